Context: an optimization exercise on an open-source flow, tuned for small area. The choices shown serve that exercise and are no tape-out recipe.
RTL that was checked went through simulation tests only; none was proved equivalent to the original.
Runs are listed by start time; runs that overlapped did not see each other's results, and the first one shown may already differ from the original design.
Not every run is shown, and edits may drop behaviour that the tests do not exercise.
No functional check of the RTL was part of runs 3 to 7 and 11 to 13.
No activity file was given, so power comes from the tool's default toggle rates. The clock port is modelled as an ideal driver; clocking choices that lean on that would not hold on a real chip.

$ cat run.sh
#!/bin/bash
# synth_recipe.tcl (not shown) runs the flow's synth.tcl, then flattens the netlist and writes it again
# the make line also repeats each setting of config.mk as NAME=value (left out here)
make -C /OpenROAD-flow-scripts/flow DESIGN_CONFIG=/design/flow/config.mk WORK_HOME=/design/flow/orfs CLKGATE_MAP_FILE= SYNTH_SCRIPT=/design/flow/synth_recipe.tcl finish
$ cat config.mk
export PLATFORM = sky130hd
export DESIGN_NAME = router
export DESIGN_NICKNAME = router
export VERILOG_FILES = /design/flow/design.v
export SDC_FILE = /design/flow/constraint.sdc
export NUM_CORES = 8
export LEC_CHECK = 0
export CAP_MARGIN = 20
export CORE_MARGIN = 2
export CORE_UTILIZATION = 35
export SLEW_MARGIN = 30
$ cat constraint.sdc
create_clock -name core_clock -period 12.0 [get_ports {clock}]
set_input_delay 2.4000 -clock core_clock [delete_from_list [all_inputs] [get_ports {clock}]]
set_output_delay 2.4000 -clock core_clock [all_outputs]
set_load 0.01 [all_outputs]
$ cat design.v
`timescale 1ns/1ps
module ingress (
    input reset_n, clock, 
    input frame_n,valid_n,di, 
    output reg [2:0] address, 
    output reg [31:0] data,
    output reg dataValid
);
    integer count; 
    always @ (posedge clock) begin
        if(!reset_n) begin 
            count = 0;
            dataValid <= 0; 
        end
        else begin
            if(!frame_n && valid_n) begin 
                if(count <= 2) begin 
                    address[count] <= di; 
                    count = count + 1; 
                end
            end
            if(!valid_n) begin 
                data[count - 3] <= di; 
                count = count + 1; 
            end
            if(count > 32 && valid_n) begin 
                dataValid <= 1'b1; 
                count = count + 1; 
            end
            if(count == 37) begin 
                dataValid <= 1'b0;
                count = 0;  
            end
        end
    end
endmodule
`timescale 1ns/1ps
module selector(
    input reset_n, clk, dataValid,
    input [2:0] address, 
    input [31:0] datain, 
    input [7:0] grant,             
    output reg [255:0] dataout,    
    output reg [7:0] push          
);
    integer i; 
    reg [2:0] addr_q;
    reg [31:0] data_q;
    reg pending;
    always@(posedge clk) begin
        if(!reset_n) begin
            pending <= 1'b0;
        end
        else if(dataValid) begin
            pending <= 1'b1;
            addr_q <= address;
            data_q <= datain;
        end
        else if(grant[addr_q]) begin
            pending <= 1'b0;
        end
    end
    always@(*) begin 
        for(i = 0; i <= 7; i = i+1) begin 
            if(pending && (addr_q == i)) begin 
                dataout[32*i +: 32] = data_q; 
                push[i] = 1'b1;
            end
            else begin 
                dataout[32*i +: 32] = 32'b0; 
                push[i] = 1'b0; 
            end
        end
    end
endmodule
`timescale 1ns/1ps
module rf32 (ra, wa, wen, din, clk, dout);
input [3:0] ra, wa;
input wen;
input [31:0] din;
input clk;
output reg [31:0] dout;
reg [31:0] r [15:0];
wire [15:0] y;
integer i;
assign y[0] = (wa == 4'b0000) && wen;
assign y[1] = (wa == 4'b0001) && wen;
assign y[2] = (wa == 4'b0010) && wen;
assign y[3] = (wa == 4'b0011) && wen;
assign y[4] = (wa == 4'b0100) && wen;
assign y[5] = (wa == 4'b0101) && wen;
assign y[6] = (wa == 4'b0110) && wen;
assign y[7] = (wa == 4'b0111) && wen;
assign y[8] = (wa == 4'b1000) && wen;
assign y[9] = (wa == 4'b1001) && wen;
assign y[10] = (wa == 4'b1010) && wen;
assign y[11] = (wa == 4'b1011) && wen;
assign y[12] = (wa == 4'b1100) && wen;
assign y[13] = (wa == 4'b1101) && wen;
assign y[14] = (wa == 4'b1110) && wen;
assign y[15] = (wa == 4'b1111) && wen;
always @(posedge clk) begin
  for (i=0; i<16; i=i+1) 
    if (y[i]) r[i]<=din;
end
always @(*)
  begin
  dout <= r[ra];
  end
endmodule
`timescale 1ns/1ps
module fifo3(clk, resetn, din, push, pop, dout, empty, full, grant);
input clk;
input resetn;
input [255:0] din;     
input [7:0] push; 
input pop;
output [31:0] dout;
output reg empty;
output full;
output reg [7:0] grant;
reg [3:0] head, tail;
wire we;
reg pushreg; 
integer i; 
reg [31:0] datareg; 
rf32 m_rf32(tail, head, we, datareg, clk, dout);
always @(*) begin
  pushreg = 1'b0;
  grant = 8'b0;
  datareg = 32'b0;
  for (i = 0; i < 8; i = i + 1) begin
    if (push[i] && !pushreg) begin
      pushreg = 1'b1;
      grant[i] = 1'b1;
      datareg = din[32*i +: 32];
    end
  end
end
always @(posedge clk) begin
  if (resetn == 0) begin
    head <= 0;
    tail <= 0;
    empty <= 1;
  end
  else begin
    if(we) begin
      head <= head + 1;
    end 
    if (!empty & pop) begin
      tail <= tail + 1;
    end
    if (we && !(!empty & pop)) empty <= 0;
    else if (!we && (!empty & pop) && (tail + 4'd1 == head)) empty <= 1;
  end
end
assign full = ((head == tail) & !empty);
assign we = (!full & pushreg);
endmodule
`timescale 1ns/1ps
module egress (
    input [31:0] datain, 
    input empty, full, clk, reset_n, push,
    output reg dataout, 
    output reg pop,
    output reg frameo_n, valido_n
);
    integer i; 
    always@(posedge clk) begin 
        if(!reset_n) begin 
            dataout <= 1'b0; 
            i = 0; 
            frameo_n <= 1'b1; 
            valido_n <= 1'b1;
            pop <= 1'b0;  
        end
        else begin
            pop <= 1'b0;
            if(!empty && !pop) begin 
                if(i < 32) begin 
                    dataout <= datain[i]; 
                    frameo_n <= 1'b0; 
                    valido_n <= 1'b0; 
                    i = i + 1;
                end
                else begin 
                    frameo_n <= 1'b1; 
                    valido_n <= 1'b1; 
                    pop <= 1'b1; 
                    i = 0;
                end
            end
            else begin 
                frameo_n <= 1'b1; 
                valido_n <= 1'b1; 
            end
        end
    end  
endmodule
`timescale 1ns/1ps
module router( 
    input clock, reset_n, 
    input [7:0] frame_n,valid_n,di, 
    output [7:0] dout,valido_n,frameo_n
);
    wire [23:0] address;           
    wire [7:0] dataValid; 
    wire [7:0] full, empty; 
    wire [255:0] ingressOut;       
    wire [255:0] datafifo;         
    wire [2047:0] dataSel;         
    wire [63:0] pushSel;           
    wire [63:0] grantSel;          
    wire [7:0] pop;
    genvar i, j;
    generate 
        for (i = 0; i < 8; i = i + 1) begin : g_in
            ingress in (.reset_n(reset_n), .clock(clock), .frame_n(frame_n[i]), .valid_n(valid_n[i]), .di(di[i]), .address(address[3*i +: 3]), .data(ingressOut[32*i +: 32]), .dataValid(dataValid[i])); 
            selector s (.reset_n(reset_n), .clk(clock), .dataValid(dataValid[i]), .address(address[3*i +: 3]), .datain(ingressOut[32*i +: 32]), .grant(grantSel[8*i +: 8]), .dataout(dataSel[256*i +: 256]), .push(pushSel[8*i +: 8])); 
        end
        for (i = 0; i < 8; i = i + 1) begin : g_out
            wire [255:0] fifoIn;       
            wire [7:0] pushfifo;
            wire [7:0] grantfifo;
            for (j = 0; j < 8; j = j + 1) begin : g_cross
                assign fifoIn[32*j +: 32] = dataSel[256*j + 32*i +: 32];
                assign pushfifo[j] = pushSel[8*j + i];
                assign grantSel[8*j + i] = grantfifo[j];
            end
            fifo3 f (.clk(clock), .resetn(reset_n), .din(fifoIn), .push(pushfifo), .pop(pop[i]), .dout(datafifo[32*i +: 32]), .empty(empty[i]), .full(full[i]), .grant(grantfifo));
            egress e (.datain(datafifo[32*i +: 32]), .empty(empty[i]), .full(full[i]), .clk(clock), .reset_n(reset_n), .push(|pushfifo), .dataout(dout[i]), .pop(pop[i]), .frameo_n(frameo_n[i]), .valido_n(valido_n[i]));
        end
    endgenerate
endmodule
==> results.py, run 1 <==
metrics = {
    "run_status": {
        "outcome": "complete, no violations",
    },
    "critical_path": {
        "cp_max_fo": 15,
        "criticalPathCategory": "in -> reg",
        "crit_chain": "clkdlybuf4s50_1, nor4b_1, nand4_1, nor4_1, a311oi_2, buf_4, inv_1, ha_1, nor2b_1, nand2_1, a21oi_1, o21ai_0, or3_1, a2111oi_0, o211ai_1, nor4_1, buf_4, nor4b_1, nand3_1, xor2_1, nand2_1, o41ai_1, nor2_1",
        "slowest_stage": "a2111oi_0",
        "worstPathArrival_ns": 10.39,
        "crit_family": "simple AND/OR/NAND/NOR gates",
        "max_stage_delay_ns": 0.89,
        "critPathCaptureType": "flop",
        "crit_required_ns": 12.93,
        "path_buf_inv": 4,
        "cp-start-kind": "primary input",
        "reg2reg_setup_slack_ns": 2.87,
    },
    "final_layout": {
        "drive_gt1_share_pct": 11.3,
        "regArea_sq_um": 152000,
        "multiInputGateArea_sq_um": 105000,
        "final_nets": 22732,
        "fillCellCount": 70797,
        "area_delta_synth_final_pct": 12.5,
    },
    "floorplan": {
        "start_util_pct": 35.1,
        "dieArea_sq_um": 757000,
        "fp-row-count": 318,
        "fp.dieH_um": 870,
        "core_area_sq_um": 749000,
        "fp.dieW_um": 870,
        "ios": 50,
    },
    "logic_synthesis": {
        "yosys_warnings": 6,
        "syn-num-nets": 23193,
        "synthesis.area_sq_um": 263000,
        "synth.distinct_cells": 115,
        "synth_ff_type": "edfxtp_1",
        "synth_edf_count": 4656,
        "synthArstFlopShare_pct": 0,
        "synth_seq_cells": 5280,
        "yosysSeqAreaShare_pct": 58.0,
        "synth_area_per_cell_sq_um": 11.4,
        "syn_inst": 23047,
    },
    "timing": {
        "rsz0062_at_grt": "no",
        "fmax_ghz": 0.106,
        "drv_slew": 0,
        "finalClockSkew_ns": 0.0849,
        "worst_pin_slew_ns": 1.18,
        "slew_headroom_pct": 21.4,
        "setup-tns-final_ns": 0,
        "setup_ws_ns": 2.54,
        "period_needed_ns": 9.46,
        "hold_viol": 0,
        "finalCritPeriodShare_pct": 78.8,
        "setup_viol": 0,
    },
    "pwr": {
        "peakVddDrop_uv": 156,
        "power_switching_w": 0.0122,
        "p_int_w": 0.0320,
        "p_sw_share_pct": 27.6,
        "leakage_nw": 93.0,
        "total_power_w": 0.0442,
        "clkPwrFrac_pct": 39.7,
        "power_density_nw_per_um2": 150,
        "power_frac_comb_pct": 14.3,
        "pwr-share-seq_pct": 45.9,
    },
    "clocking": {
        "htreeDepth": 6,
        "cts_tree": "done",
        "cts-resized-gates": 0,
        "cts_max_path_buffers": 4,
        "clkSlewWorstSetupHoldPaths_ns": 0.06,
        "postCtsHoldBufs": 0,
        "cts_setup_buffers": 0,
        "cts-root-buf": "clkbuf_16",
        "clk_latency_ns": 1.12,
        "clock-sinks": 5280,
        "cts_inserted_buffers": 562,
    },
    "detailed_routing": {
        "first_pass_iters": 8,
        "routed-via-count": 207557,
        "antenna_left": 0,
        "wl_per_cell_um": 30.2,
        "routed_via_density": 6.29,
        "drc": 0,
        "drt_iter0_drc": 28304,
        "drt_wl_total_mm": 997,
    },
    "job": {
        "drv_cap": 0,
    },
    "worst_hold_path": {
        "hold_path_class": "reg -> reg",
    },
    "placement": {
        "io_buffers": 49,
        "place_ws_ns": 1.72,
        "hpwl_mm": 636,
        "gp_congestion": 1.01,
    },
    "global_route": {
        "gr-total-overflow": 0,
        "grt_pass1_wl_mm": 1420,
        "grt_max_degree": 95,
        "antenna_found_initial": 35,
        "grt_util_all_layers_pct": 25.0,
        "grt_pass1_vias": 193840,
    },
}
-- worst paths after layout --
check,startpoint,to,cells after the start
setup / recovery,valid_n[5],g_in[5].in.count[2]$_SDFF_PP0_,23
hold / removal,g_in[3].in.address[2]$_DFFE_PP_,g_in[3].s.addr_q[2]$_DFFE_PP_,0
setup reg to reg,g_in[7].in.count[20]$_SDFF_PP0_,g_in[7].in.count[0]$_SDFF_PP0_,26
hold reg to reg,g_in[3].in.address[2]$_DFFE_PP_,g_in[3].s.addr_q[2]$_DFFE_PP_,0
-- cell families after synthesis --
group | count (synthesis) | synth area share, %
adder cells (fa/ha/maj) | 120 | 0.572
AO/OA/AOI/OAI | 5712 | 16.0
multiplexers | 435 | 1.90
XOR/XNOR | 1454 | 4.86
flip-flops | 5280 | 58.0
AND/OR/NAND/NOR | 7979 | 15.6
buffers and inverters | 2067 | 3.07
-- state kept, by name (all words and copies together), names as in the netlist --
signal / flops
g_out.f.m_rf32.r: 4096
g_in.in.count: 256
g_in.in.data: 256
g_in.s.data_q: 256
g_out.e.i: 256
g_out.f.head: 32
g_out.f.tail: 32
g_in.in.address: 24
g_in.s.addr_q: 24
g_in.in.dataValid: 8
g_in.s.pending: 8
g_out.e.dataout: 8
g_out.e.pop: 8
g_out.f.empty: 8
g_out.e.valido_n: 7
g_out.e.frameo_n: 1
-- per-stage QoR --
stage               std cells  hold slack (ns)  utilization [%]  area (sq um)
floorplan               23047            0.420                -        263000
global placement        31915            0.428             36.8        276000
detailed placement      31925            0.429             36.9        276000
CTS                     32949            0.426             39.4        295000
global route            32972            0.432             39.4        295000
finish                  32987            0.422             39.5        295000
-- cells in the final DEF, fill, tap and decap left out, types with 618 or more instances in the layout --
cell,n
a21oi_1,696
o21ai_0,618
nor2_1,1816
buf_4,758
a22oi_1,1351
nand3_1,959
nand2_1,1329
xnor2_1,918
nand4_1,826
nor3_1,694
a221oi_1,629
dfxtp_1,622
edfxtp_1,4656
-- layout make-up --
class | count | share of cell area, %
clock buffers | 689 | 5.03
well taps | 9920 | 4.20
multi-input cells | 15700 | 35.5
flip-flops and latches | 5280 | 51.6
repair buffers | 835 | 2.20
inverters | 207 | 0.266
diodes | 21 | 0.0178
clock inverters | 335 | 1.25
-- worst register-to-register path, cell delays in order (launching register included) --
cell	delay [ns]
dfxtp_1	0.50
nor3_1	0.59
nand4b_1	0.49
or3_1	0.57
o21ai_1	0.15
buf_4	0.30
nand3_1	0.20
nand2_1	0.31
ha_1	0.20
buf_4	0.18
inv_1	0.15
nor2_1	0.26
nand3_1	0.11
buf_4	0.23
a21oi_1	0.13
o2111ai_1	0.16
a211oi_1	0.70
xnor2_1	0.37
a211o_1	0.31
or4b_1	0.47
or4_1	0.61
o21ai_1	0.17
buf_4	0.21
mux2_2	0.34
or4_1	0.52
nor4_2	0.65
nor3_1	0.11
-- cells in the mapped netlist (48+ instances only) --
cell type  instances  area, sq um
o2111ai_1         70          613
a222oi_1         100         1000
a21oi_1          751         3760
o41ai_1           48          420
o21ai_0          658         3290
o31ai_1          114          856
dfxtp_1          624        12500
edfxtp_1        4656       140000
nand2b_1         125          782
a221o_1          182         1820
o221ai_1          99          867
or2_2            112          701
or4_1            168         1260
nor2_1          1948         7310
o211ai_1         149         1120
or3_1            204         1280
xnor2_1          927         8120
mux2i_1          101         1010
nand3_1          962         4810
o22ai_1          130          813
mux2_1            49          552
o211a_1           48          480
inv_1            204          766
nand2_1         1337         5020
and2_1           297         1860
a41oi_1           54          473
a211oi_1         113          848
xor2_1           526         4610
nand4_1          826         5170
ha_1             120         1500
o21a_1            65          488
clkbuf_1        1478         5550
a31oi_1          256         1600
a22o_1           366         3210
clkbuf_2          84          420
nor4_1           430         2690
and3_1           265         1660
nor3b_1           54          405
buf_1            219          822
nor2b_1          114          713
a221oi_1         633         5540
a22oi_1         1351        10100
nor3_1           743         3720
mux2_2           266         3000
and4_1           142         1240
-- power groups by stage --
| stage | registers, W | clock network [W] | logic, W |
|---|---|---|---|
| 3_3_place_gp | 0.0207 | 0 | 0.00607 |
| 3_5_place_dp | 0.0207 | 0 | 0.00614 |
| 4_1_cts | 0.0203 | 0.0178 | 0.00616 |
| 2_1_floorplan | 0.0205 | 0 | 0.00437 |
| 6_report | 0.0203 | 0.0176 | 0.00634 |
| 5_1_grt | 0.0203 | 0.0185 | 0.00682 |
-- per-layer routing --
| metal | wire length, um | global-route usage [%] |
|---|---|---|
| met4 | 47900 | 9.99 |
| met1 | 399000 | 33.9 |
| met5 | 374 | 0 |
| met3 | 112000 | 6.09 |
| met2 | 437000 | 38.5 |
==> run 2, diff against run 1 <==
==> design.v (replaced) <==
`timescale 1ns/1ps
module ingress #(parameter LL = 72) (
    input clock, reset_n,
    input frame_n, valid_n, di,
    input granted,
    output reg pend,
    output reg [2:0] aq,
    output reg [2:0] w,
    output reg [LL-1:0] line,
    output b0                   
);
    reg [1:0] ca;
    reg [2:0] ain;
    reg d1, d2;
    always @(posedge clock) begin
        line <= {line[LL-2:0], di};
        if (!reset_n) begin
            ca <= 2'd0;
            d1 <= 1'b0;
            d2 <= 1'b0;
            pend <= 1'b0;
        end else begin
            if (frame_n & valid_n) ca <= 2'd0;
            else if (!frame_n & valid_n & (ca != 2'd3)) begin
                ca <= ca + 2'd1;
                ain <= {di, ain[2:1]};
            end
            d1 <= !valid_n & frame_n;
            d2 <= d1;
            if (d2) pend <= 1'b1;
            else if (granted) pend <= 1'b0;
        end
        if (d2) begin
            aq <= ain;
            w <= 3'd0;
        end else if (pend) w <= w + 3'd1;
    end
    assign b0 = line[33 + w];
endmodule
`timescale 1ns/1ps
module selector #(parameter LL = 72) (
    input clock, reset_n, start,
    input [2:0] aq,             
    input [3:0] hd,             
    input [4:0] jc1,            
    input [2:0] w,              
    input [LL-1:0] line,
    output reg act,
    output reg [2:0] tq,
    output reg [3:0] ts,
    output busy,
    output stream
);
    reg [4:0] jc, cnt;
    reg [6:0] k;
    always @(posedge clock) begin
        if (!reset_n) act <= 1'b0;
        else if (start) act <= 1'b1;
        else if (cnt == 5'd0) act <= 1'b0;
        if (start) begin
            tq <= aq;
            ts <= hd;
            jc <= jc1;
            k <= 7'd34 + w - jc1;
            cnt <= (jc1 == 5'd1) ? 5'd30 : 5'd31;
        end else begin
            jc <= jc + 5'd1;
            cnt <= cnt - 5'd1;
            if (jc == 5'd31) k <= k + 7'd32;
        end
    end
    assign busy = act & (cnt != 5'd0);
    assign stream = line[k];
endmodule
`timescale 1ns/1ps
module rf32 (
    input clock, x, clr,
    output r1
);
    reg [31:0] r;
    always @(posedge clock) r <= {r[30:2], r[1] & ~clr, r[0], r[31] | x};
    assign r1 = r[1];
endmodule
`timescale 1ns/1ps
module fifo3 (
    input clock, reset_n, init,
    input [4:0] G,
    input [7:0] req,            
    input xs,                   
    input [9:0] cq,             
    input [159:0] csd,          
    output we,
    output reg [3:0] head,
    output [4:0] jc1,
    output dout, valido_n
);
    reg [3:0] tail;
    reg emp;
    reg [4:0] L;
    wire pop, snd;
    wire full = (head == tail) & ~emp;
    assign we = (|req) & ~full;
    assign jc1 = emp ? 5'd1 : G - L;
    wire jz = (jc1 == 5'd1);
    always @(posedge clock) begin
        if (!reset_n) begin
            head <= 4'd0;
            tail <= 4'd0;
            emp <= 1'b1;
        end else begin
            if (we) head <= head + 4'd1;
            if (pop) tail <= tail + 4'd1;
            if (we && !pop) emp <= 1'b0;
            else if (!we && pop && (tail + 4'd1 == head)) emp <= 1'b1;
        end
        if (we) L <= emp ? G + 5'd1 : L + 5'd2;
    end
    egress e (.clock(clock), .reset_n(reset_n), .empty(emp), .pop(pop), .snd(snd),
        .valido_n(valido_n));
    wire [15:0] r1v;
    genvar s, c;
    generate
        for (s = 0; s < 16; s = s + 1) begin : g_s
            wire [9:0] hd;
            for (c = 0; c < 10; c = c + 1) begin : g_h
                assign hd[c] = cq[c] & csd[16*c + s];
            end
            wire x = (we & jz & (head == s) & xs) | (|hd);
            wire clr = init | (snd & (tail == s));
            rf32 r (.clock(clock), .x(x), .clr(clr), .r1(r1v[s]));
        end
    endgenerate
    assign dout = r1v[tail];
endmodule
`timescale 1ns/1ps
module egress (
    input clock, reset_n, empty,
    output pop, snd, valido_n
);
    reg [5:0] ec;
    always @(posedge clock) begin
        if (!reset_n) ec <= 6'd0;
        else if (ec == 6'd0) ec <= empty ? 6'd0 : 6'd1;
        else if (ec == 6'd33) ec <= 6'd0;
        else ec <= ec + 6'd1;
    end
    assign pop = (ec == 6'd33);
    assign snd = (ec != 6'd0) & (ec != 6'd33);
    assign valido_n = ~snd;
endmodule
`timescale 1ns/1ps
module router(
    input clock, reset_n,
    input [7:0] frame_n, valid_n, di,
    output [7:0] dout, valido_n, frameo_n
);
    reg [4:0] G;
    always @(posedge clock) if (!reset_n) G <= 5'd0; else G <= G + 5'd1;
    reg init;
    always @(posedge clock) if (!reset_n) init <= 1'b1; else if (G == 5'd31) init <= 1'b0;
    wire [7:0] pend, granted, b0;
    wire [23:0] aq, wv;
    wire [63:0] grant;            
    wire [7:0] we_all, jz_all;
    wire [31:0] head_all;
    wire [39:0] jc1_all;
    wire [9:0] cact, cbusy, cstr;
    wire [29:0] ctq;
    wire [39:0] cts;
    wire [79:0] cq;               
    wire [159:0] csd;             
    genvar i, q, s, c;
    generate
        for (c = 0; c < 10; c = c + 1) begin : g_dec
            for (q = 0; q < 8; q = q + 1) begin : g_dq
                assign cq[8*c + q] = cact[c] & (ctq[3*c +: 3] == q);
            end
            for (s = 0; s < 16; s = s + 1) begin : g_ds
                assign csd[16*c + s] = (cts[4*c +: 4] == s) & cstr[c];
            end
        end
        for (i = 0; i < 8; i = i + 1) begin : g_in
            wire [64+i:0] line;
            ingress #(.LL(65 + i)) ip (.clock(clock), .reset_n(reset_n), .frame_n(frame_n[i]),
                .valid_n(valid_n[i]), .di(di[i]), .granted(granted[i]), .pend(pend[i]),
                .aq(aq[3*i +: 3]), .w(wv[3*i +: 3]), .line(line), .b0(b0[i]));
            wire [7:0] blk;
            for (c = 0; c < 8; c = c + 1) begin : g_b
                if (c < i) assign blk[c] = pend[c] & (aq[3*c +: 3] == aq[3*i +: 3]);
                else assign blk[c] = 1'b0;
            end
            assign granted[i] = pend[i] & ~|blk;
            wire [7:0] g;
            wire [3:0] hd;
            wire [4:0] j1;
            wire st;
            for (q = 0; q < 8; q = q + 1) begin : g_g
                assign g[q] = grant[8*q + i];
            end
            assign st = |(g & we_all);
            sel8 #(.W(4)) sh (.s(g), .d(head_all), .y(hd));
            sel8 #(.W(5)) sj (.s(g), .d(jc1_all), .y(j1));
            wire prim_start = (i < 6) ? st : (st & ~cbusy[i]);
            selector #(.LL(65 + i)) ch (.clock(clock), .reset_n(reset_n), .start(prim_start),
                .aq(aq[3*i +: 3]), .hd(hd), .jc1(j1), .w(wv[3*i +: 3]),
                .line(line), .act(cact[i]), .tq(ctq[3*i +: 3]), .ts(cts[4*i +: 4]),
                .busy(cbusy[i]), .stream(cstr[i]));
            if (i >= 6) begin : g_sec
                selector #(.LL(65 + i)) ch2 (.clock(clock), .reset_n(reset_n), .start(st & cbusy[i]),
                    .aq(aq[3*i +: 3]), .hd(hd), .jc1(j1), .w(wv[3*i +: 3]),
                    .line(line), .act(cact[i+2]), .tq(ctq[3*(i+2) +: 3]), .ts(cts[4*(i+2) +: 4]),
                    .busy(cbusy[i+2]), .stream(cstr[i+2]));
            end
        end
        for (q = 0; q < 8; q = q + 1) begin : g_q
            wire [7:0] req;
            for (i = 0; i < 8; i = i + 1) begin : g_r
                assign req[i] = pend[i] & (aq[3*i +: 3] == q);
            end
            assign grant[8*q +: 8] = req & granted;
            wire [9:0] cqq;
            for (c = 0; c < 10; c = c + 1) begin : g_c
                assign cqq[c] = cq[8*c + q];
            end
            fifo3 f (.clock(clock), .reset_n(reset_n), .init(init), .G(G), .req(req),
                .xs(|(req & granted & b0)), .cq(cqq), .csd(csd), .we(we_all[q]),
                .head(head_all[4*q +: 4]), .jc1(jc1_all[5*q +: 5]),
                .dout(dout[q]), .valido_n(valido_n[q]));
            assign frameo_n[q] = valido_n[q];
        end
    endgenerate
endmodule
module sel8 #(parameter W = 4) (
    input [7:0] s,
    input [8*W-1:0] d,
    output [W-1:0] y
);
    genvar b, q;
    generate
        for (b = 0; b < W; b = b + 1) begin : g_b
            wire [7:0] t;
            for (q = 0; q < 8; q = q + 1) begin : g_q
                assign t[q] = s[q] & d[W*q + b];
            end
            assign y[b] = |t;
        end
    endgenerate
endmodule
==> run 2 against run 1 <==
- clock skew up 0.029 ns
- final area decreased by 42%
- non-clock buffer count fell by 435
- core utilization increased by 1.8 points
- sequential power fell by 13%
- setup slack better by 3.6 ns
- first-iteration DRC count decreased by 66%
- critical endpoint is now valido_n[6]
- largest power group unchanged
- highest routed layer unchanged
==> results.py, run 2 <==
metrics = {
    "detailed_routing": {
        "routed-via-count": 87253,
        "routed_via_density": 5.07,
        "drt_iter0_drc": 9621,
        "wl_per_cell_um": 28.5,
        "first_pass_iters": 14,
        "drc": 0,
        "drt_wl_total_mm": 490,
        "antenna_left": 0,
    },
    "timing": {
        "fmax_ghz": 0.171,
        "rsz0062_at_grt": "no",
        "setup_ws_ns": 6.14,
        "slew_headroom_pct": 20.2,
        "finalClockSkew_ns": 0.114,
        "hold_viol": 0,
        "drv_slew": 0,
        "worst_pin_slew_ns": 1.20,
        "setup-tns-final_ns": 0,
        "finalCritPeriodShare_pct": 48.8,
        "setup_viol": 0,
        "period_needed_ns": 5.86,
    },
    "clocking": {
        "postCtsHoldBufs": 0,
        "clk_latency_ns": 1.04,
        "cts-resized-gates": 0,
        "cts_max_path_buffers": 4,
        "cts_inserted_buffers": 464,
        "htreeDepth": 5,
        "cts-root-buf": "clkbuf_16",
        "cts_setup_buffers": 0,
        "clock-sinks": 5172,
        "cts_tree": "done",
        "clkSlewWorstSetupHoldPaths_ns": 0.06,
    },
    "final_layout": {
        "regArea_sq_um": 106000,
        "fin_area_sq_um": 170000,
        "final_common_cell": "dfxtp_1",
        "largest_register_ffs": 4096,
        "final_nets": 11568,
        "area_delta_synth_final_pct": 17.5,
        "multiInputGateArea_sq_um": 36800,
        "utilization_pct": 41.2,
        "regMostFlops": "g_q.f.g_s.r.r",
        "instances_no_fill": 17216,
        "largest_registers": "g_q.f.g_s.r.r (4096), g_in.ip.line (548), g_in.ch.k (56)",
        "fillCellCount": 38077,
        "drive_gt1_share_pct": 13.1,
        "layout_common_cells": "dfxtp_1, nand2_1, nor2_1, clkbuf_16, buf_4",
    },
    "placement": {
        "io_buffers": 49,
        "place_ws_ns": 7.05,
        "hpwl_mm": 360,
        "dpl.cell_count": 16308,
        "dpl_cell_area_sq_um": 153000,
        "gp_congestion": 1.08,
    },
    "logic_synthesis": {
        "synth_top_area_cell": "dfxtp_1",
        "synth_edf_count": 228,
        "syn-num-nets": 11180,
        "synth.distinct_cells": 113,
        "synth_area_per_cell_sq_um": 13.3,
        "synth_seq_cells": 5172,
        "synth_common_cells": "dfxtp_1, nand2_1, nor2_1",
        "synthesis.area_sq_um": 145000,
        "yosysSeqAreaShare_pct": 73.1,
        "yosysTopAreaCellShare_pct": 68.4,
        "netlist_top_cells_area": "dfxtp_1, edfxtp_1, mux4_2, ha_1, mux2i_1",
        "synthArstFlopShare_pct": 0,
        "yosys_warnings": 20,
        "synth_ff_type": "dfxtp_1",
        "synth_most_common_cell": "dfxtp_1",
        "syn_inst": 10914,
    },
    "pwr": {
        "power_switching_w": 0.00700,
        "leakage_nw": 65.1,
        "power_density_nw_per_um2": 199,
        "pwr-share-seq_pct": 52.5,
        "p_int_w": 0.0268,
        "p_sw_share_pct": 20.7,
        "power_frac_comb_pct": 2.4,
        "peakVddDrop_uv": 145,
        "clkPwrFrac_pct": 45.1,
    },
    "critical_path": {
        "criticalPathCategory": "reg -> out",
        "critPathCaptureType": "output port",
        "slowest_stage": "clkdlybuf4s50_1",
        "crit_chain": "inv_1, ha_1, and3_1, nor2b_1, inv_1, clkdlybuf4s50_1",
        "worstPathArrival_ns": 3.46,
        "cp-start-kind": "flop",
        "cp_max_fo": 7,
        "max_stage_delay_ns": 0.59,
        "crit_required_ns": 9.60,
        "worst_path_most_repeated_cell": "inv_1",
    },
    "floorplan": {
        "start_util_pct": 35.1,
        "ios": 50,
        "fp.dieW_um": 647,
        "core_area_sq_um": 413000,
        "dieArea_sq_um": 419000,
        "fp.dieH_um": 647,
        "fp-row-count": 236,
    },
    "global_route": {
        "grt_pass1_wl_mm": 668,
        "grt_max_degree": 69,
        "grt_pass1_vias": 82926,
        "gr-total-overflow": 0,
        "antenna_found_initial": 73,
        "grt_util_all_layers_pct": 22.9,
    },
    "worst_hold_path": {
        "hold_path_class": "reg -> reg",
    },
    "job": {
        "drv_cap": 0,
    },
    "run_status": {
        "outcome": "complete, no violations",
    },
}
run 2: cell types whose count changed after synthesis, sizes merged, moves of 740 or more:
cell    previous run  this run
nor2            1948       517
a22oi           1351       249
edfxtp          4656       228
nand2           1338       598
clkbuf          1562       275
dfxtp            624      4944
run 2: area by class of cell:
cell class	instances	area share (%)
flip-flops and latches	5172	62.2
repair buffers	400	1.86
clock inverters	184	1.51
inverters	227	0.502
multi-input cells	5037	21.6
clock buffers	684	8.18
diodes	38	0.0559
well taps	5474	4.03
run 2: routing by layer:
layer	up-vias	track usage, %	share of wire, %
li1	39021	-	-
met1	43072	30.7	44
met2	3992	32.8	41
met3	1150	7.05	9.4
met4	18	12.3	6.2
met5	-	0	0.024
run 2: power by group through the flow:
| stage | logic [W] | registers (W) | clock network [W] |
|---|---|---|---|
| after floorplan | 0.000602 | 0.0181 | 0 |
| after global placement | 0.000783 | 0.0181 | 0 |
| after detailed placement | 0.000806 | 0.0181 | 0 |
| after CTS | 0.000811 | 0.0177 | 0.0157 |
| after global routing | 0.000911 | 0.0178 | 0.0164 |
| final | 0.000813 | 0.0177 | 0.0152 |
run 2: logic make-up (layout without fill, tap and decap cells):
logic type      Yosys count  after routing  share of synthesized area, %
flops                  5172           5172                          73.1
simple gates           2472           2472                          8.71
compound gates         1562           1562                          7.63
buf+inv                 705           1495                          2.10
mux                     418            418                          4.20
xor+xnor                345            345                          2.10
fa+ha+maj               240            240                          2.16
other cells               0             38                             0
run 2: path summary, 6_finish.rpt:
check        slack (ns)                             end  depth (start not counted)                        start
min reg2reg        0.24     g_in[5].ip.line[66]$_DFF_P_                          0  g_in[5].ip.line[65]$_DFF_P_
max reg2reg        6.79  g_q[5].f.g_s[6].r.r[0]$_DFF_P_                         11    g_in[7].ch.k[1]$_DFFE_PP_
min                0.24     g_in[5].ip.line[66]$_DFF_P_                          0  g_in[5].ip.line[65]$_DFF_P_
max                6.14                     valido_n[6]                          6  g_q[6].f.e.ec[1]$_SDFF_PP0_
run 2: worst max-delay path: cells and delay by family (launching register included):
kind                     cells  cell delay (ns)
buffers and inverters        3             1.11
flip-flops                   1             0.37
AND/OR/NAND/NOR              2             0.77
adder cells (fa/ha/maj)      1             0.18
run 2: per-stage QoR:
step / hold slack, ns / total power (W)
finish: 0.242 / 0.0338
global route: 0.250 / 0.0350
CTS: 0.232 / 0.0342
detailed placement: 0.312 / 0.0189
global placement: 0.309 / 0.0189
floorplan: 0.310 / 0.0187
==> run 3, diff against run 2 <==
==> design.v (replaced) <==
`timescale 1ns/1ps
module ingress (
    input clock, reset_n,
    input frame_n, valid_n, di,
    input granted,
    output reg pend,
    output reg [2:0] aq,
    output reg [2:0] w,
    output reg cur,
    output reg [31:0] ra, rb
);
    reg [1:0] ca;
    reg [2:0] ain;
    reg d1;
    wire last = !valid_n & frame_n;
    always @(posedge clock) begin
        ra <= {ra[30:0], (!valid_n & !cur) ? di : ra[31]};
        rb <= {rb[30:0], (!valid_n & cur) ? di : rb[31]};
        if (last) cur <= ~cur;
        if (!reset_n) begin
            ca <= 2'd0;
            d1 <= 1'b0;
            pend <= 1'b0;
        end else begin
            if (frame_n & valid_n) ca <= 2'd0;
            else if (!frame_n & valid_n & (ca != 2'd3)) begin
                ca <= ca + 2'd1;
                ain <= {di, ain[2:1]};
            end
            d1 <= last;
            if (d1) pend <= 1'b1;
            else if (granted) pend <= 1'b0;
        end
        if (d1) begin
            aq <= ain;
            w <= 3'd0;
        end else if (pend) w <= w + 3'd1;
    end
endmodule
`timescale 1ns/1ps
module selector #(parameter TWO = 1, parameter OWNQ = 1) (
    input clock, reset_n, start,
    input [2:0] aq,             
    input [3:0] hd,             
    input [4:0] m,              
    input [2:0] w,              
    input rsel,                 
    input [31:0] ra, rb,
    output reg act,
    output [2:0] tq,
    output reg [3:0] ts,
    output stream
);
    reg [4:0] kp, cnt;
    reg rs;
    reg [2:0] tqr;
    always @(posedge clock) begin
        if (!reset_n) act <= 1'b0;
        else if (start) act <= 1'b1;
        else if (cnt == 5'd0) act <= 1'b0;
        if (start) begin
            tqr <= aq;
            ts <= hd;
            rs <= rsel;
            kp <= m + w;
            cnt <= 5'd31;
        end else begin
            cnt <= cnt - 5'd1;
        end
    end
    assign tq = OWNQ ? tqr : aq;
    wire [31:0] r = (TWO && rs) ? rb : ra;
    assign stream = r[kp];
endmodule
`timescale 1ns/1ps
module rf32 (
    input clock, x, clr,
    output r1
);
    reg [31:0] r;
    always @(posedge clock) r <= {r[30:2], r[1] & ~clr, r[0], r[31] | x};
    assign r1 = r[1];
endmodule
`timescale 1ns/1ps
module fifo3 (
    input clock, reset_n, init,
    input [4:0] G,
    input [7:0] req,            
    input [9:0] cq,             
    input [159:0] csd,          
    output we,
    output reg [3:0] head,
    output [4:0] m,             
    output dout, valido_n
);
    reg [3:0] tail;
    reg emp, emp_d;
    reg [4:0] L;
    wire pop, snd;
    wire full = (head == tail) & ~emp;
    assign we = (|req) & ~full;
    assign m = emp ? 5'd1 : L + 5'd1 - G;
    always @(posedge clock) begin
        if (!reset_n) begin
            head <= 4'd0;
            tail <= 4'd0;
            emp <= 1'b1;
        end else begin
            if (we) head <= head + 4'd1;
            if (pop) tail <= tail + 4'd1;
            if (we && !pop) emp <= 1'b0;
            else if (!we && pop && (tail + 4'd1 == head)) emp <= 1'b1;
        end
        if (we) L <= emp ? G + 5'd2 : L + 5'd2;
        emp_d <= emp | ~reset_n;
    end
    egress e (.clock(clock), .reset_n(reset_n), .empty(emp_d), .pop(pop), .snd(snd),
        .valido_n(valido_n));
    wire [15:0] r1v;
    genvar s, c;
    generate
        for (s = 0; s < 16; s = s + 1) begin : g_s
            wire [9:0] hd;
            for (c = 0; c < 10; c = c + 1) begin : g_h
                assign hd[c] = cq[c] & csd[16*c + s];
            end
            wire x = |hd;
            wire clr = init | (snd & (tail == s));
            rf32 r (.clock(clock), .x(x), .clr(clr), .r1(r1v[s]));
        end
    endgenerate
    assign dout = r1v[tail];
endmodule
`timescale 1ns/1ps
module egress (
    input clock, reset_n, empty,
    output pop, snd, valido_n
);
    reg [5:0] ec;
    always @(posedge clock) begin
        if (!reset_n) ec <= 6'd0;
        else if (ec == 6'd0) ec <= empty ? 6'd0 : 6'd1;
        else if (ec == 6'd33) ec <= 6'd0;
        else ec <= ec + 6'd1;
    end
    assign pop = (ec == 6'd32);
    assign snd = (ec != 6'd0) & (ec != 6'd33);
    assign valido_n = ~snd;
endmodule
`timescale 1ns/1ps
module router(
    input clock, reset_n,
    input [7:0] frame_n, valid_n, di,
    output [7:0] dout, valido_n, frameo_n
);
    reg [4:0] G;
    always @(posedge clock) if (!reset_n) G <= 5'd0; else G <= G + 5'd1;
    reg init;
    always @(posedge clock) if (!reset_n) init <= 1'b1; else if (G == 5'd31) init <= 1'b0;
    wire [7:0] pend, granted;
    wire [23:0] aq, wv;
    wire [63:0] grant;            
    wire [7:0] we_all;
    wire [31:0] head_all;
    wire [39:0] m_all;
    wire [9:0] cact, cstr;
    wire [29:0] ctq;
    wire [39:0] cts;
    wire [79:0] cq;               
    wire [159:0] csd;             
    genvar i, q, s, c;
    generate
        for (c = 0; c < 10; c = c + 1) begin : g_dec
            for (q = 0; q < 8; q = q + 1) begin : g_dq
                assign cq[8*c + q] = cact[c] & (ctq[3*c +: 3] == q);
            end
            for (s = 0; s < 16; s = s + 1) begin : g_ds
                assign csd[16*c + s] = (cts[4*c +: 4] == s) & cstr[c];
            end
        end
        for (i = 0; i < 8; i = i + 1) begin : g_in
            wire [31:0] ra, rb;
            wire cur;
            ingress ip (.clock(clock), .reset_n(reset_n), .frame_n(frame_n[i]),
                .valid_n(valid_n[i]), .di(di[i]), .granted(granted[i]), .pend(pend[i]),
                .aq(aq[3*i +: 3]), .w(wv[3*i +: 3]), .cur(cur), .ra(ra), .rb(rb));
            wire [7:0] blk;
            for (c = 0; c < 8; c = c + 1) begin : g_b
                if (c < i) assign blk[c] = pend[c] & (aq[3*c +: 3] == aq[3*i +: 3]);
                else assign blk[c] = 1'b0;
            end
            assign granted[i] = pend[i] & ~|blk;
            wire [7:0] g;
            wire [3:0] hd;
            wire [4:0] m;
            wire st;
            for (q = 0; q < 8; q = q + 1) begin : g_g
                assign g[q] = grant[8*q + i];
            end
            assign st = |(g & we_all);
            sel8 #(.W(4)) sh (.s(g), .d(head_all), .y(hd));
            sel8 #(.W(5)) sm (.s(g), .d(m_all), .y(m));
            if (i < 6) begin : g_one
                selector #(.TWO(1), .OWNQ(i >= 5)) ch (.clock(clock), .reset_n(reset_n),
                    .start(st), .aq(aq[3*i +: 3]), .hd(hd), .m(m), .w(wv[3*i +: 3]),
                    .rsel(cur), .ra(rb), .rb(ra), .act(cact[i]), .tq(ctq[3*i +: 3]),
                    .ts(cts[4*i +: 4]), .stream(cstr[i]));
            end else begin : g_two
                selector #(.TWO(0), .OWNQ(1)) cha (.clock(clock), .reset_n(reset_n),
                    .start(st & cur), .aq(aq[3*i +: 3]), .hd(hd), .m(m), .w(wv[3*i +: 3]),
                    .rsel(1'b0), .ra(ra), .rb(ra), .act(cact[i]), .tq(ctq[3*i +: 3]),
                    .ts(cts[4*i +: 4]), .stream(cstr[i]));
                selector #(.TWO(0), .OWNQ(1)) chb (.clock(clock), .reset_n(reset_n),
                    .start(st & ~cur), .aq(aq[3*i +: 3]), .hd(hd), .m(m), .w(wv[3*i +: 3]),
                    .rsel(1'b0), .ra(rb), .rb(rb), .act(cact[i+2]), .tq(ctq[3*(i+2) +: 3]),
                    .ts(cts[4*(i+2) +: 4]), .stream(cstr[i+2]));
            end
        end
        for (q = 0; q < 8; q = q + 1) begin : g_q
            wire [7:0] req;
            for (i = 0; i < 8; i = i + 1) begin : g_r
                assign req[i] = pend[i] & (aq[3*i +: 3] == q);
            end
            assign grant[8*q +: 8] = req & granted;
            wire [9:0] cqq;
            for (c = 0; c < 10; c = c + 1) begin : g_c
                assign cqq[c] = cq[8*c + q];
            end
            fifo3 f (.clock(clock), .reset_n(reset_n), .init(init), .G(G), .req(req),
                .cq(cqq), .csd(csd), .we(we_all[q]),
                .head(head_all[4*q +: 4]), .m(m_all[5*q +: 5]),
                .dout(dout[q]), .valido_n(valido_n[q]));
            assign frameo_n[q] = valido_n[q];
        end
    endgenerate
endmodule
module sel8 #(parameter W = 4) (
    input [7:0] s,
    input [8*W-1:0] d,
    output [W-1:0] y
);
    genvar b, q;
    generate
        for (b = 0; b < W; b = b + 1) begin : g_b
            wire [7:0] t;
            for (q = 0; q < 8; q = q + 1) begin : g_q
                assign t[q] = s[q] & d[W*q + b];
            end
            assign y[b] = |t;
        end
    endgenerate
endmodule
--- a/config.mk
+++ b/config.mk
@@ -9,3 +9,4 @@
 export CORE_MARGIN = 2
 export CORE_UTILIZATION = 35
+export CTS_BUF_LIST = sky130_fd_sc_hd__clkbuf_8
 export SLEW_MARGIN = 30
==> run 3 against run 2 <==
- count of clock-buffer cells in the layout is 228 higher
- sequential power is 2% lower
- sequential share of layout area is 2.1 points higher
- synthesized cell count is 7.4% lower
- clock skew is 0.020 ns higher
- sequential cell count is 107 lower
- combinational power is 31% lower
- die area is 5.2% lower
- first-iteration DRC count is 6.8% lower
- area after synthesis is 5.2% lower
- non-clock buffer count is 83 lower
- critical path type unchanged
- largest cell class unchanged
==> results.py, run 3 <==
metrics = {
    "run_status": {
        "outcome": "complete, no violations",
    },
    "logic_synthesis": {
        "synth_most_common_cell": "dfxtp_1",
        "synth_common_cells": "dfxtp_1, nor2_1, nand2_1",
        "synth_top_area_cell": "dfxtp_1",
        "syn-num-nets": 10339,
        "synth_ff_type": "dfxtp_1",
        "netlist_top_cells_area": "dfxtp_1, edfxtp_1, a22oi_1, mux4_2, ha_1",
        "synth_area_per_cell_sq_um": 13.6,
        "yosysSeqAreaShare_pct": 75.4,
        "synth.distinct_cells": 96,
        "synthArstFlopShare_pct": 0,
        "synth_seq_cells": 5065,
        "synth_edf_count": 207,
        "yosys_warnings": 8,
        "yosysTopAreaCellShare_pct": 70.9,
        "synthesis.area_sq_um": 137000,
        "syn_inst": 10110,
    },
    "timing": {
        "rsz0062_at_grt": "no",
        "finalCritPeriodShare_pct": 51.1,
        "worst_pin_slew_ns": 1.24,
        "hold_viol": 0,
        "slew_headroom_pct": 16.8,
        "finalClockSkew_ns": 0.134,
        "fmax_ghz": 0.163,
        "period_needed_ns": 6.13,
        "setup-tns-final_ns": 0,
        "setup_viol": 0,
        "drv_slew": 0,
    },
    "critical_path": {
        "path_buf_inv": 1,
        "critPathCaptureType": "output port",
        "worstPathArrival_ns": 3.73,
        "cp-start-kind": "flop",
        "criticalPathCategory": "reg -> out",
        "cp_max_fo": 10,
        "worst_path_most_repeated_cell": "mux4_2",
        "slowest_stage": "mux4_2",
        "crit_chain": "mux4_2, mux4_2, clkdlybuf4s50_1",
        "crit_required_ns": 9.60,
        "crit_family": "multiplexers",
        "max_stage_delay_ns": 0.68,
    },
    "final_layout": {
        "utilization_pct": 41.3,
        "final_common_cell": "dfxtp_1",
        "area_delta_synth_final_pct": 17.2,
        "drive_gt1_share_pct": 14.5,
        "largest_register_ffs": 4096,
        "layout_common_cells": "dfxtp_1, clkbuf_8, nand2_1, nor2_1, inv_1",
        "final_nets": 10942,
        "regMostFlops": "g_q.f.g_s.r.r",
        "largest_registers": "g_q.f.g_s.r.r (4096), g_in.ip.ra (256), g_in.ip.rb (256)",
    },
    "global_route": {
        "antenna_found_initial": 48,
        "grt_util_all_layers_pct": 19.7,
        "gr-total-overflow": 0,
        "grt_pass1_vias": 77155,
        "grt_pass1_wl_mm": 562,
        "grt_max_degree": 69,
    },
    "floorplan": {
        "dieArea_sq_um": 397000,
        "start_util_pct": 35.2,
        "fp.dieH_um": 630,
        "fp-row-count": 229,
        "ios": 50,
        "fp.dieW_um": 630,
        "core_area_sq_um": 390000,
    },
    "clocking": {
        "cts_setup_buffers": 0,
        "htreeDepth": 6,
        "clkSlewWorstSetupHoldPaths_ns": 0.06,
        "cts-root-buf": "clkbuf_8",
        "clock-sinks": 5065,
        "cts_inserted_buffers": 738,
        "cts-resized-gates": 0,
        "cts_max_path_buffers": 4,
        "cts_tree": "done",
        "postCtsHoldBufs": 0,
        "clk_latency_ns": 1.25,
    },
    "pwr": {
        "p_sw_share_pct": 21.7,
        "power_switching_w": 0.00694,
        "clkPwrFrac_pct": 44.1,
        "peakVddDrop_uv": 162,
        "power_density_nw_per_um2": 198,
        "pwr-share-seq_pct": 54.2,
        "leakage_nw": 62.7,
        "power_frac_comb_pct": 1.8,
        "p_int_w": 0.0250,
    },
    "placement": {
        "gp_congestion": 1.06,
        "io_buffers": 49,
        "hpwl_mm": 277,
    },
    "detailed_routing": {
        "drt_wl_total_mm": 402,
        "wl_per_cell_um": 24.3,
        "first_pass_iters": 10,
        "drt_iter0_drc": 8964,
        "routed-via-count": 80797,
        "routed_via_density": 4.89,
        "antenna_left": 0,
        "drc": 0,
    },
    "worst_hold_path": {
        "hold_path_class": "reg -> reg",
    },
    "job": {
        "drv_cap": 0,
    },
}
[run 3: cell types whose count changed in the layout (fill, tap and decap cells not counted), moves of 110 or more]
cell	before	now
nand2_1	596	486
o22ai_1	293	71
inv_1	220	422
clkbuf_8	126	912
clkbuf_16	474	0
a22oi_1	249	366
[run 3: final cells by class]
class | instances | area (sq um)
antenna | 26 | 65.1
clock buffer | 912 | 12600
clock inverter | 408 | 3420
fill | 36255 | 229000
inverter | 189 | 711
multi-input combinational | 4402 | 31600
sequential | 5065 | 103000
tap | 5197 | 6500
timing repair buffer | 317 | 2510
[run 3: metal layers]
layer	track usage, %	wire length, um	up-vias	share of wire [%]
met5	0.145	243	-	0.060
met4	10.1	22400	26	5.6
met3	7.19	41600	1181	10
met2	28.3	165000	4203	41
met1	25.8	173000	38967	43
li1	-	-	36420	-
[run 3: final timing paths]
kind / start / to / slack, ns / cells after the start
hold reg to reg: g_q[4].f.g_s[13].r.r[10]$_DFF_P_ / g_q[4].f.g_s[13].r.r[11]$_DFF_P_ / 0.28 / 0
setup / recovery: g_q[0].f.tail[0]$_SDFFE_PN0P_ / dout[0] / 5.87 / 3
setup reg to reg: g_in[6].ip.aq[1]$_DFFE_PP_ / g_in[5].g_one.ch.kp[4]$_DFFE_PP_ / 7.14 / 8
hold / removal: g_q[4].f.g_s[13].r.r[10]$_DFF_P_ / g_q[4].f.g_s[13].r.r[11]$_DFF_P_ / 0.28 / 0
[run 3: cells by family after synthesis]
logic type	after synthesis	synth area share [%]
XOR/XNOR	334	2.13
multiplexers	326	3.42
flip-flops	5065	75.4
AO/OA/AOI/OAI	1281	6.83
AND/OR/NAND/NOR	2258	8.29
adder cells (fa/ha/maj)	203	1.94
buffers and inverters	643	1.96
[run 3: power groups by stage]
stage,registers [W],clock network [W],logic [W]
finish,0.0173,0.0141,0.000560
CTS,0.0173,0.0146,0.000552
floorplan,0.0176,0,0.000371
detailed placement,0.0176,0,0.000547
global route,0.0173,0.0153,0.000611
global placement,0.0176,0,0.000540
[run 3: per-stage QoR]
step	total power (W)	cell area [sq um]	worst slack, ns	hold WS [ns]	instances
final	0.0319	161000	5.87	0.275	16516
after global routing	0.0332	161000	5.66	0.266	16494
after CTS	0.0324	161000	5.67	0.246	16488
after detailed placement	0.0182	145000	7.07	0.312	15168
after global placement	0.0182	145000	7.12	0.309	15168
after floorplan	0.0180	137000	7.78	0.310	10110
==> run 4, diff against run 3 <==
--- a/config.mk
+++ b/config.mk
@@ -9,4 +9,4 @@
 export CORE_MARGIN = 2
 export CORE_UTILIZATION = 35
-export CTS_BUF_LIST = sky130_fd_sc_hd__clkbuf_8
+export CTS_BUF_LIST = sky130_fd_sc_hd__clkbuf_4
 export SLEW_MARGIN = 30
==> run 4 against run 3 <==
- fmax is 6.8% lower
- highest routed layer unchanged
- synthesized cell count stayed put
- routed wire length is 0.56% higher
- die area stayed put
- sequential power hardly changed
- final cell count is 4.6% higher
- critical endpoint unchanged
- largest power group unchanged
- sequential cell count stayed put
- core utilization is 0.17 points lower
==> results.py, run 4 <==
metrics = {
    "run_status": {
        "outcome": "complete, no violations",
    },
    "logic_synthesis": {
        "synthArstFlopShare_pct": 0,
        "synth_common_cells": "dfxtp_1, nor2_1, nand2_1",
        "synth_most_common_cell": "dfxtp_1",
        "synth_top_area_cell": "dfxtp_1",
        "synth_edf_count": 207,
        "synth_seq_cells": 5065,
        "syn-num-nets": 10339,
        "yosys_warnings": 8,
        "synth.distinct_cells": 96,
        "synth_area_per_cell_sq_um": 13.6,
        "netlist_top_cells_area": "dfxtp_1, edfxtp_1, a22oi_1, mux4_2, ha_1",
        "synth_ff_type": "dfxtp_1",
        "syn_inst": 10110,
        "synthesis.area_sq_um": 137000,
        "yosysSeqAreaShare_pct": 75.4,
        "yosysTopAreaCellShare_pct": 70.9,
    },
    "floorplan": {
        "core_area_sq_um": 390000,
        "fp.dieW_um": 630,
        "dieArea_sq_um": 397000,
        "start_util_pct": 35.2,
        "fp-row-count": 229,
        "ios": 50,
        "fp.dieH_um": 630,
    },
    "clocking": {
        "cts-resized-gates": 0,
        "cts_tree": "done",
        "cts-root-buf": "clkbuf_4",
        "clock-sinks": 5065,
        "cts_inserted_buffers": 1267,
        "clk_latency_ns": 1.71,
        "clkSlewWorstSetupHoldPaths_ns": 0.07,
        "cts_setup_buffers": 0,
        "htreeDepth": 7,
        "postCtsHoldBufs": 0,
        "cts_max_path_buffers": 5,
    },
    "final_layout": {
        "drive_gt1_share_pct": 20.5,
        "regMostFlops": "g_q.f.g_s.r.r",
        "final_nets": 11471,
        "largest_registers": "g_q.f.g_s.r.r (4096), g_in.ip.ra (256), g_in.ip.rb (256)",
        "fillCellCount": 36752,
        "final_common_cell": "dfxtp_1",
        "largest_register_ffs": 4096,
        "fin_area_sq_um": 160000,
        "area_delta_synth_final_pct": 16.7,
        "layout_common_cells": "dfxtp_1, clkbuf_4, nand2_1, nor2_1, a22oi_1",
    },
    "timing": {
        "period_needed_ns": 6.58,
        "setup-tns-final_ns": 0,
        "finalClockSkew_ns": 0.216,
        "rsz0062_at_grt": "no",
        "worst_pin_slew_ns": 1.21,
        "hold_viol": 0,
        "finalCritPeriodShare_pct": 54.8,
        "setup_viol": 0,
        "setup_ws_ns": 5.42,
        "slew_headroom_pct": 18.9,
        "drv_slew": 0,
        "fmax_ghz": 0.152,
    },
    "detailed_routing": {
        "routed_via_density": 4.84,
        "drt_iter0_drc": 8921,
        "drt_wl_total_mm": 404,
        "drc": 0,
        "routed-via-count": 83644,
        "first_pass_iters": 9,
        "wl_per_cell_um": 23.4,
        "antenna_left": 0,
    },
    "global_route": {
        "grt_max_degree": 69,
        "grt_util_all_layers_pct": 20.2,
        "grt_pass1_wl_mm": 569,
        "grt_pass1_vias": 81906,
        "antenna_found_initial": 48,
        "gr-total-overflow": 0,
    },
    "pwr": {
        "peakVddDrop_uv": 145,
        "leakage_nw": 62.9,
        "power_density_nw_per_um2": 196,
    },
    "critical_path": {
        "cp_max_fo": 10,
        "crit_required_ns": 9.60,
        "critPathCaptureType": "output port",
        "worst_path_most_repeated_cell": "mux4_2",
        "criticalPathCategory": "reg -> out",
        "crit_family": "multiplexers",
        "max_stage_delay_ns": 0.68,
        "path_buf_inv": 1,
        "crit_chain": "mux4_2, mux4_2, clkdlybuf4s50_1",
        "slowest_stage": "mux4_2",
        "worstPathArrival_ns": 4.18,
        "cp-start-kind": "flop",
    },
    "job": {
        "drv_cap": 0,
    },
    "placement": {
        "place_ws_ns": 7.07,
        "hpwl_mm": 277,
        "io_buffers": 49,
        "gp_congestion": 1.06,
        "dpl_cell_area_sq_um": 145000,
    },
    "worst_hold_path": {
        "hold_path_class": "reg -> reg",
    },
}
==> run 4: cell counts after synthesis <==
No cell type changed its count.
==> run 4: power by group <==
| part | internal (W) | switching, W |
|---|---|---|
| Combinational | 0.000231 | 0.000328 |
| Sequential | 0.0171 | 0.000143 |
| Clock | 0.00739 | 0.00610 |
==> run 4: cells by family (layout without fill, tap and decap cells) <==
family,count (synthesis),after routing,synth area share [%]
adders and majority gates,203,203,1.94
xor gates and xnor gates,334,334,2.13
other,0,36,0
DFF,5065,5065,75.4
buffers and inverters,643,2573,1.96
AOI/OAI and AO/OA,1281,1281,6.83
and+or+nand+nor,2258,2258,8.29
muxes,326,326,3.42
==> run 4: final timing paths <==
kind | from | end | slack (ns) | cells past startpoint
worst max register to register | g_in[6].ip.aq[1]$_DFFE_PP_ | g_in[5].g_one.ch.tqr[2]$_DFFE_PP_ | 7.06 | 8
worst max-delay path | g_q[0].f.tail[0]$_SDFFE_PN0P_ | dout[0] | 5.42 | 3
worst min register to register | g_q[7].f.g_s[0].r.r[10]$_DFF_P_ | g_q[7].f.g_s[0].r.r[11]$_DFF_P_ | 0.19 | 0
worst min-delay path | g_q[7].f.g_s[0].r.r[10]$_DFF_P_ | g_q[7].f.g_s[0].r.r[11]$_DFF_P_ | 0.19 | 0
==> run 4: per-layer routing <==
| metal | up-vias | wire [um] | global-route usage (%) | part of all wire [%] |
|---|---|---|---|---|
| met1 | 40040 | 171000 | 25.4 | 42 |
| met4 | 37 | 24100 | 12.2 | 6.0 |
| met2 | 4242 | 165000 | 28.3 | 41 |
| met5 | - | 579 | 0.145 | 0.14 |
| li1 | 38139 | - | - | - |
| met3 | 1186 | 42700 | 8.80 | 11 |
==> run 4: layout make-up <==
class,count,area (sq um),area share (%)
Clock inverter,243,1570,0.983
Inverter,189,711,0.444
Timing Repair Buffer,317,2510,1.57
Tap cell,5197,6500,4.06
Antenna cell,36,90.1,0.0563
Sequential cell,5065,103000,64.6
Multi-Input combinational cell,4402,31600,19.7
Clock buffer,1824,13700,8.55
==> run 4: per-stage QoR <==
step | power (W) | hold slack (ns) | std cells | util, %
2_1_floorplan | 0.0180 | 0.310 | 10110 | -
3_3_place_gp | 0.0182 | 0.309 | 15168 | 37.1
3_5_place_dp | 0.0182 | 0.312 | 15168 | 37.1
4_1_cts | 0.0319 | 0.185 | 17235 | 41.1
5_1_grt | 0.0329 | 0.204 | 17251 | 41.1
6_report | 0.0313 | 0.192 | 17273 | 41.1
==> run 5, diff against run 4 <==
--- a/config.mk
+++ b/config.mk
@@ -9,4 +9,6 @@
 export CORE_MARGIN = 2
 export CORE_UTILIZATION = 35
-export CTS_BUF_LIST = sky130_fd_sc_hd__clkbuf_4
+export CTS_BUF_LIST = sky130_fd_sc_hd__clkbuf_16
+export CTS_CLUSTER_DIAMETER = 60
+export CTS_CLUSTER_SIZE = 30
 export SLEW_MARGIN = 30
==> run 5 against run 4 <==
- via count shrank 7.0%
- synthesized cell count unchanged
- non-clock buffer count down 1
- final area fell by 2.5%
- routed wire length fell by 2.3%
- critical path depth is the same
- fmax increased by 12%
- sequential power barely moved
- die area is the same
- sequential share of layout area rose by 1.7 points
- final cell count is 8.8% lower
- first-iteration DRC count increased by 5.8%
==> results.py, run 5 <==
metrics = {
    "run_status": {
        "outcome": "complete, no violations",
    },
    "timing": {
        "drv_slew": 0,
        "hold_viol": 0,
        "rsz0062_at_grt": "no",
        "finalCritPeriodShare_pct": 49.0,
        "period_needed_ns": 5.89,
        "fmax_ghz": 0.170,
        "setup_viol": 0,
        "worst_pin_slew_ns": 1.23,
        "finalClockSkew_ns": 0.120,
        "setup-tns-final_ns": 0,
        "slew_headroom_pct": 17.9,
    },
    "critical_path": {
        "worstPathArrival_ns": 3.49,
        "critPathCaptureType": "output port",
        "crit_required_ns": 9.60,
        "criticalPathCategory": "reg -> out",
        "cp_max_fo": 10,
        "cp-start-kind": "flop",
    },
    "logic_synthesis": {
        "synth_compound_area_share_pct": 6.83,
        "synth.distinct_cells": 96,
        "synthArstFlopShare_pct": 0,
        "synth_area_per_cell_sq_um": 13.6,
        "yosysSeqAreaShare_pct": 75.4,
        "synth_simple_gate_area_share_pct": 8.29,
        "syn_inst": 10110,
        "syn-num-nets": 10339,
        "netlist_top_cells_area": "dfxtp_1, edfxtp_1, a22oi_1, mux4_2, ha_1",
        "yosysTopAreaCellShare_pct": 70.9,
        "synthMuxAreaShare_pct": 3.42,
        "synth_seq_cells": 5065,
        "synth_common_cells": "dfxtp_1, nor2_1, nand2_1",
        "yosys_warnings": 8,
        "synthesis.area_sq_um": 137000,
        "synth_top_area_cell": "dfxtp_1",
        "synth_top_family_by_area": "simple AND/OR/NAND/NOR gates",
        "synthAdderAreaFrac_pct": 1.94,
        "synth_edf_count": 207,
        "synth_most_common_cell": "dfxtp_1",
        "synth_ff_type": "dfxtp_1",
        "yosys.area_share.xor_xnor_pct": 2.13,
    },
    "clocking": {
        "cts_setup_buffers": 0,
        "clk_latency_ns": 0.98,
        "cts_inserted_buffers": 305,
        "cts-resized-gates": 0,
        "cts_max_path_buffers": 4,
        "htreeDepth": 5,
        "postCtsHoldBufs": 0,
        "clock-sinks": 5065,
        "cts-root-buf": "clkbuf_16",
        "clkSlewWorstSetupHoldPaths_ns": 0.10,
        "cts_tree": "done",
    },
    "final_layout": {
        "fin_area_sq_um": 156000,
        "final_common_cell": "dfxtp_1",
        "regMostFlops": "g_q.f.g_s.r.r",
        "largest_register_ffs": 4096,
        "drive_gt1_share_pct": 10.4,
        "final_nets": 10508,
        "fillCellCount": 36474,
        "largest_registers": "g_q.f.g_s.r.r (4096), g_in.ip.ra (256), g_in.ip.rb (256)",
        "area_delta_synth_final_pct": 13.8,
        "layout_common_cells": "dfxtp_1, nand2_1, nor2_1, a22oi_1, clkbuf_16",
    },
    "detailed_routing": {
        "first_pass_iters": 8,
        "antenna_left": 0,
        "routed-via-count": 77827,
        "drc": 0,
        "drt_wl_total_mm": 395,
        "wl_per_cell_um": 25.1,
        "drt_iter0_drc": 9440,
        "routed_via_density": 4.94,
    },
    "pwr": {
        "power_density_nw_per_um2": 189,
        "peakVddDrop_uv": 152,
        "leakage_nw": 59.1,
    },
    "placement": {
        "gp_congestion": 1.06,
        "hpwl_mm": 277,
        "io_buffers": 49,
        "dpl_cell_area_sq_um": 145000,
    },
    "global_route": {
        "grt_pass1_vias": 72646,
        "gr-total-overflow": 0,
        "antenna_found_initial": 42,
        "grt_pass1_wl_mm": 548,
        "grt_max_degree": 69,
        "grt_util_all_layers_pct": 19.3,
    },
    "job": {
        "drv_cap": 0,
    },
    "floorplan": {
        "dieArea_sq_um": 397000,
        "core_area_sq_um": 390000,
        "fp.dieH_um": 630,
        "fp-row-count": 229,
        "ios": 50,
        "start_util_pct": 35.2,
        "fp.dieW_um": 630,
    },
    "worst_hold_path": {
        "hold_path_class": "reg -> reg",
    },
}
==> run 5: area by class of cell <==
type / instances / area, sq um / share of cell area, %
flip-flops and latches: 5065 / 103000 / 66.3
multi-input cells: 4402 / 31600 / 20.2
clock buffers: 309 / 7730 / 4.95
well taps: 5197 / 6500 / 4.17
clock inverters: 246 / 3500 / 2.24
repair buffers: 316 / 2500 / 1.60
inverters: 189 / 711 / 0.455
diodes: 27 / 67.6 / 0.0433
==> run 5: per-layer routing <==
| layer | vias to the layer above | global-route usage [%] | share of wire [%] | wire length [um] |
|---|---|---|---|---|
| met5 | - | 0.145 | 0.032 | 127 |
| li1 | 35366 | - | - | - |
| met2 | 3879 | 27.5 | 40 | 159000 |
| met3 | 1061 | 6.48 | 10 | 40700 |
| met4 | 18 | 9.55 | 5.9 | 23400 |
| met1 | 37503 | 26.0 | 44 | 172000 |
==> run 5: final timing paths <==
check / to / start / cells after the start / slack (ns)
min: g_q[5].f.g_s[9].r.r[22]$_DFF_P_ / g_q[5].f.g_s[9].r.r[21]$_DFF_P_ / 0 / 0.30
max: dout[0] / g_q[0].f.tail[0]$_SDFFE_PN0P_ / 3 / 6.11
min reg2reg: g_q[5].f.g_s[9].r.r[22]$_DFF_P_ / g_q[5].f.g_s[9].r.r[21]$_DFF_P_ / 0 / 0.30
max reg2reg: g_in[5].g_one.ch.tqr[1]$_DFFE_PP_ / g_in[6].ip.aq[1]$_DFFE_PP_ / 8 / 7.14
==> run 5: cell families after synthesis <==
kind of cell	Yosys count
mux	326
buf+inv	643
fa+ha+maj	203
xor+xnor	334
flops	5065
compound gates	1281
simple gates	2258
==> run 5: worst max-delay path: stages, from the launching register on <==
cell and delay (ns):
dfxtp_1 0.64, mux4_2 0.58, mux4_2 0.68, clkdlybuf4s50_1 0.57
==> run 5: stage by stage <==
stage / cells / util (%) / hold WS [ns] / setup slack, ns / total power (W)
after floorplan: 10110 / - / 0.310 / 7.78 / 0.0180
after global placement: 15168 / 37.1 / 0.309 / 7.12 / 0.0182
after detailed placement: 15168 / 37.1 / 0.312 / 7.07 / 0.0182
after CTS: 15723 / 40.0 / 0.287 / 5.99 / 0.0299
after global routing: 15725 / 40.0 / 0.277 / 5.97 / 0.0306
final: 15751 / 40.1 / 0.301 / 6.11 / 0.0296
==> run 5: report_power, final <==
part           total, W  switching (W)  leakage [nW]  internal [W]
combinational  0.000559       0.000328          12.6      0.000231
sequential       0.0172       0.000144          41.2        0.0171
clock            0.0118        0.00625          5.41       0.00551
==> run 6, diff against run 5 <==
--- a/config.mk
+++ b/config.mk
@@ -10,5 +10,5 @@
 export CORE_UTILIZATION = 35
 export CTS_BUF_LIST = sky130_fd_sc_hd__clkbuf_16
-export CTS_CLUSTER_DIAMETER = 60
-export CTS_CLUSTER_SIZE = 30
+export CTS_CLUSTER_DIAMETER = 50
+export CTS_CLUSTER_SIZE = 24
 export SLEW_MARGIN = 30
==> run 6 against run 5 <==
- final cell count is 0.53% higher
- clock power rose by 8%
- largest cell class unchanged
- clock skew fell by 0.029 ns
- count of clock-buffer cells in the layout grew 56
- still clean on timing, DRC and antenna
- sequential power about the same
- total power rose by 3.4%
==> results.py, run 6 <==
metrics = {
    "critical_path": {
        "crit_chain": "mux4_2, mux4_2, clkdlybuf4s50_1",
        "r2r_start": "g_in[6].ip.aq[1]$_DFFE_PP_",
        "worstSetupStartpoint": "g_q[0].f.tail[0]$_SDFFE_PN0P_",
        "crit_family": "multiplexers",
        "crit_path_end": "dout[0]",
        "worstSetupPathDepth": 3,
        "criticalPathCategory": "reg -> out",
        "max_stage_delay_ns": 0.68,
        "worstPathArrival_ns": 3.49,
        "worst_path_most_repeated_cell": "mux4_2",
        "cp-start-kind": "flop",
        "cp_max_fo": 10,
        "crit_required_ns": 9.60,
        "reg2reg_setup_slack_ns": 7.15,
        "critPathCaptureType": "output port",
        "reg2reg_to": "g_in[5].g_one.ch.tqr[2]$_DFFE_PP_",
        "slowest_stage": "mux4_2",
        "path_buf_inv": 1,
        "rr_worst_depth": 8,
    },
    "clocking": {
        "clkSlewWorstSetupHoldPaths_ns": 0.08,
        "postCtsHoldBufs": 0,
        "cts_setup_buffers": 0,
        "clock-sinks": 5065,
        "htreeDepth": 5,
        "cts_inserted_buffers": 361,
        "clk_latency_ns": 0.98,
        "cts-root-buf": "clkbuf_16",
        "cts_tree": "done",
        "cts_max_path_buffers": 4,
        "cts-resized-gates": 0,
    },
    "pwr": {
        "p_sw_share_pct": 22.7,
        "leakage_nw": 60.0,
        "clkPwrFrac_pct": 41.8,
        "power_density_nw_per_um2": 194,
        "peakVddDrop_uv": 145,
        "power_frac_comb_pct": 1.8,
        "total_power_w": 0.0306,
        "power_switching_w": 0.00696,
        "p_int_w": 0.0236,
        "pwr-share-seq_pct": 56.4,
    },
    "global_route": {
        "gr-total-overflow": 0,
        "antenna_found_initial": 38,
        "grt_util_all_layers_pct": 19.3,
        "grt_max_degree": 69,
        "grt_pass1_wl_mm": 550,
        "grt_pass1_vias": 73200,
    },
    "timing": {
        "drv_slew": 0,
        "setup-tns-final_ns": 0,
        "fmax_ghz": 0.170,
        "worst_pin_slew_ns": 1.19,
        "setup_viol": 0,
        "hold_viol": 0,
        "period_needed_ns": 5.89,
        "finalClockSkew_ns": 0.0906,
        "rsz0062_at_grt": "no",
        "setup_ws_ns": 6.11,
        "slew_headroom_pct": 20.3,
        "finalCritPeriodShare_pct": 49.1,
    },
    "floorplan": {
        "dieArea_sq_um": 397000,
        "start_util_pct": 35.2,
        "core_area_sq_um": 390000,
        "ios": 50,
        "fp.dieW_um": 630,
        "fp-row-count": 229,
        "fp.dieH_um": 630,
    },
    "logic_synthesis": {
        "synth.distinct_cells": 96,
        "synth_seq_cells": 5065,
        "synthArstFlopShare_pct": 0,
        "yosysTopAreaCellShare_pct": 70.9,
        "synth_top_area_cell": "dfxtp_1",
        "netlist_top_cells_area": "dfxtp_1, edfxtp_1, a22oi_1, mux4_2, ha_1",
        "synth_common_cells": "dfxtp_1, nor2_1, nand2_1",
        "synth_most_common_cell": "dfxtp_1",
        "synth_ff_type": "dfxtp_1",
        "syn-num-nets": 10339,
        "syn_inst": 10110,
        "synth_edf_count": 207,
        "synthesis.area_sq_um": 137000,
        "synth_area_per_cell_sq_um": 13.6,
        "yosysSeqAreaShare_pct": 75.4,
        "yosys_warnings": 8,
    },
    "detailed_routing": {
        "first_pass_iters": 9,
        "antenna_left": 0,
        "wl_per_cell_um": 25.0,
        "routed-via-count": 77977,
        "routed_via_density": 4.92,
        "drt_wl_total_mm": 396,
        "drc": 0,
        "drt_iter0_drc": 8733,
    },
    "final_layout": {
        "largest_registers": "g_q.f.g_s.r.r (4096), g_in.ip.ra (256), g_in.ip.rb (256)",
        "area_delta_synth_final_pct": 15.0,
        "final_common_cell": "dfxtp_1",
        "regMostFlops": "g_q.f.g_s.r.r",
        "layout_common_cells": "dfxtp_1, nand2_1, nor2_1, a22oi_1, clkbuf_16",
        "drive_gt1_share_pct": 11.0,
        "largest_register_ffs": 4096,
        "utilization_pct": 40.5,
        "fin_area_sq_um": 158000,
        "final_nets": 10564,
    },
    "placement": {
        "place_ws_ns": 7.07,
        "dpl_cell_area_sq_um": 145000,
        "gp_congestion": 1.06,
        "io_buffers": 49,
        "hpwl_mm": 277,
    },
    "worst_hold_path": {
        "hold_path_class": "reg -> reg",
    },
    "job": {
        "drv_cap": 0,
    },
    "run_status": {
        "outcome": "complete, no violations",
    },
}
==> run 6: changes by cell type in the layout (fill, tap and decap cells not counted), moves of 2 or more <==
cell,previous run,this run
clkinvlp_4,14,17
inv_6,40,31
inv_8,17,20
inv_1,198,203
clkinv_1,16,18
clkbuf_16,309,365
clkinv_16,19,26
clkinv_2,12,26
clkinv_8,30,51
clkinv_4,15,10
inv_16,31,24
inv_12,29,21
==> run 6: area by class of cell <==
class	instances	area, sq um
Timing Repair Buffer	316	2500
Clock buffer	365	9130
Multi-Input combinational cell	4402	31600
Fill cell	36354	232000
Inverter	189	711
Antenna cell	27	67.6
Clock inverter	273	3790
Tap cell	5197	6500
Sequential cell	5065	103000
==> run 6: kinds of logic after synthesis <==
logic type | after synthesis | share of synthesized area, %
compound gates | 1281 | 6.83
xor+xnor | 334 | 2.13
fa+ha+maj | 203 | 1.94
buf+inv | 643 | 1.96
flops | 5065 | 75.4
mux | 326 | 3.42
simple gates | 2258 | 8.29
==> run 6: worst reg2reg max path: cells and delay by family (launching register included) <==
kind,cells,cell delay (ns)
and+or+nand+nor,4,2.05
buffers and inverters,2,0.79
DFF,1,0.86
AOI/OAI and AO/OA,2,0.83
==> run 6: power groups by stage <==
stage / Clock (W) / Sequential, W / Combinational [W]
after global placement: 0 / 0.0176 / 0.000540
final: 0.0128 / 0.0172 / 0.000560
after CTS: 0.0132 / 0.0172 / 0.000552
after floorplan: 0 / 0.0176 / 0.000371
after detailed placement: 0 / 0.0176 / 0.000547
after global routing: 0.0138 / 0.0173 / 0.000612
==> run 6: how the worst min path moves through the flow <==
stage                     slack [ns]  cells past startpoint                          endpoint                        startpoint
after CTS                       0.26                      0  g_q[0].f.g_s[14].r.r[21]$_DFF_P_  g_q[0].f.g_s[14].r.r[20]$_DFF_P_
after global placement          0.31                      0    g_q[6].f.g_s[5].r.r[1]$_DFF_P_    g_q[6].f.g_s[5].r.r[0]$_DFF_P_
after detailed placement        0.31                      0   g_q[0].f.g_s[13].r.r[6]$_DFF_P_   g_q[0].f.g_s[13].r.r[5]$_DFF_P_
final                           0.26                      0  g_q[0].f.g_s[14].r.r[21]$_DFF_P_  g_q[0].f.g_s[14].r.r[20]$_DFF_P_
after floorplan                 0.31                      0   g_q[0].f.g_s[0].r.r[10]$_DFF_P_    g_q[0].f.g_s[0].r.r[9]$_DFF_P_
after global routing            0.27                      0  g_q[0].f.g_s[14].r.r[21]$_DFF_P_  g_q[0].f.g_s[14].r.r[20]$_DFF_P_
==> run 6: stage by stage <==
step	instances	hold WS, ns
floorplan	10110	0.310
global placement	15168	0.309
detailed placement	15168	0.312
CTS	15806	0.256
global route	15808	0.271
finish	15834	0.261
==> run 6: metal layers <==
layer	part of all wire (%)	track usage, %	up-vias
met3	11	6.95	1095
li1	-	-	35496
met4	5.8	9.57	32
met1	43	25.7	37585
met2	40	27.7	3769
met5	0.070	0.145	-
==> run 7, diff against run 6 <==
--- a/config.mk
+++ b/config.mk
@@ -10,5 +10,5 @@
 export CORE_UTILIZATION = 35
 export CTS_BUF_LIST = sky130_fd_sc_hd__clkbuf_16
-export CTS_CLUSTER_DIAMETER = 50
-export CTS_CLUSTER_SIZE = 24
+export CTS_CLUSTER_DIAMETER = 80
+export CTS_CLUSTER_SIZE = 32
 export SLEW_MARGIN = 30
==> run 7 against run 6 <==
- core utilization decreased by 1.6 points
- combinational power about the same
- fmax about the same
- global-route usage decreased by 0.18 points
- clock skew increased by 0.039 ns
- total power decreased by 14%
- first-iteration DRC count increased by 5.1%
==> results.py, run 7 <==
metrics = {
    "logic_synthesis": {
        "synth_edf_count": 207,
        "yosysSeqAreaShare_pct": 75.4,
        "netlist_top_cells_area": "dfxtp_1, edfxtp_1, a22oi_1, mux4_2, ha_1",
        "synth_top_area_cell": "dfxtp_1",
        "synth.distinct_cells": 96,
        "synth_most_common_cell": "dfxtp_1",
        "yosys_warnings": 8,
        "synth_common_cells": "dfxtp_1, nor2_1, nand2_1",
        "synth_ff_type": "dfxtp_1",
        "syn-num-nets": 10339,
        "synth_seq_cells": 5065,
        "synthArstFlopShare_pct": 0,
        "syn_inst": 10110,
        "yosysTopAreaCellShare_pct": 70.9,
        "synthesis.area_sq_um": 137000,
        "synth_area_per_cell_sq_um": 13.6,
    },
    "floorplan": {
        "core_area_sq_um": 390000,
        "dieArea_sq_um": 397000,
        "fp.dieW_um": 630,
        "fp-row-count": 229,
        "fp.dieH_um": 630,
        "start_util_pct": 35.2,
        "ios": 50,
    },
    "worst_hold_path": {
        "hold_path_class": "reg -> reg",
    },
    "pwr": {
        "p_int_w": 0.0208,
        "leakage_nw": 56.9,
        "power_switching_w": 0.00566,
        "p_sw_share_pct": 21.4,
        "pwr-share-seq_pct": 65.3,
        "power_density_nw_per_um2": 174,
        "clkPwrFrac_pct": 32.5,
        "peakVddDrop_uv": 151,
        "power_frac_comb_pct": 2.1,
    },
    "job": {
        "drv_cap": 0,
    },
    "detailed_routing": {
        "antenna_left": 0,
        "routed_via_density": 4.95,
        "drc": 0,
        "first_pass_iters": 11,
        "routed-via-count": 76657,
        "wl_per_cell_um": 25.4,
        "drt_iter0_drc": 9179,
        "drt_wl_total_mm": 393,
    },
    "critical_path": {
        "path_buf_inv": 1,
        "crit_family": "multiplexers",
        "criticalPathCategory": "reg -> out",
        "cp_max_fo": 10,
        "slowest_stage": "dfxtp_1",
        "crit_required_ns": 9.60,
        "crit_chain": "mux4_2, mux4_2, clkdlybuf4s50_1",
        "cp-start-kind": "flop",
        "critPathCaptureType": "output port",
        "worst_path_most_repeated_cell": "mux4_2",
        "max_stage_delay_ns": 0.67,
        "worstPathArrival_ns": 3.50,
    },
    "final_layout": {
        "area_delta_synth_final_pct": 10.4,
        "final_common_cell": "dfxtp_1",
        "utilization_pct": 38.9,
        "regMostFlops": "g_q.f.g_s.r.r",
        "layout_common_cells": "dfxtp_1, nand2_1, nor2_1, a22oi_1, nand3_1",
        "final_nets": 10409,
        "fin_area_sq_um": 151000,
        "largest_register_ffs": 4096,
        "drive_gt1_share_pct": 8.12,
        "instances_no_fill": 15476,
        "largest_registers": "g_q.f.g_s.r.r (4096), g_in.ip.ra (256), g_in.ip.rb (256)",
    },
    "global_route": {
        "antenna_found_initial": 46,
        "grt_pass1_vias": 71324,
        "grt_max_degree": 69,
        "grt_util_all_layers_pct": 19.2,
        "gr-total-overflow": 0,
        "grt_pass1_wl_mm": 543,
    },
    "clocking": {
        "cts_max_path_buffers": 4,
        "postCtsHoldBufs": 0,
        "cts-root-buf": "clkbuf_16",
        "cts_inserted_buffers": 205,
        "cts_tree": "done",
        "clk_latency_ns": 1.01,
        "clkSlewWorstSetupHoldPaths_ns": 0.12,
        "clock-sinks": 5065,
        "cts-resized-gates": 0,
        "htreeDepth": 4,
        "cts_setup_buffers": 0,
    },
    "timing": {
        "whs_ns": 0.273,
        "finalClockSkew_ns": 0.130,
        "setup-tns-final_ns": 0,
        "hold_viol": 0,
        "fmax_ghz": 0.170,
        "setup_viol": 0,
        "period_needed_ns": 5.90,
        "drv_slew": 0,
        "rsz0062_at_grt": "no",
        "slew_headroom_pct": 20.2,
        "finalCritPeriodShare_pct": 49.1,
        "worst_pin_slew_ns": 1.19,
    },
    "placement": {
        "gp_congestion": 1.06,
        "hpwl_mm": 277,
        "dpl.cell_count": 15168,
        "io_buffers": 49,
        "dpl_cell_area_sq_um": 145000,
    },
    "run_status": {
        "outcome": "complete, no violations",
    },
}
run 7: cell counts after synthesis:
No cell type changed its count.
run 7: routing by layer:
metal / wire, um / global-route usage (%) / part of all wire, % / vias up
met5: 321 / 0.145 / 0.082 / -
met4: 23100 / 9.24 / 5.9 / 36
met3: 39100 / 6.25 / 10 / 1071
met2: 158000 / 27.5 / 40 / 3587
met1: 172000 / 25.9 / 44 / 37084
li1: - / - / - / 34879
run 7: final timing paths:
kind,startpoint,end,slack [ns],depth (start not counted)
max,g_q[0].f.tail[0]$_SDFFE_PN0P_,dout[0],6.10,3
min,g_q[4].f.g_s[13].r.r[13]$_DFF_P_,g_q[4].f.g_s[13].r.r[14]$_DFF_P_,0.27,0
max reg2reg,g_in[6].ip.aq[1]$_DFFE_PP_,g_in[5].g_one.ch.tqr[1]$_DFFE_PP_,6.99,8
min reg2reg,g_q[4].f.g_s[13].r.r[13]$_DFF_P_,g_q[4].f.g_s[13].r.r[14]$_DFF_P_,0.27,0
run 7: final cells by class:
cell class | instances | area (sq um)
fillers | 36934 | 238000
flip-flops and latches | 5065 | 103000
multi-input cells | 4402 | 31600
well taps | 5197 | 6500
clock buffers | 208 | 5200
repair buffers | 317 | 2510
clock inverters | 79 | 1370
inverters | 189 | 711
diodes | 19 | 47.5
run 7: power groups by stage:
stage | clock network, W | registers (W) | logic (W)
global placement | 0 | 0.0176 | 0.000540
global route | 0.00949 | 0.0173 | 0.000612
finish | 0.00859 | 0.0173 | 0.000561
floorplan | 0 | 0.0176 | 0.000371
CTS | 0.00892 | 0.0173 | 0.000553
detailed placement | 0 | 0.0176 | 0.000547
run 7: metrics by stage:
step	setup WS (ns)	total power (W)
6_report	6.10	0.0264
5_1_grt	5.95	0.0274
2_1_floorplan	7.78	0.0180
4_1_cts	5.97	0.0267
3_5_place_dp	7.07	0.0182
3_3_place_gp	7.12	0.0182
run 7: kinds of logic after synthesis:
| logic type | Yosys count | synth area share, % |
|---|---|---|
| simple gates | 2258 | 8.29 |
| flops | 5065 | 75.4 |
| compound gates | 1281 | 6.83 |
| xor+xnor | 334 | 2.13 |
| buf+inv | 643 | 1.96 |
| fa+ha+maj | 203 | 1.94 |
| mux | 326 | 3.42 |
==> run 8, diff against run 7 <==
--- a/design.v
+++ b/design.v
@@ -1,10 +1,11 @@
 `timescale 1ns/1ps
-module ingress (
+module ingress #(parameter SHARED = 0) (
     input clock, reset_n,
     input frame_n, valid_n, di,
     input granted,
+    input start,                
     output reg pend,
     output reg [2:0] aq,
-    output reg [2:0] w,
+    output reg [4:0] w,
     output reg cur,
     output reg [31:0] ra, rb
@@ -32,17 +33,21 @@
             else if (granted) pend <= 1'b0;
         end
-        if (d1) begin
-            aq <= ain;
-            w <= 3'd0;
-        end else if (pend) w <= w + 3'd1;
-    end
-endmodule
-`timescale 1ns/1ps
-module selector #(parameter TWO = 1, parameter OWNQ = 1) (
+        if (d1) aq <= ain;
+        if (SHARED) begin
+            if (d1 | start) w <= 5'd0;
+            else w <= w + 5'd1;
+        end else begin
+            if (d1) w <= 5'd0;
+            else if (pend) w <= {2'b00, w[2:0] + 3'd1};
+        end
+    end
+endmodule
+`timescale 1ns/1ps
+module selector #(parameter TWO = 1, parameter OWNQ = 1, parameter EXTCNT = 0) (
     input clock, reset_n, start,
     input [2:0] aq,             
     input [3:0] hd,             
     input [4:0] m,              
-    input [2:0] w,              
+    input [4:0] w,              
     input rsel,                 
     input [31:0] ra, rb,
@@ -58,10 +63,10 @@
         if (!reset_n) act <= 1'b0;
         else if (start) act <= 1'b1;
-        else if (cnt == 5'd0) act <= 1'b0;
+        else if (EXTCNT ? (w == 5'd31) : (cnt == 5'd0)) act <= 1'b0;
         if (start) begin
             tqr <= aq;
             ts <= hd;
             rs <= rsel;
-            kp <= m + w;
+            kp <= m + w[2:0];
             cnt <= 5'd31;
         end else begin
@@ -85,5 +90,4 @@
 module fifo3 (
     input clock, reset_n, init,
-    input [4:0] G,
     input [7:0] req,            
     input [9:0] cq,             
@@ -96,9 +100,9 @@
     reg [3:0] tail;
     reg emp, emp_d;
-    reg [4:0] L;
+    reg [4:0] M;
     wire pop, snd;
     wire full = (head == tail) & ~emp;
     assign we = (|req) & ~full;
-    assign m = emp ? 5'd1 : L + 5'd1 - G;
+    assign m = emp ? 5'd1 : M;
     always @(posedge clock) begin
         if (!reset_n) begin
@@ -112,5 +116,6 @@
             else if (!we && pop && (tail + 4'd1 == head)) emp <= 1'b1;
         end
-        if (we) L <= emp ? G + 5'd2 : L + 5'd2;
+        if (we) M <= emp ? 5'd2 : M + 5'd1;
+        else M <= M - 5'd1;
         emp_d <= emp | ~reset_n;
     end
@@ -159,5 +164,6 @@
     always @(posedge clock) if (!reset_n) init <= 1'b1; else if (G == 5'd31) init <= 1'b0;
     wire [7:0] pend, granted;
-    wire [23:0] aq, wv;
+    wire [23:0] aq;
+    wire [39:0] wv;
     wire [63:0] grant;            
     wire [7:0] we_all;
@@ -182,17 +188,12 @@
             wire [31:0] ra, rb;
             wire cur;
-            ingress ip (.clock(clock), .reset_n(reset_n), .frame_n(frame_n[i]),
-                .valid_n(valid_n[i]), .di(di[i]), .granted(granted[i]), .pend(pend[i]),
-                .aq(aq[3*i +: 3]), .w(wv[3*i +: 3]), .cur(cur), .ra(ra), .rb(rb));
-            wire [7:0] blk;
-            for (c = 0; c < 8; c = c + 1) begin : g_b
-                if (c < i) assign blk[c] = pend[c] & (aq[3*c +: 3] == aq[3*i +: 3]);
-                else assign blk[c] = 1'b0;
-            end
-            assign granted[i] = pend[i] & ~|blk;
+            wire st;
+            ingress #(.SHARED(i < 5)) ip (.clock(clock), .reset_n(reset_n), .frame_n(frame_n[i]),
+                .valid_n(valid_n[i]), .di(di[i]), .granted(granted[i]), .start(st),
+                .pend(pend[i]), .aq(aq[3*i +: 3]), .w(wv[5*i +: 5]), .cur(cur), .ra(ra), .rb(rb));
             wire [7:0] g;
+            assign granted[i] = |g;
             wire [3:0] hd;
             wire [4:0] m;
-            wire st;
             for (q = 0; q < 8; q = q + 1) begin : g_g
                 assign g[q] = grant[8*q + i];
@@ -202,15 +203,15 @@
             sel8 #(.W(5)) sm (.s(g), .d(m_all), .y(m));
             if (i < 6) begin : g_one
-                selector #(.TWO(1), .OWNQ(i >= 5)) ch (.clock(clock), .reset_n(reset_n),
-                    .start(st), .aq(aq[3*i +: 3]), .hd(hd), .m(m), .w(wv[3*i +: 3]),
+                selector #(.TWO(1), .OWNQ(i >= 5), .EXTCNT(i < 5)) ch (.clock(clock), .reset_n(reset_n),
+                    .start(st), .aq(aq[3*i +: 3]), .hd(hd), .m(m), .w(wv[5*i +: 5]),
                     .rsel(cur), .ra(rb), .rb(ra), .act(cact[i]), .tq(ctq[3*i +: 3]),
                     .ts(cts[4*i +: 4]), .stream(cstr[i]));
             end else begin : g_two
                 selector #(.TWO(0), .OWNQ(1)) cha (.clock(clock), .reset_n(reset_n),
-                    .start(st & cur), .aq(aq[3*i +: 3]), .hd(hd), .m(m), .w(wv[3*i +: 3]),
+                    .start(st & cur), .aq(aq[3*i +: 3]), .hd(hd), .m(m), .w(wv[5*i +: 5]),
                     .rsel(1'b0), .ra(ra), .rb(ra), .act(cact[i]), .tq(ctq[3*i +: 3]),
                     .ts(cts[4*i +: 4]), .stream(cstr[i]));
                 selector #(.TWO(0), .OWNQ(1)) chb (.clock(clock), .reset_n(reset_n),
-                    .start(st & ~cur), .aq(aq[3*i +: 3]), .hd(hd), .m(m), .w(wv[3*i +: 3]),
+                    .start(st & ~cur), .aq(aq[3*i +: 3]), .hd(hd), .m(m), .w(wv[5*i +: 5]),
                     .rsel(1'b0), .ra(rb), .rb(rb), .act(cact[i+2]), .tq(ctq[3*(i+2) +: 3]),
                     .ts(cts[4*(i+2) +: 4]), .stream(cstr[i+2]));
@@ -222,10 +223,13 @@
                 assign req[i] = pend[i] & (aq[3*i +: 3] == q);
             end
-            assign grant[8*q +: 8] = req & granted;
+            for (i = 0; i < 8; i = i + 1) begin : g_w
+                if (i == 0) assign grant[8*q] = req[0];
+                else assign grant[8*q + i] = req[i] & ~|req[i-1:0];
+            end
             wire [9:0] cqq;
             for (c = 0; c < 10; c = c + 1) begin : g_c
                 assign cqq[c] = cq[8*c + q];
             end
-            fifo3 f (.clock(clock), .reset_n(reset_n), .init(init), .G(G), .req(req),
+            fifo3 f (.clock(clock), .reset_n(reset_n), .init(init), .req(req),
                 .cq(cqq), .csd(csd), .we(we_all[q]),
                 .head(head_all[4*q +: 4]), .m(m_all[5*q +: 5]),
==> flow/run.sh (new file) <==
#!/bin/bash
# The standard layout (standard.sh), with two changes:
#  - synthesis maps the logic with an area-oriented ABC script
#    (strash; dch -f; amap -m) instead of ORFS's delay-oriented one; every step
#    before it, flip-flop mapping included, is unchanged, so the registers are
#    the standard synthesis's;
#  - the clock tree is built from sink clusters of up to 32 flip-flops within
#    80 um, driven by clkbuf_16, without dummy loads.
set -eo pipefail
rm -rf scripts_abc
cp -r "$FLOW_HOME/scripts" scripts_abc
printf 'strash\ndch -f\namap -m\n' > scripts_abc/abc_speed.script
export SCRIPTS_DIR="$PWD/scripts_abc"
export CTS_ARGS="-sink_clustering_enable -repair_clock_nets -sink_clustering_size 32 -sink_clustering_max_diameter 80 -buf_list sky130_fd_sc_hd__clkbuf_16 -dont_use_dummy_load"
bash standard.sh > standard.log 2>&1
==> standard.sh (new file) <==
#!/bin/bash
# synth_recipe.tcl (not shown) runs the flow's synth.tcl, then flattens the netlist and writes it again
# the make line also repeats each setting of config.mk as NAME=value (left out here)
make -C /OpenROAD-flow-scripts/flow DESIGN_CONFIG=/design/flow/config.mk WORK_HOME=/design/flow/orfs CLKGATE_MAP_FILE= SYNTH_SCRIPT=/design/flow/synth_recipe.tcl "${@:-finish}"
--- a/config.mk
+++ b/config.mk
@@ -9,6 +9,3 @@
 export CORE_MARGIN = 2
 export CORE_UTILIZATION = 35
-export CTS_BUF_LIST = sky130_fd_sc_hd__clkbuf_16
-export CTS_CLUSTER_DIAMETER = 80
-export CTS_CLUSTER_SIZE = 32
 export SLEW_MARGIN = 30
removed: run.sh
==> run 8 against run 7 <==
- register-to-register slack got worse by 2.0 ns
- sequential cell count decreased by 15
- via count decreased by 3.0%
- clock skew increased by 0.039 ns
- worst hold slack got worse by 0.054 ns
- area after synthesis decreased by 5.6%
- final cell count decreased by 4.9%
- die area decreased by 5.6%
- synthesized cell count decreased by 7.3%
- combinational power increased by 49%
- critical path depth increased by 12
- sequential power about the same
==> results.py, run 8 <==
metrics = {
    "run_status": {
        "outcome": "complete, no violations",
    },
    "timing": {
        "slew_headroom_pct": 22.7,
        "worst_pin_slew_ns": 1.15,
        "period_needed_ns": 6.97,
        "finalCritPeriodShare_pct": 58.1,
        "drv_slew": 0,
        "finalClockSkew_ns": 0.169,
        "setup-tns-final_ns": 0,
        "setup_viol": 0,
        "fmax_ghz": 0.143,
        "rsz0062_at_grt": "no",
        "hold_viol": 0,
    },
    "final_layout": {
        "final_nets": 9916,
        "layout_common_cells": "dfxtp_1, o22ai_1, clkinv_1, nor2_1, or3_1",
        "largest_register_ffs": 4096,
        "drive_gt1_share_pct": 3.85,
        "final_common_cell": "dfxtp_1",
        "regMostFlops": "g_q.f.g_s.r.r",
        "area_delta_synth_final_pct": 10.1,
        "largest_registers": "g_q.f.g_s.r.r (4096), g_in.ip.ra (256), g_in.ip.rb (256)",
    },
    "detailed_routing": {
        "drt_iter0_drc": 6664,
        "routed-via-count": 74384,
        "wl_per_cell_um": 26.6,
        "routed_via_density": 5.06,
        "drc": 0,
        "first_pass_iters": 6,
        "antenna_left": 0,
        "drt_wl_total_mm": 391,
    },
    "job": {
        "drv_cap": 0,
    },
    "pwr": {
        "total_power_w": 0.0262,
        "peakVddDrop_uv": 126,
        "leakage_nw": 51.7,
        "power_density_nw_per_um2": 184,
    },
    "global_route": {
        "antenna_found_initial": 45,
        "gr-total-overflow": 0,
        "grt_pass1_vias": 71076,
        "grt_pass1_wl_mm": 541,
        "grt_util_all_layers_pct": 20.3,
        "grt_max_degree": 78,
    },
    "clocking": {
        "clock-sinks": 5050,
        "clkSlewWorstSetupHoldPaths_ns": 0.10,
        "cts_setup_buffers": 0,
        "cts_inserted_buffers": 215,
        "postCtsHoldBufs": 0,
        "cts_tree": "done",
        "cts-resized-gates": 0,
        "cts_max_path_buffers": 4,
        "cts-root-buf": "clkbuf_16",
        "htreeDepth": 4,
        "clk_latency_ns": 0.98,
    },
    "logic_synthesis": {
        "synthesis.area_sq_um": 129000,
        "synth_area_per_cell_sq_um": 13.8,
        "synthArstFlopShare_pct": 0,
        "synth_common_cells": "dfxtp_1, o22ai_1, clkinv_1",
        "yosys_warnings": 9,
        "synth_top_area_cell": "dfxtp_1",
        "synth_seq_cells": 5050,
        "synth_edf_count": 167,
        "yosysSeqAreaShare_pct": 79.4,
        "synth_most_common_cell": "dfxtp_1",
        "syn_inst": 9370,
        "syn-num-nets": 9540,
        "netlist_top_cells_area": "dfxtp_1, o22ai_1, edfxtp_1, clkinv_1, nor2_1",
        "yosysTopAreaCellShare_pct": 75.5,
        "synth.distinct_cells": 50,
        "synth_ff_type": "dfxtp_1",
    },
    "placement": {
        "io_buffers": 49,
        "gp_congestion": 0.980,
        "hpwl_mm": 282,
    },
    "critical_path": {
        "critPathCaptureType": "flop",
        "crit_required_ns": 12.77,
        "slowest_stage": "clkinv_1",
        "cp-start-kind": "flop",
        "worst_path_most_repeated_cell": "clkinv_1",
        "worstPathArrival_ns": 7.74,
        "criticalPathCategory": "reg -> reg",
        "crit_family": "simple AND/OR/NAND/NOR gates",
        "max_stage_delay_ns": 0.88,
        "crit_chain": "clkinv_1, nor4_1, clkinv_1, nand4_1, o21bai_1, nor2_1, o21ai_0, nor2_1, a21oi_1, clkinv_1, o22ai_1, nor4_1, nor2_1, clkinv_1, o311ai_0",
        "path_buf_inv": 4,
        "cp_max_fo": 19,
    },
    "worst_hold_path": {
        "hold_path_class": "reg -> reg",
    },
    "floorplan": {
        "start_util_pct": 35.1,
        "dieArea_sq_um": 375000,
        "fp.dieH_um": 612,
        "core_area_sq_um": 369000,
        "fp-row-count": 223,
        "fp.dieW_um": 612,
        "ios": 50,
    },
}
[run 8: cell count changes after synthesis, sizes merged, moves of 205 or more]
cell	before	now
nand3	295	90
or3	10	238
xnor2	230	13
nand2	488	175
clkinv	0	521
o22ai	71	808
clkbuf	295	0
[run 8: final timing paths]
check,startpoint,end,slack [ns],cells past startpoint
hold reg to reg,g_q[1].f.g_s[12].r.r[26]$_DFF_P_,g_q[1].f.g_s[12].r.r[27]$_DFF_P_,0.22,0
hold / removal,g_q[1].f.g_s[12].r.r[26]$_DFF_P_,g_q[1].f.g_s[12].r.r[27]$_DFF_P_,0.22,0
setup reg to reg,g_in[0].ip.aq[0]$_DFFE_PP_,g_in[7].g_two.cha.cnt[4]$_SDFF_PP1_,5.03,15
setup / recovery,g_in[0].ip.aq[0]$_DFFE_PP_,g_in[7].g_two.cha.cnt[4]$_SDFF_PP1_,5.03,15
[run 8: final cells by class]
| class | count | area, sq um |
|---|---|---|
| Multi-Input combinational cell | 3775 | 24700 |
| Antenna cell | 16 | 40.0 |
| Inverter | 521 | 1960 |
| Tap cell | 4950 | 6190 |
| Fill cell | 34335 | 226000 |
| Timing Repair Buffer | 183 | 1510 |
| Sequential cell | 5050 | 103000 |
| Clock buffer | 215 | 5380 |
[run 8: layer usage]
layer	GRT usage (%)	wire length, um	up-vias
met3	4.17	26400	732
met1	27.0	172000	36594
met2	31.6	172000	2626
met5	0	37	-
li1	-	-	34426
met4	9.30	20800	6
[run 8: where the power goes]
| part | total (W) | switching, W | internal (W) | leakage [nW] |
|---|---|---|---|---|
| registers | 0.0174 | 0.000269 | 0.0171 | 41.1 |
| logic | 0.000835 | 0.000529 | 0.000306 | 7.94 |
| clock network | 0.00793 | 0.00472 | 0.00320 | 2.65 |
[run 8: kinds of logic after synthesis]
| family | count (synthesis) | share of synthesized area, % |
|---|---|---|
| buffers and inverters | 545 | 1.65 |
| AOI/OAI and AO/OA | 1990 | 10.9 |
| adders and majority gates | 144 | 1.44 |
| DFF | 5050 | 79.4 |
| xor gates and xnor gates | 13 | 0.0880 |
| and+or+nand+nor | 1625 | 6.51 |
| muxes | 3 | 0.0261 |
[run 8: worst reg2reg max path, delay by kind of cell, from the launching register on]
kind | cells | cell delay, ns
flip-flops | 1 | 0.51
AND/OR/NAND/NOR | 6 | 2.41
AO/OA/AOI/OAI | 5 | 1.72
buffers and inverters | 4 | 2.16
[run 8: per-stage QoR]
step                      utilization [%]  hold slack [ns]  setup WS [ns]  instance area (sq um)  std cells
final                                38.7            0.219           5.03                 143000      14710
after global routing                 38.7            0.212           4.64                 143000      14695
after floorplan                         -            0.310           7.17                 129000       9370
after global placement               37.2            0.309           5.47                 137000      14477
after detailed placement             37.2            0.312           5.27                 137000      14477
after CTS                            38.7            0.212           5.16                 142000      14692
==> run 9, diff against run 8 <==
--- a/design.v
+++ b/design.v
@@ -1,4 +1,4 @@
 `timescale 1ns/1ps
-module ingress #(parameter SHARED = 0) (
+module ingress #(parameter SHARED = 0, parameter WRST = 0) (
     input clock, reset_n,
     input frame_n, valid_n, di,
@@ -35,5 +35,5 @@
         if (d1) aq <= ain;
         if (SHARED) begin
-            if (d1 | start) w <= 5'd0;
+            if (d1 | start | (WRST && !reset_n)) w <= 5'd0;
             else w <= w + 5'd1;
         end else begin
@@ -44,5 +44,6 @@
 endmodule
 `timescale 1ns/1ps
-module selector #(parameter TWO = 1, parameter OWNQ = 1, parameter EXTCNT = 0) (
+module selector #(parameter TWO = 1, parameter OWNQ = 1, parameter EXTCNT = 0,
+                  parameter LIVE = 0) (
     input clock, reset_n, start,
     input [2:0] aq,             
@@ -75,5 +76,5 @@
     end
     assign tq = OWNQ ? tqr : aq;
-    wire [31:0] r = (TWO && rs) ? rb : ra;
+    wire [31:0] r = (TWO && (LIVE ? rsel : rs)) ? rb : ra;
     assign stream = r[kp];
 endmodule
@@ -159,11 +160,9 @@
     output [7:0] dout, valido_n, frameo_n
 );
-    reg [4:0] G;
-    always @(posedge clock) if (!reset_n) G <= 5'd0; else G <= G + 5'd1;
     reg init;
-    always @(posedge clock) if (!reset_n) init <= 1'b1; else if (G == 5'd31) init <= 1'b0;
+    wire [39:0] wv;
+    always @(posedge clock) if (!reset_n) init <= 1'b1; else if (wv[4:0] == 5'd31) init <= 1'b0;
     wire [7:0] pend, granted;
     wire [23:0] aq;
-    wire [39:0] wv;
     wire [63:0] grant;            
     wire [7:0] we_all;
@@ -189,5 +188,5 @@
             wire cur;
             wire st;
-            ingress #(.SHARED(i < 5)) ip (.clock(clock), .reset_n(reset_n), .frame_n(frame_n[i]),
+            ingress #(.SHARED(i < 5), .WRST(i == 0)) ip (.clock(clock), .reset_n(reset_n), .frame_n(frame_n[i]),
                 .valid_n(valid_n[i]), .di(di[i]), .granted(granted[i]), .start(st),
                 .pend(pend[i]), .aq(aq[3*i +: 3]), .w(wv[5*i +: 5]), .cur(cur), .ra(ra), .rb(rb));
@@ -203,5 +202,5 @@
             sel8 #(.W(5)) sm (.s(g), .d(m_all), .y(m));
             if (i < 6) begin : g_one
-                selector #(.TWO(1), .OWNQ(i >= 5), .EXTCNT(i < 5)) ch (.clock(clock), .reset_n(reset_n),
+                selector #(.TWO(1), .OWNQ(i >= 5), .EXTCNT(i < 5), .LIVE(i < 3)) ch (.clock(clock), .reset_n(reset_n),
                     .start(st), .aq(aq[3*i +: 3]), .hd(hd), .m(m), .w(wv[5*i +: 5]),
                     .rsel(cur), .ra(rb), .rb(ra), .act(cact[i]), .tq(ctq[3*i +: 3]),
==> run 9 against run 8 <==
- still clean
- clock skew decreased by 0.039 ns
- sequential cell count shrank 8
- sequential share of layout area rose by 0.061 points
- final cell count shrank 1.2%
- non-clock buffer count rose by 2
- setup slack better by 0.64 ns
- sequential power about the same
- die area decreased by 0.23%
- critical endpoint is now dout[2]
==> results.py, run 9 <==
metrics = {
    "logic_synthesis": {
        "netlist_top_cells_area": "dfxtp_1, edfxtp_1, o22ai_1, o221ai_1, clkinv_1",
        "synth_area_per_cell_sq_um": 13.9,
        "yosysSeqAreaShare_pct": 79.4,
        "syn_inst": 9315,
        "synth_common_cells": "dfxtp_1, o22ai_1, clkinv_1",
        "synthArstFlopShare_pct": 0,
        "synth.distinct_cells": 46,
        "synth_most_common_cell": "dfxtp_1",
        "syn-num-nets": 9481,
        "synthesis.area_sq_um": 129000,
        "synth_seq_cells": 5042,
        "synth_top_area_cell": "dfxtp_1",
        "synth_ff_type": "dfxtp_1",
        "yosysTopAreaCellShare_pct": 75.6,
        "synth_edf_count": 164,
        "yosys_warnings": 11,
    },
    "pwr": {
        "p_sw_share_pct": 21.2,
        "power_switching_w": 0.00554,
        "clkPwrFrac_pct": 30.4,
        "pwr-share-seq_pct": 66.4,
        "leakage_nw": 51.5,
        "peakVddDrop_uv": 121,
        "power_density_nw_per_um2": 184,
        "p_int_w": 0.0206,
        "power_frac_comb_pct": 3.2,
    },
    "global_route": {
        "grt_util_all_layers_pct": 20.1,
        "grt_pass1_vias": 71262,
        "antenna_found_initial": 39,
        "grt_max_degree": 97,
        "grt_pass1_wl_mm": 539,
        "gr-total-overflow": 0,
    },
    "worst_hold_path": {
        "hold_path_class": "reg -> reg",
    },
    "clocking": {
        "clk_latency_ns": 0.98,
        "cts_max_path_buffers": 4,
        "clock-sinks": 5042,
        "cts_setup_buffers": 0,
        "clkSlewWorstSetupHoldPaths_ns": 0.10,
        "cts_inserted_buffers": 215,
        "cts-root-buf": "clkbuf_16",
        "cts_tree": "done",
        "htreeDepth": 4,
        "postCtsHoldBufs": 0,
        "cts-resized-gates": 0,
    },
    "final_layout": {
        "largest_registers": "g_q.f.g_s.r.r (4096), g_in.ip.ra (256), g_in.ip.rb (256)",
        "regMostFlops": "g_q.f.g_s.r.r",
        "area_delta_synth_final_pct": 10.1,
        "drive_gt1_share_pct": 3.99,
        "final_common_cell": "dfxtp_1",
        "layout_common_cells": "dfxtp_1, o22ai_1, clkinv_1, nor2_1, o221ai_1",
        "largest_register_ffs": 4096,
        "final_nets": 9859,
    },
    "timing": {
        "period_needed_ns": 6.33,
        "finalCritPeriodShare_pct": 52.7,
        "setup-tns-final_ns": 0,
        "setup_viol": 0,
        "rsz0062_at_grt": "no",
        "whs_ns": 0.248,
        "hold_viol": 0,
        "drv_slew": 0,
        "finalClockSkew_ns": 0.130,
        "worst_pin_slew_ns": 1.12,
        "fmax_ghz": 0.158,
        "slew_headroom_pct": 25.5,
    },
    "floorplan": {
        "core_area_sq_um": 368000,
        "ios": 50,
        "start_util_pct": 35.1,
        "dieArea_sq_um": 374000,
        "fp.dieH_um": 611,
        "fp-row-count": 223,
        "fp.dieW_um": 611,
    },
    "critical_path": {
        "crit_required_ns": 9.60,
        "cp-start-kind": "flop",
        "worstPathArrival_ns": 3.93,
        "cp_max_fo": 13,
        "criticalPathCategory": "reg -> out",
        "critPathCaptureType": "output port",
    },
    "placement": {
        "io_buffers": 49,
        "hpwl_mm": 276,
        "gp_congestion": 0.989,
    },
    "detailed_routing": {
        "drt_wl_total_mm": 388,
        "drt_iter0_drc": 7451,
        "routed_via_density": 5.12,
        "antenna_left": 0,
        "first_pass_iters": 6,
        "wl_per_cell_um": 26.7,
        "drc": 0,
        "routed-via-count": 74398,
    },
    "job": {
        "drv_cap": 0,
    },
    "run_status": {
        "outcome": "complete, no violations",
    },
}
==> run 9: cell count changes in the layout (fill, tap and decap cells not counted), sizes merged, moves of 21 or more <==
| cell | delta |
|---|---|
| nor4 | -26 |
| o221ai | +73 |
| or4 | -30 |
| nor3 | +39 |
| o21ai | -44 |
| o22a | +21 |
| o22ai | -47 |
==> run 9: power groups by stage <==
stage	Combinational, W	Sequential [W]	Clock (W)
after global placement	0.000757	0.0177	0
after CTS	0.000822	0.0174	0.00825
final	0.000835	0.0174	0.00794
after global routing	0.000915	0.0174	0.00883
after detailed placement	0.000818	0.0177	0
after floorplan	0.000527	0.0177	0
==> run 9: layout make-up <==
class                           count  area [sq um]
Antenna cell                       12          30.0
Clock buffer                      215          5380
Fill cell                       34168        226000
Inverter                          515          1940
Multi-Input combinational cell   3734         24700
Sequential cell                  5042        103000
Tap cell                         4837          6050
Timing Repair Buffer              185          1550
==> run 9: worst max-delay path, stage by stage (launching register included) <==
cell,delay (ns)
dfxtp_1,0.79
clkinv_1,0.70
a22oi_1,0.37
o22a_1,0.18
o22a_1,0.12
o221ai_1,0.23
clkdlybuf4s50_1,0.56
==> run 9: layer usage <==
metal / GRT usage, % / share of wire [%]
met5: 0 / 0.023
met4: 8.68 / 5.0
met3: 4.64 / 7.4
met2: 30.9 / 43
met1: 27.1 / 44
==> run 9: cell families after synthesis <==
logic type | count (synthesis) | synth area share (%)
flip-flops | 5042 | 79.4
AO/OA/AOI/OAI | 1988 | 11.1
AND/OR/NAND/NOR | 1593 | 6.36
buffers and inverters | 539 | 1.64
adder cells (fa/ha/maj) | 140 | 1.40
XOR/XNOR | 9 | 0.0610
multiplexers | 4 | 0.0349
==> run 9: metrics by stage <==
stage / total power [W] / util, % / cells / setup WS (ns) / cell area (sq um)
floorplan: 0.0182 / - / 9315 / 7.13 / 129000
global placement: 0.0185 / 37.1 / 14300 / 6.00 / 137000
detailed placement: 0.0186 / 37.1 / 14304 / 5.91 / 137000
CTS: 0.0264 / 38.6 / 14519 / 5.60 / 142000
global route: 0.0271 / 38.6 / 14529 / 5.50 / 142000
finish: 0.0261 / 38.6 / 14540 / 5.67 / 142000
==> run 9: worst paths after layout <==
check	startpoint	end	slack (ns)	depth (start not counted)
max	g_q[2].f.tail[0]$_SDFFE_PN0P_	dout[2]	5.67	6
min	g_q[2].f.g_s[7].r.r[25]$_DFF_P_	g_q[2].f.g_s[7].r.r[26]$_DFF_P_	0.25	0
max reg2reg	g_in[4].g_one.ch.rs$_DFFE_PP_	g_q[7].f.g_s[3].r.r[0]$_DFF_P_	5.99	11
min reg2reg	g_q[2].f.g_s[7].r.r[25]$_DFF_P_	g_q[2].f.g_s[7].r.r[26]$_DFF_P_	0.25	0
==> run 10, diff against run 9 <==
--- a/flow/run.sh
+++ b/flow/run.sh
@@ -12,4 +12,4 @@
 printf 'strash\ndch -f\namap -m\n' > scripts_abc/abc_speed.script
 export SCRIPTS_DIR="$PWD/scripts_abc"
-export CTS_ARGS="-sink_clustering_enable -repair_clock_nets -sink_clustering_size 32 -sink_clustering_max_diameter 80 -buf_list sky130_fd_sc_hd__clkbuf_16 -dont_use_dummy_load"
+export CTS_ARGS="-sink_clustering_enable -repair_clock_nets -sink_clustering_size 36 -sink_clustering_max_diameter 70 -buf_list sky130_fd_sc_hd__clkbuf_16 -dont_use_dummy_load"
 bash standard.sh > standard.log 2>&1
--- a/config.mk
+++ b/config.mk
@@ -8,4 +8,4 @@
 export CAP_MARGIN = 20
 export CORE_MARGIN = 2
-export CORE_UTILIZATION = 35
+export CORE_UTILIZATION = 50
 export SLEW_MARGIN = 30
==> run 10 against run 9 <==
- core utilization is 16 points higher
- sequential cell count unchanged
- combinational power shrank 1%
- final area decreased by 1.7%
- via count increased by 0.43%
- final cell count is 10% lower
- non-clock buffer count decreased by 22
- count of clock-buffer cells in the layout down 18
- sequential power about the same
- register-to-register slack better by 0.61 ns
- global-route usage is 7.2 points higher
- synthesized cell count unchanged
- critical path type unchanged
- critical endpoint is now dout[7]
==> results.py, run 10 <==
metrics = {
    "logic_synthesis": {
        "yosys_warnings": 11,
        "syn_inst": 9315,
        "yosysSeqAreaShare_pct": 79.4,
        "synth_seq_cells": 5042,
        "yosysTopAreaCellShare_pct": 75.6,
        "synthesis.area_sq_um": 129000,
        "synth.distinct_cells": 46,
        "synth_edf_count": 164,
        "synthArstFlopShare_pct": 0,
        "netlist_top_cells_area": "dfxtp_1, edfxtp_1, o22ai_1, o221ai_1, clkinv_1",
        "synth_area_per_cell_sq_um": 13.9,
        "synth_common_cells": "dfxtp_1, o22ai_1, clkinv_1",
        "synth_top_area_cell": "dfxtp_1",
        "synth_ff_type": "dfxtp_1",
        "syn-num-nets": 9481,
        "synth_most_common_cell": "dfxtp_1",
    },
    "placement": {
        "hpwl_mm": 262,
        "io_buffers": 49,
        "gp_congestion": 1.00,
        "dpl.cell_count": 12832,
        "place_ws_ns": 6.27,
    },
    "final_layout": {
        "area_delta_synth_final_pct": 8.17,
        "largest_register_ffs": 4096,
        "instances_no_fill": 13060,
        "final_common_cell": "dfxtp_1",
        "regMostFlops": "g_q.f.g_s.r.r",
        "final_nets": 9819,
        "multiInputGateArea_sq_um": 24600,
        "fillCellCount": 20997,
        "layout_common_cells": "dfxtp_1, o22ai_1, clkinv_1, nor2_1, o221ai_1",
        "drive_gt1_share_pct": 3.48,
        "largest_registers": "g_q.f.g_s.r.r (4096), g_in.ip.ra (256), g_in.ip.rb (256)",
        "regArea_sq_um": 103000,
    },
    "timing": {
        "setup_viol": 0,
        "period_needed_ns": 5.98,
        "drv_slew": 0,
        "slew_headroom_pct": 19.5,
        "worst_pin_slew_ns": 1.20,
        "finalClockSkew_ns": 0.173,
        "hold_viol": 0,
        "rsz0062_at_grt": "no",
        "finalCritPeriodShare_pct": 49.8,
        "setup-tns-final_ns": 0,
        "fmax_ghz": 0.167,
        "setup_ws_ns": 6.02,
    },
    "pwr": {
        "leakage_nw": 51.2,
        "peakVddDrop_uv": 168,
        "power_density_nw_per_um2": 184,
    },
    "clocking": {
        "cts_tree": "done",
        "cts_max_path_buffers": 3,
        "clk_latency_ns": 0.92,
        "postCtsHoldBufs": 0,
        "cts_inserted_buffers": 197,
        "cts-root-buf": "clkbuf_16",
        "htreeDepth": 4,
        "clkSlewWorstSetupHoldPaths_ns": 0.12,
        "clock-sinks": 5042,
        "cts_setup_buffers": 0,
        "cts-resized-gates": 0,
    },
    "detailed_routing": {
        "routed-via-count": 74715,
        "drt_iter0_drc": 8017,
        "drc": 0,
        "drt_wl_total_mm": 369,
        "routed_via_density": 5.72,
        "antenna_left": 0,
        "wl_per_cell_um": 28.3,
        "first_pass_iters": 7,
    },
    "critical_path": {
        "worst_path_most_repeated_cell": "o22a_1",
        "max_stage_delay_ns": 0.70,
        "crit_required_ns": 9.60,
        "slowest_stage": "dfxtp_1",
        "critPathCaptureType": "output port",
        "crit_chain": "clkinv_1, a22oi_1, o22a_1, o22a_1, o221ai_1, clkdlybuf4s50_1",
        "path_buf_inv": 2,
        "cp_max_fo": 14,
        "crit_family": "buffers and inverters",
        "cp-start-kind": "flop",
        "r2r_start": "g_in[3].g_one.ch.rs$_DFFE_PP_",
        "worstPathArrival_ns": 3.58,
        "worstSetupStartpoint": "g_q[7].f.tail[0]$_SDFFE_PN0P_",
        "criticalPathCategory": "reg -> out",
    },
    "floorplan": {
        "fp-row-count": 186,
        "start_util_pct": 50.3,
        "fp.dieH_um": 512,
        "core_area_sq_um": 257000,
        "ios": 50,
        "fp.dieW_um": 512,
        "dieArea_sq_um": 262000,
    },
    "job": {
        "drv_cap": 0,
    },
    "run_status": {
        "outcome": "complete, no violations",
    },
    "global_route": {
        "grt_pass1_vias": 69971,
        "gr-total-overflow": 0,
        "grt_max_degree": 77,
        "grt_util_all_layers_pct": 27.4,
        "antenna_found_initial": 65,
        "grt_pass1_wl_mm": 514,
    },
    "worst_hold_path": {
        "hp-start": "g_q[3].f.g_s[4].r.r[9]$_DFF_P_",
        "hold_path_class": "reg -> reg",
    },
}
==> run 10: cell counts after synthesis <==
No cell type changed its count.
==> run 10: final timing paths <==
check                                    end  slack (ns)  depth (start not counted)
min          g_q[3].f.g_s[4].r.r[10]$_DFF_P_        0.17                          0
max                                  dout[7]        6.02                          6
min reg2reg  g_q[3].f.g_s[4].r.r[10]$_DFF_P_        0.17                          0
max reg2reg  g_q[2].f.g_s[11].r.r[0]$_DFF_P_        6.60                         14
==> run 10: stage by stage <==
step	utilization, %	cell area [sq um]	power (W)	hold slack (ns)
finish	54.4	140000	0.0257	0.173
global route	54.4	140000	0.0266	0.150
floorplan	-	129000	0.0182	0.310
global placement	52.4	135000	0.0185	0.310
CTS	54.3	140000	0.0259	0.142
detailed placement	52.4	135000	0.0185	0.312
==> run 10: area by class of cell <==
cell class,instances,share of cell area (%)
inverters,515,1.39
multi-input cells,3734,17.6
flip-flops and latches,5042,73.4
well taps,3384,3.03
clock buffers,197,3.53
diodes,25,0.0448
repair buffers,163,0.982
==> run 10: power breakdown <==
part	switching, W	internal (W)	total (W)
logic	0.000525	0.000300	0.000825
registers	0.000265	0.0171	0.0174
clock network	0.00458	0.00294	0.00752
==> run 10: worst reg2reg max path, stage by stage (launching register included) <==
cell and delay [ns]:
edfxtp_1 0.65, buf_8 0.24, clkinv_1 0.66, o221ai_1 0.44, o21ai_0 0.11, o21ai_0 0.16
a31oi_1 0.07, a311oi_1 0.27, nor3_1 0.10, a21oi_2 0.67, or3_1 0.34, or3_1 0.37
o22ai_1 0.15, or4_1 0.49, or4_1 0.46
==> run 10: per-layer routing <==
layer	vias to the layer above	track usage, %	routed length (um)
met3	812	7.14	31800
met1	36310	38.3	165000
li1	34266	-	-
met4	28	11.1	17200
met5	-	0.292	411
met2	3299	40.3	155000
==> run 10: kinds of logic (layout without fill, tap and decap cells) <==
kind of cell / Yosys count / in the layout / share of synthesized area [%]
AND/OR/NAND/NOR: 1593 / 1593 / 6.36
buffers and inverters: 539 / 875 / 1.64
AO/OA/AOI/OAI: 1988 / 1988 / 11.1
other: 0 / 25 / 0
multiplexers: 4 / 4 / 0.0349
flip-flops: 5042 / 5042 / 79.4
adder cells (fa/ha/maj): 140 / 140 / 1.40
XOR/XNOR: 9 / 9 / 0.0610
==> run 11, diff against run 10 <==
--- a/design.v
+++ b/design.v
@@ -178,8 +178,8 @@
         for (c = 0; c < 10; c = c + 1) begin : g_dec
             for (q = 0; q < 8; q = q + 1) begin : g_dq
-                assign cq[8*c + q] = cact[c] & (ctq[3*c +: 3] == q);
+                assign cq[8*c + q] = cact[c] & cstr[c] & (ctq[3*c +: 3] == q);
             end
             for (s = 0; s < 16; s = s + 1) begin : g_ds
-                assign csd[16*c + s] = (cts[4*c +: 4] == s) & cstr[c];
+                assign csd[16*c + s] = (cts[4*c +: 4] == s);
             end
         end
==> run 11 against run 10 <==
- sequential share of layout area is 0.29 points lower
- count of clock-buffer cells in the layout is 7 lower
- global-route usage is 0.26 points lower
- synthesized cell count is 0.64% lower
- largest cell class unchanged
- via count is 0.27% higher
- register-to-register slack worse by 0.66 ns
==> results.py, run 11 <==
metrics = {
    "timing": {
        "finalCritPeriodShare_pct": 50.6,
        "setup-tns-final_ns": 0,
        "fmax_ghz": 0.165,
        "worst_pin_slew_ns": 1.19,
        "slew_headroom_pct": 20.5,
        "finalClockSkew_ns": 0.157,
        "hold_viol": 0,
        "setup_viol": 0,
        "setup_ws_ns": 5.92,
        "drv_slew": 0,
        "period_needed_ns": 6.08,
        "rsz0062_at_grt": "no",
    },
    "logic_synthesis": {
        "synth.distinct_cells": 49,
        "yosysSeqAreaShare_pct": 79.5,
        "synth_common_cells": "dfxtp_1, o22ai_1, clkinv_1",
        "syn-num-nets": 9421,
        "synth_area_per_cell_sq_um": 13.9,
        "syn_inst": 9255,
        "synth_ff_type": "dfxtp_1",
        "synth_edf_count": 164,
        "synthesis.area_sq_um": 129000,
        "synth_seq_cells": 5042,
        "netlist_top_cells_area": "dfxtp_1, o22ai_1, edfxtp_1, o221ai_1, clkinv_1",
        "synth_most_common_cell": "dfxtp_1",
        "synth_top_area_cell": "dfxtp_1",
        "yosysTopAreaCellShare_pct": 75.7,
        "yosys_warnings": 11,
        "synthArstFlopShare_pct": 0,
    },
    "final_layout": {
        "final_nets": 9854,
        "layout_common_cells": "dfxtp_1, o22ai_1, clkinv_1, nor2_1, o221ai_1",
        "largest_register_ffs": 4096,
        "regMostFlops": "g_q.f.g_s.r.r",
        "drive_gt1_share_pct": 4.46,
        "final_common_cell": "dfxtp_1",
        "largest_registers": "g_q.f.g_s.r.r (4096), g_in.ip.ra (256), g_in.ip.rb (256)",
        "area_delta_synth_final_pct": 8.66,
    },
    "worst_hold_path": {
        "hold_depth": 0,
        "hp-start": "g_q[7].f.g_s[14].r.r[29]$_DFF_P_",
        "hold_path_class": "reg -> reg",
    },
    "clocking": {
        "clk_latency_ns": 0.91,
        "cts_tree": "done",
        "cts_max_path_buffers": 3,
        "postCtsHoldBufs": 0,
        "cts-resized-gates": 0,
        "clock-sinks": 5042,
        "cts_setup_buffers": 0,
        "cts_inserted_buffers": 190,
        "clkSlewWorstSetupHoldPaths_ns": 0.10,
        "cts-root-buf": "clkbuf_16",
        "htreeDepth": 4,
    },
    "floorplan": {
        "ios": 50,
        "core_area_sq_um": 257000,
        "start_util_pct": 50.3,
        "fp-row-count": 186,
        "fp.dieW_um": 512,
        "fp.dieH_um": 512,
        "dieArea_sq_um": 262000,
    },
    "critical_path": {
        "cp-start-kind": "flop",
        "reg2reg_setup_slack_ns": 5.94,
        "worstPathArrival_ns": 3.68,
        "critPathCaptureType": "output port",
        "worstSetupStartpoint": "g_q[6].f.tail[0]$_SDFFE_PN0P_",
        "cp_max_fo": 13,
        "rr_worst_depth": 13,
        "crit_required_ns": 9.60,
        "r2r_start": "g_in[5].g_one.ch.rs$_DFFE_PP_",
        "criticalPathCategory": "reg -> out",
    },
    "global_route": {
        "antenna_found_initial": 27,
        "gr-total-overflow": 0,
        "grt_pass1_vias": 70813,
        "grt_pass1_wl_mm": 512,
        "grt_util_all_layers_pct": 27.1,
        "grt_max_degree": 79,
    },
    "detailed_routing": {
        "routed_via_density": 5.73,
        "drt_iter0_drc": 7839,
        "first_pass_iters": 7,
        "routed-via-count": 74920,
        "drt_wl_total_mm": 366,
        "wl_per_cell_um": 28.0,
        "antenna_left": 0,
        "drc": 0,
    },
    "pwr": {
        "peakVddDrop_uv": 170,
        "power_switching_w": 0.00529,
        "pwr-share-seq_pct": 68.0,
        "power_density_nw_per_um2": 182,
        "power_frac_comb_pct": 3.2,
        "p_int_w": 0.0203,
        "leakage_nw": 51.4,
        "clkPwrFrac_pct": 28.8,
        "total_power_w": 0.0255,
        "p_sw_share_pct": 20.7,
    },
    "placement": {
        "io_buffers": 49,
        "place_ws_ns": 5.92,
        "hpwl_mm": 251,
        "gp_congestion": 1.05,
    },
    "job": {
        "drv_cap": 0,
    },
    "run_status": {
        "outcome": "complete, no violations",
    },
}
==> run 11: cell count changes after synthesis, moves of 38 or more <==
cell | previous run | this run
o22a_1 | 106 | 68
or2_0 | 30 | 172
nor2_1 | 479 | 372
o22ai_1 | 761 | 885
nand4_1 | 67 | 180
or4_1 | 157 | 63
nor3_1 | 218 | 124
a22oi_1 | 172 | 237
or3_1 | 252 | 70
nor4_1 | 86 | 169
o21ai_0 | 133 | 77
==> run 11: power groups by stage <==
stage,Combinational [W],Sequential [W],Clock (W)
global route,0.000902,0.0174,0.00812
global placement,0.000751,0.0177,0
floorplan,0.000546,0.0177,0
finish,0.000815,0.0174,0.00737
detailed placement,0.000795,0.0177,0
CTS,0.000801,0.0174,0.00759
==> run 11: final cells by class <==
class / count / area, sq um
antenna: 14 / 35.0
tap: 3384 / 4230
fill: 20735 / 116000
multi-input combinational: 3643 / 24400
inverter: 546 / 2050
timing repair buffer: 265 / 2250
sequential: 5042 / 103000
clock buffer: 190 / 4750
==> run 11: cell families after synthesis <==
family,Yosys count,synth area share [%]
AOI/OAI and AO/OA,2044,11.3
xor gates and xnor gates,6,0.0407
adders and majority gates,140,1.40
buffers and inverters,570,1.73
DFF,5042,79.5
and+or+nand+nor,1453,6.01
==> run 11: final timing paths <==
path / to
worst max register to register: g_q[6].f.g_s[6].r.r[0]$_DFF_P_
worst min-delay path: g_q[7].f.g_s[14].r.r[30]$_DFF_P_
worst min register to register: g_q[7].f.g_s[14].r.r[30]$_DFF_P_
worst max-delay path: dout[6]
==> run 11: metal layers <==
| metal | part of all wire (%) | track usage, % | vias up |
|---|---|---|---|
| li1 | - | - | 34281 |
| met1 | 45 | 37.8 | 36501 |
| met2 | 41 | 39.3 | 3259 |
| met3 | 8.4 | 6.81 | 871 |
| met4 | 5.7 | 13.3 | 8 |
| met5 | 0.013 | 0 | - |
==> run 11: critical path, stage by stage (launching register included) <==
cell and delay (ns):
dfxtp_1 0.68, clkinv_1 0.52, a22oi_1 0.31, o22a_1 0.16, o22a_1 0.11, o221ai_1 0.38
clkdlybuf4s50_1 0.63
==> run 11: through the flow <==
step                hold WS, ns  util (%)  instances  cell area, sq um
floorplan                 0.310         -       9255            129000
global placement          0.309      52.6      12844            135000
detailed placement        0.312      52.7      12870            135000
CTS                       0.226      54.6      13060            140000
global route              0.235      54.6      13072            140000
finish                    0.240      54.6      13084            140000
==> run 12, diff against run 11 <==
--- a/config.mk
+++ b/config.mk
@@ -6,6 +6,6 @@
 export NUM_CORES = 8
 export LEC_CHECK = 0
-export CAP_MARGIN = 20
+export CAP_MARGIN = 10
 export CORE_MARGIN = 2
 export CORE_UTILIZATION = 50
-export SLEW_MARGIN = 30
+export SLEW_MARGIN = 10
==> run 12 against run 11 <==
- still clean on timing, DRC and antenna
- setup slack lost 0.24 ns
- clock power rose by 1%
- final area decreased by 0.20%
- critical endpoint is now g_q[0].f.g_s[6].r.r[0]$_DFF_P_
==> results.py, run 12 <==
metrics = {
    "timing": {
        "drv_slew": 0,
        "setup-tns-final_ns": 0,
        "period_needed_ns": 6.32,
        "worst_pin_slew_ns": 1.44,
        "fmax_ghz": 0.158,
        "rsz0062_at_grt": "no",
        "finalClockSkew_ns": 0.174,
        "setup_viol": 0,
        "hold_viol": 0,
        "slew_headroom_pct": 3.74,
        "finalCritPeriodShare_pct": 52.6,
    },
    "logic_synthesis": {
        "syn-num-nets": 9421,
        "synth_area_per_cell_sq_um": 13.9,
        "synthArstFlopShare_pct": 0,
        "synthesis.area_sq_um": 129000,
        "synth.distinct_cells": 49,
        "synth_top_area_cell": "dfxtp_1",
        "netlist_top_cells_area": "dfxtp_1, o22ai_1, edfxtp_1, o221ai_1, clkinv_1",
        "yosysSeqAreaShare_pct": 79.5,
        "synth_most_common_cell": "dfxtp_1",
        "yosysTopAreaCellShare_pct": 75.7,
        "synth_common_cells": "dfxtp_1, o22ai_1, clkinv_1",
        "synth_edf_count": 164,
        "syn_inst": 9255,
        "synth_ff_type": "dfxtp_1",
        "yosys_warnings": 11,
        "synth_seq_cells": 5042,
    },
    "detailed_routing": {
        "drt_wl_total_mm": 366,
        "antenna_left": 0,
        "routed-via-count": 75101,
        "wl_per_cell_um": 28.0,
        "drt_iter0_drc": 7943,
        "first_pass_iters": 10,
        "drc": 0,
        "routed_via_density": 5.75,
    },
    "placement": {
        "hpwl_mm": 249,
        "io_buffers": 49,
        "gp_congestion": 1.05,
        "dpl.cell_count": 12847,
    },
    "clocking": {
        "htreeDepth": 4,
        "cts_tree": "done",
        "clock-sinks": 5042,
        "clkSlewWorstSetupHoldPaths_ns": 0.12,
        "cts_inserted_buffers": 194,
        "cts_max_path_buffers": 3,
        "cts_setup_buffers": 0,
        "clk_latency_ns": 0.92,
        "postCtsHoldBufs": 0,
        "cts-resized-gates": 0,
        "cts-root-buf": "clkbuf_16",
    },
    "global_route": {
        "grt_pass1_wl_mm": 513,
        "antenna_found_initial": 35,
        "gr-total-overflow": 0,
        "grt_max_degree": 79,
        "grt_pass1_vias": 71033,
        "grt_util_all_layers_pct": 27.1,
    },
    "critical_path": {
        "crit_chain": "clkinv_1, a22oi_1, o22a_1, a21oi_1, a32oi_1, a21oi_1, a22oi_1, or2_1, or2_0, buf_4, o22ai_1, nor4_1, or4b_1",
        "crit_required_ns": 12.74,
        "worstPathArrival_ns": 7.05,
        "critPathCaptureType": "flop",
        "slowest_stage": "edfxtp_1",
        "criticalPathCategory": "reg -> reg",
        "cp-start-kind": "flop",
        "cp_max_fo": 30,
        "max_stage_delay_ns": 1.04,
    },
    "final_layout": {
        "area_delta_synth_final_pct": 8.45,
        "instances_no_fill": 13058,
        "fillCellCount": 20759,
        "regMostFlops": "g_q.f.g_s.r.r",
        "largest_registers": "g_q.f.g_s.r.r (4096), g_in.ip.ra (256), g_in.ip.rb (256)",
        "drive_gt1_share_pct": 4.04,
        "largest_register_ffs": 4096,
        "multiInputGateArea_sq_um": 24300,
        "regArea_sq_um": 103000,
        "final_common_cell": "dfxtp_1",
        "layout_common_cells": "dfxtp_1, o22ai_1, clkinv_1, nor2_1, o221ai_1",
        "final_nets": 9826,
    },
    "pwr": {
        "power_density_nw_per_um2": 183,
        "total_power_w": 0.0256,
        "leakage_nw": 51.2,
        "peakVddDrop_uv": 181,
    },
    "floorplan": {
        "dieArea_sq_um": 262000,
        "core_area_sq_um": 257000,
        "fp.dieH_um": 512,
        "start_util_pct": 50.3,
        "fp.dieW_um": 512,
        "fp-row-count": 186,
        "ios": 50,
    },
    "worst_hold_path": {
        "hold_path_class": "reg -> reg",
    },
    "run_status": {
        "outcome": "complete, no violations",
    },
    "job": {
        "drv_cap": 0,
    },
}
-- run 12: final timing paths --
kind / startpoint / end / slack (ns) / cells after the start
worst min-delay path: g_q[7].f.g_s[14].r.r[29]$_DFF_P_ / g_q[7].f.g_s[14].r.r[30]$_DFF_P_ / 0.25 / 0
worst max register to register: g_in[4].g_one.ch.rs$_DFFE_PP_ / g_q[0].f.g_s[6].r.r[0]$_DFF_P_ / 5.68 / 13
worst min register to register: g_q[7].f.g_s[14].r.r[29]$_DFF_P_ / g_q[7].f.g_s[14].r.r[30]$_DFF_P_ / 0.25 / 0
worst max-delay path: g_in[4].g_one.ch.rs$_DFFE_PP_ / g_q[0].f.g_s[6].r.r[0]$_DFF_P_ / 5.68 / 13
-- run 12: report_power, final --
part           switching (W)  internal (W)
clock network        0.00456       0.00290
logic               0.000501      0.000309
registers           0.000262        0.0171
total                0.00532        0.0203
-- run 12: cells by family (layout without fill, tap and decap cells) --
family,count (synthesis),after routing,synth area share (%)
compound gates,2044,2044,11.3
xor+xnor,6,6,0.0407
fa+ha+maj,140,140,1.40
buf+inv,570,973,1.73
flops,5042,5042,79.5
other cells,0,16,0
simple gates,1453,1453,6.01
-- run 12: through the flow --
stage	util, %	setup WS (ns)	area (sq um)	hold slack [ns]
after global placement	52.6	5.95	135000	0.309
final	54.5	5.68	140000	0.253
after detailed placement	52.6	5.87	135000	0.312
after global routing	54.5	5.42	140000	0.233
after floorplan	-	7.10	129000	0.310
after CTS	54.5	5.82	140000	0.227
-- run 12: critical path, delay by kind of cell (launching register included) --
family / cells / cell delay, ns
AOI/OAI and AO/OA: 7 / 1.47
and+or+nand+nor: 4 / 2.35
DFF: 1 / 1.04
buffers and inverters: 2 / 1.28
-- run 12: metal layers --
layer / track usage (%) / up-vias / routed length [um]
li1: - / 34259 / -
met1: 37.4 / 36646 / 163000
met2: 39.5 / 3288 / 152000
met3: 7.20 / 890 / 30300
met4: 13.1 / 18 / 20400
met5: 0.311 / - / 224
-- run 12: area by class of cell --
class	count	area share, %
antenna	16	0.0286
clock buffer	194	3.47
inverter	546	1.47
multi-input combinational	3643	17.4
sequential	5042	73.3
tap	3384	3.02
timing repair buffer	233	1.35
==> run 13, diff against run 12 <==
--- a/flow/run.sh
+++ b/flow/run.sh
@@ -13,3 +13,4 @@
 export SCRIPTS_DIR="$PWD/scripts_abc"
 export CTS_ARGS="-sink_clustering_enable -repair_clock_nets -sink_clustering_size 36 -sink_clustering_max_diameter 70 -buf_list sky130_fd_sc_hd__clkbuf_16 -dont_use_dummy_load"
+export BUFFER_PORTS_ARGS="-buffer_cell sky130_fd_sc_hd__buf_1"
 bash standard.sh > standard.log 2>&1
--- a/config.mk
+++ b/config.mk
@@ -6,6 +6,6 @@
 export NUM_CORES = 8
 export LEC_CHECK = 0
-export CAP_MARGIN = 10
+export CAP_MARGIN = 20
 export CORE_MARGIN = 2
 export CORE_UTILIZATION = 50
-export SLEW_MARGIN = 10
+export SLEW_MARGIN = 30
==> run 13 against run 12 <==
- still clean
- critical path depth is 1 higher
- sequential share of layout area is 0.052 points lower
- via count is 1.2% higher
- setup slack better by 0.48 ns
- synthesized cell count stayed put
- global-route usage hardly changed
- core utilization hardly changed
- final cell count is 0.27% higher
- non-clock buffer count is 39 higher
- largest power group unchanged
- highest routed layer unchanged
==> results.py, run 13 <==
metrics = {
    "run_status": {
        "outcome": "complete, no violations",
    },
    "clocking": {
        "clk_latency_ns": 0.94,
        "htreeDepth": 4,
        "cts_tree": "done",
        "cts-root-buf": "clkbuf_16",
        "cts-resized-gates": 0,
        "cts_inserted_buffers": 189,
        "clock-sinks": 5042,
        "cts_max_path_buffers": 3,
        "postCtsHoldBufs": 0,
        "clkSlewWorstSetupHoldPaths_ns": 0.12,
        "cts_setup_buffers": 0,
    },
    "critical_path": {
        "cp-start-kind": "flop",
        "worstPathArrival_ns": 6.53,
        "cp_max_fo": 29,
        "rr_worst_depth": 14,
        "crit_required_ns": 12.69,
        "crit_chain": "clkinv_1, a22oi_1, o22ai_1, o22ai_1, nor2_1, a31oi_1, o22ai_1, a21oi_1, or2_1, or2_1, o22ai_1, nor4_1, o221ai_1, or2_0",
        "slowest_stage": "edfxtp_1",
        "criticalPathCategory": "reg -> reg",
        "crit_family": "simple AND/OR/NAND/NOR gates",
        "reg2reg_setup_slack_ns": 6.16,
        "worst_path_most_repeated_cell": "o22ai_1",
        "path_buf_inv": 1,
        "critPathCaptureType": "flop",
        "max_stage_delay_ns": 0.95,
        "worstSetupPathDepth": 14,
    },
    "timing": {
        "drv_slew": 0,
        "setup_ws_ns": 6.16,
        "worst_pin_slew_ns": 1.25,
        "setup_viol": 0,
        "rsz0062_at_grt": "no",
        "period_needed_ns": 5.84,
        "slew_headroom_pct": 16.1,
        "finalCritPeriodShare_pct": 48.7,
        "finalClockSkew_ns": 0.165,
        "fmax_ghz": 0.171,
        "hold_viol": 0,
        "setup-tns-final_ns": 0,
    },
    "logic_synthesis": {
        "yosysTopAreaCellShare_pct": 75.7,
        "synth_simple_gate_area_share_pct": 6.01,
        "synth_top_area_cell": "dfxtp_1",
        "netlist_top_cells_area": "dfxtp_1, o22ai_1, edfxtp_1, o221ai_1, clkinv_1",
        "yosys_warnings": 11,
        "synth_seq_cells": 5042,
        "syn-num-nets": 9421,
        "synthesis.area_sq_um": 129000,
        "syn_inst": 9255,
        "synth_most_common_cell": "dfxtp_1",
        "yosys.area_share.xor_xnor_pct": 0.0407,
        "synth_edf_count": 164,
        "synthMuxAreaShare_pct": 0,
        "synth_ff_type": "dfxtp_1",
        "synth_top_family_by_area": "compound AO/OA/AOI/OAI gates",
        "synth_area_per_cell_sq_um": 13.9,
        "yosysSeqAreaShare_pct": 79.5,
        "synthArstFlopShare_pct": 0,
        "synthAdderAreaFrac_pct": 1.40,
        "synth_compound_area_share_pct": 11.3,
        "synth_common_cells": "dfxtp_1, o22ai_1, clkinv_1",
        "synth.distinct_cells": 49,
    },
    "pwr": {
        "pwr-share-seq_pct": 68.0,
        "peakVddDrop_uv": 152,
        "clkPwrFrac_pct": 28.9,
        "power_density_nw_per_um2": 182,
        "p_int_w": 0.0202,
        "leakage_nw": 51.3,
        "power_switching_w": 0.00529,
        "total_power_w": 0.0255,
        "power_frac_comb_pct": 3.1,
        "p_sw_share_pct": 20.7,
    },
    "final_layout": {
        "largest_registers": "g_q.f.g_s.r.r (4096), g_in.ip.ra (256), g_in.ip.rb (256)",
        "drive_gt1_share_pct": 4.48,
        "largest_register_ffs": 4096,
        "area_delta_synth_final_pct": 8.53,
        "utilization_pct": 54.6,
        "layout_common_cells": "dfxtp_1, o22ai_1, clkinv_1, nor2_1, o221ai_1",
        "final_common_cell": "dfxtp_1",
        "regMostFlops": "g_q.f.g_s.r.r",
        "final_nets": 9860,
    },
    "detailed_routing": {
        "wl_per_cell_um": 27.9,
        "first_pass_iters": 10,
        "antenna_left": 0,
        "drt_iter0_drc": 8806,
        "routed_via_density": 5.81,
        "routed-via-count": 76034,
        "drc": 0,
        "drt_wl_total_mm": 365,
    },
    "global_route": {
        "grt_max_degree": 84,
        "grt_pass1_wl_mm": 512,
        "antenna_found_initial": 37,
        "gr-total-overflow": 0,
        "grt_util_all_layers_pct": 27.1,
        "grt_pass1_vias": 70900,
    },
    "placement": {
        "gp_congestion": 1.06,
        "hpwl_mm": 248,
        "io_buffers": 49,
        "place_ws_ns": 6.14,
    },
    "worst_hold_path": {
        "hold_depth": 0,
        "hold_path_class": "reg -> reg",
    },
    "floorplan": {
        "fp.dieW_um": 512,
        "dieArea_sq_um": 262000,
        "fp-row-count": 186,
        "fp.dieH_um": 512,
        "start_util_pct": 50.3,
        "ios": 50,
        "core_area_sq_um": 257000,
    },
    "job": {
        "drv_cap": 0,
    },
}
## run 13: logic make-up (layout without fill, tap and decap cells)
group / after synthesis / count (layout)
compound gates: 2044 / 2044
xor+xnor: 6 / 6
fa+ha+maj: 140 / 140
buf+inv: 570 / 1007
flops: 5042 / 5042
other cells: 0 / 17
simple gates: 1453 / 1453
## run 13: area by class of cell
type / instances / area [sq um]
Multi-Input combinational cell: 3643 / 24400
Antenna cell: 17 / 42.5
Tap cell: 3384 / 4230
Clock buffer: 189 / 4730
Fill cell: 21134 / 117000
Sequential cell: 5042 / 103000
Timing Repair Buffer: 272 / 2070
Inverter: 546 / 2050
## run 13: metal layers
metal / global-route usage (%) / share of wire [%] / wire length (um) / up-vias
met5: 0 / 0.061 / 221 / -
li1: - / - / - / 34314
met3: 8.77 / 9.7 / 35400 / 1076
met2: 37.8 / 40 / 146000 / 3698
met4: 14.9 / 6.5 / 23600 / 26
met1: 37.2 / 44 / 160000 / 36920
## run 13: path summary, 6_finish.rpt
| check | end | from |
|---|---|---|
| max reg2reg | g_q[4].f.g_s[4].r.r[0]$_DFF_P_ | g_in[1].ip.cur$_DFFE_PP_ |
| min | g_q[6].f.g_s[12].r.r[1]$_DFF_P_ | g_q[6].f.g_s[12].r.r[0]$_DFF_P_ |
| max | g_q[4].f.g_s[4].r.r[0]$_DFF_P_ | g_in[1].ip.cur$_DFFE_PP_ |
| min reg2reg | g_q[6].f.g_s[12].r.r[1]$_DFF_P_ | g_q[6].f.g_s[12].r.r[0]$_DFF_P_ |
## run 13: power by group through the flow
| stage | combinational, W | sequential (W) | clock (W) |
|---|---|---|---|
| after global routing | 0.000885 | 0.0174 | 0.00815 |
| final | 0.000793 | 0.0174 | 0.00736 |
| after floorplan | 0.000546 | 0.0177 | 0 |
| after CTS | 0.000779 | 0.0174 | 0.00760 |
| after global placement | 0.000732 | 0.0177 | 0 |
| after detailed placement | 0.000775 | 0.0177 | 0 |
## run 13: per-stage QoR
stage / hold WS (ns) / cells / area, sq um
3_3_place_gp: 0.309 / 12836 / 135000
6_report: 0.259 / 13093 / 140000
2_1_floorplan: 0.310 / 9255 / 129000
5_1_grt: 0.233 / 13077 / 140000
4_1_cts: 0.224 / 13066 / 140000
3_5_place_dp: 0.312 / 12877 / 135000
==> run 14, diff against run 13 <==
--- a/design.v
+++ b/design.v
@@ -202,5 +202,5 @@
             sel8 #(.W(5)) sm (.s(g), .d(m_all), .y(m));
             if (i < 6) begin : g_one
-                selector #(.TWO(1), .OWNQ(i >= 5), .EXTCNT(i < 5), .LIVE(i < 3)) ch (.clock(clock), .reset_n(reset_n),
+                selector #(.TWO(1), .OWNQ(i >= 5), .EXTCNT(i < 5), .LIVE(i < 4)) ch (.clock(clock), .reset_n(reset_n),
                     .start(st), .aq(aq[3*i +: 3]), .hd(hd), .m(m), .w(wv[5*i +: 5]),
                     .rsel(cur), .ra(rb), .rb(ra), .act(cact[i]), .tq(ctq[3*i +: 3]),
--- a/flow/run.sh
+++ b/flow/run.sh
@@ -13,4 +13,3 @@
 export SCRIPTS_DIR="$PWD/scripts_abc"
 export CTS_ARGS="-sink_clustering_enable -repair_clock_nets -sink_clustering_size 36 -sink_clustering_max_diameter 70 -buf_list sky130_fd_sc_hd__clkbuf_16 -dont_use_dummy_load"
-export BUFFER_PORTS_ARGS="-buffer_cell sky130_fd_sc_hd__buf_1"
 bash standard.sh > standard.log 2>&1
==> run 14 against run 13 <==
- register-to-register slack got worse by 0.58 ns
- still clean
- die area barely moved
- worst hold slack improved by 0.0087 ns
- non-clock buffer count fell by 16
- critical path type unchanged
- largest cell class unchanged
- sequential cell count fell by 1
- clock skew rose by 0.0024 ns
- fmax fell by 9.0%
==> results.py, run 14 <==
metrics = {
    "logic_synthesis": {
        "synth_top_area_cell": "dfxtp_1",
        "synthAdderAreaFrac_pct": 1.40,
        "synth_compound_area_share_pct": 11.4,
        "synth_most_common_cell": "dfxtp_1",
        "syn-num-nets": 9410,
        "synth_area_per_cell_sq_um": 14.0,
        "synthArstFlopShare_pct": 0,
        "yosysTopAreaCellShare_pct": 75.7,
        "synth_ff_type": "dfxtp_1",
        "synthesis.area_sq_um": 129000,
        "synth_common_cells": "dfxtp_1, o22ai_1, clkinv_1",
        "yosys_warnings": 11,
        "synth_seq_cells": 5041,
        "synth.distinct_cells": 44,
        "syn_inst": 9244,
        "synth_edf_count": 163,
        "yosys.area_share.xor_xnor_pct": 0.0340,
        "synth_top_family_by_area": "compound AO/OA/AOI/OAI gates",
        "synth_simple_gate_area_share_pct": 5.92,
        "yosysSeqAreaShare_pct": 79.5,
        "synthMuxAreaShare_pct": 0,
        "netlist_top_cells_area": "dfxtp_1, o22ai_1, edfxtp_1, o221ai_1, clkinv_1",
    },
    "final_layout": {
        "drive_gt1_share_pct": 4.51,
        "largest_registers": "g_q.f.g_s.r.r (4096), g_in.ip.ra (256), g_in.ip.rb (256)",
        "fin_area_sq_um": 140000,
        "regMostFlops": "g_q.f.g_s.r.r",
        "area_delta_synth_final_pct": 8.71,
        "largest_register_ffs": 4096,
        "layout_common_cells": "dfxtp_1, o22ai_1, clkinv_1, nor2_1, o221ai_1",
        "instances_no_fill": 13068,
        "final_common_cell": "dfxtp_1",
        "final_nets": 9834,
        "fillCellCount": 20760,
    },
    "clocking": {
        "cts_tree": "done",
        "htreeDepth": 4,
        "cts_max_path_buffers": 3,
        "clk_latency_ns": 0.91,
        "cts_inserted_buffers": 190,
        "postCtsHoldBufs": 0,
        "clkSlewWorstSetupHoldPaths_ns": 0.12,
        "cts_setup_buffers": 0,
        "clock-sinks": 5041,
        "cts-resized-gates": 0,
        "cts-root-buf": "clkbuf_16",
    },
    "global_route": {
        "grt_use_met3_pct": 7.10,
        "grt_pass1_wl_mm": 518,
        "gr-usage-met1_pct": 38.3,
        "use_met2_pct": 39.8,
        "grt_util_all_layers_pct": 27.4,
        "grt_pass1_vias": 71237,
        "gr-total-overflow": 0,
        "antenna_found_initial": 30,
        "top_usage_layer": "met2",
        "grt_max_degree": 85,
    },
    "run_status": {
        "outcome": "complete, no violations",
    },
    "placement": {
        "dpl_cell_area_sq_um": 135000,
        "dpl.cell_count": 12850,
        "io_buffers": 49,
        "gp_congestion": 1.09,
        "hpwl_mm": 255,
    },
    "detailed_routing": {
        "routed_via_density": 5.77,
        "routed-via-count": 75441,
        "wl_per_cell_um": 28.2,
        "drc": 0,
        "drt_iter0_drc": 7480,
        "first_pass_iters": 7,
        "antenna_left": 0,
        "drt_wl_total_mm": 369,
    },
    "floorplan": {
        "ios": 50,
        "fp-row-count": 186,
        "fp.dieW_um": 512,
        "fp.dieH_um": 512,
        "dieArea_sq_um": 262000,
        "start_util_pct": 50.2,
        "core_area_sq_um": 257000,
    },
    "timing": {
        "rsz0062_at_grt": "no",
        "setup-tns-final_ns": 0,
        "worst_pin_slew_ns": 1.24,
        "setup_viol": 0,
        "slew_headroom_pct": 17.3,
        "finalCritPeriodShare_pct": 53.5,
        "drv_slew": 0,
        "finalClockSkew_ns": 0.167,
        "fmax_ghz": 0.156,
        "period_needed_ns": 6.42,
        "hold_viol": 0,
    },
    "critical_path": {
        "max_stage_delay_ns": 0.97,
        "criticalPathCategory": "reg -> reg",
        "cp_max_fo": 30,
        "cp-start-kind": "flop",
        "crit_chain": "clkinv_1, a22oi_1, o22a_1, a21oi_1, a32oi_1, o22ai_1, a22oi_1, or2_0, or4_1, o22ai_1, nor4_1, or4b_1",
        "critPathCaptureType": "flop",
        "worstPathArrival_ns": 7.07,
        "slowest_stage": "edfxtp_1",
        "crit_required_ns": 12.65,
    },
    "pwr": {
        "p_sw_share_pct": 20.8,
        "p_int_w": 0.0203,
        "peakVddDrop_uv": 160,
        "power_frac_comb_pct": 3.2,
        "power_density_nw_per_um2": 182,
        "leakage_nw": 51.3,
        "pwr-share-seq_pct": 67.8,
        "clkPwrFrac_pct": 28.9,
        "power_switching_w": 0.00533,
    },
    "job": {
        "drv_cap": 0,
    },
    "worst_hold_path": {
        "hold_path_class": "reg -> reg",
    },
}
run 14: power groups by stage:
stage | clock (W) | combinational (W) | sequential (W)
floorplan | 0 | 0.000551 | 0.0176
global placement | 0 | 0.000763 | 0.0177
detailed placement | 0 | 0.000806 | 0.0177
CTS | 0.00762 | 0.000810 | 0.0174
global route | 0.00816 | 0.000921 | 0.0174
finish | 0.00740 | 0.000824 | 0.0174
run 14: final cells by class:
type,instances,area [sq um],share of cell area [%]
antenna,18,45.0,0.0321
sequential,5041,103000,73.1
tap,3384,4230,3.02
inverter,550,2070,1.48
multi-input combinational,3629,24300,17.4
timing repair buffer,256,2230,1.59
clock buffer,190,4750,3.39
run 14: worst max-delay path, delay by kind of cell, from the launching register on:
kind | cells | cell delay (ns)
and+or+nand+nor | 4 | 2.77
AOI/OAI and AO/OA | 7 | 1.49
DFF | 1 | 0.97
buffers and inverters | 1 | 0.96
run 14: through the flow:
| stage | hold WS, ns | total power, W | utilization, % | worst slack, ns |
|---|---|---|---|---|
| finish | 0.268 | 0.0256 | 54.6 | 5.58 |
| global route | 0.231 | 0.0265 | 54.6 | 5.40 |
| CTS | 0.239 | 0.0258 | 54.5 | 5.70 |
| detailed placement | 0.312 | 0.0185 | 52.7 | 5.79 |
| global placement | 0.309 | 0.0185 | 52.5 | 5.96 |
| floorplan | 0.310 | 0.0182 | - | 7.10 |
run 14: final timing paths:
kind / to / slack, ns / depth (start not counted) / start
setup / recovery: g_q[0].f.g_s[3].r.r[0]$_DFF_P_ / 5.58 / 12 / g_in[3].ip.cur$_DFFE_PP_
hold / removal: g_q[4].f.g_s[8].r.r[24]$_DFF_P_ / 0.27 / 0 / g_q[4].f.g_s[8].r.r[23]$_DFF_P_
setup reg to reg: g_q[0].f.g_s[3].r.r[0]$_DFF_P_ / 5.58 / 12 / g_in[3].ip.cur$_DFFE_PP_
hold reg to reg: g_q[4].f.g_s[8].r.r[24]$_DFF_P_ / 0.27 / 0 / g_q[4].f.g_s[8].r.r[23]$_DFF_P_
run 14: per-layer routing:
| metal | up-vias | share of wire, % |
|---|---|---|
| li1 | 34301 | - |
| met5 | - | 0.025 |
| met4 | 14 | 5.4 |
| met3 | 872 | 8.3 |
| met2 | 3231 | 41 |
| met1 | 37023 | 45 |
run 14: cells by family (layout without fill, tap and decap cells):
family	count (synthesis)	in the layout
simple gates	1435	1435
compound gates	2049	2049
other cells	0	18
buf+inv	574	996
fa+ha+maj	140	140
xor+xnor	5	5
flops	5041	5041
==> run 15, diff against run 14 <==
--- a/design.v
+++ b/design.v
@@ -79,4 +79,49 @@
     assign stream = r[kp];
 endmodule
+module selector_e #(parameter TH = 5) (
+    input clock, reset_n,
+    input pend, granted, st,    
+    input we_q,                 
+    input full_n,               
+    input [2:0] aq,
+    input [3:0] hd,             
+    input [4:0] m,              
+    input [4:0] w,
+    input rsel,
+    input [31:0] ra, rb,
+    output act_e,
+    output [2:0] tq_e,
+    output [3:0] ts_e,
+    output stream
+);
+    reg act, rs;
+    reg [2:0] tqr;
+    reg [3:0] ts;
+    reg [4:0] kp, cnt;
+    wire es = pend & (w[2:0] == TH) & (granted ? st : ~full_n);
+    wire ns = st & (w[2:0] < TH);
+    wire nx = ~granted & we_q;
+    wire [3:0] ts_c = hd + {3'd0, nx};
+    wire [4:0] kp_c = m + {2'd0, w[2:0]} + {3'd0, nx, 1'b0};
+    always @(posedge clock) begin
+        if (!reset_n) act <= 1'b0;
+        else if (es | ns) act <= 1'b1;
+        else if (cnt == 5'd0) act <= 1'b0;
+        if (es | ns) begin
+            tqr <= aq;
+            ts <= ts_c;
+            rs <= rsel;
+            kp <= kp_c;
+            cnt <= es ? 5'd30 : 5'd31;
+        end else begin
+            cnt <= cnt - 5'd1;
+        end
+    end
+    assign act_e = act | es;
+    assign tq_e = es ? aq : tqr;
+    assign ts_e = es ? ts_c : ts;
+    wire [31:0] r = (es ? rsel : rs) ? rb : ra;
+    assign stream = r[es ? kp_c : kp];
+endmodule
 `timescale 1ns/1ps
 module rf32 (
@@ -92,9 +137,10 @@
     input clock, reset_n, init,
     input [7:0] req,            
-    input [9:0] cq,             
-    input [159:0] csd,          
+    input [7:0] cq,             
+    input [127:0] csd,          
     output we,
     output reg [3:0] head,
     output [4:0] m,             
+    output full_n,              
     output dout, valido_n
 );
@@ -106,4 +152,9 @@
     assign we = (|req) & ~full;
     assign m = emp ? 5'd1 : M;
+    wire [3:0] head_n = head + {3'd0, we};
+    wire [3:0] tail_n = tail + {3'd0, pop};
+    wire emp_n = (we && !pop) ? 1'b0 : (!we && pop && (tail + 4'd1 == head)) ? 1'b1 : emp;
+    wire [4:0] M_n = we ? (emp ? 5'd2 : M + 5'd1) : M - 5'd1;
+    assign full_n = (head_n == tail_n) & ~emp_n;
     always @(posedge clock) begin
         if (!reset_n) begin
@@ -112,11 +163,9 @@
             emp <= 1'b1;
         end else begin
-            if (we) head <= head + 4'd1;
-            if (pop) tail <= tail + 4'd1;
-            if (we && !pop) emp <= 1'b0;
-            else if (!we && pop && (tail + 4'd1 == head)) emp <= 1'b1;
-        end
-        if (we) M <= emp ? 5'd2 : M + 5'd1;
-        else M <= M - 5'd1;
+            head <= head_n;
+            tail <= tail_n;
+            emp <= emp_n;
+        end
+        M <= M_n;
         emp_d <= emp | ~reset_n;
     end
@@ -127,6 +176,6 @@
     generate
         for (s = 0; s < 16; s = s + 1) begin : g_s
-            wire [9:0] hd;
-            for (c = 0; c < 10; c = c + 1) begin : g_h
+            wire [7:0] hd;
+            for (c = 0; c < 8; c = c + 1) begin : g_h
                 assign hd[c] = cq[c] & csd[16*c + s];
             end
@@ -169,12 +218,14 @@
     wire [31:0] head_all;
     wire [39:0] m_all;
-    wire [9:0] cact, cstr;
-    wire [29:0] ctq;
-    wire [39:0] cts;
-    wire [79:0] cq;               
-    wire [159:0] csd;             
+    wire [7:0] cact, cstr;
+    wire [23:0] ctq;
+    wire [31:0] cts;
+    wire [63:0] reqv;             
+    wire [7:0] fulln_all;
+    wire [63:0] cq;               
+    wire [127:0] csd;             
     genvar i, q, s, c;
     generate
-        for (c = 0; c < 10; c = c + 1) begin : g_dec
+        for (c = 0; c < 8; c = c + 1) begin : g_dec
             for (q = 0; q < 8; q = q + 1) begin : g_dq
                 assign cq[8*c + q] = cact[c] & cstr[c] & (ctq[3*c +: 3] == q);
@@ -191,5 +242,5 @@
                 .valid_n(valid_n[i]), .di(di[i]), .granted(granted[i]), .start(st),
                 .pend(pend[i]), .aq(aq[3*i +: 3]), .w(wv[5*i +: 5]), .cur(cur), .ra(ra), .rb(rb));
-            wire [7:0] g;
+            wire [7:0] g, rq;
             assign granted[i] = |g;
             wire [3:0] hd;
@@ -197,8 +248,9 @@
             for (q = 0; q < 8; q = q + 1) begin : g_g
                 assign g[q] = grant[8*q + i];
+                assign rq[q] = reqv[8*q + i];
             end
             assign st = |(g & we_all);
-            sel8 #(.W(4)) sh (.s(g), .d(head_all), .y(hd));
-            sel8 #(.W(5)) sm (.s(g), .d(m_all), .y(m));
+            sel8 #(.W(4)) sh (.s(rq), .d(head_all), .y(hd));
+            sel8 #(.W(5)) sm (.s(rq), .d(m_all), .y(m));
             if (i < 6) begin : g_one
                 selector #(.TWO(1), .OWNQ(i >= 5), .EXTCNT(i < 5), .LIVE(i < 4)) ch (.clock(clock), .reset_n(reset_n),
@@ -206,13 +258,10 @@
                     .rsel(cur), .ra(rb), .rb(ra), .act(cact[i]), .tq(ctq[3*i +: 3]),
                     .ts(cts[4*i +: 4]), .stream(cstr[i]));
-            end else begin : g_two
-                selector #(.TWO(0), .OWNQ(1)) cha (.clock(clock), .reset_n(reset_n),
-                    .start(st & cur), .aq(aq[3*i +: 3]), .hd(hd), .m(m), .w(wv[5*i +: 5]),
-                    .rsel(1'b0), .ra(ra), .rb(ra), .act(cact[i]), .tq(ctq[3*i +: 3]),
-                    .ts(cts[4*i +: 4]), .stream(cstr[i]));
-                selector #(.TWO(0), .OWNQ(1)) chb (.clock(clock), .reset_n(reset_n),
-                    .start(st & ~cur), .aq(aq[3*i +: 3]), .hd(hd), .m(m), .w(wv[5*i +: 5]),
-                    .rsel(1'b0), .ra(rb), .rb(rb), .act(cact[i+2]), .tq(ctq[3*(i+2) +: 3]),
-                    .ts(cts[4*(i+2) +: 4]), .stream(cstr[i+2]));
+            end else begin : g_early
+                selector_e #(.TH(i - 1)) ch (.clock(clock), .reset_n(reset_n),
+                    .pend(pend[i]), .granted(granted[i]), .st(st), .we_q(|(rq & we_all)),
+                    .full_n(|(rq & fulln_all)), .aq(aq[3*i +: 3]), .hd(hd), .m(m),
+                    .w(wv[5*i +: 5]), .rsel(cur), .ra(rb), .rb(ra), .act_e(cact[i]),
+                    .tq_e(ctq[3*i +: 3]), .ts_e(cts[4*i +: 4]), .stream(cstr[i]));
             end
         end
@@ -226,6 +275,7 @@
                 else assign grant[8*q + i] = req[i] & ~|req[i-1:0];
             end
-            wire [9:0] cqq;
-            for (c = 0; c < 10; c = c + 1) begin : g_c
+            assign reqv[8*q +: 8] = req;
+            wire [7:0] cqq;
+            for (c = 0; c < 8; c = c + 1) begin : g_c
                 assign cqq[c] = cq[8*c + q];
             end
@@ -233,4 +283,5 @@
                 .cq(cqq), .csd(csd), .we(we_all[q]),
                 .head(head_all[4*q +: 4]), .m(m_all[5*q +: 5]),
+                .full_n(fulln_all[q]),
                 .dout(dout[q]), .valido_n(valido_n[q]));
             assign frameo_n[q] = valido_n[q];
==> run 15 against run 14 <==
- still clean on timing, DRC and antenna
- sequential share of layout area up 0.37 points
- core utilization decreased by 0.12 points
- critical path depth rose by 15
- register-to-register slack got worse by 3.7 ns
- critical path type unchanged
- critical endpoint is now g_q[6].f.g_s[6].r.r[0]$_DFF_P_
==> results.py, run 15 <==
metrics = {
    "logic_synthesis": {
        "synth_area_per_cell_sq_um": 14.0,
        "synthArstFlopShare_pct": 0,
        "synth_common_cells": "dfxtp_1, o22ai_1, clkinv_1",
        "synth_ff_type": "dfxtp_1",
        "yosysSeqAreaShare_pct": 79.9,
        "netlist_top_cells_area": "dfxtp_1, o22ai_1, edfxtp_1, ha_1, clkinv_1",
        "syn-num-nets": 9311,
        "synth.distinct_cells": 48,
        "synth_seq_cells": 5007,
        "yosys_warnings": 12,
        "synth_most_common_cell": "dfxtp_1",
        "synth_edf_count": 141,
        "synth_top_area_cell": "dfxtp_1",
        "yosysTopAreaCellShare_pct": 76.5,
        "syn_inst": 9111,
        "synthesis.area_sq_um": 127000,
    },
    "timing": {
        "hold_viol": 0,
        "period_needed_ns": 10.15,
        "fmax_ghz": 0.0985,
        "finalClockSkew_ns": 0.134,
        "slew_headroom_pct": 21.0,
        "setup_viol": 0,
        "setup-tns-final_ns": 0,
        "finalCritPeriodShare_pct": 84.6,
        "worst_pin_slew_ns": 1.18,
        "drv_slew": 0,
        "rsz0062_at_grt": "no",
    },
    "detailed_routing": {
        "drc": 0,
        "first_pass_iters": 10,
        "routed_via_density": 5.68,
        "routed-via-count": 73251,
        "antenna_left": 0,
        "wl_per_cell_um": 26.7,
        "drt_wl_total_mm": 344,
        "drt_iter0_drc": 8071,
    },
    "critical_path": {
        "cp-start-kind": "flop",
        "crit_required_ns": 12.66,
        "criticalPathCategory": "reg -> reg",
        "worst_path_most_repeated_cell": "clkinv_1",
        "cp_max_fo": 16,
        "worstPathArrival_ns": 10.81,
        "slowest_stage": "o22ai_1",
        "max_stage_delay_ns": 0.77,
        "path_buf_inv": 6,
        "crit_family": "compound AO/OA/AOI/OAI gates",
        "critPathCaptureType": "flop",
    },
    "final_layout": {
        "final_common_cell": "dfxtp_1",
        "fillCellCount": 20663,
        "largest_registers": "g_q.f.g_s.r.r (4096), g_in.ip.ra (256), g_in.ip.rb (256)",
        "drive_gt1_share_pct": 4.33,
        "layout_common_cells": "dfxtp_1, o22ai_1, clkinv_1, nor2_1, nand2_1",
        "area_delta_synth_final_pct": 8.65,
        "final_nets": 9719,
        "regArea_sq_um": 102000,
        "largest_register_ffs": 4096,
        "regMostFlops": "g_q.f.g_s.r.r",
        "instances_no_fill": 12898,
        "multiInputGateArea_sq_um": 23800,
    },
    "clocking": {
        "htreeDepth": 4,
        "clk_latency_ns": 0.87,
        "cts_inserted_buffers": 190,
        "cts-root-buf": "clkbuf_16",
        "postCtsHoldBufs": 0,
        "cts_max_path_buffers": 3,
        "clock-sinks": 5007,
        "cts_tree": "done",
        "cts-resized-gates": 0,
        "cts_setup_buffers": 0,
        "clkSlewWorstSetupHoldPaths_ns": 0.12,
    },
    "global_route": {
        "grt_util_all_layers_pct": 25.9,
        "grt_pass1_wl_mm": 483,
        "gr-total-overflow": 0,
        "grt_max_degree": 97,
        "antenna_found_initial": 30,
        "grt_pass1_vias": 68038,
    },
    "pwr": {
        "power_density_nw_per_um2": 184,
        "leakage_nw": 51.7,
        "peakVddDrop_uv": 191,
    },
    "floorplan": {
        "fp.dieH_um": 509,
        "core_area_sq_um": 254000,
        "fp.dieW_um": 509,
        "dieArea_sq_um": 259000,
        "fp-row-count": 185,
        "start_util_pct": 50.2,
        "ios": 50,
    },
    "job": {
        "drv_cap": 0,
    },
    "placement": {
        "dpl.cell_count": 12684,
        "gp_congestion": 1.05,
        "io_buffers": 49,
        "hpwl_mm": 243,
    },
    "run_status": {
        "outcome": "complete, no violations",
    },
    "worst_hold_path": {
        "hold_path_class": "reg -> reg",
    },
}
[run 15: changes by cell type after synthesis, sizes merged, moves of 32 or more]
cell and delta:
nor4 -46, nand4 -55, or4b -39, o221ai -110
nand2 +64, clkinv -67, nand2b +91, ha +32
or2 -92
[run 15: cell families after synthesis]
family / Yosys count / share of synthesized area [%]
DFF: 5007 / 79.9
AOI/OAI and AO/OA: 1975 / 11.0
adders and majority gates: 174 / 1.77
and+or+nand+nor: 1444 / 5.80
xor gates and xnor gates: 4 / 0.0275
buffers and inverters: 507 / 1.57
[run 15: worst paths after layout]
path	slack, ns	cells past startpoint	to	start
worst max-delay path	1.85	27	g_q[6].f.g_s[6].r.r[0]$_DFF_P_	g_q[5].f.tail[1]$_SDFF_PN0_
worst min-delay path	0.24	0	g_q[1].f.g_s[4].r.r[1]$_DFF_P_	g_q[1].f.g_s[4].r.r[0]$_DFF_P_
worst max register to register	1.85	27	g_q[6].f.g_s[6].r.r[0]$_DFF_P_	g_q[5].f.tail[1]$_SDFF_PN0_
worst min register to register	0.24	0	g_q[1].f.g_s[4].r.r[1]$_DFF_P_	g_q[1].f.g_s[4].r.r[0]$_DFF_P_
[run 15: layout make-up]
type / count / share of cell area (%)
sequential: 5007 / 73.5
multi-input combinational: 3597 / 17.2
clock buffer: 190 / 3.44
tap: 3366 / 3.05
timing repair buffer: 240 / 1.47
inverter: 483 / 1.31
antenna: 15 / 0.0271
[run 15: power breakdown]
group	switching, W	internal (W)	total [W]
combinational	0.000506	0.000306	0.000812
sequential	0.000245	0.0170	0.0172
clock	0.00452	0.00284	0.00736
[run 15: metal layers]
layer,GRT usage [%],vias up,part of all wire (%)
met5,0.0926,-,0.030
met4,12.8,10,5.8
met3,6.12,923,8.0
met2,37.6,3230,41
met1,36.3,35625,45
li1,-,33463,-
[run 15: through the flow]
step | area (sq um) | total power (W) | hold WS [ns] | worst slack [ns] | utilization [%]
CTS | 138000 | 0.0256 | 0.220 | 2.10 | 54.4
finish | 138000 | 0.0254 | 0.240 | 1.85 | 54.5
floorplan | 127000 | 0.0180 | 0.310 | 1.46 | -
global placement | 133000 | 0.0183 | 0.309 | 2.19 | 52.5
global route | 138000 | 0.0263 | 0.220 | 1.40 | 54.5
detailed placement | 133000 | 0.0184 | 0.312 | 2.14 | 52.6
==> run 16, diff against run 15 <==
--- a/flow/run.sh
+++ b/flow/run.sh
@@ -12,4 +12,4 @@
 printf 'strash\ndch -f\namap -m\n' > scripts_abc/abc_speed.script
 export SCRIPTS_DIR="$PWD/scripts_abc"
-export CTS_ARGS="-sink_clustering_enable -repair_clock_nets -sink_clustering_size 36 -sink_clustering_max_diameter 70 -buf_list sky130_fd_sc_hd__clkbuf_16 -dont_use_dummy_load"
+export CTS_ARGS="-sink_clustering_enable -repair_clock_nets -sink_clustering_size 32 -sink_clustering_max_diameter 80 -buf_list sky130_fd_sc_hd__clkbuf_16 -dont_use_dummy_load"
 bash standard.sh > standard.log 2>&1
--- a/config.mk
+++ b/config.mk
@@ -8,4 +8,4 @@
 export CAP_MARGIN = 20
 export CORE_MARGIN = 2
-export CORE_UTILIZATION = 50
+export CORE_UTILIZATION = 35
 export SLEW_MARGIN = 30
==> run 16 against run 15 <==
- setup slack lost 0.059 ns
- count of clock-buffer cells in the layout grew 9
- worst hold slack lost 0.0011 ns
- sequential power is essentially flat
- critical path depth grew 5
- final cell count grew 11%
==> results.py, run 16 <==
metrics = {
    "placement": {
        "gp_congestion": 1.02,
        "io_buffers": 49,
        "place_ws_ns": 2.13,
        "hpwl_mm": 252,
    },
    "critical_path": {
        "crit_family": "simple AND/OR/NAND/NOR gates",
        "cp_max_fo": 33,
        "max_stage_delay_ns": 0.98,
        "worst_path_most_repeated_cell": "clkinv_1",
        "slowest_stage": "nor4_1",
        "path_buf_inv": 8,
        "crit_required_ns": 12.74,
        "criticalPathCategory": "reg -> reg",
        "critPathCaptureType": "flop",
        "cp-start-kind": "flop",
        "worstPathArrival_ns": 10.95,
        "reg2reg_setup_slack_ns": 1.79,
    },
    "worst_hold_path": {
        "hold_path_class": "reg -> reg",
    },
    "logic_synthesis": {
        "syn-num-nets": 9311,
        "synthesis.area_sq_um": 127000,
        "synth_edf_count": 141,
        "yosys_warnings": 12,
        "yosysSeqAreaShare_pct": 79.9,
        "synth_common_cells": "dfxtp_1, o22ai_1, clkinv_1",
        "syn_inst": 9111,
        "synth_top_area_cell": "dfxtp_1",
        "yosysTopAreaCellShare_pct": 76.5,
        "synth_most_common_cell": "dfxtp_1",
        "synthArstFlopShare_pct": 0,
        "synth_seq_cells": 5007,
        "netlist_top_cells_area": "dfxtp_1, o22ai_1, edfxtp_1, ha_1, clkinv_1",
        "synth_ff_type": "dfxtp_1",
        "synth_area_per_cell_sq_um": 14.0,
        "synth.distinct_cells": 48,
    },
    "clocking": {
        "cts_max_path_buffers": 4,
        "cts_tree": "done",
        "clock-sinks": 5007,
        "clkSlewWorstSetupHoldPaths_ns": 0.11,
        "cts_inserted_buffers": 199,
        "cts-root-buf": "clkbuf_16",
        "htreeDepth": 4,
        "cts-resized-gates": 0,
        "cts_setup_buffers": 0,
        "clk_latency_ns": 0.97,
        "postCtsHoldBufs": 0,
    },
    "timing": {
        "setup_viol": 0,
        "fmax_ghz": 0.0979,
        "period_needed_ns": 10.21,
        "worst_pin_slew_ns": 1.20,
        "rsz0062_at_grt": "no",
        "slew_headroom_pct": 19.7,
        "finalClockSkew_ns": 0.127,
        "drv_slew": 0,
        "finalCritPeriodShare_pct": 85.1,
        "hold_viol": 0,
        "whs_ns": 0.239,
        "setup_ws_ns": 1.79,
        "setup-tns-final_ns": 0,
    },
    "detailed_routing": {
        "drc": 0,
        "drt_iter0_drc": 8273,
        "routed_via_density": 5.10,
        "drt_wl_total_mm": 360,
        "wl_per_cell_um": 25.1,
        "antenna_left": 0,
        "routed-via-count": 73220,
        "first_pass_iters": 6,
    },
    "run_status": {
        "outcome": "complete, no violations",
    },
    "final_layout": {
        "largest_register_ffs": 4096,
        "largest_registers": "g_q.f.g_s.r.r (4096), g_in.ip.ra (256), g_in.ip.rb (256)",
        "layout_common_cells": "dfxtp_1, o22ai_1, clkinv_1, nor2_1, nand2_1",
        "final_common_cell": "dfxtp_1",
        "final_nets": 9744,
        "area_delta_synth_final_pct": 10.4,
        "regMostFlops": "g_q.f.g_s.r.r",
        "drive_gt1_share_pct": 4.63,
    },
    "floorplan": {
        "core_area_sq_um": 362000,
        "ios": 50,
        "start_util_pct": 35.1,
        "fp-row-count": 221,
        "fp.dieH_um": 607,
        "dieArea_sq_um": 368000,
        "fp.dieW_um": 607,
    },
    "pwr": {
        "power_switching_w": 0.00536,
        "power_frac_comb_pct": 3.2,
        "p_sw_share_pct": 20.9,
        "peakVddDrop_uv": 133,
        "power_density_nw_per_um2": 182,
        "pwr-share-seq_pct": 67.2,
        "p_int_w": 0.0202,
        "clkPwrFrac_pct": 29.6,
        "leakage_nw": 51.9,
    },
    "global_route": {
        "grt_pass1_wl_mm": 501,
        "antenna_found_initial": 26,
        "grt_max_degree": 68,
        "grt_util_all_layers_pct": 18.9,
        "grt_pass1_vias": 69821,
        "gr-total-overflow": 0,
    },
    "job": {
        "drv_cap": 0,
    },
}
## run 16: cell counts after synthesis
No cell type changed its count.
## run 16: final cells by class
class,instances,area [sq um]
antenna,13,32.5
clock buffer,199,4980
fill,33751,222000
inverter,483,1820
multi-input combinational,3597,23800
sequential,5007,102000
tap,4794,6000
timing repair buffer,256,2190
## run 16: worst paths after layout
check	start	to	depth (start not counted)
setup / recovery	g_in[2].ip.aq[0]$_DFFE_PP_	g_q[6].f.g_s[12].r.r[0]$_DFF_P_	32
hold / removal	g_q[1].f.g_s[4].r.r[14]$_DFF_P_	g_q[1].f.g_s[4].r.r[15]$_DFF_P_	0
setup reg to reg	g_in[2].ip.aq[0]$_DFFE_PP_	g_q[6].f.g_s[12].r.r[0]$_DFF_P_	32
hold reg to reg	g_q[1].f.g_s[4].r.r[14]$_DFF_P_	g_q[1].f.g_s[4].r.r[15]$_DFF_P_	0
## run 16: layer usage
metal	global-route usage, %	vias to the layer above	part of all wire (%)
met2	28.3	3124	42
met1	26.0	35715	45
met4	10.1	8	6.2
li1	-	33472	-
met3	3.47	901	7.2
met5	0	-	0.017
## run 16: power groups by stage
stage	registers [W]	clock network, W	logic, W
finish	0.0172	0.00757	0.000826
global placement	0.0176	0	0.000755
global route	0.0173	0.00841	0.000902
floorplan	0.0175	0	0.000519
detailed placement	0.0176	0	0.000806
CTS	0.0172	0.00788	0.000810
## run 16: logic make-up after synthesis
logic type	after synthesis	synth area share (%)
AND/OR/NAND/NOR	1444	5.80
flip-flops	5007	79.9
adder cells (fa/ha/maj)	174	1.77
AO/OA/AOI/OAI	1975	11.0
buffers and inverters	507	1.57
XOR/XNOR	4	0.0275
## run 16: metrics by stage
stage | power [W] | util (%) | cell area, sq um | instances
CTS | 0.0259 | 38.8 | 140000 | 14331
finish | 0.0256 | 38.8 | 140000 | 14349
global placement | 0.0183 | 37.3 | 135000 | 14102
floorplan | 0.0180 | - | 127000 | 9111
detailed placement | 0.0184 | 37.4 | 135000 | 14132
global route | 0.0266 | 38.8 | 140000 | 14337
## run 16: worst register-to-register path: cells and delay by family, from the launching register on
kind,cells,cell delay [ns]
AOI/OAI and AO/OA,14,2.46
adders and majority gates,2,0.57
and+or+nand+nor,8,3.93
buffers and inverters,8,2.64
DFF,1,0.49
==> run 17, diff against run 16 <==
--- a/flow/run.sh
+++ b/flow/run.sh
@@ -12,4 +12,4 @@
 printf 'strash\ndch -f\namap -m\n' > scripts_abc/abc_speed.script
 export SCRIPTS_DIR="$PWD/scripts_abc"
-export CTS_ARGS="-sink_clustering_enable -repair_clock_nets -sink_clustering_size 32 -sink_clustering_max_diameter 80 -buf_list sky130_fd_sc_hd__clkbuf_16 -dont_use_dummy_load"
+export CTS_ARGS="-sink_clustering_enable -repair_clock_nets -sink_clustering_size 34 -sink_clustering_max_diameter 75 -buf_list sky130_fd_sc_hd__clkbuf_16 -dont_use_dummy_load"
 bash standard.sh > standard.log 2>&1
--- a/config.mk
+++ b/config.mk
@@ -8,4 +8,4 @@
 export CAP_MARGIN = 20
 export CORE_MARGIN = 2
-export CORE_UTILIZATION = 35
+export CORE_UTILIZATION = 45
 export SLEW_MARGIN = 30
==> run 17 against run 16 <==
- still clean on timing, DRC and antenna
- clock power shrank 0.5%
- non-clock buffer count grew 13
- area after synthesis is the same
- core utilization grew 11 points
- critical endpoint is now g_q[2].f.g_s[15].r.r[0]$_DFF_P_
==> results.py, run 17 <==
metrics = {
    "worst_hold_path": {
        "hold_path_class": "reg -> reg",
        "hp-start": "g_q[3].f.g_s[0].r.r[27]$_DFF_P_",
        "hold_depth": 0,
        "worstHoldEndpoint": "g_q[3].f.g_s[0].r.r[28]$_DFF_P_",
    },
    "floorplan": {
        "start_util_pct": 45.2,
        "ios": 50,
        "fp.dieH_um": 536,
        "dieArea_sq_um": 287000,
        "fp.dieW_um": 536,
        "fp-row-count": 195,
        "core_area_sq_um": 282000,
    },
    "placement": {
        "io_buffers": 49,
        "hpwl_mm": 257,
        "gp_congestion": 1.05,
        "place_ws_ns": 2.11,
    },
    "logic_synthesis": {
        "yosysTopAreaCellShare_pct": 76.5,
        "synth_area_per_cell_sq_um": 14.0,
        "synth_most_common_cell": "dfxtp_1",
        "synth_ff_type": "dfxtp_1",
        "synth_edf_count": 141,
        "yosys_warnings": 12,
        "netlist_top_cells_area": "dfxtp_1, o22ai_1, edfxtp_1, ha_1, clkinv_1",
        "synth_top_area_cell": "dfxtp_1",
        "synth.distinct_cells": 48,
        "synth_seq_cells": 5007,
        "synth_common_cells": "dfxtp_1, o22ai_1, clkinv_1",
        "yosysSeqAreaShare_pct": 79.9,
        "syn_inst": 9111,
        "synthesis.area_sq_um": 127000,
        "syn-num-nets": 9311,
        "synthArstFlopShare_pct": 0,
    },
    "critical_path": {
        "rr_worst_depth": 32,
        "slowest_stage": "nor4_1",
        "crit_family": "simple AND/OR/NAND/NOR gates",
        "cp-start-kind": "flop",
        "worstPathArrival_ns": 10.74,
        "max_stage_delay_ns": 0.65,
        "cp_max_fo": 19,
        "reg2reg_setup_slack_ns": 1.96,
        "critPathCaptureType": "flop",
        "crit_required_ns": 12.70,
        "reg2reg_to": "g_q[2].f.g_s[15].r.r[0]$_DFF_P_",
        "path_buf_inv": 7,
        "worst_path_most_repeated_cell": "o22ai_1",
        "criticalPathCategory": "reg -> reg",
        "worstSetupPathDepth": 32,
        "r2r_start": "g_in[3].ip.aq[0]$_DFFE_PP_",
    },
    "timing": {
        "hold_viol": 0,
        "whs_ns": 0.274,
        "fmax_ghz": 0.0996,
        "setup_ws_ns": 1.96,
        "finalCritPeriodShare_pct": 83.6,
        "drv_slew": 0,
        "worst_pin_slew_ns": 1.27,
        "finalClockSkew_ns": 0.140,
        "period_needed_ns": 10.04,
        "setup_viol": 0,
        "setup-tns-final_ns": 0,
        "rsz0062_at_grt": "no",
        "slew_headroom_pct": 15.0,
    },
    "final_layout": {
        "fillCellCount": 24164,
        "utilization_pct": 49.4,
        "largest_register_ffs": 4096,
        "layout_common_cells": "dfxtp_1, o22ai_1, clkinv_1, nor2_1, nand2_1",
        "largest_registers": "g_q.f.g_s.r.r (4096), g_in.ip.ra (256), g_in.ip.rb (256)",
        "regArea_sq_um": 102000,
        "final_nets": 9756,
        "final_common_cell": "dfxtp_1",
        "drive_gt1_share_pct": 4.76,
        "multiInputGateArea_sq_um": 23800,
        "regMostFlops": "g_q.f.g_s.r.r",
        "area_delta_synth_final_pct": 9.35,
    },
    "clocking": {
        "cts_max_path_buffers": 4,
        "cts-root-buf": "clkbuf_16",
        "cts_inserted_buffers": 198,
        "cts_tree": "done",
        "postCtsHoldBufs": 0,
        "clkSlewWorstSetupHoldPaths_ns": 0.11,
        "htreeDepth": 4,
        "clk_latency_ns": 0.93,
        "cts_setup_buffers": 0,
        "cts-resized-gates": 0,
        "clock-sinks": 5007,
    },
    "detailed_routing": {
        "antenna_left": 0,
        "drc": 0,
        "routed_via_density": 5.49,
        "drt_wl_total_mm": 363,
        "routed-via-count": 73066,
        "wl_per_cell_um": 27.3,
        "drt_iter0_drc": 6659,
        "first_pass_iters": 6,
    },
    "global_route": {
        "grt_max_degree": 88,
        "gr-total-overflow": 0,
        "grt_pass1_wl_mm": 506,
        "grt_pass1_vias": 69376,
        "antenna_found_initial": 44,
        "grt_util_all_layers_pct": 24.6,
    },
    "pwr": {
        "peakVddDrop_uv": 161,
        "power_density_nw_per_um2": 184,
        "leakage_nw": 51.9,
    },
    "run_status": {
        "outcome": "complete, no violations",
    },
    "job": {
        "drv_cap": 0,
    },
}
==> run 17: cell counts after synthesis <==
No cell type changed its count.
==> run 17: worst max path at each step <==
stage	startpoint	end	slack [ns]
after CTS	g_in[0].ip.aq[0]$_DFFE_PP_	g_q[2].f.g_s[15].r.r[0]$_DFF_P_	2.13
after global placement	g_in[0].ip.aq[0]$_DFFE_PP_	g_q[1].f.g_s[3].r.r[0]$_DFF_P_	2.35
final	g_in[3].ip.aq[0]$_DFFE_PP_	g_q[2].f.g_s[15].r.r[0]$_DFF_P_	1.96
after floorplan	g_in[3].ip.aq[1]$_DFFE_PP_	g_q[5].f.g_s[10].r.r[0]$_DFF_P_	1.46
after global routing	g_in[0].ip.aq[0]$_DFFE_PP_	g_q[2].f.g_s[15].r.r[0]$_DFF_P_	1.42
after detailed placement	g_in[0].ip.aq[0]$_DFFE_PP_	g_q[2].f.g_s[2].r.r[0]$_DFF_P_	2.11
==> run 17: area by class of cell <==
type,instances,share of cell area (%)
inverters,483,1.31
well taps,3743,3.37
flip-flops and latches,5007,73.0
repair buffers,269,1.61
clock buffers,198,3.56
diodes,12,0.0216
multi-input cells,3597,17.1
==> run 17: worst register-to-register path, delay by kind of cell, from the launching register on <==
| kind | cells | cell delay, ns |
|---|---|---|
| AND/OR/NAND/NOR | 9 | 4.00 |
| AO/OA/AOI/OAI | 14 | 2.70 |
| buffers and inverters | 7 | 2.01 |
| adder cells (fa/ha/maj) | 2 | 0.75 |
| flip-flops | 1 | 0.48 |
==> run 17: cell families after synthesis <==
family,synth area share [%]
compound gates,11.0
fa+ha+maj,1.77
simple gates,5.80
flops,79.9
xor+xnor,0.0275
buf+inv,1.57
==> run 17: per-stage QoR <==
stage | power, W | instance area (sq um) | std cells
floorplan | 0.0180 | 127000 | 9111
global placement | 0.0183 | 134000 | 13067
detailed placement | 0.0184 | 134000 | 13092
CTS | 0.0258 | 139000 | 13290
global route | 0.0265 | 139000 | 13298
finish | 0.0255 | 139000 | 13309
==> run 17: layer usage <==
metal / GRT usage, % / share of wire (%) / vias to the layer above
li1: - / - / 33532
met1: 34.3 / 45 / 35832
met2: 36.7 / 42 / 2871
met3: 4.50 / 6.6 / 823
met4: 12.7 / 6.0 / 8
met5: 0 / 0.015 / -
==> run 17: power breakdown <==
group	switching, W	total [W]	internal (W)	leakage, nW
registers	0.000248	0.0172	0.0170	40.7
logic	0.000505	0.000809	0.000305	8.80
clock network	0.00457	0.00753	0.00297	2.44
total	0.00532	0.0255	0.0202	51.9
==> run 18, diff against run 17 <==
--- a/flow/run.sh
+++ b/flow/run.sh
@@ -12,4 +12,4 @@
 printf 'strash\ndch -f\namap -m\n' > scripts_abc/abc_speed.script
 export SCRIPTS_DIR="$PWD/scripts_abc"
-export CTS_ARGS="-sink_clustering_enable -repair_clock_nets -sink_clustering_size 34 -sink_clustering_max_diameter 75 -buf_list sky130_fd_sc_hd__clkbuf_16 -dont_use_dummy_load"
+export CTS_ARGS="-sink_clustering_enable -repair_clock_nets -sink_clustering_size 36 -sink_clustering_max_diameter 70 -buf_list sky130_fd_sc_hd__clkbuf_16 -dont_use_dummy_load"
 bash standard.sh > standard.log 2>&1
--- a/config.mk
+++ b/config.mk
@@ -8,4 +8,5 @@
 export CAP_MARGIN = 20
 export CORE_MARGIN = 2
-export CORE_UTILIZATION = 45
+export CORE_UTILIZATION = 50
+export GPL_TIMING_DRIVEN = 0
 export SLEW_MARGIN = 30
==> run 18 against run 17 <==
- still clean
- routed wire length decreased by 12%
- synthesized cell count unchanged
- non-clock buffer count is 101 lower
- sequential cell count stayed put
- fmax down 15%
- sequential share of layout area grew 0.51 points
- core utilization grew 5.1 points
- critical endpoint is now g_q[5].f.g_s[9].r.r[0]$_DFF_P_
==> results.py, run 18 <==
metrics = {
    "pwr": {
        "total_power_w": 0.0252,
        "leakage_nw": 51.4,
        "power_density_nw_per_um2": 182,
        "peakVddDrop_uv": 158,
    },
    "run_status": {
        "outcome": "complete, no violations",
    },
    "clocking": {
        "clkSlewWorstSetupHoldPaths_ns": 0.12,
        "cts_max_path_buffers": 3,
        "cts-root-buf": "clkbuf_16",
        "clk_latency_ns": 0.89,
        "postCtsHoldBufs": 0,
        "cts_inserted_buffers": 184,
        "clock-sinks": 5007,
        "htreeDepth": 4,
        "cts_tree": "done",
    },
    "logic_synthesis": {
        "synth_simple_gate_area_share_pct": 5.80,
        "synth_seq_cells": 5007,
        "synth_ff_type": "dfxtp_1",
        "yosysTopAreaCellShare_pct": 76.5,
        "syn-num-nets": 9311,
        "yosys.area_share.xor_xnor_pct": 0.0275,
        "synth_top_family_by_area": "compound AO/OA/AOI/OAI gates",
        "synthMuxAreaShare_pct": 0,
        "synth_common_cells": "dfxtp_1, o22ai_1, clkinv_1",
        "synthArstFlopShare_pct": 0,
        "synth_top_area_cell": "dfxtp_1",
        "synthesis.area_sq_um": 127000,
        "synth_area_per_cell_sq_um": 14.0,
        "synth_compound_area_share_pct": 11.0,
        "synth_edf_count": 141,
        "synthAdderAreaFrac_pct": 1.77,
        "yosysSeqAreaShare_pct": 79.9,
        "synth.distinct_cells": 48,
        "netlist_top_cells_area": "dfxtp_1, o22ai_1, edfxtp_1, ha_1, clkinv_1",
        "syn_inst": 9111,
        "yosys_warnings": 12,
        "synth_most_common_cell": "dfxtp_1",
    },
    "timing": {
        "finalClockSkew_ns": 0.145,
        "slew_headroom_pct": 20.3,
        "period_needed_ns": 11.76,
        "setup_viol": 0,
        "hold_viol": 0,
        "fmax_ghz": 0.0851,
        "drv_slew": 0,
        "worst_pin_slew_ns": 1.19,
        "rsz0062_at_grt": "no",
        "finalCritPeriodShare_pct": 98.0,
        "whs_ns": 0.245,
    },
    "global_route": {
        "grt_max_degree": 81,
        "grt_pass1_wl_mm": 457,
        "grt_util_all_layers_pct": 24.2,
        "grt_pass1_vias": 67731,
        "antenna_found_initial": 19,
        "gr-total-overflow": 0,
    },
    "critical_path": {
        "critPathCaptureType": "flop",
        "cp-start-kind": "flop",
        "worstPathArrival_ns": 12.38,
        "worstSetupStartpoint": "g_in[3].ip.aq[0]$_DFFE_PP_",
        "criticalPathCategory": "reg -> reg",
        "cp_max_fo": 32,
        "slowest_stage": "or4_1",
        "rr_worst_depth": 33,
        "worst_path_most_repeated_cell": "a21oi_1",
        "max_stage_delay_ns": 0.85,
        "crit_required_ns": 12.62,
        "r2r_start": "g_in[3].ip.aq[0]$_DFFE_PP_",
    },
    "floorplan": {
        "ios": 50,
        "core_area_sq_um": 254000,
        "dieArea_sq_um": 259000,
        "fp-row-count": 185,
        "fp.dieH_um": 509,
        "fp.dieW_um": 509,
        "start_util_pct": 50.2,
    },
    "placement": {
        "dpl_cell_area_sq_um": 133000,
        "hpwl_mm": 222,
        "io_buffers": 49,
        "dpl.cell_count": 12598,
        "gp_congestion": 0.988,
    },
    "detailed_routing": {
        "first_pass_iters": 7,
        "drt_wl_total_mm": 320,
        "drt_iter0_drc": 6228,
        "drc": 0,
        "routed_via_density": 5.54,
        "wl_per_cell_um": 25.0,
        "antenna_left": 0,
        "routed-via-count": 71065,
    },
    "final_layout": {
        "largest_registers": "g_q.f.g_s.r.r (4096), g_in.ip.ra (256), g_in.ip.rb (256)",
        "regMostFlops": "g_q.f.g_s.r.r",
        "final_common_cell": "dfxtp_1",
        "largest_register_ffs": 4096,
        "fin_area_sq_um": 138000,
        "drive_gt1_share_pct": 4.65,
        "fillCellCount": 20812,
        "final_nets": 9641,
        "instances_no_fill": 12818,
        "area_delta_synth_final_pct": 8.59,
        "layout_common_cells": "dfxtp_1, o22ai_1, clkinv_1, nor2_1, nand2_1",
    },
    "job": {
        "drv_cap": 0,
    },
    "worst_hold_path": {
        "hold_depth": 0,
        "hp-start": "g_q[5].f.g_s[9].r.r[0]$_DFF_P_",
        "hold_path_class": "reg -> reg",
    },
}
[run 18: cell counts after synthesis]
Identical to the previous run, type by type.
[run 18: layout make-up]
cell class | instances | area (sq um) | share of cell area [%]
Antenna cell | 13 | 32.5 | 0.0235
Buffer | 24 | 180 | 0.130
Clock buffer | 184 | 4600 | 3.33
Inverter | 483 | 1850 | 1.34
Multi-Input combinational cell | 3597 | 24300 | 17.6
Sequential cell | 5007 | 102000 | 73.6
Tap cell | 3366 | 4210 | 3.05
Timing Repair Buffer | 144 | 1360 | 0.981
[run 18: routing by layer]
metal	share of wire (%)	up-vias	GRT usage, %
li1	-	33311	-
met5	0.014	-	0
met2	43	2437	36.3
met3	6.2	715	4.54
met4	5.5	8	11.7
met1	46	34594	33.6
[run 18: critical path: cells and delay by family, from the launching register on]
kind	cells	cell delay, ns
adder cells (fa/ha/maj)	2	0.60
flip-flops	1	0.68
AND/OR/NAND/NOR	11	4.77
buffers and inverters	6	2.07
AO/OA/AOI/OAI	14	3.35
[run 18: final timing paths]
path | endpoint | slack, ns
min | g_q[5].f.g_s[9].r.r[1]$_DFF_P_ | 0.24
min reg2reg | g_q[5].f.g_s[9].r.r[1]$_DFF_P_ | 0.24
max | g_q[5].f.g_s[9].r.r[0]$_DFF_P_ | 0.24
max reg2reg | g_q[5].f.g_s[9].r.r[0]$_DFF_P_ | 0.24
[run 18: per-stage QoR]
stage                     TNS (ns)  util [%]  setup slack [ns]
after detailed placement    -84.90      52.5             -1.06
after global routing             0      54.5            0.0265
after floorplan                  0         -              1.46
after CTS                        0      54.3            0.0212
after global placement     -826.13      52.0             -7.14
final                            0      54.5             0.244
[run 18: kinds of logic after synthesis]
group	after synthesis
buf+inv	507
xor+xnor	4
flops	5007
simple gates	1444
fa+ha+maj	174
compound gates	1975
[run 18: report_power, final]
part           internal, W  switching (W)
Clock              0.00276        0.00447
Combinational     0.000300       0.000480
Sequential          0.0170       0.000251
[run 18: what timing repair did]
item | CTS | global route
endpoints found under the setup margin | 128 | 125
gates resized for setup | 13 | 18
setup buffers | 1 | 7
pin swaps | 1 | 4
==> run 19, diff against run 18 <==
--- a/flow/run.sh
+++ b/flow/run.sh
@@ -5,6 +5,8 @@
 #    before it, flip-flop mapping included, is unchanged, so the registers are
 #    the standard synthesis's;
-#  - the clock tree is built from sink clusters of up to 32 flip-flops within
-#    80 um, driven by clkbuf_16, without dummy loads.
+#  - the clock tree is built from sink clusters of up to 36 flip-flops within
+#    70 um, each driven by a clkbuf_16, without dummy loads.
+# Each tool's full output is in ORFS's own logs (orfs/logs); standard.sh's in
+# standard.log.
 set -eo pipefail
 rm -rf scripts_abc
--- a/config.mk
+++ b/config.mk
@@ -9,4 +9,3 @@
 export CORE_MARGIN = 2
 export CORE_UTILIZATION = 50
-export GPL_TIMING_DRIVEN = 0
 export SLEW_MARGIN = 30
==> run 19 against run 18 <==
- area after synthesis did not move
- first-iteration DRC count is 30% higher
- core utilization about the same
- die area unchanged
- clock power increased by 2%
- final area barely moved
- sequential power barely moved
- combinational power rose by 4.1%
- count of clock-buffer cells in the layout grew 6
- via count up 3.1%
- critical endpoint is now g_q[6].f.g_s[6].r.r[0]$_DFF_P_
- highest routed layer unchanged
==> results.py, run 19 <==
metrics = {
    "floorplan": {
        "fp.dieH_um": 509,
        "ios": 50,
        "core_area_sq_um": 254000,
        "fp.dieW_um": 509,
        "fp-row-count": 185,
        "dieArea_sq_um": 259000,
        "start_util_pct": 50.2,
    },
    "placement": {
        "dpl_cell_area_sq_um": 133000,
        "io_buffers": 49,
        "hpwl_mm": 243,
        "gp_congestion": 1.05,
        "dpl.cell_count": 12684,
        "place_ws_ns": 2.14,
    },
    "final_layout": {
        "final_common_cell": "dfxtp_1",
        "instances_no_fill": 12898,
        "area_delta_synth_final_pct": 8.65,
        "drive_gt1_share_pct": 4.33,
        "layout_common_cells": "dfxtp_1, o22ai_1, clkinv_1, nor2_1, nand2_1",
        "utilization_pct": 54.5,
        "largest_register_ffs": 4096,
        "fin_area_sq_um": 138000,
        "largest_registers": "g_q.f.g_s.r.r (4096), g_in.ip.ra (256), g_in.ip.rb (256)",
        "regMostFlops": "g_q.f.g_s.r.r",
        "final_nets": 9719,
    },
    "run_status": {
        "outcome": "complete, no violations",
    },
    "clocking": {
        "cts_inserted_buffers": 190,
        "clock-sinks": 5007,
        "htreeDepth": 4,
        "cts_tree": "done",
        "clk_latency_ns": 0.87,
        "postCtsHoldBufs": 0,
        "clkSlewWorstSetupHoldPaths_ns": 0.12,
        "cts_setup_buffers": 0,
        "cts-root-buf": "clkbuf_16",
        "cts-resized-gates": 0,
        "cts_max_path_buffers": 3,
    },
    "logic_synthesis": {
        "synth.distinct_cells": 48,
        "synth_top_area_cell": "dfxtp_1",
        "yosysSeqAreaShare_pct": 79.9,
        "synth_ff_type": "dfxtp_1",
        "yosysTopAreaCellShare_pct": 76.5,
        "synth_seq_cells": 5007,
        "syn-num-nets": 9311,
        "netlist_top_cells_area": "dfxtp_1, o22ai_1, edfxtp_1, ha_1, clkinv_1",
        "synth_common_cells": "dfxtp_1, o22ai_1, clkinv_1",
        "syn_inst": 9111,
        "synth_most_common_cell": "dfxtp_1",
        "yosys_warnings": 12,
        "synthesis.area_sq_um": 127000,
        "synth_area_per_cell_sq_um": 14.0,
        "synthArstFlopShare_pct": 0,
        "synth_edf_count": 141,
    },
    "timing": {
        "finalClockSkew_ns": 0.134,
        "period_needed_ns": 10.15,
        "setup-tns-final_ns": 0,
        "finalCritPeriodShare_pct": 84.6,
        "worst_pin_slew_ns": 1.18,
        "slew_headroom_pct": 21.0,
        "hold_viol": 0,
        "setup_viol": 0,
        "setup_ws_ns": 1.85,
        "fmax_ghz": 0.0985,
        "rsz0062_at_grt": "no",
        "drv_slew": 0,
    },
    "critical_path": {
        "crit_required_ns": 12.66,
        "worstSetupStartpoint": "g_q[5].f.tail[1]$_SDFF_PN0_",
        "criticalPathCategory": "reg -> reg",
        "r2r_start": "g_q[5].f.tail[1]$_SDFF_PN0_",
        "critPathCaptureType": "flop",
        "worstPathArrival_ns": 10.81,
        "cp-start-kind": "flop",
        "cp_max_fo": 16,
        "reg2reg_to": "g_q[6].f.g_s[6].r.r[0]$_DFF_P_",
        "reg2reg_setup_slack_ns": 1.85,
        "rr_worst_depth": 27,
    },
    "detailed_routing": {
        "drt_wl_total_mm": 344,
        "routed_via_density": 5.68,
        "antenna_left": 0,
        "wl_per_cell_um": 26.7,
        "first_pass_iters": 10,
        "drc": 0,
        "drt_iter0_drc": 8071,
        "routed-via-count": 73251,
    },
    "global_route": {
        "gr-total-overflow": 0,
        "grt_max_degree": 97,
        "grt_pass1_wl_mm": 483,
        "grt_util_all_layers_pct": 25.9,
        "antenna_found_initial": 30,
        "grt_pass1_vias": 68038,
    },
    "worst_hold_path": {
        "hold_path_class": "reg -> reg",
        "worstHoldEndpoint": "g_q[1].f.g_s[4].r.r[1]$_DFF_P_",
        "hp-start": "g_q[1].f.g_s[4].r.r[0]$_DFF_P_",
        "hold_depth": 0,
    },
    "pwr": {
        "peakVddDrop_uv": 191,
        "power_density_nw_per_um2": 184,
        "leakage_nw": 51.7,
    },
    "job": {
        "drv_cap": 0,
    },
}
run 19: how the worst max path moves through the flow:
| stage | to | slack, ns | cells past startpoint |
|---|---|---|---|
| 3_3_place_gp | g_q[4].f.g_s[6].r.r[0]$_DFF_P_ | 2.19 | 29 |
| 4_1_cts | g_q[6].f.g_s[6].r.r[0]$_DFF_P_ | 2.10 | 28 |
| 2_1_floorplan | g_q[5].f.g_s[10].r.r[0]$_DFF_P_ | 1.46 | 28 |
| 3_5_place_dp | g_q[4].f.g_s[5].r.r[0]$_DFF_P_ | 2.14 | 27 |
| 5_1_grt | g_q[6].f.g_s[6].r.r[0]$_DFF_P_ | 1.40 | 27 |
| 6_report | g_q[6].f.g_s[6].r.r[0]$_DFF_P_ | 1.85 | 27 |
run 19: cells by family after synthesis:
group / count (synthesis) / share of synthesized area, %
AO/OA/AOI/OAI: 1975 / 11.0
XOR/XNOR: 4 / 0.0275
adder cells (fa/ha/maj): 174 / 1.77
buffers and inverters: 507 / 1.57
flip-flops: 5007 / 79.9
AND/OR/NAND/NOR: 1444 / 5.80
run 19: layer usage:
layer  vias up  GRT usage, %  part of all wire [%]
met4        10          12.8                   5.8
met3       923          6.12                   8.0
li1      33463             -                     -
met1     35625          36.3                    45
met2      3230          37.6                    41
met5         -        0.0926                 0.030
run 19: power breakdown:
| part | switching, W | internal [W] |
|---|---|---|
| clock | 0.00452 | 0.00284 |
| sequential | 0.000245 | 0.0170 |
| combinational | 0.000506 | 0.000306 |
run 19: cell type report:
cell class / instances / area (sq um)
antenna: 15 / 37.5
clock buffer: 190 / 4750
fill: 20663 / 115000
inverter: 483 / 1820
multi-input combinational: 3597 / 23800
sequential: 5007 / 102000
tap: 3366 / 4210
timing repair buffer: 240 / 2030
run 19: worst max-delay path: stages, from the launching register on:
cell and delay [ns]:
dfxtp_1 0.70, clkinv_1 0.56, a221oi_1 0.45, nand4_1 0.25, o41ai_1 0.12, buf_4 0.24
clkinv_1 0.54, ha_1 0.46, ha_1 0.20, a21oi_1 0.24, a21oi_1 0.10, or4_1 0.63
o22ai_1 0.27, nor4_1 0.09, o21ai_1 0.13, buf_4 0.24, clkinv_1 0.45, o22ai_1 0.77
clkinv_1 0.44, a221oi_1 0.35, a31oi_1 0.06, a21oi_1 0.20, o22ai_1 0.11, o21ai_0 0.34
or2_0 0.60, or3_1 0.69, o221ai_1 0.21, or4_1 0.53
run 19: metrics by stage:
step / power (W) / hold WS [ns]
floorplan: 0.0180 / 0.310
detailed placement: 0.0184 / 0.312
finish: 0.0254 / 0.240
global placement: 0.0183 / 0.309
CTS: 0.0256 / 0.220
global route: 0.0263 / 0.220
==> run 20, diff against run 19 <==
--- a/config.mk
+++ b/config.mk
@@ -9,3 +9,3 @@
 export CORE_MARGIN = 2
 export CORE_UTILIZATION = 50
-export SLEW_MARGIN = 30
+export SLEW_MARGIN = 20
==> run 20 against run 19 <==
- still clean on timing, DRC and antenna
- worst hold slack gained 0.0084 ns
- sequential power is essentially flat
- total power is essentially flat
- sequential share of layout area up 0.12 points
- clock skew is 0.052 ns higher
- largest power group unchanged
==> results.py, run 20 <==
metrics = {
    "run_status": {
        "outcome": "complete, no violations",
    },
    "final_layout": {
        "largest_registers": "g_q.f.g_s.r.r (4096), g_in.ip.ra (256), g_in.ip.rb (256)",
        "fillCellCount": 20802,
        "instances_no_fill": 12881,
        "area_delta_synth_final_pct": 8.47,
        "utilization_pct": 54.4,
        "layout_common_cells": "dfxtp_1, o22ai_1, clkinv_1, nor2_1, nand2_1",
        "regMostFlops": "g_q.f.g_s.r.r",
        "final_common_cell": "dfxtp_1",
        "drive_gt1_share_pct": 4.01,
        "final_nets": 9698,
        "largest_register_ffs": 4096,
    },
    "placement": {
        "dpl.cell_count": 12665,
        "gp_congestion": 1.05,
        "io_buffers": 49,
        "place_ws_ns": 2.13,
        "hpwl_mm": 241,
    },
    "timing": {
        "finalCritPeriodShare_pct": 84.5,
        "setup_viol": 0,
        "hold_viol": 0,
        "fmax_ghz": 0.0986,
        "worst_pin_slew_ns": 1.31,
        "setup_ws_ns": 1.86,
        "rsz0062_at_grt": "no",
        "finalClockSkew_ns": 0.187,
        "period_needed_ns": 10.14,
        "drv_slew": 0,
        "slew_headroom_pct": 12.7,
        "setup-tns-final_ns": 0,
    },
    "pwr": {
        "peakVddDrop_uv": 164,
        "leakage_nw": 51.6,
        "total_power_w": 0.0254,
        "power_density_nw_per_um2": 184,
    },
    "job": {
        "drv_cap": 0,
    },
    "global_route": {
        "grt_util_all_layers_pct": 26.0,
        "grt_pass1_vias": 68243,
        "gr-total-overflow": 0,
        "antenna_found_initial": 31,
        "grt_max_degree": 97,
        "top_usage_layer": "met2",
        "grt_use_met3_pct": 6.08,
        "gr-usage-met1_pct": 36.4,
        "use_met2_pct": 37.4,
        "grt_pass1_wl_mm": 484,
    },
    "critical_path": {
        "cp-start-kind": "flop",
        "worstPathArrival_ns": 10.84,
        "crit_family": "compound AO/OA/AOI/OAI gates",
        "worstSetupPathDepth": 27,
        "cp_max_fo": 16,
        "reg2reg_to": "g_q[4].f.g_s[5].r.r[0]$_DFF_P_",
        "r2r_start": "g_q[5].f.tail[1]$_SDFF_PN0_",
        "worst_path_most_repeated_cell": "clkinv_1",
        "criticalPathCategory": "reg -> reg",
        "crit_required_ns": 12.70,
        "rr_worst_depth": 27,
        "critPathCaptureType": "flop",
        "path_buf_inv": 6,
        "slowest_stage": "o22ai_1",
        "max_stage_delay_ns": 0.80,
        "reg2reg_setup_slack_ns": 1.86,
    },
    "floorplan": {
        "core_area_sq_um": 254000,
        "fp.dieW_um": 509,
        "ios": 50,
        "fp-row-count": 185,
        "dieArea_sq_um": 259000,
        "fp.dieH_um": 509,
        "start_util_pct": 50.2,
    },
    "clocking": {
        "cts_inserted_buffers": 190,
        "clkSlewWorstSetupHoldPaths_ns": 0.11,
        "htreeDepth": 4,
        "cts-resized-gates": 0,
        "cts_tree": "done",
        "clk_latency_ns": 0.94,
        "cts_setup_buffers": 0,
        "postCtsHoldBufs": 0,
        "clock-sinks": 5007,
        "cts-root-buf": "clkbuf_16",
        "cts_max_path_buffers": 3,
    },
    "logic_synthesis": {
        "synthArstFlopShare_pct": 0,
        "synth_seq_cells": 5007,
        "synth_ff_type": "dfxtp_1",
        "yosysTopAreaCellShare_pct": 76.5,
        "netlist_top_cells_area": "dfxtp_1, o22ai_1, edfxtp_1, ha_1, clkinv_1",
        "synth_most_common_cell": "dfxtp_1",
        "yosysSeqAreaShare_pct": 79.9,
        "synth_top_area_cell": "dfxtp_1",
        "synth_edf_count": 141,
        "yosys_warnings": 12,
        "synth_area_per_cell_sq_um": 14.0,
        "syn_inst": 9111,
        "synthesis.area_sq_um": 127000,
        "syn-num-nets": 9311,
        "synth.distinct_cells": 48,
        "synth_common_cells": "dfxtp_1, o22ai_1, clkinv_1",
    },
    "detailed_routing": {
        "routed_via_density": 5.67,
        "wl_per_cell_um": 26.7,
        "first_pass_iters": 9,
        "routed-via-count": 73039,
        "drc": 0,
        "drt_iter0_drc": 8229,
        "drt_wl_total_mm": 345,
        "antenna_left": 0,
    },
    "worst_hold_path": {
        "hold_path_class": "reg -> reg",
        "worstHoldEndpoint": "g_q[6].f.g_s[7].r.r[24]$_DFF_P_",
        "hp-start": "g_q[6].f.g_s[7].r.r[23]$_DFF_P_",
        "hold_depth": 0,
    },
}
[run 20: cell types whose count changed in the layout (fill, tap and decap cells not counted), sizes merged]
cell,previous run,this run
diode,15,19
buf,190,170
clkbuf,191,190
[run 20: kinds of logic after synthesis]
family / Yosys count / share of synthesized area (%)
AO/OA/AOI/OAI: 1975 / 11.0
buffers and inverters: 507 / 1.57
adder cells (fa/ha/maj): 174 / 1.77
XOR/XNOR: 4 / 0.0275
flip-flops: 5007 / 79.9
AND/OR/NAND/NOR: 1444 / 5.80
[run 20: per-stage QoR]
step	hold slack [ns]	cell area [sq um]
floorplan	0.310	127000
global placement	0.309	133000
detailed placement	0.312	133000
CTS	0.231	138000
global route	0.234	138000
finish	0.248	138000
[run 20: final cells by class]
cell class | instances | area, sq um | area share, %
inverter | 483 | 1820 | 1.32
timing repair buffer | 219 | 1820 | 1.32
antenna | 19 | 47.5 | 0.0344
sequential | 5007 | 102000 | 73.6
clock buffer | 190 | 4750 | 3.44
multi-input combinational | 3597 | 23800 | 17.2
tap | 3366 | 4210 | 3.05
[run 20: per-layer routing]
layer | share of wire [%] | vias to the layer above
li1 | - | 33451
met1 | 45 | 35412
met2 | 41 | 3259
met3 | 8.0 | 913
met4 | 6.0 | 4
met5 | 0.021 | -
[run 20: worst max path at each step]
stage / from / to
after global placement: g_in[5].ip.pend$_SDFFE_PN0P_ / g_q[4].f.g_s[6].r.r[0]$_DFF_P_
after floorplan: g_in[3].ip.aq[1]$_DFFE_PP_ / g_q[5].f.g_s[10].r.r[0]$_DFF_P_
after detailed placement: g_q[5].f.tail[1]$_SDFF_PN0_ / g_q[4].f.g_s[5].r.r[0]$_DFF_P_
after CTS: g_in[0].ip.aq[0]$_DFFE_PP_ / g_q[6].f.g_s[6].r.r[0]$_DFF_P_
after global routing: g_q[5].f.tail[1]$_SDFF_PN0_ / g_q[6].f.g_s[8].r.r[0]$_DFF_P_
final: g_q[5].f.tail[1]$_SDFF_PN0_ / g_q[4].f.g_s[5].r.r[0]$_DFF_P_
[run 20: report_power, final]
part           total [W]  switching, W  leakage (nW)  internal, W
Combinational   0.000805      0.000501          8.56     0.000304
Sequential        0.0172      0.000247          40.7       0.0170
Clock            0.00736       0.00452          2.34      0.00284
Total             0.0254       0.00527          51.6       0.0201
==> run 21, diff against run 20 <==
--- a/flow/run.sh
+++ b/flow/run.sh
@@ -14,4 +14,4 @@
 printf 'strash\ndch -f\namap -m\n' > scripts_abc/abc_speed.script
 export SCRIPTS_DIR="$PWD/scripts_abc"
-export CTS_ARGS="-sink_clustering_enable -repair_clock_nets -sink_clustering_size 36 -sink_clustering_max_diameter 70 -buf_list sky130_fd_sc_hd__clkbuf_16 -dont_use_dummy_load"
+export CTS_ARGS="-sink_clustering_enable -repair_clock_nets -sink_clustering_size 34 -sink_clustering_max_diameter 65 -buf_list sky130_fd_sc_hd__clkbuf_16 -dont_use_dummy_load"
 bash standard.sh > standard.log 2>&1
--- a/config.mk
+++ b/config.mk
@@ -8,4 +8,4 @@
 export CAP_MARGIN = 20
 export CORE_MARGIN = 2
-export CORE_UTILIZATION = 50
-export SLEW_MARGIN = 20
+export CORE_UTILIZATION = 55
+export SLEW_MARGIN = 30
==> run 21 against run 20 <==
- area after synthesis did not move
- sequential power barely moved
- sequential share of layout area increased by 0.053 points
- critical endpoint is now g_q[7].f.g_s[14].r.r[0]$_DFF_P_
- total power is 0.72% higher
- die area decreased by 9.0%
- final cell count is 2.6% lower
- register-to-register slack lost 0.55 ns
- combinational power down 1%
- fmax down 5.2%
- highest routed layer unchanged
- worst hold slack lost 0.0014 ns
==> results.py, run 21 <==
metrics = {
    "pwr": {
        "clkPwrFrac_pct": 29.6,
        "total_power_w": 0.0256,
        "p_int_w": 0.0203,
        "leakage_nw": 51.7,
        "peakVddDrop_uv": 182,
        "power_density_nw_per_um2": 185,
        "p_sw_share_pct": 20.7,
        "power_frac_comb_pct": 3.1,
        "pwr-share-seq_pct": 67.3,
        "power_switching_w": 0.00529,
    },
    "detailed_routing": {
        "drt_iter0_drc": 7588,
        "antenna_left": 0,
        "first_pass_iters": 6,
        "wl_met2_mm": 143,
        "routed_via_density": 5.87,
        "wirelength_met1_mm": 149,
        "wl_met3_mm": 29.0,
        "wl_per_cell_um": 27.4,
        "top_layer": "met5",
        "drt_wl_total_mm": 343,
        "routed-via-count": 73624,
        "drc": 0,
    },
    "logic_synthesis": {
        "synth_area_per_cell_sq_um": 14.0,
        "synth_common_cells": "dfxtp_1, o22ai_1, clkinv_1",
        "synthMuxAreaShare_pct": 0,
        "synthesis.area_sq_um": 127000,
        "synth_compound_area_share_pct": 11.0,
        "syn_inst": 9111,
        "syn-num-nets": 9311,
        "yosysTopAreaCellShare_pct": 76.5,
        "synth.distinct_cells": 48,
        "synthAdderAreaFrac_pct": 1.77,
        "synth_seq_cells": 5007,
        "synthArstFlopShare_pct": 0,
        "synth_simple_gate_area_share_pct": 5.80,
        "synth_top_family_by_area": "compound AO/OA/AOI/OAI gates",
        "yosys_warnings": 12,
        "synth_top_area_cell": "dfxtp_1",
        "netlist_top_cells_area": "dfxtp_1, o22ai_1, edfxtp_1, ha_1, clkinv_1",
        "yosys.area_share.xor_xnor_pct": 0.0275,
        "synth_edf_count": 141,
        "synth_ff_type": "dfxtp_1",
        "synth_most_common_cell": "dfxtp_1",
        "yosysSeqAreaShare_pct": 79.9,
    },
    "global_route": {
        "grt_pass1_vias": 69191,
        "antenna_found_initial": 36,
        "grt_max_degree": 96,
        "grt_pass1_wl_mm": 484,
        "gr-total-overflow": 0,
        "grt_util_all_layers_pct": 28.4,
    },
    "floorplan": {
        "dieArea_sq_um": 235000,
        "start_util_pct": 55.3,
        "fp-row-count": 176,
        "fp.dieH_um": 485,
        "fp.dieW_um": 485,
        "ios": 50,
        "core_area_sq_um": 230000,
    },
    "final_layout": {
        "largest_registers": "g_q.f.g_s.r.r (4096), g_in.ip.ra (256), g_in.ip.rb (256)",
        "area_delta_synth_final_pct": 8.40,
        "largest_register_ffs": 4096,
        "regArea_sq_um": 102000,
        "final_common_cell": "dfxtp_1",
        "multiInputGateArea_sq_um": 23800,
        "regMostFlops": "g_q.f.g_s.r.r",
        "layout_common_cells": "dfxtp_1, o22ai_1, clkinv_1, nor2_1, nand2_1",
        "drive_gt1_share_pct": 4.18,
        "final_nets": 9702,
        "fillCellCount": 17349,
    },
    "critical_path": {
        "worstPathArrival_ns": 11.36,
        "criticalPathCategory": "reg -> reg",
        "cp-start-kind": "flop",
        "critPathCaptureType": "flop",
        "cp_max_fo": 33,
        "crit_required_ns": 12.67,
        "slowest_stage": "clkinv_1",
        "max_stage_delay_ns": 0.73,
    },
    "timing": {
        "drv_slew": 0,
        "rsz0062_at_grt": "no",
        "setup_viol": 0,
        "hold_viol": 0,
        "worst_pin_slew_ns": 1.14,
        "slew_headroom_pct": 23.5,
        "finalCritPeriodShare_pct": 89.1,
        "setup_ws_ns": 1.31,
        "finalClockSkew_ns": 0.160,
        "period_needed_ns": 10.69,
        "setup-tns-final_ns": 0,
        "fmax_ghz": 0.0935,
    },
    "clocking": {
        "postCtsHoldBufs": 0,
        "clk_latency_ns": 0.88,
        "htreeDepth": 4,
        "cts_setup_buffers": 0,
        "cts_max_path_buffers": 3,
        "cts-root-buf": "clkbuf_16",
        "cts-resized-gates": 0,
        "cts_tree": "done",
        "clkSlewWorstSetupHoldPaths_ns": 0.11,
        "clock-sinks": 5007,
        "cts_inserted_buffers": 202,
    },
    "placement": {
        "hpwl_mm": 235,
        "gp_congestion": 1.08,
        "io_buffers": 49,
        "place_ws_ns": 1.61,
    },
    "worst_hold_path": {
        "hold_path_class": "reg -> reg",
    },
    "job": {
        "drv_cap": 0,
    },
    "run_status": {
        "outcome": "complete, no violations",
    },
}
-- run 21: cell counts after synthesis --
Identical to the previous run, type by type.
-- run 21: cell families (layout without fill, tap and decap cells) --
family,Yosys count,in the layout
compound gates,1975,1975
xor+xnor,4,4
fa+ha+maj,174,174
buf+inv,507,896
flops,5007,5007
other cells,0,21
simple gates,1444,1444
-- run 21: worst paths after layout --
kind | start | to | slack, ns | depth (start not counted)
worst max-delay path | g_in[2].ip.aq[0]$_DFFE_PP_ | g_q[7].f.g_s[14].r.r[0]$_DFF_P_ | 1.31 | 32
worst min-delay path | g_q[7].f.g_s[3].r.r[2]$_DFF_P_ | g_q[7].f.g_s[3].r.r[3]$_DFF_P_ | 0.25 | 0
worst max register to register | g_in[2].ip.aq[0]$_DFFE_PP_ | g_q[7].f.g_s[14].r.r[0]$_DFF_P_ | 1.31 | 32
worst min register to register | g_q[7].f.g_s[3].r.r[2]$_DFF_P_ | g_q[7].f.g_s[3].r.r[3]$_DFF_P_ | 0.25 | 0
-- run 21: worst max-delay path, delay by kind of cell (launching register included) --
| family | cells | cell delay, ns |
|---|---|---|
| AOI/OAI and AO/OA | 14 | 2.79 |
| adders and majority gates | 2 | 0.43 |
| buffers and inverters | 8 | 2.51 |
| DFF | 1 | 0.49 |
| and+or+nand+nor | 8 | 4.32 |
-- run 21: metrics by stage --
stage	utilization, %	instance area (sq um)	hold slack [ns]	instances
6_report	59.9	138000	0.247	12547
5_1_grt	59.9	138000	0.227	12528
4_1_cts	59.9	138000	0.221	12519
3_5_place_dp	57.7	133000	0.312	12317
3_3_place_gp	57.6	133000	0.309	12300
2_1_floorplan	-	127000	0.310	9111
-- run 21: final cells by class --
type                       count  share of cell area (%)
timing repair buffer         211                    1.31
multi-input combinational   3597                    17.2
inverter                     483                    1.32
antenna                       21                  0.0381
clock buffer                 202                    3.66
tap                         3026                    2.74
sequential                  5007                    73.7
-- run 21: per-layer routing --
layer	track usage, %	vias up
met1	39.1	35595
met3	6.94	1053
met2	41.6	3508
met5	0.143	-
met4	15.1	6
li1	-	33462
-- run 21: power groups by stage --
stage                     registers, W  logic [W]  clock network, W
after global placement          0.0176   0.000739                 0
after floorplan                 0.0175   0.000519                 0
final                           0.0172   0.000796           0.00756
after global routing            0.0173   0.000878           0.00827
after detailed placement        0.0176   0.000778                 0
after CTS                       0.0172   0.000782           0.00774
==> run 22, diff against run 21 <==
--- a/design.v
+++ b/design.v
@@ -18,5 +18,6 @@
         ra <= {ra[30:0], (!valid_n & !cur) ? di : ra[31]};
         rb <= {rb[30:0], (!valid_n & cur) ? di : rb[31]};
-        if (last) cur <= ~cur;
+        if (!reset_n) cur <= 1'b0;
+        else if (last) cur <= ~cur;
         if (!reset_n) begin
             ca <= 2'd0;
--- a/flow/run.sh
+++ b/flow/run.sh
@@ -14,4 +14,4 @@
 printf 'strash\ndch -f\namap -m\n' > scripts_abc/abc_speed.script
 export SCRIPTS_DIR="$PWD/scripts_abc"
-export CTS_ARGS="-sink_clustering_enable -repair_clock_nets -sink_clustering_size 34 -sink_clustering_max_diameter 65 -buf_list sky130_fd_sc_hd__clkbuf_16 -dont_use_dummy_load"
+export CTS_ARGS="-sink_clustering_enable -repair_clock_nets -sink_clustering_size 36 -sink_clustering_max_diameter 70 -buf_list sky130_fd_sc_hd__clkbuf_16 -dont_use_dummy_load"
 bash standard.sh > standard.log 2>&1
--- a/config.mk
+++ b/config.mk
@@ -8,4 +8,4 @@
 export CAP_MARGIN = 20
 export CORE_MARGIN = 2
-export CORE_UTILIZATION = 55
+export CORE_UTILIZATION = 50
 export SLEW_MARGIN = 30
==> run 22 against run 21 <==
- setup slack gained 0.99 ns
- core utilization down 5.4 points
- global-route usage fell by 2.4 points
- sequential cell count did not move
- clock skew increased by 0.0063 ns
- worst hold slack got worse by 0.010 ns
- critical path depth unchanged
- final cell count rose by 3.0%
- register-to-register slack improved by 0.99 ns
- fmax rose by 10%
==> results.py, run 22 <==
metrics = {
    "run_status": {
        "outcome": "complete, no violations",
    },
    "critical_path": {
        "criticalPathCategory": "reg -> reg",
        "slowest_stage": "or4_1",
        "crit_family": "simple AND/OR/NAND/NOR gates",
        "path_buf_inv": 7,
        "critPathCaptureType": "flop",
        "crit_required_ns": 12.71,
        "cp_max_fo": 31,
        "cp-start-kind": "flop",
        "max_stage_delay_ns": 0.70,
        "worstPathArrival_ns": 10.41,
    },
    "floorplan": {
        "ios": 50,
        "fp.dieW_um": 509,
        "dieArea_sq_um": 259000,
        "fp.dieH_um": 509,
        "core_area_sq_um": 254000,
        "fp-row-count": 185,
        "start_util_pct": 50.2,
    },
    "timing": {
        "hold_viol": 0,
        "rsz0062_at_grt": "no",
        "finalClockSkew_ns": 0.166,
        "slew_headroom_pct": 19.9,
        "period_needed_ns": 9.70,
        "setup-tns-final_ns": 0,
        "setup_viol": 0,
        "fmax_ghz": 0.103,
        "worst_pin_slew_ns": 1.20,
        "finalCritPeriodShare_pct": 80.8,
        "drv_slew": 0,
    },
    "pwr": {
        "p_sw_share_pct": 20.8,
        "p_int_w": 0.0202,
        "power_frac_comb_pct": 3.2,
        "power_switching_w": 0.00532,
        "pwr-share-seq_pct": 67.7,
        "clkPwrFrac_pct": 29.1,
        "leakage_nw": 51.7,
        "power_density_nw_per_um2": 184,
        "peakVddDrop_uv": 176,
    },
    "logic_synthesis": {
        "synth.distinct_cells": 50,
        "syn-num-nets": 9333,
        "yosysSeqAreaShare_pct": 79.8,
        "synthArstFlopShare_pct": 0,
        "syn_inst": 9134,
        "yosys_warnings": 12,
        "synth_edf_count": 133,
        "synth_seq_cells": 5007,
        "synth_most_common_cell": "dfxtp_1",
        "synth_top_area_cell": "dfxtp_1",
        "netlist_top_cells_area": "dfxtp_1, o22ai_1, edfxtp_1, ha_1, clkinv_1",
        "synth_common_cells": "dfxtp_1, o22ai_1, clkinv_1",
        "synthesis.area_sq_um": 127000,
        "synth_area_per_cell_sq_um": 13.9,
        "synth_ff_type": "dfxtp_1",
        "yosysTopAreaCellShare_pct": 76.7,
    },
    "clocking": {
        "cts-root-buf": "clkbuf_16",
        "cts_setup_buffers": 0,
        "cts-resized-gates": 0,
        "htreeDepth": 4,
        "clock-sinks": 5007,
        "cts_tree": "done",
        "clkSlewWorstSetupHoldPaths_ns": 0.12,
        "cts_inserted_buffers": 193,
        "cts_max_path_buffers": 3,
        "clk_latency_ns": 0.93,
        "postCtsHoldBufs": 0,
    },
    "detailed_routing": {
        "routed_via_density": 5.64,
        "routed-via-count": 72877,
        "first_pass_iters": 6,
        "drt_iter0_drc": 7227,
        "wl_per_cell_um": 26.6,
        "drc": 0,
        "antenna_left": 0,
        "drt_wl_total_mm": 344,
    },
    "final_layout": {
        "multiInputGateArea_sq_um": 23800,
        "final_nets": 9741,
        "fillCellCount": 20696,
        "largest_register_ffs": 4096,
        "layout_common_cells": "dfxtp_1, o22ai_1, clkinv_1, nor2_1, nand2_1",
        "regArea_sq_um": 102000,
        "largest_registers": "g_q.f.g_s.r.r (4096), g_in.ip.ra (256), g_in.ip.rb (256)",
        "final_common_cell": "dfxtp_1",
        "drive_gt1_share_pct": 4.38,
        "fin_area_sq_um": 138000,
        "area_delta_synth_final_pct": 8.71,
        "regMostFlops": "g_q.f.g_s.r.r",
    },
    "placement": {
        "dpl_cell_area_sq_um": 133000,
        "gp_congestion": 1.03,
        "hpwl_mm": 242,
        "io_buffers": 49,
    },
    "global_route": {
        "grt_pass1_wl_mm": 487,
        "grt_util_all_layers_pct": 26.0,
        "grt_pass1_vias": 69540,
        "grt_max_degree": 84,
        "antenna_found_initial": 35,
        "gr-total-overflow": 0,
    },
    "worst_hold_path": {
        "hold_path_class": "reg -> reg",
    },
    "job": {
        "drv_cap": 0,
    },
}
==> run 22: logic make-up after synthesis <==
group,share of synthesized area [%]
compound gates,11.0
xor+xnor,0.0275
fa+ha+maj,1.76
buf+inv,1.61
flops,79.8
simple gates,5.77
==> run 22: metal layers <==
layer | wire, um | share of wire [%] | vias up | GRT usage [%]
li1 | - | - | 33501 | -
met1 | 153000 | 45 | 35490 | 35.7
met2 | 147000 | 43 | 2977 | 39.0
met3 | 24400 | 7.1 | 893 | 5.71
met4 | 19100 | 5.6 | 16 | 12.6
met5 | 181 | 0.053 | - | 0.0926
==> run 22: stage by stage <==
stage	power, W	hold WS [ns]	worst slack (ns)	util [%]	instances
2_1_floorplan	0.0181	0.310	1.68	-	9134
3_3_place_gp	0.0184	0.309	2.64	52.5	12679
3_5_place_dp	0.0185	0.312	2.55	52.6	12701
4_1_cts	0.0257	0.210	2.47	54.5	12894
5_1_grt	0.0264	0.213	1.79	54.5	12907
6_report	0.0255	0.236	2.30	54.5	12921
==> run 22: path summary, 6_finish.rpt <==
check                                               startpoint                              to  slack, ns  cells after the start
worst max-delay path                g_in[3].ip.aq[0]$_DFFE_PP_  g_q[7].f.g_s[0].r.r[0]$_DFF_P_       2.30                     32
worst min-delay path            g_q[7].f.g_s[9].r.r[2]$_DFF_P_  g_q[7].f.g_s[9].r.r[3]$_DFF_P_       0.24                      0
worst max register to register      g_in[3].ip.aq[0]$_DFFE_PP_  g_q[7].f.g_s[0].r.r[0]$_DFF_P_       2.30                     32
worst min register to register  g_q[7].f.g_s[9].r.r[2]$_DFF_P_  g_q[7].f.g_s[9].r.r[3]$_DFF_P_       0.24                      0
==> run 22: cell type report <==
type,instances,share of cell area (%)
clock buffer,193,3.49
sequential,5007,73.4
antenna,15,0.0271
multi-input combinational,3604,17.2
timing repair buffer,237,1.46
tap,3366,3.04
inverter,499,1.36
==> run 22: power groups by stage <==
stage / registers (W) / clock network (W) / logic, W
floorplan: 0.0176 / 0 / 0.000541
global placement: 0.0176 / 0 / 0.000766
detailed placement: 0.0176 / 0 / 0.000806
CTS: 0.0173 / 0.00765 / 0.000810
global route: 0.0173 / 0.00817 / 0.000905
finish: 0.0173 / 0.00742 / 0.000818
==> run 22: worst register-to-register path, delay by kind of cell (launching register included) <==
family / cells / cell delay [ns]
DFF: 1 / 0.47
and+or+nand+nor: 9 / 3.82
AOI/OAI and AO/OA: 14 / 2.56
buffers and inverters: 7 / 2.30
adders and majority gates: 2 / 0.41
==> run 23, diff against run 22 <==
==> flow/run.sh (replaced) <==
#!/bin/bash
# The standard layout (standard.sh), with two changes:
#  - synthesis maps the logic with an area-oriented ABC script
#    (strash; dch -f; amap -m) instead of ORFS's delay-oriented one; every step
#    before it, flip-flop mapping included, is unchanged, so the registers are
#    the standard synthesis's;
#  - the clock tree is built from sink clusters of up to 34 flip-flops within
#    65 um, each driven by a clkbuf_16, without dummy loads.
# Each tool's full output is in ORFS's own logs (orfs/logs); standard.sh's in
# standard.log.
set -eo pipefail
rm -rf scripts_abc
cp -r "$FLOW_HOME/scripts" scripts_abc
printf 'strash\ndch -f\namap -m\n' > scripts_abc/abc_speed.script
export SCRIPTS_DIR="$PWD/scripts_abc"
export CTS_ARGS="-sink_clustering_enable -repair_clock_nets -sink_clustering_size 34 -sink_clustering_max_diameter 65 -buf_list sky130_fd_sc_hd__clkbuf_16 -dont_use_dummy_load"
bash standard.sh > standard.log 2>&1
--- a/config.mk
+++ b/config.mk
@@ -8,4 +8,4 @@
 export CAP_MARGIN = 20
 export CORE_MARGIN = 2
-export CORE_UTILIZATION = 50
+export CORE_UTILIZATION = 55
 export SLEW_MARGIN = 30
==> run 23 against run 22 <==
- final area is 0.56% lower
- routed wire length is 3.8% lower
- sequential power hardly changed
- critical path type unchanged
- clock power hardly changed
- core utilization is 5.2 points higher
==> results.py, run 23 <==
metrics = {
    "run_status": {
        "outcome": "complete, no violations",
    },
    "timing": {
        "fmax_ghz": 0.101,
        "period_needed_ns": 9.89,
        "rsz0062_at_grt": "no",
        "drv_slew": 0,
        "slew_headroom_pct": 22.2,
        "finalClockSkew_ns": 0.135,
        "worst_pin_slew_ns": 1.16,
        "hold_viol": 0,
        "setup_viol": 0,
        "setup-tns-final_ns": 0,
        "finalCritPeriodShare_pct": 82.4,
    },
    "clocking": {
        "postCtsHoldBufs": 0,
        "cts_setup_buffers": 0,
        "clock-sinks": 5007,
        "cts-root-buf": "clkbuf_16",
        "cts_max_path_buffers": 3,
        "clkSlewWorstSetupHoldPaths_ns": 0.11,
        "htreeDepth": 4,
        "cts_tree": "done",
        "cts-resized-gates": 0,
        "clk_latency_ns": 0.88,
        "cts_inserted_buffers": 194,
    },
    "floorplan": {
        "fp.dieH_um": 485,
        "start_util_pct": 55.3,
        "fp-row-count": 176,
        "core_area_sq_um": 230000,
        "ios": 50,
        "dieArea_sq_um": 235000,
        "fp.dieW_um": 485,
    },
    "final_layout": {
        "final_nets": 9698,
        "instances_no_fill": 12534,
        "final_common_cell": "dfxtp_1",
        "drive_gt1_share_pct": 3.89,
        "area_delta_synth_final_pct": 8.10,
        "regMostFlops": "g_q.f.g_s.r.r",
        "fin_area_sq_um": 138000,
        "largest_register_ffs": 4096,
        "layout_common_cells": "dfxtp_1, o22ai_1, clkinv_1, nor2_1, nand2_1",
        "largest_registers": "g_q.f.g_s.r.r (4096), g_in.ip.ra (256), g_in.ip.rb (256)",
    },
    "critical_path": {
        "crit_required_ns": 12.71,
        "cp-start-kind": "flop",
        "criticalPathCategory": "reg -> reg",
        "slowest_stage": "nor4_2",
        "cp_max_fo": 20,
        "worst_path_most_repeated_cell": "o22ai_1",
        "worstPathArrival_ns": 10.59,
        "max_stage_delay_ns": 0.81,
        "critPathCaptureType": "flop",
    },
    "detailed_routing": {
        "drc": 0,
        "first_pass_iters": 7,
        "drt_wl_total_mm": 331,
        "wl_per_cell_um": 26.4,
        "routed-via-count": 72930,
        "antenna_left": 0,
        "drt_iter0_drc": 7861,
        "routed_via_density": 5.82,
    },
    "logic_synthesis": {
        "synth_area_per_cell_sq_um": 13.9,
        "synth_most_common_cell": "dfxtp_1",
        "syn-num-nets": 9333,
        "yosysSeqAreaShare_pct": 79.8,
        "syn_inst": 9134,
        "synth_ff_type": "dfxtp_1",
        "synthMuxAreaShare_pct": 0,
        "synth_seq_cells": 5007,
        "synth_top_family_by_area": "compound AO/OA/AOI/OAI gates",
        "yosysTopAreaCellShare_pct": 76.7,
        "synth_top_area_cell": "dfxtp_1",
        "synth_compound_area_share_pct": 11.0,
        "synthArstFlopShare_pct": 0,
        "yosys.area_share.xor_xnor_pct": 0.0275,
        "synthAdderAreaFrac_pct": 1.76,
        "synth_common_cells": "dfxtp_1, o22ai_1, clkinv_1",
        "synthesis.area_sq_um": 127000,
        "synth.distinct_cells": 50,
        "yosys_warnings": 12,
        "synth_simple_gate_area_share_pct": 5.77,
        "netlist_top_cells_area": "dfxtp_1, o22ai_1, edfxtp_1, ha_1, clkinv_1",
        "synth_edf_count": 133,
    },
    "global_route": {
        "grt_pass1_vias": 69444,
        "antenna_found_initial": 31,
        "grt_util_all_layers_pct": 27.4,
        "gr-total-overflow": 0,
        "grt_max_degree": 67,
        "grt_pass1_wl_mm": 471,
    },
    "placement": {
        "hpwl_mm": 228,
        "dpl_cell_area_sq_um": 133000,
        "io_buffers": 49,
        "gp_congestion": 1.07,
        "dpl.cell_count": 12318,
    },
    "job": {
        "drv_cap": 0,
    },
    "worst_hold_path": {
        "hold_path_class": "reg -> reg",
    },
    "pwr": {
        "power_density_nw_per_um2": 185,
        "leakage_nw": 51.5,
        "peakVddDrop_uv": 186,
    },
}
## run 23: cell type report
class | instances | area (sq um)
flip-flops and latches | 5007 | 102000
fillers | 17722 | 92500
multi-input cells | 3604 | 23800
clock buffers | 194 | 4850
well taps | 3026 | 3790
inverters | 499 | 1880
repair buffers | 193 | 1650
diodes | 11 | 27.5
## run 23: worst paths after layout
| check | endpoint | slack, ns | from | cells past startpoint |
|---|---|---|---|---|
| worst max-delay path | g_q[2].f.g_s[9].r.r[0]$_DFF_P_ | 2.11 | g_in[1].ip.aq[2]$_DFFE_PP_ | 30 |
| worst min-delay path | g_in[2].ip.rb[14]$_DFF_P_ | 0.25 | g_in[2].ip.rb[13]$_DFF_P_ | 0 |
| worst max register to register | g_q[2].f.g_s[9].r.r[0]$_DFF_P_ | 2.11 | g_in[1].ip.aq[2]$_DFFE_PP_ | 30 |
| worst min register to register | g_in[2].ip.rb[14]$_DFF_P_ | 0.25 | g_in[2].ip.rb[13]$_DFF_P_ | 0 |
## run 23: per-stage QoR
stage | util, % | power (W) | worst slack, ns | hold WS, ns
2_1_floorplan | - | 0.0181 | 1.68 | 0.310
3_3_place_gp | 57.6 | 0.0184 | 2.82 | 0.310
3_5_place_dp | 57.6 | 0.0184 | 2.50 | 0.312
4_1_cts | 59.7 | 0.0257 | 2.49 | 0.249
5_1_grt | 59.8 | 0.0264 | 1.68 | 0.249
6_report | 59.8 | 0.0255 | 2.11 | 0.255
## run 23: routing by layer
| metal | global-route usage (%) | part of all wire [%] |
|---|---|---|
| met5 | 0.122 | 0.025 |
| met4 | 15.0 | 6.6 |
| met3 | 6.73 | 8.5 |
| met2 | 40.0 | 41 |
| met1 | 37.6 | 43 |
## run 23: cell families after synthesis
group / count (synthesis)
AOI/OAI and AO/OA: 1982
xor gates and xnor gates: 4
adders and majority gates: 173
buffers and inverters: 523
DFF: 5007
and+or+nand+nor: 1445
## run 23: where the power goes
part / internal (W) / switching [W] / total, W
Clock: 0.00290 / 0.00452 / 0.00742
Combinational: 0.000312 / 0.000497 / 0.000809
Sequential: 0.0170 / 0.000272 / 0.0173
## run 23: worst max-delay path, delay by kind of cell, from the launching register on
family	cells	cell delay (ns)
AND/OR/NAND/NOR	8	4.47
AO/OA/AOI/OAI	14	2.64
adder cells (fa/ha/maj)	2	0.59
buffers and inverters	6	1.62
flip-flops	1	0.46
==> run 24, diff against run 23 <==
--- a/config.mk
+++ b/config.mk
@@ -8,4 +8,4 @@
 export CAP_MARGIN = 20
 export CORE_MARGIN = 2
-export CORE_UTILIZATION = 55
+export CORE_UTILIZATION = 50
 export SLEW_MARGIN = 30
==> run 24 against run 23 <==
- still clean
- count of clock-buffer cells in the layout grew 8
- die area increased by 9.9%
- non-clock buffer count is 45 higher
- sequential share of layout area down 0.53 points
- worst hold slack got worse by 0.016 ns
==> results.py, run 24 <==
metrics = {
    "critical_path": {
        "cp-start-kind": "flop",
        "critPathCaptureType": "flop",
        "max_stage_delay_ns": 0.73,
        "worst_path_most_repeated_cell": "buf_4",
        "crit_required_ns": 12.68,
        "slowest_stage": "or4_1",
        "crit_path_end": "g_q[2].f.g_s[15].r.r[0]$_DFF_P_",
        "reg2reg_to": "g_q[2].f.g_s[15].r.r[0]$_DFF_P_",
        "reg2reg_setup_slack_ns": 2.35,
        "criticalPathCategory": "reg -> reg",
        "worstSetupStartpoint": "g_in[3].ip.aq[0]$_DFFE_PP_",
        "worstPathArrival_ns": 10.33,
        "cp_max_fo": 33,
        "rr_worst_depth": 37,
        "r2r_start": "g_in[3].ip.aq[0]$_DFFE_PP_",
    },
    "placement": {
        "io_buffers": 49,
        "hpwl_mm": 242,
        "gp_congestion": 1.03,
        "dpl_cell_area_sq_um": 133000,
        "place_ws_ns": 2.55,
    },
    "logic_synthesis": {
        "synth_ff_type": "dfxtp_1",
        "synthArstFlopShare_pct": 0,
        "netlist_top_cells_area": "dfxtp_1, o22ai_1, edfxtp_1, ha_1, clkinv_1",
        "yosys_warnings": 12,
        "synthMuxAreaShare_pct": 0,
        "synthesis.area_sq_um": 127000,
        "synth_simple_gate_area_share_pct": 5.77,
        "synth_area_per_cell_sq_um": 13.9,
        "yosysTopAreaCellShare_pct": 76.7,
        "synth_compound_area_share_pct": 11.0,
        "synthAdderAreaFrac_pct": 1.76,
        "synth_edf_count": 133,
        "synth_top_area_cell": "dfxtp_1",
        "synth_top_family_by_area": "compound AO/OA/AOI/OAI gates",
        "syn_inst": 9134,
        "synth.distinct_cells": 50,
        "syn-num-nets": 9333,
        "synth_most_common_cell": "dfxtp_1",
        "yosys.area_share.xor_xnor_pct": 0.0275,
        "synth_common_cells": "dfxtp_1, o22ai_1, clkinv_1",
        "yosysSeqAreaShare_pct": 79.8,
        "synth_seq_cells": 5007,
    },
    "detailed_routing": {
        "drt_iter0_drc": 7463,
        "antenna_left": 0,
        "routed-via-count": 72960,
        "wirelength_met1_mm": 153,
        "top_layer": "met5",
        "wl_met2_mm": 147,
        "wl_per_cell_um": 26.6,
        "wl_met3_mm": 24.9,
        "routed_via_density": 5.64,
        "drt_wl_total_mm": 344,
        "first_pass_iters": 6,
        "drc": 0,
    },
    "floorplan": {
        "core_area_sq_um": 254000,
        "fp.dieW_um": 509,
        "dieArea_sq_um": 259000,
        "fp-row-count": 185,
        "fp.dieH_um": 509,
        "ios": 50,
        "start_util_pct": 50.2,
    },
    "worst_hold_path": {
        "hp-start": "g_q[7].f.g_s[9].r.r[2]$_DFF_P_",
        "hold_path_class": "reg -> reg",
    },
    "timing": {
        "finalCritPeriodShare_pct": 80.4,
        "setup-tns-final_ns": 0,
        "setup_ws_ns": 2.35,
        "hold_viol": 0,
        "finalClockSkew_ns": 0.153,
        "drv_slew": 0,
        "slew_headroom_pct": 19.1,
        "rsz0062_at_grt": "no",
        "setup_viol": 0,
        "fmax_ghz": 0.104,
        "worst_pin_slew_ns": 1.21,
        "whs_ns": 0.239,
        "period_needed_ns": 9.65,
    },
    "global_route": {
        "grt_pass1_wl_mm": 488,
        "antenna_found_initial": 32,
        "grt_pass1_vias": 69751,
        "gr-total-overflow": 0,
        "grt_max_degree": 84,
        "grt_util_all_layers_pct": 26.1,
    },
    "clocking": {
        "cts_inserted_buffers": 202,
        "clk_latency_ns": 0.88,
        "cts-root-buf": "clkbuf_16",
        "cts_setup_buffers": 0,
        "cts-resized-gates": 0,
        "cts_tree": "done",
        "htreeDepth": 4,
        "clkSlewWorstSetupHoldPaths_ns": 0.11,
        "clock-sinks": 5007,
        "postCtsHoldBufs": 0,
        "cts_max_path_buffers": 3,
    },
    "final_layout": {
        "largest_registers": "g_q.f.g_s.r.r (4096), g_in.ip.ra (256), g_in.ip.rb (256)",
        "drive_gt1_share_pct": 4.46,
        "largest_register_ffs": 4096,
        "final_common_cell": "dfxtp_1",
        "final_nets": 9751,
        "utilization_pct": 54.6,
        "regMostFlops": "g_q.f.g_s.r.r",
        "area_delta_synth_final_pct": 8.89,
        "fin_area_sq_um": 139000,
        "layout_common_cells": "dfxtp_1, o22ai_1, clkinv_1, nor2_1, nand2_1",
        "fillCellCount": 20667,
    },
    "pwr": {
        "power_density_nw_per_um2": 185,
        "peakVddDrop_uv": 169,
        "leakage_nw": 51.8,
    },
    "run_status": {
        "outcome": "complete, no violations",
    },
    "job": {
        "drv_cap": 0,
    },
}
[run 24: cell counts after synthesis]
Identical to the previous run, type by type.
[run 24: final cells by class]
| cell class | count | area (sq um) | area share [%] |
|---|---|---|---|
| multi-input combinational | 3604 | 23800 | 17.2 |
| timing repair buffer | 238 | 2020 | 1.46 |
| tap | 3366 | 4210 | 3.04 |
| sequential | 5007 | 102000 | 73.3 |
| clock buffer | 202 | 5050 | 3.65 |
| inverter | 499 | 1880 | 1.35 |
| antenna | 11 | 27.5 | 0.0199 |
[run 24: cell families after synthesis]
kind of cell / Yosys count
AOI/OAI and AO/OA: 1982
xor gates and xnor gates: 4
adders and majority gates: 173
buffers and inverters: 523
DFF: 5007
and+or+nand+nor: 1445
[run 24: worst min-delay path by stage]
stage                     cells after the start                          endpoint  slack (ns)
final                                         0    g_q[7].f.g_s[9].r.r[3]$_DFF_P_        0.24
after global routing                          0    g_q[7].f.g_s[8].r.r[3]$_DFF_P_        0.22
after CTS                                     0    g_q[7].f.g_s[8].r.r[5]$_DFF_P_        0.22
after detailed placement                      0    g_q[0].f.g_s[5].r.r[4]$_DFF_P_        0.31
after global placement                        0  g_q[4].f.g_s[10].r.r[23]$_DFF_P_        0.31
after floorplan                               0   g_q[0].f.g_s[0].r.r[10]$_DFF_P_        0.31
[run 24: power by group]
group,internal (W),switching [W]
clock,0.00301,0.00458
combinational,0.000317,0.000501
sequential,0.0170,0.000279
[run 24: stage by stage]
stage               instances  total power [W]
global route            12919           0.0266
finish                  12927           0.0257
CTS                     12903           0.0259
floorplan                9134           0.0181
global placement        12679           0.0184
detailed placement      12701           0.0185
[run 24: critical path, delay by kind of cell (launching register included)]
family	cells	cell delay, ns
buffers and inverters	10	2.43
adders and majority gates	2	0.41
AOI/OAI and AO/OA	14	1.91
and+or+nand+nor	11	4.25
DFF	1	0.48
[run 24: routing by layer]
layer	vias to the layer above	GRT usage, %
met5	-	0.0926
met4	18	12.5
met3	917	5.84
met2	3006	39.1
met1	35488	35.8
li1	33531	-

afterwards: timing with drivers on the ports:
In the flow no input, the clock included, has a driving cell. The finished layouts below were timed again as built, in two steps. Step 1, drivers: a clkbuf_16 drives clock and a buf_2 each remaining input, both assumed. Step 2, shift: input delay + t, output delay - t, t = (earliest + latest rising clock arrival at the registers) / 2. This alone moves slack from input paths to output paths. Three values: ideal, step 1, step 2; two values: the first two.
| run | t, ns | setup WS [ns] | hold slack, ns | clock arrival spread, ns |
|---|---|---|---|---|
| run 1 | 1.234 | 2.540 / 2.666 / 1.433 | 0.422 / 0.422 / 0.422 | 0.089 / 0.089 |
| run 2 | 1.099 | 6.139 / 6.030 / 6.786 | 0.242 / 0.242 / 0.242 | 0.121 / 0.121 |
| run 3 | 1.299 | 5.869 / 5.757 / 7.056 | 0.275 / 0.275 / 0.275 | 0.135 / 0.134 |
| run 4 | 1.703 | 5.422 / 5.310 / 7.013 | 0.192 / 0.192 / 0.192 | 0.227 / 0.227 |
| run 5 | 1.038 | 6.114 / 5.999 / 7.037 | 0.301 / 0.301 / 0.301 | 0.122 / 0.122 |
| run 6 | 1.056 | 6.107 / 5.992 / 7.048 | 0.261 / 0.261 / 0.261 | 0.115 / 0.115 |
| run 7 | 1.062 | 6.104 / 5.991 / 6.994 | 0.273 / 0.273 / 0.273 | 0.130 / 0.130 |
| run 8 | 1.006 | 5.031 / 5.031 / 5.031 | 0.219 / 0.219 / 0.219 | 0.170 / 0.170 |
| run 9 | 1.023 | 5.671 / 5.563 / 5.989 | 0.248 / 0.248 / 0.248 | 0.130 / 0.130 |
| run 10 | 0.929 | 6.020 / 5.923 / 6.596 | 0.173 / 0.173 / 0.173 | 0.178 / 0.177 |
| run 11 | 0.939 | 5.925 / 5.825 / 5.943 | 0.240 / 0.240 / 0.240 | 0.184 / 0.184 |
| run 12 | 0.940 | 5.684 / 5.684 / 5.684 | 0.253 / 0.253 / 0.253 | 0.188 / 0.189 |
| run 13 | 0.964 | 6.160 / 6.160 / 6.160 | 0.259 / 0.259 / 0.259 | 0.175 / 0.176 |
| run 14 | 0.934 | 5.582 / 5.582 / 5.582 | 0.268 / 0.268 / 0.268 | 0.192 / 0.192 |
| run 15 | 0.932 | 1.848 / 1.848 / 1.848 | 0.240 / 0.240 / 0.240 | 0.200 / 0.200 |
| run 16 | 0.990 | 1.789 / 1.789 / 1.789 | 0.239 / 0.239 / 0.239 | 0.169 / 0.169 |
| run 17 | 0.962 | 1.964 / 1.964 / 1.964 | 0.274 / 0.274 / 0.274 | 0.147 / 0.147 |
| run 18 | 0.922 | 0.244 / 0.244 / 0.244 | 0.245 / 0.245 / 0.245 | 0.153 / 0.153 |
| run 19 | 0.932 | 1.848 / 1.848 / 1.848 | 0.240 / 0.240 / 0.240 | 0.200 / 0.200 |
| run 20 | 0.934 | 1.859 / 1.859 / 1.859 | 0.248 / 0.248 / 0.248 | 0.212 / 0.212 |
| run 21 | 0.916 | 1.307 / 1.307 / 1.307 | 0.247 / 0.247 / 0.247 | 0.178 / 0.178 |
| run 22 | 0.928 | 2.302 / 2.302 / 2.302 | 0.236 / 0.236 / 0.236 | 0.189 / 0.188 |
| run 23 | 0.922 | 2.113 / 2.113 / 2.113 | 0.255 / 0.255 / 0.255 | 0.165 / 0.164 |
| run 24 | 0.914 | 2.350 / 2.350 / 2.350 | 0.239 / 0.239 / 0.239 | 0.183 / 0.183 |
After both steps setup and hold are still met in every run listed. The setup slack of run 1, which loses most, moves by +0.126 ns with the drivers and by -1.107 ns with both steps.
